This design comes from an exercise in tuning for a short achievable clock period and few clock cycles on the open sky130 flow, not from production work. At most, simulation tests tie the RTL to the original design; equivalence was not proved. Runs are listed by start time; runs that overlapped did not see each other's results, and the first one shown may already differ from the original design. Not every run is shown, and edits may drop behaviour that the tests do not exercise. Function not checked in run 2: the RTL went through the layout flow alone.

--- design/flow/run.sh ---
#!/bin/bash
# synth_recipe.tcl (not shown) runs the flow's synth.tcl, then flattens the netlist and writes it again
# the make line also repeats each setting of config.mk as NAME=value (left out here)
make -C /OpenROAD-flow-scripts/flow DESIGN_CONFIG=/design/flow/config.mk WORK_HOME=/design/flow/orfs CLKGATE_MAP_FILE= SYNTH_SCRIPT=/design/flow/synth_recipe.tcl finish
--- design/flow/config.mk ---
export PLATFORM = sky130hd
export DESIGN_NAME = as2650
export DESIGN_NICKNAME = as2650
export VERILOG_FILES = /design/flow/design.v
export SDC_FILE = /design/flow/constraint.sdc
export NUM_CORES = 4
export LEC_CHECK = 0
export CAP_MARGIN = 20
export CORE_MARGIN = 2
export CORE_UTILIZATION = 40
export SLEW_MARGIN = 20
--- design/flow/constraint.sdc ---
create_clock -name core_clock -period 8.0 [get_ports {clk}]
set_input_delay 1.6000 -clock core_clock [delete_from_list [all_inputs] [get_ports {clk}]]
set_output_delay 1.6000 -clock core_clock [all_outputs]
set_load 0.01 [all_outputs]
--- design/flow/design.v ---
`default_nettype none
module as2650(
	input reset,
	output [12:0] adr,
	input [7:0] dbus_in,
	output [7:0] dbus_out,
	output oeb,
	output rw,
	output opreq,
	output wrp,
	output m_io,
	output d_c,
	input sense,
	output flag,
	input clk
);
	reg [7:0] r0;
	reg [7:0] r123[2:0];
	reg [7:0] r123_2[2:0];
	reg [14:0] pc;
	reg [7:0] psu;
	reg [7:0] psl;
	reg [7:0] ins_reg;
	reg [14:0] stack[7:0];
	reg [7:0] cycle;
	reg halted;
	reg [7:0] holding_reg;
	reg [7:0] addr_buff;
	reg [1:0] idx_ctrl;
	assign flag = psu[6];
	reg r_opreq;
	assign opreq = r_opreq;
	reg r_rw;
	assign rw = r_rw;
	reg [12:0] r_addr;
	assign adr = r_addr;
	reg r_m_io;
	assign m_io = r_m_io;
	reg r_d_c;
	assign d_c = r_d_c;
	reg r_wrp;
	assign wrp = r_wrp;
	reg [7:0] b_buf;
	assign oeb = r_rw ? 0 : 1;
	assign dbus_out = b_buf;
	wire [7:0] instr_reg = ins_reg[1:0] == 0 ? r0 : (psl[4] ? r123_2[ins_reg[1:0] - 1] : r123[ins_reg[1:0] - 1]);
	wire [7:0] instr_reg_p1 = instr_reg + 1;
	wire [7:0] instr_reg_m1 = instr_reg - 1;
	wire [14:0] branch_addr = pc + (dbus_in[6:0] >= 64 ? -(64 - (dbus_in[6:0] - 64)) : dbus_in[6:0]);
	wire carry = psl[0];
	wire overflow = psl[2];
	wire [7:0] rrr = psl[3] ? {carry, instr_reg[7:1]} : {instr_reg[0], instr_reg[7:1]};
	wire [7:0] rrl = psl[3] ? {instr_reg[6:0], carry} : {instr_reg[6:0], instr_reg[7]};
	wire [7:0] input1 = ins_reg[3:2] == 0 ? holding_reg : instr_reg;
	wire [7:0] input2 = ins_reg[3:2] == 0 ? instr_reg : holding_reg;
	wire [7:0] alu_next = alu_step(input1, input2);
	wire [16:0] mul_res = r0 * (psl[4] ? r123_2[0] : r123[0]);
	always @(posedge clk) begin
		if(reset) begin
			pc <= 0;
			r0 <= 0;
			r123[0] <= 0;
			r123[1] <= 0;
			r123[2] <= 0;
			r123_2[0] <= 0;
			r123_2[1] <= 0;
			r123_2[2] <= 0;
			psu <= 0;
			psl <= 0;
			cycle <= 0;
			r_opreq <= 0;
			r_rw <= 0;
			r_addr <= 0;
			r_m_io <= 1;
			r_d_c <= 0;
			r_wrp <= 0;
			halted <= 0;
			idx_ctrl <= 0;
			b_buf <= 0;
		end else if(!halted) begin
			psu[7] <= sense;
			cycle <= cycle + 1;
			if(cycle == 0) begin  
				idx_ctrl <= 0;
				r_m_io <= 1;
				r_opreq <= 1;
				r_rw <= 0;
				r_addr <= pc[12:0];
				pc <= pc + 1;
			end else if(cycle == 1) begin  
				ins_reg <= dbus_in;
				r_opreq <= 0;
			end else begin
				if(ins_reg[4]) begin
					if(ins_reg[3]) begin
						if(ins_reg == 'h9B || ins_reg == 'hBB) begin
							if(cycle == 2) begin  
								pc <= pc + 1;
								r_addr <= pc[12:0];
								r_opreq <= 1;
								r_rw <= 0;
							end else if(cycle == 3) begin  
								if(dbus_in[7]) begin  
									r_addr <= branch_addr[12:0];
									r_opreq <= 1;
									r_rw <= 0;
									cycle <= 8;
									ins_reg <= ins_reg == 'h9B ? 'h1B : 'h3B;
								end else begin  
									pc <= {1'b0, 1'b0, branch_addr[12:0]};
									r_opreq <= 0;
									cycle <= 0;
								end
							end
						end else if(ins_reg == 'h9F || ins_reg == 'hBF) begin
							if(cycle == 2) begin
								pc <= pc + 1;
								r_addr <= pc;
								r_opreq <= 1;
								r_rw <= 0;
							end else if(cycle == 3) begin
								addr_buff <= dbus_in;
								pc <= pc + 1;
								r_addr <= pc;
							end else if(cycle == 4) begin
								if(ins_reg == 'hBF) begin
									stack[psu[2:0]] <= pc;
									psu[2:0] <= psu[2:0] + 1;
								end
								if(addr_buff[7]) begin  
									r_addr <= {addr_buff[4:0], dbus_in};
								end else begin  
									r_opreq <= 0;
									pc <= {addr_buff[4:0], dbus_in} + (psl[4] ? r123_2[2] : r123[2]);
									cycle <= 0;
								end
							end else if(cycle == 5) begin
								addr_buff <= dbus_in;
								r_addr <= r_addr + 1;
							end else if(cycle == 6) begin
								pc <= {addr_buff[6:0], dbus_in};
								r_opreq <= 0;
								cycle <= 0;
							end
						end else begin
							if(cycle == 2) begin
								if(ins_reg[7:4] == 'h5 || ins_reg[7:4] == 'h7 || ins_reg[7:4] == 'hD || ins_reg[7:4] == 'hF) begin
									write_reg(ins_reg[7:4] == 'hD ? instr_reg_p1 : (ins_reg[7:4] == 'hF ? instr_reg_m1 : instr_reg), ins_reg[1:0]);
									if((ins_reg[7:4] == 'hD ? instr_reg_p1 : (ins_reg[7:4] == 'hF ? instr_reg_m1 : instr_reg)) == 0) begin  
										pc <= pc + (ins_reg[2] ? 2 : 1);
										cycle <= 0;
									end else begin
										pc <= pc + 1;
										r_addr <= pc;
										r_opreq <= 1;
										r_rw <= 0;
									end
								end else begin
									if(
										((ins_reg[7:4] == 'h1 || ins_reg[7:4] == 'h3)
										&&
										(ins_reg[1:0] != 'b11 && ins_reg[1:0] != psl[7:6]))
										||
										((ins_reg[7:4] == 'h9 || ins_reg[7:4] == 'hB)
										&&
										(ins_reg[1:0] == psl[7:6]))
										) begin  
										pc <= pc + (ins_reg[2] ? 2 : 1);
										cycle <= 0;
									end else begin
										pc <= pc + 1;
										r_addr <= pc;
										r_opreq <= 1;
										r_rw <= 0;
									end
								end
							end else if(cycle == 3) begin
								if(!ins_reg[2]) begin  
									if(dbus_in[7]) begin  
										r_addr <= branch_addr[12:0];
										cycle <= 8;
									end else begin  
										push_stack();
										pc <= branch_addr[12:0];
										r_opreq <= 0;
										cycle <= 0;
									end
								end else begin  
									addr_buff <= dbus_in;
									pc <= pc + 1;
									r_addr <= pc;
								end
							end else if(cycle == 4) begin  
								if(addr_buff[7]) begin  
									r_addr <= {addr_buff[4:0], dbus_in};
									cycle <= 8;
								end else begin  
									push_stack();
									pc <= {addr_buff[6:0], dbus_in};
									r_opreq <= 0;
									cycle <= 0;
								end
							end else if(cycle == 8) begin  
								addr_buff <= dbus_in;
								r_addr <= r_addr + 1;
							end else if(cycle == 9) begin  
								push_stack();
								pc <= {dbus_in[4:0], addr_buff};
								r_opreq <= 0;
								cycle <= 0;
							end
						end
					end else begin
						if((ins_reg[7:4] == 'h1 || ins_reg[7:4] == 'h3) && ins_reg[2]) begin
							if(cycle == 2) begin
								if(ins_reg[1:0] == 'b11 || ins_reg[1:0] == psl[7:6]) begin  
									pc <= stack[psu[2:0] - 3'd1];
									psu[2:0] <= psu[2:0] - 1;
									if(ins_reg[7:4] == 'h3) begin  
										psu[5] <= 0;
									end
									cycle <= 0;
								end else begin  
									cycle <= 0;
								end
							end
						end else if((ins_reg[7:4] == 'h3 || ins_reg[7:4] == 'h7) && !ins_reg[2]) begin
							if(cycle == 2) begin
								r_opreq <= 1;
								r_rw <= 0;
								r_m_io <= 0;
								r_d_c <= ins_reg[7:4] == 'h7 ? 1 : 0;
							end else if(cycle == 3) begin
								set_cc_for(dbus_in);
								write_reg(dbus_in, ins_reg[1:0]);
								r_opreq <= 0;
								r_m_io <= 1;
								cycle <= 0;
							end
						end else if((ins_reg[7:4] == 'hB || ins_reg[7:4] == 'hF) && !ins_reg[2]) begin
							if(cycle == 2) begin
								r_opreq <= 1;
								r_rw <= 1;
								b_buf <= instr_reg;
								r_m_io <= 0;
								r_d_c <= ins_reg[7:4] == 'hF ? 1 : 0;
							end else if(cycle == 3) begin
								r_wrp <= 1;
							end else if(cycle == 4) begin
								r_wrp <= 0;
								r_opreq <= 0;
								r_rw <= 0;
								r_m_io <= 1;
								cycle <= 0;
							end
						end else if(ins_reg[7:4] == 'h5 && !ins_reg[2]) begin
							if(cycle == 2) begin
								if(psl[3]) begin
									psl[0] <= instr_reg[0];
									psl[5] <= instr_reg[6];
								end
								set_cc_for(rrr);
								write_reg(rrr, ins_reg[1:0]);
								cycle <= 0;
							end
						end else if(ins_reg[7:4] == 'hD && !ins_reg[2]) begin
							if(cycle == 2) begin
								if(psl[3]) begin
									psl[0] <= instr_reg[7];
									psl[5] <= instr_reg[4];
								end
								set_cc_for(rrl);
								write_reg(rrl, ins_reg[1:0]);
								cycle <= 0;
							end
						end else if(ins_reg[7:4] >= 'h94 && ins_reg[7:4] <= 'h97) begin  
							if(cycle == 2) begin
								write_reg(instr_reg + (psl[0] ? 0 : 'hA0) + (psl[5] ? 0 : 'h0A), ins_reg[1:0]);
								cycle <= 0;
							end
						end else begin
							if(cycle == 2) begin
								if(ins_reg == 'h90) begin  
									if(psl[4]) begin
										r123_2[1] <= mul_res[7:0];
										r123_2[2] <= mul_res[15:8];
									end else begin
										r123[1] <= mul_res[7:0];
										r123[2] <= mul_res[15:8];
									end
									cycle <= 0;
								end else if(ins_reg == 'h91) begin  
									if(psl[4]) begin
										r0 <= r123_2[0];
										r123_2[0] <= r0;
									end else begin
										r0 <= r123[0];
										r123[0] <= r0;
									end
									cycle <= 0;
								end else if(ins_reg == 'h10) begin  
									r0 <= stack[psu[2:0] - 3'd1][7:0];
									if(psl[4]) begin
										r123_2[0] <= stack[psu[2:0] - 3'd1][14:8];
									end else begin
										r123[0] <= stack[psu[2:0] - 3'd1][14:8];
									end
									psu[2:0] <= psu[2:0] - 1;
									cycle <= 0;
								end else if(ins_reg == 'h11) begin  
									stack[psu[2:0] - 3'd1][7:0] <= r0;
									if(psl[4]) begin
										stack[psu[2:0]][14:8] <= r123_2[0];
									end else begin
										stack[psu[2:0]][14:8] <= r123[0];
									end
									psu[2:0] <= psu[2:0] + 1;
									cycle <= 0;
								end else if(ins_reg == 'h12) begin
									r0 <= psu;
									set_cc_for(r0);
									cycle <= 0;
								end else if(ins_reg == 'h13) begin
									r0 <= psl;
									set_cc_for(r0);
									cycle <= 0;
								end else if(ins_reg == 'h92) begin
									psu <= r0;
								end else if(ins_reg == 'h93) begin
									psl <= r0;
								end else begin
									r_rw <= 0;
									r_opreq <= 1;
									pc <= pc + 1;
									r_addr <= pc;
								end
							end else if(cycle == 3) begin
								if(ins_reg == 'h74) begin
									psu <= psu & ~dbus_in;
								end else if(ins_reg == 'h75) begin
									psl <= psl & ~dbus_in;
								end else if(ins_reg == 'h76) begin
									psu <= psu | dbus_in;
								end else if(ins_reg == 'h77) begin
									psl <= psl | dbus_in;
								end else if(ins_reg == 'hB4 || ins_reg == 'hB6) begin
									psl[7:6] <= (psu & dbus_in) == dbus_in ? 0 : 2;
								end else if(ins_reg == 'hB5 || ins_reg == 'hB7) begin
									psl[7:6] <= (psl & dbus_in) == dbus_in ? 0 : 2;
								end else if(ins_reg >= 'hF4 && ins_reg <= 'hF7) begin  
									psl[7:6] <= (instr_reg & dbus_in) == dbus_in ? 0 : 2;
								end
								r_opreq <= 0;
								cycle <= 0;
							end
						end
					end
				end else begin
					if(cycle == 2) begin
						if(ins_reg == 'h40) begin  
							halted <= 1;
							cycle <= 0;
						end else if(ins_reg == 'hC0) begin  
							cycle <= 0;
						end else begin
							if(ins_reg[3:2] == 0) begin  
								if(ins_reg[7:4] == 0) begin  
									r0 <= instr_reg;
									set_cc_for(instr_reg);
									cycle <= 0;
								end else if(ins_reg[7:4] == 'hC && ins_reg[3:2] == 0) begin  
									write_reg(r0, ins_reg[1:0]);
									set_cc_for(r0);
									cycle <= 0;
								end else begin  
									holding_reg <= r0;
									cycle <= 4;
								end
							end else begin
								r_opreq <= 1;
								r_rw <= 0;
								r_addr <= pc[12:0];
								pc <= pc + 1;
								if(ins_reg[3:2] == 1) begin
									cycle <= 3;
								end else if(ins_reg[3:2] == 2) begin
									cycle <= 'b10_000000;
								end else if(ins_reg[3:2] == 3) begin
									cycle <= 'b11_000000;
								end
							end
						end
					end else if(cycle == 3) begin
						r_opreq <= 0;
						holding_reg <= dbus_in;
					end else if(cycle == 4) begin
						if(ins_reg[7:5] == 7) begin
							if(psl[1]) begin
								psl[7:6] <= input1 > input2 ? 'b01 : (input1 < input2 ? 'b10 : 'b00);
							end else begin
								psl[7:6] <= input1[7] == input2[7] ? (input1 > input2 ? 'b01 : (input1 < input2 ? 'b10 : 'b00)) : (input1[7] ? 'b10 : 'b01);
							end
						end else begin
							set_cc_for(alu_next);
							write_reg(alu_next, idx_ctrl != 0 || ins_reg[3:2] == 0 ? 0 : ins_reg[1:0]);
							if(ins_reg[7:5] == 4 || ins_reg[7:5] == 5) begin
								psl[5] <= alu_next[4];
								psl[2] <= input1[7] == input2[7] && alu_next[7] != input1[7];
								psl[0] <= alu_next < input1;
							end
						end
						r_opreq <= 0;
						cycle <= 0;
					end
					else if(cycle == 8) begin
						if(ins_reg >= 'hC4 && ins_reg <= 'hC7) begin
							cycle <= 0;
						end else begin
							r_wrp <= 1;
						end
					end else if(cycle == 9) begin
						r_rw <= 0;
						r_wrp <= 0;
						r_opreq <= 0;
						cycle <= 0;
					end
					else if(cycle == 'b10_000000) begin
						cycle <= dbus_in[7] ? 'b01_000000 : (ins_reg[7:5] == 6 ? 8 : 3);  
						r_addr <= pc[12:0] + 1 + (dbus_in[6:0] >= 64 ? -(64 - (dbus_in[6:0] - 64)) : dbus_in[6:0]);  
						if(!dbus_in[7]) begin
							setup_read();
						end
					end
					else if(cycle == 'b11_000000) begin
						addr_buff <= dbus_in;  
						r_addr <= r_addr + 1;  
						pc <= pc + 1;
					end else if(cycle == 'b11_000001) begin
						cycle <= addr_buff[7] ? 'b01_000000 : (ins_reg[7:5] == 6 ? 8 : 3);  
						idx_ctrl <= addr_buff[6:5];
						if(!addr_buff[7]) begin
							if(addr_buff[6:5] == 0) begin
								r_addr <= {addr_buff[4:0], dbus_in};
							end else begin
								r_addr <= {addr_buff[4:0], dbus_in} + (addr_buff[6:5] == 1 ? instr_reg_p1 : (addr_buff[6:5] == 2 ? instr_reg_m1 : instr_reg));
								write_reg(addr_buff[6:5] == 1 ? instr_reg_p1 : (addr_buff[6:5] == 2 ? instr_reg_m1 : instr_reg), ins_reg[1:0]);
							end
							setup_read();
						end else begin
							r_addr <= {addr_buff[4:0], dbus_in};
						end
					end
					else if(cycle == 'b01_000000) begin
						addr_buff <= dbus_in;  
						r_addr <= r_addr + 1;  
					end else if(cycle == 'b01_000001) begin
						if(idx_ctrl == 0) begin
							r_addr <= {addr_buff[4:0], dbus_in};
						end else begin
							r_addr <= {addr_buff[4:0], dbus_in} + (idx_ctrl[1:0] == 1 ? instr_reg_p1 : (idx_ctrl[1:0] == 2 ? instr_reg_m1 : instr_reg));
							write_reg(idx_ctrl[1:0] == 1 ? instr_reg_p1 : (idx_ctrl[1:0] == 2 ? instr_reg_m1 : instr_reg), ins_reg[1:0]);
						end
						cycle <= ins_reg[7:5] == 6 ? 8 : 3;  
						setup_read();
					end
				end
			end
		end
	end
	task write_reg(input [7:0] data, input [1:0] r_addr);
		begin
			if(r_addr == 0) begin
				r0 <= data;
			end else begin
				if(psl[4]) begin
					r123_2[r_addr - 1] <= data;
				end else begin
					r123[r_addr - 1] <= data;
				end
			end
		end
	endtask
	task push_stack();
		begin
			if(ins_reg[7:4] == 'h3 || ins_reg[7:4] == 'h7 || ins_reg[7:4] == 'hB) begin
				stack[psu[2:0]] <= pc;
				psu[2:0] <= psu[2:0] + 1;
			end
		end
	endtask
	task set_cc_for(input [7:0] val);
		begin
			psl[7:6] <= val > 127 ? 'b10 : (val != 0 ? 'b01 : 'b00);
		end
	endtask
	task setup_read();
		begin
			if(ins_reg[7:4] == 'hC) begin
				r_rw <= 1;
				b_buf <= addr_buff[6:5] != 0 ? r0 : instr_reg;  
				cycle <= 8;
			end
		end
	endtask
	function [7:0] alu_step(input [7:0] input1, input [7:0] input2);
		begin
			if(ins_reg[7:5] == 1) begin
				alu_step = input1 ^ input2;
			end else if(ins_reg[7:5] == 2) begin
				alu_step = input1 & input2;
			end else if(ins_reg[7:5] == 3) begin
				alu_step = input1 | input2;
			end else if(ins_reg[7:5] == 4) begin
				alu_step = input1 + input2 + (psl[3] && psl[0]);
			end else if(ins_reg[7:5] == 5) begin
				alu_step = input1 + ~input2 + (!psl[3] || psl[0]);
			end else begin
				alu_step = input2;
			end
		end
	endfunction
endmodule
==> results of run 1 <==
-- layout make-up --
type | instances | area, µm²
clock inverters | 21 | 296.5
clock buffers | 49 | 1012
repair buffers | 190 | 1516
multi-input cells | 2835 | 19560
flip-flops and latches | 284 | 7769
well taps | 950 | 1189
inverters | 179 | 671.9
fillers | 7211 | 39720
-- cells in the final DEF, fill, tap and decap left out, types with 54 or more instances in the layout --
cell type,count
mux2i_1,96
edfxtp_1,208
a21oi_1,267
nor2_1,336
ha_1,120
buf_4,151
nand2_1,389
o22ai_1,83
nand3_1,95
o211ai_1,54
inv_1,171
mux2_2,79
o21ai_0,225
nor3_1,71
a211oi_1,61
dfxtp_1,75
xnor2_1,88
-- critical path: cells and delay by family (launching register included) --
family	cells	cell delay [ps]
xor gates and xnor gates	1	410
adders and majority gates	3	1690
AOI/OAI and AO/OA	8	2100
and+or+nand+nor	4	810
buffers and inverters	7	1340
muxes	1	100
DFF	1	450
-- logic make-up (layout without fill, tap and decap cells) --
| family | after synthesis | in the layout | share of synthesized area |
|---|---|---|---|
| simple gates | 1178 | 1178 | 0.1879 |
| compound gates | 1154 | 1154 | 0.2676 |
| buf+inv | 490 | 439 | 0.06423 |
| flops | 284 | 284 | 0.2674 |
| mux | 213 | 213 | 0.09275 |
| fa+ha+maj | 165 | 165 | 0.08236 |
| xor+xnor | 125 | 125 | 0.03769 |
-- cell usage after synthesis (all sizes together), types with 16 or more instances --
cell | n | area share
dfxtp | 76 | 0.052
mux2 | 79 | 0.031
o211ai | 54 | 0.014
o21ai | 233 | 0.040
mux2i | 97 | 0.033
xnor2 | 88 | 0.027
and3 | 27 | 0.0058
nand2b | 17 | 0.0037
xor2 | 37 | 0.011
nand2 | 390 | 0.050
nor3 | 78 | 0.014
a311oi | 20 | 0.0060
ha | 120 | 0.052
a31oi | 39 | 0.0084
a22oi | 30 | 0.0078
and2 | 50 | 0.011
a221o | 17 | 0.0059
fa | 44 | 0.030
nor4 | 43 | 0.0098
buf | 42 | 0.0062
nor2b | 24 | 0.0052
o31ai | 20 | 0.0052
a21oi | 269 | 0.047
o221ai | 44 | 0.013
a21o | 38 | 0.0098
edfxtp | 208 | 0.22
nor2 | 337 | 0.044
mux4 | 37 | 0.029
a22o | 16 | 0.0048
inv | 173 | 0.022
nand3 | 95 | 0.016
o22ai | 83 | 0.018
or3 | 19 | 0.0041
o21bai | 23 | 0.0059
a211oi | 61 | 0.016
nand4 | 32 | 0.0069
a221oi | 45 | 0.015
or4 | 16 | 0.0043
clkbuf | 269 | 0.035
-- final timing paths --
check | from | end | slack (ps) | depth (start not counted)
worst max-delay path | ins_reg[1] | r_addr[8] | 930 | 24
worst min-delay path | b_buf[6] | b_buf[6] | 490 | 2
worst max register to register | ins_reg[1] | r_addr[8] | 930 | 24
worst min register to register | b_buf[6] | b_buf[6] | 490 | 2
-- stage by stage --
step	utilization	area, µm²	hold slack (ps)	worst slack, ps	cells
after CTS	0.4456	31960	496.5	1189	4506
final	0.4463	32010	494.0	932.3	4508
after floorplan	-	29050	460.1	1741	3609
after detailed placement	0.4274	30660	482.8	950.8	4436
after global placement	0.4274	30660	478.4	917.9	4436
after global routing	0.4463	32010	529.6	712.0	4508
-- per-layer routing --
layer / track usage / share of wire / vias to the layer above
met2: 0.5471 / 0.40 / 2564
met5: 0 / 0 / -
met4: 0.2259 / 0.073 / 0
met1: 0.4988 / 0.38 / 15146
met3: 0.1297 / 0.15 / 624
li1: - / - / 13358
==> results by group, run 1 <==
Clock network
  • H-tree Lvls: 2
  • CTS Buf Count: 38
  • CTS tree: yes
  • Clock sink count: 284
  • Root Buffer: clkbuf_16
  • Clk Latency, worst-skew pair: 600 ps
  • Post-CTS Setup Bufs: 0
  • Post-CTS sizing: 0
  • Clock tree buffer depth: 3
  • # hold bufs at CTS: 0
  • Reg clk slew, reported paths: 60 ps

Setup path
  • Slowest-stage cell, CP: ha_1
  • WP data arrival: 7520 ps
  • Critical Path Start Type: flip-flop
  • Req. time, crit path: 8450 ps
  • Crit-path most repeated cell: inv_1
  • Crit path largest cell delay: 850 ps
  • Critical path class: reg -> reg
  • Crit-path max FO: 19
  • Worst setup EP type: flip-flop
  • Crit-path cells: inv_1 > ha_1 > buf_4 > mux2i_1 > o22ai_1 > nor3_2 > buf_4 > inv_1 > buf_4 > ha_1 > o311ai_2 > nor3_1 > a22oi_1 > xnor2_1 > inv_1 > ha_1 > inv_1 > o21bai_1 > a21oi_1 > nor2_1 > o221ai_1 > nand3_1 > a222oi_1 > a211oi_1

STA
  • Max_slew headroom: 0.1880
  • Count of final hold-check violations: 0
  • Unrepaired setup endpoints after global routing: false
  • Worst-Margin Slew: 1205 ps
  • Final period utilization: 0.8835
  • Setup TNS: 0 ps
  • Final setup viols: 0
  • Clock skew: 31.05 ps
  • Tmin final: 7068 ps
  • Max Clk Rate: 0.1415 GHz
  • Pins Over Slew Limit: 0

Drt
  • Vias per cell: 7.030
  • Antenna-violating nets left: 0
  • First-pass iteration count of the detailed router: 8
  • Post-Route WL: 146800 µm
  • Initial DRC count: 5593
  • Drt drc: 0
  • DR WL/cell: 32.57 µm
  • Total number of vias: 31692

Logic synthesis
  • Synth Flop Type: edfxtp_1
  • Post-synth EDFFs: 208
  • Register area share after synthesis: 0.2674
  • Fraction of registers with async set/reset: 0
  • Cell Area, Synth: 29050 µm²
  • Yosys reg bits: 284
  • Avg Synthesized Cell Area: 8.048 µm²
  • Post-synthesis cell type count: 100
  • Synthesis Warnings: 1
  • Synthesized instance count: 3609

GRT
  • GRT Total Usage: 0.3828
  • First-pass GRT wire length: 210300 µm
  • Initial antenna violation count: 3
  • Grt ovf: 0
  • Largest net degree at the start of global routing: 63
  • Vias in the first global route: 29141

Floorplan
  • Row count: 98
  • Core area: 71730 µm²
  • Die Footprint: 74790 µm²
  • Num ports: 39
  • Die width: 273.5 µm
  • Die Height: 273.5 µm
  • Initial Util: 0.4049

Placement
  • DP HPWL: 106600 µm
  • Placer Congestion: 1.077
  • Port buffer count: 38

Finish
  • Synthesis-to-finish area growth: 10.21%
  • Nets: 3703
  • Antenna cells: 0
  • Max reg flops: 120
  • Layout cells sized above 1: 0.1074

Job
  • Max_cap viols: 0

Run status
  • Status: complete, no violations

Hold path
  • Hold Crit Class: reg -> reg
Testbench counts, summed over its fixed seeds: cycles 45,937.
Power of run 1 is not shown: the default activity estimate is doubtful for this run.
==> run 2: changes to the inputs <==
==> design/flow/design.v (replaced) <==
`default_nettype none
module as2650(
	input reset,
	output [12:0] adr,
	input [7:0] dbus_in,
	output [7:0] dbus_out,
	output oeb,
	output rw,
	output opreq,
	output wrp,
	output m_io,
	output d_c,
	input sense,
	output flag,
	input clk
);
	localparam F     = 0;   
	localparam OP1   = 1;   
	localparam REL1  = 2;   
	localparam ABSH  = 3;   
	localparam ABSL  = 4;   
	localparam INDH  = 5;   
	localparam INDL  = 6;   
	localparam DATA  = 7;   
	localparam WR    = 8;   
	localparam IOR   = 9;   
	localparam IOW   = 10;  
	localparam IOWL  = 11;  
	localparam MUL   = 12;  
	localparam RETL  = 13;  
	localparam BRT   = 14;  
	localparam BRL   = 15;  
	localparam BR2   = 16;  
	localparam BIND1 = 17;  
	localparam BIND2 = 18;  
	localparam BX1   = 19;  
	localparam BX2   = 20;  
	localparam BXI1  = 21;  
	localparam BXI2  = 22;  
	localparam HALT  = 23;
	localparam NPH   = 24;
	localparam EX_NONE = 3'd0;
	localparam EX_ALU  = 3'd1;  
	localparam EX_ROT  = 3'd2;
	localparam EX_MISC = 3'd3;  
	localparam EX_MUL  = 3'd4;
	reg [7:0] r0;
	reg [7:0] r1, r2, r3;
	reg [7:0] s1, s2, s3;
	reg [14:0] pc;
	reg [6:0] psu;
	reg psu7;
	reg [7:0] psl;
	reg [14:0] stack[7:0];
	reg [7:0] addr_buff;
	reg [1:0] idx_ctrl;
	reg [NPH-1:0] ph;
	reg [2:0] ex;
	reg [7:0] ir;
	reg [11:0] mp_lo;
	reg [11:0] mp_hi;
	reg [12:0] r_addr;
	reg r_opreq, r_rw, r_oeb, r_m_io, r_d_c, r_wrp;
	reg [7:0] b_buf;
	assign adr = r_addr;
	assign opreq = r_opreq;
	assign rw = r_rw;
	assign oeb = r_oeb;
	assign m_io = r_m_io;
	assign d_c = r_d_c;
	assign wrp = r_wrp;
	assign flag = psu[6];
	assign dbus_out = b_buf;
	wire [7:0] d = dbus_in;
	wire [7:0] psu_full = {psu7, psu};
	function [7:0] regsel(input [1:0] n);
		regsel = n == 0 ? r0 : (n == 1 ? r1 : (n == 2 ? r2 : r3));
	endfunction
	function [1:0] cc_for(input [7:0] v);
		cc_for = v[7] ? 2'b10 : (v != 0 ? 2'b01 : 2'b00);
	endfunction
	task write_reg(input [1:0] n, input [7:0] v);
		begin
			case(n)
				2'd0: r0 <= v;
				2'd1: r1 <= v;
				2'd2: r2 <= v;
				2'd3: r3 <= v;
			endcase
		end
	endtask
	wire [7:0] rn = regsel(ir[1:0]);
	wire [7:0] rn_p1 = rn + 8'd1;
	wire [7:0] rn_m1 = rn - 8'd1;
	wire [2:0] sp = psu[2:0];
	wire [2:0] sp_m1 = sp - 3'd1;
	wire [14:0] stk_top = stack[sp_m1];
	wire [14:0] pc_p1 = pc + 15'd1;
	wire [14:0] pc_p2 = pc + 15'd2;
	wire [14:0] pc_p3 = pc + 15'd3;
	function reg_nz(input [3:0] h, input [7:0] v);
		reg_nz = h == 4'hD ? (v != 8'hFF) : (h == 4'hF ? (v != 8'h01) : (v != 8'h00));
	endfunction
	function is_regbr(input [3:0] h);
		is_regbr = h == 4'h5 || h == 4'h7 || h == 4'hD || h == 4'hF;
	endfunction
	function cc_taken(input [3:0] h, input [1:0] c);
		cc_taken = (h == 4'h1 || h == 4'h3) ? (c == 2'b11 || c == psl[7:6]) : (c != psl[7:6]);
	endfunction
	function is_call(input [3:0] h);
		is_call = h == 4'h3 || h == 4'h7 || h == 4'hB;
	endfunction
	wire [3:0] hi = ir[7:4];
	wire br_taken = is_regbr(hi) ? reg_nz(hi, rn) : cc_taken(hi, ir[1:0]);
	wire ret_taken = ir[1:0] == 2'b11 || ir[1:0] == psl[7:6];
	wire [3:0] dhi = d[7:4];
	wire [7:0] rd = regsel(d[1:0]);
	wire [3:0] nz_any = {r3 != 8'h00, r2 != 8'h00, r1 != 8'h00, r0 != 8'h00};
	wire [3:0] nz_inc = {r3 != 8'hFF, r2 != 8'hFF, r1 != 8'hFF, r0 != 8'hFF};
	wire [3:0] nz_dec = {r3 != 8'h01, r2 != 8'h01, r1 != 8'h01, r0 != 8'h01};
	wire d_reg_nz = dhi == 4'hD ? nz_inc[d[1:0]] : (dhi == 4'hF ? nz_dec[d[1:0]] : nz_any[d[1:0]]);
	wire d_taken = is_regbr(dhi) ? d_reg_nz : cc_taken(dhi, d[1:0]);
	wire d_ret_taken = d[1:0] == 2'b11 || d[1:0] == psl[7:6];
	wire [7:0] rd_p1 = rd + 8'd1;
	wire [7:0] rd_m1 = rd - 8'd1;
	wire d_branch = d[4] && d[3];
	wire d_zbr = d == 8'h9B || d == 8'hBB;
	wire d_bxa = d == 8'h9F || d == 8'hBF;
	wire d_uncond = (dhi == 4'h1 || dhi == 4'h3) && d[1:0] == 2'b11;
	wire d_ret = d[4] && !d[3] && (dhi == 4'h1 || dhi == 4'h3) && d[2];
	wire d_red = d[4] && !d[3] && (dhi == 4'h3 || dhi == 4'h7) && !d[2];
	wire d_wrt = d[4] && !d[3] && (dhi == 4'hB || dhi == 4'hF) && !d[2];
	wire d_rot = d[4] && !d[3] && (dhi == 4'h5 || dhi == 4'hD) && !d[2];
	wire d_misc1 = d == 8'h10 || d == 8'h11 || d == 8'h12 || d == 8'h13 ||
		d == 8'h91 || d == 8'h92 || d == 8'h93;
	wire d_mul = d == 8'h90;
	wire e_pend = ex != EX_NONE;
	wire br_defer = !d_uncond && e_pend;
	wire ret_defer = ex == EX_MISC || (d[1:0] != 2'b11 && e_pend);
	function [12:0] rel_add(input [12:0] base, input [6:0] dd);
		reg [7:0] lo;
		reg [5:0] up;
		begin
			lo = {1'b0, base[6:0]} + {1'b0, dd};
			case({dd[6], lo[7]})
				2'b01: up = base[12:7] + 6'd1;
				2'b10: up = base[12:7] - 6'd1;
				default: up = base[12:7];
			endcase
			rel_add = {up, lo[6:0]};
		end
	endfunction
	wire [12:0] br_target = rel_add(pc_p1[12:0], d[6:0]);
	wire [12:0] rel_data = rel_add(pc_p2[12:0], d[6:0]);
	wire [12:0] abs_base = {addr_buff[4:0], d};
	function [7:0] idx_val(input [1:0] c);
		idx_val = c == 1 ? rn_p1 : (c == 2 ? rn_m1 : rn);
	endfunction
	wire [1:0] ind_idx = ir[3:2] == 2'b11 ? idx_ctrl : 2'b00;
	reg [7:0] idxv;
	wire [4:0] ab_p1 = addr_buff[4:0] + 5'd1;
	wire [8:0] idx_lo = {1'b0, d} + {1'b0, idxv};
	wire [12:0] idx_addr = {idx_lo[8] ? ab_p1 : addr_buff[4:0], idx_lo[7:0]};
	wire [12:0] abs_addr = addr_buff[6:5] != 0 ? idx_addr : abs_base;
	wire [12:0] ind_addr = ind_idx != 0 ? idx_addr : abs_base;
	wire [8:0] bxa_lo = {1'b0, d} + {1'b0, r3};
	wire [6:0] ab7_p1 = {2'b00, addr_buff[4:0]} + 7'd1;
	wire [14:0] bxa_target = {bxa_lo[8] ? ab7_p1 : {2'b00, addr_buff[4:0]}, bxa_lo[7:0]};
	wire is_store = ir[7:5] == 3'd6;
	wire [7:0] st_data = addr_buff[6:5] != 0 ? r0 : rn;
	wire push_early = is_call(hi) && ir != 8'hBB;
	wire [2:0] aop = ir[7:5];
	wire cin_add = psl[3] && psl[0];
	wire cin_sub = !psl[3] || psl[0];
	wire [8:0] a_add9 = {1'b0, rn} + {1'b0, d} + {8'd0, cin_add};
	wire [8:0] a_sub9 = {1'b0, rn} + {1'b0, ~d} + {8'd0, cin_sub};
	wire [7:0] a_add = a_add9[7:0];
	wire [7:0] a_sub = a_sub9[7:0];
	wire a_c = aop == 3'd4 ? (a_add9[8] && !(d == 8'hFF && cin_add)) : (a_sub9[8] && !(d == 8'h00 && cin_sub));
	reg [7:0] a_res;
	always @(*) begin
		case(aop)
			3'd1: a_res = rn ^ d;
			3'd2: a_res = rn & d;
			3'd3: a_res = rn | d;
			3'd4: a_res = a_add;
			3'd5: a_res = a_sub;
			default: a_res = d;
		endcase
	end
	wire [1:0] a_cmp = (psl[1] || rn[7] == d[7]) ?
		(rn > d ? 2'b01 : (rn < d ? 2'b10 : 2'b00)) : (rn[7] ? 2'b10 : 2'b01);
	wire [1:0] a_dest = (ir[3:2] == 2'b11 && idx_ctrl != 0) ? 2'd0 : ir[1:0];
	wire [8:0] z_add9 = {1'b0, r0} + {1'b0, rn} + {8'd0, cin_add};
	wire [8:0] z_sub9 = {1'b0, r0} + {1'b0, ~rn} + {8'd0, cin_sub};
	wire [7:0] z_add = z_add9[7:0];
	wire [7:0] z_sub = z_sub9[7:0];
	wire z_c = aop == 3'd4 ? (z_add9[8] && !(rn == 8'hFF && cin_add)) : (z_sub9[8] && !(rn == 8'h00 && cin_sub));
	reg [7:0] z_res;
	always @(*) begin
		case(aop)
			3'd1: z_res = r0 ^ rn;
			3'd2: z_res = r0 & rn;
			3'd3: z_res = r0 | rn;
			3'd4: z_res = z_add;
			3'd5: z_res = z_sub;
			default: z_res = rn;
		endcase
	end
	wire [1:0] z_cmp = (psl[1] || r0[7] == rn[7]) ?
		(r0 > rn ? 2'b01 : (r0 < rn ? 2'b10 : 2'b00)) : (r0[7] ? 2'b10 : 2'b01);
	wire [15:0] mul_res = {4'd0, mp_lo} + {mp_hi, 4'd0};
	wire [7:0] rrr = psl[3] ? {psl[0], rn[7:1]} : {rn[0], rn[7:1]};
	wire [7:0] rrl = psl[3] ? {rn[6:0], psl[0]} : {rn[6:0], rn[7]};
	task write_psl(input [7:0] v);
		begin
			psl <= v;
			if(v[4] != psl[4]) begin
				r1 <= s1; r2 <= s2; r3 <= s3;
				s1 <= r1; s2 <= r2; s3 <= r3;
			end
		end
	endtask
	task goto_f(input [14:0] a);
		begin
			pc <= a;
			r_addr <= a[12:0];
			ph <= 1 << F;
		end
	endtask
	task start_write(input [7:0] v);
		begin
			ph <= 1 << WR;
			r_rw <= 1;
			r_oeb <= 0;
			r_wrp <= 1;
			b_buf <= v;
		end
	endtask
	always @(posedge clk) begin
		if(reset) begin
			pc <= 0;
			r0 <= 0;
			r1 <= 0; r2 <= 0; r3 <= 0;
			s1 <= 0; s2 <= 0; s3 <= 0;
			psu <= 0;
			psu7 <= 0;
			psl <= 0;
			ph <= 1 << F;
			ex <= EX_NONE;
			r_addr <= 0;
			r_opreq <= 1;
			r_rw <= 0;
			r_oeb <= 1;
			r_m_io <= 1;
			r_d_c <= 0;
			r_wrp <= 0;
			b_buf <= 0;
			idx_ctrl <= 0;
		end else if(!ph[HALT]) begin
			psu7 <= sense;
			if(ph[F]) begin
				case(ex)
					EX_ALU: begin
						if(aop == 3'd7) begin
							psl[7:6] <= z_cmp;
						end else if(aop == 3'd6) begin  
							write_reg(ir[1:0], r0);
							psl[7:6] <= cc_for(r0);
						end else begin
							psl[7:6] <= cc_for(z_res);
							r0 <= z_res;
							if(aop == 3'd4 || aop == 3'd5) begin
								psl[5] <= z_res[4];
								psl[2] <= r0[7] == rn[7] && z_res[7] != r0[7];
								psl[0] <= z_c;
							end
						end
					end
					EX_ROT: begin
						if(!ir[7]) begin
							if(psl[3]) begin
								psl[0] <= rn[0];
								psl[5] <= rn[6];
							end
							psl[7:6] <= cc_for(rrr);
							write_reg(ir[1:0], rrr);
						end else begin
							if(psl[3]) begin
								psl[0] <= rn[7];
								psl[5] <= rn[4];
							end
							psl[7:6] <= cc_for(rrl);
							write_reg(ir[1:0], rrl);
						end
					end
					EX_MISC: begin
						if(ir == 8'h91) begin
							r0 <= r1;
							write_reg(2'd1, r0);
						end else if(ir == 8'h10) begin
							r0 <= stk_top[7:0];
							write_reg(2'd1, {1'b0, stk_top[14:8]});
							psu[2:0] <= sp_m1;
						end else if(ir == 8'h11) begin
							stack[sp_m1][7:0] <= r0;
							stack[sp][14:8] <= r1[6:0];
							psu[2:0] <= sp + 3'd1;
						end else if(ir == 8'h12) begin
							r0 <= psu_full;
							psl[7:6] <= cc_for(r0);
						end else if(ir == 8'h13) begin
							r0 <= psl;
							psl[7:6] <= cc_for(r0);
						end else if(ir == 8'h92) begin
							psu <= r0[6:0];
						end else begin  
							write_psl(r0);
						end
					end
					EX_MUL: begin
						write_reg(2'd2, mul_res[7:0]);
						write_reg(2'd3, mul_res[15:8]);
					end
					default: ;
				endcase
				ir <= d;
				ex <= EX_NONE;
				pc <= pc_p1;
				r_addr <= pc_p1[12:0];
				ph <= 1 << F;
				if(d == 8'h40) begin  
					ph <= 1 << HALT;
					r_opreq <= 0;
				end else if(d[4] == 0) begin
					if(d[3:2] == 2'b00) begin
						ex <= d == 8'hC0 ? EX_NONE : EX_ALU;
					end else if(d[3:2] == 2'b01) begin
						ph <= 1 << OP1;
					end else if(d[3:2] == 2'b10) begin
						ph <= 1 << REL1;
					end else begin
						ph <= 1 << ABSH;
					end
				end else if(d_branch) begin
					if(d_zbr) begin
						ph <= 1 << BRT;
					end else if(d_bxa) begin
						ph <= 1 << BX1;
					end else if(br_defer) begin
						ph <= 1 << BRL;
					end else begin
						if(dhi == 4'hD) write_reg(d[1:0], rd_p1);
						if(dhi == 4'hF) write_reg(d[1:0], rd_m1);
						if(d_taken) begin
							ph <= 1 << BRT;
						end else begin
							pc <= d[2] ? pc_p3 : pc_p2;
							r_addr <= d[2] ? pc_p3[12:0] : pc_p2[12:0];
						end
					end
				end else if(d_ret) begin
					if(ret_defer) begin
						ph <= 1 << RETL;
						r_opreq <= 0;
					end else if(d_ret_taken) begin
						pc <= stk_top;
						r_addr <= stk_top[12:0];
						psu[2:0] <= sp_m1;
						if(dhi == 4'h3) psu[5] <= 0;
					end
				end else if(d_red) begin
					ph <= 1 << IOR;
					r_m_io <= 0;
					r_d_c <= d[6];
				end else if(d_wrt) begin
					r_d_c <= d[6];
					if(e_pend) begin
						ph <= 1 << IOWL;
						r_opreq <= 0;
					end else begin
						ph <= 1 << IOW;
						r_m_io <= 0;
						r_rw <= 1;
						r_oeb <= 0;
						r_wrp <= 1;
						b_buf <= rd;
					end
				end else if(d_rot) begin
					ex <= EX_ROT;
				end else if(d_misc1) begin
					ex <= EX_MISC;
				end else if(d_mul) begin
					ph <= 1 << MUL;
					r_opreq <= 0;
				end else begin  
					ph <= 1 << OP1;
				end
			end
			if(ph[OP1]) begin
				goto_f(pc_p1);
				if(!ir[4]) begin  
					if(aop == 3'd7) begin
						psl[7:6] <= a_cmp;
					end else begin
						psl[7:6] <= cc_for(a_res);
						write_reg(ir[1:0], a_res);
						if(aop == 3'd4 || aop == 3'd5) begin
							psl[5] <= a_res[4];
							psl[2] <= rn[7] == d[7] && a_res[7] != rn[7];
							psl[0] <= a_c;
						end
					end
				end else begin
					case(ir)
						8'h74: psu <= psu & ~d[6:0];
						8'h75: write_psl(psl & ~d);
						8'h76: psu <= psu | d[6:0];
						8'h77: write_psl(psl | d);
						8'hB4, 8'hB6: psl[7:6] <= (psu_full & d) == d ? 2'b00 : 2'b10;
						8'hB5, 8'hB7: psl[7:6] <= (psl & d) == d ? 2'b00 : 2'b10;
						8'hF4, 8'hF5, 8'hF6, 8'hF7: psl[7:6] <= (rn & d) == d ? 2'b00 : 2'b10;
						default: ;
					endcase
				end
			end
			if(ph[DATA]) begin
				goto_f(pc);
				if(aop == 3'd7) begin
					psl[7:6] <= a_cmp;
				end else begin
					psl[7:6] <= cc_for(a_res);
					write_reg(a_dest, a_res);
					if(aop == 3'd4 || aop == 3'd5) begin
						psl[5] <= a_res[4];
						psl[2] <= rn[7] == d[7] && a_res[7] != rn[7];
						psl[0] <= a_c;
					end
				end
			end
			if(ph[IOR]) begin
				goto_f(pc);
				r_m_io <= 1;
				write_reg(ir[1:0], d);
				psl[7:6] <= cc_for(d);
			end
			if(ph[REL1]) begin
				pc <= pc_p1;
				r_addr <= rel_data;
				if(d[7]) begin
					ph <= 1 << INDH;
				end else if(is_store) begin
					start_write(st_data);
				end else begin
					ph <= 1 << DATA;
				end
			end
			if(ph[ABSH]) begin
				addr_buff <= d;
				idxv <= idx_val(d[6:5]);
				pc <= pc_p1;
				r_addr <= pc_p1[12:0];
				ph <= 1 << ABSL;
			end
			if(ph[ABSL]) begin
				pc <= pc_p1;
				idx_ctrl <= addr_buff[6:5];
				if(addr_buff[7]) begin
					r_addr <= abs_base;
					ph <= 1 << INDH;
				end else begin
					r_addr <= abs_addr;
					if(addr_buff[6:5] != 0) write_reg(ir[1:0], idxv);
					if(is_store) start_write(st_data);
					else ph <= 1 << DATA;
				end
			end
			if(ph[INDH]) begin
				addr_buff <= d;
				r_addr <= r_addr + 13'd1;
				ph <= 1 << INDL;
			end
			if(ph[INDL]) begin
				r_addr <= ind_addr;
				if(ind_idx != 0) write_reg(ir[1:0], idxv);
				if(is_store) start_write(st_data);
				else ph <= 1 << DATA;
			end
			if(ph[WR] || ph[IOW]) begin
				goto_f(pc);
				r_rw <= 0;
				r_oeb <= 1;
				r_wrp <= 0;
				r_m_io <= 1;
			end
			if(ph[IOWL]) begin
				ph <= 1 << IOW;
				r_opreq <= 1;
				r_m_io <= 0;
				r_rw <= 1;
				r_oeb <= 0;
				r_wrp <= 1;
				b_buf <= rn;
			end
			if(ph[MUL]) begin
				mp_lo <= r0 * r1[3:0];
				mp_hi <= r0 * r1[7:4];
				ex <= EX_MUL;
				goto_f(pc);
				r_opreq <= 1;
			end
			if(ph[RETL]) begin
				r_opreq <= 1;
				if(ret_taken) begin
					goto_f(stk_top);
					psu[2:0] <= sp_m1;
					if(hi == 4'h3) psu[5] <= 0;
				end else begin
					goto_f(pc);
				end
			end
			if(ph[BRL]) begin
				if(hi == 4'hD) write_reg(ir[1:0], rn_p1);
				if(hi == 4'hF) write_reg(ir[1:0], rn_m1);
				if(!br_taken) goto_f(ir[2] ? pc_p2 : pc_p1);
			end
			if(ph[BRT] || (ph[BRL] && br_taken)) begin
				if(!ir[2]) begin
					pc <= pc_p1;
					if(push_early) begin
						stack[sp] <= pc_p1;
						psu[2:0] <= sp + 3'd1;
					end
					if(d[7]) begin
						r_addr <= br_target;
						ph <= 1 << BIND1;
					end else begin
						goto_f({2'b00, br_target});
					end
				end else begin
					addr_buff <= d;
					pc <= pc_p1;
					r_addr <= pc_p1[12:0];
					ph <= 1 << BR2;
				end
			end
			if(ph[BR2]) begin
				if(is_call(hi)) begin
					stack[sp] <= pc_p1;
					psu[2:0] <= sp + 3'd1;
				end
				if(addr_buff[7]) begin
					pc <= pc_p1;
					r_addr <= abs_base;
					ph <= 1 << BIND1;
				end else begin
					pc <= {addr_buff[6:0], d};
					r_addr <= abs_base;
					ph <= 1 << F;
				end
			end
			if(ph[BIND1]) begin
				addr_buff <= d;
				r_addr <= r_addr + 13'd1;
				ph <= 1 << BIND2;
			end
			if(ph[BIND2]) begin
				if(ir == 8'hBB) begin
					stack[sp] <= pc;
					psu[2:0] <= sp + 3'd1;
				end
				goto_f({2'b00, d[4:0], addr_buff});
			end
			if(ph[BX1]) begin
				addr_buff <= d;
				pc <= pc_p1;
				r_addr <= pc_p1[12:0];
				ph <= 1 << BX2;
			end
			if(ph[BX2]) begin
				if(ir[5]) begin  
					stack[sp] <= pc_p1;
					psu[2:0] <= sp + 3'd1;
				end
				if(addr_buff[7]) begin
					pc <= pc_p1;
					r_addr <= abs_base;
					ph <= 1 << BXI1;
				end else begin
					goto_f(bxa_target);
				end
			end
			if(ph[BXI1]) begin
				addr_buff <= d;
				r_addr <= r_addr + 13'd1;
				ph <= 1 << BXI2;
			end
			if(ph[BXI2]) begin
				pc <= {addr_buff[6:0], d};
				r_addr <= abs_base;
				ph <= 1 << F;
			end
		end
	end
endmodule
--- a/design/flow/config.mk
+++ b/design/flow/config.mk
@@ -7,2 +7,3 @@
 export LEC_CHECK = 0
+export ABC_CLOCK_PERIOD_IN_PS = 3000
 export CAP_MARGIN = 20
@@ -10,2 +11,3 @@
 export CORE_UTILIZATION = 40
+export SETUP_SLACK_MARGIN = 4.5
 export SLEW_MARGIN = 20
==> results by group, run 2 <==
Run status
  • Status: complete, no violations

STA
  • Unrepaired setup endpoints after global routing: true
  • Count of final hold-check violations: 0
  • Clock skew: 37.55 ps
  • Tmin final: 4483 ps
  • Max_slew headroom: 0.1341
  • Max Clk Rate: 0.2231 GHz
  • Worst-Margin Slew: 1290 ps
  • Final setup viols: 0
  • Setup TNS: 0 ps
  • Final period utilization: 0.5603
  • Pins Over Slew Limit: 0

Hold path
  • Hold Crit Class: reg -> reg
  • Hold Path Depth: 1
  • Hold_sp: r_rw

Floorplan
  • Die width: 300.2 µm
  • Die Footprint: 90130 µm²
  • Num ports: 39
  • Die Height: 300.2 µm
  • Row count: 108
  • Initial Util: 0.4039
  • Core area: 86890 µm²

Drt
  • Initial DRC count: 8439
  • Vias per cell: 7.395
  • Total number of vias: 45543
  • DR WL/cell: 37.35 µm
  • Drt drc: 0
  • Antenna-violating nets left: 0
  • First-pass iteration count of the detailed router: 14
  • Post-Route WL: 230100 µm

Placement
  • Placer Congestion: 1.084
  • DP HPWL: 150800 µm
  • Port buffer count: 38

GRT
  • Largest net degree at the start of global routing: 56
  • First-pass GRT wire length: 315400 µm
  • Grt ovf: 0
  • GRT Total Usage: 0.4858
  • Vias in the first global route: 41512
  • Initial antenna violation count: 16

Clock network
  • Clock tree buffer depth: 3
  • Clock sink count: 311
  • H-tree Lvls: 2
  • CTS Buf Count: 41
  • CTS tree: yes
  • Clk Latency, worst-skew pair: 660 ps
  • Reg clk slew, reported paths: 70 ps
  • Root Buffer: clkbuf_16
  • # hold bufs at CTS: 0

Logic synthesis
  • Yosys top cell by area: edfxtp_1
  • Fraction of registers with async set/reset: 0
  • Synthesis Warnings: 1
  • Top post-synthesis cells by area: edfxtp_1, dfxtp_1, nand2_1
  • Post-synth EDFFs: 168
  • Avg Synthesized Cell Area: 7.426 µm²
  • Post-synthesis cell type count: 103
  • Cell Area, Synth: 35100 µm²
  • Leading cell types by count after synthesis: nand2_1, a21oi_1, nor2_1
  • Synth Flop Type: edfxtp_1
  • Share of the synthesized area in the top cell type: 0.1437
  • Register area share after synthesis: 0.2253
  • Yosys reg bits: 311
  • Synthesized instance count: 4726
  • Most frequent cell after synthesis: nand2_1

Setup path
  • Worst Path Buf+Inv: 3
  • CP Depth: 18
  • Crit-path max FO: 20
  • R2r startpoint: pc[3]
  • Cell family with most CP delay: compound AO/OA/AOI/OAI gates
  • Crit-path cells: buf_4 > and3_4 > xnor2_4 > inv_2 > ha_1 > a21oi_2 > o21bai_1 > a21oi_1 > ha_2 > buf_12 > ha_4 > a21o_1 > a31oi_2 > xnor2_2 > nand2_1 > a32o_1 > or4_4 > o211a_1
  • CP endpoint: r_addr[12]
  • R2R depth: 18
  • Req. time, crit path: 8550 ps
  • RR Endpoint: r_addr[12]
  • Critical path class: reg -> reg
  • Critical Path Start Type: flip-flop
  • Slowest-stage cell, CP: or4_4
  • Crit path largest cell delay: 420 ps
  • WP data arrival: 5040 ps
  • Flop2flop setup slack: 3520 ps
  • Worst setup EP type: flip-flop
  • Crit path from: pc[3]

Finish
  • Max reg flops: 120
  • Layout cells sized above 1: 0.2912
  • Nets: 5164
  • Most frequent cells in the layout: nand2_1, nor2_1, buf_4
  • Commonest non-fill, non-tap cell in the layout: nand2_1
  • Synthesis-to-finish area growth: 35.65%

Job
  • Max_cap viols: 0
==> run 2: cell count changes after synthesis, moves of 59 or more <==
cell / before / now
a21oi_1: 267 / 449
dfxtp_1: 76 / 143
mux2_2: 79 / 20
nand2_1: 390 / 601
nor2_1: 337 / 441
o21ai_0: 225 / 391
==> run 2: layout make-up <==
class | count | area, µm²
Tap cell | 1155 | 1445
Timing Repair Buffer | 602 | 6437
Clock buffer | 50 | 1091
Fill cell | 8024 | 39280
Sequential cell | 311 | 7971
Clock inverter | 25 | 375.4
Inverter | 155 | 679.4
Antenna cell | 15 | 37.54
Multi-Input combinational cell | 3846 | 29570
==> run 2: metal layers <==
layer  vias to the layer above  wire (µm)  GRT usage
met4                        24      18700     0.2915
met2                      4367      85430     0.6388
met3                      1220      40840     0.2447
li1                      18178          -          -
met5                         -        321    0.02011
met1                     21754      84770     0.6245
==> run 2: timing repair <==
action                     CTS  global route
gates resized for setup    699           368
buffers inserted           267            89
pin swaps                  225           231
setup endpoints to repair  377           365
cloned                      27             3
==> run 2: how the worst min path moves through the flow <==
stage	to	slack [ps]
final	r_rw	470
after detailed placement	r_wrp	460
after CTS	r_rw	480
after global placement	r_rw	450
after floorplan	s3[1]	450
after global routing	r_rw	500
==> run 2: logic make-up (layout without fill, tap and decap cells) <==
group | Yosys count | in the layout | share of synthesized area
other | 0 | 15 | 0
AO/OA/AOI/OAI | 1696 | 1696 | 0.3152
multiplexers | 163 | 163 | 0.06396
XOR/XNOR | 192 | 192 | 0.04834
AND/OR/NAND/NOR | 1593 | 1599 | 0.2051
buffers and inverters | 575 | 832 | 0.06389
flip-flops | 311 | 311 | 0.2253
adder cells (fa/ha/maj) | 196 | 196 | 0.07822
==> run 2: metrics by stage <==
stage | hold slack [ps] | std cells | area, µm² | utilization | setup slack [ps]
after floorplan | 445.7 | 4726 | 36610 | - | 3334
after global placement | 451.0 | 5683 | 37670 | 0.4336 | 2075
after detailed placement | 460.0 | 5683 | 37680 | 0.4336 | 2042
after CTS | 478.5 | 6052 | 45080 | 0.5188 | 3528
after global routing | 497.5 | 6145 | 47570 | 0.5475 | 3394
final | 473.3 | 6159 | 47610 | 0.5479 | 3517
Power of run 2 is not shown: the default activity estimate is doubtful for this run.
==> run 3: changes to the inputs <==
--- a/design/flow/design.v
+++ b/design/flow/design.v
@@ -16,27 +16,26 @@
 );
-	localparam F     = 0;   
-	localparam OP1   = 1;   
-	localparam REL1  = 2;   
-	localparam ABSH  = 3;   
-	localparam ABSL  = 4;   
-	localparam INDH  = 5;   
-	localparam INDL  = 6;   
-	localparam DATA  = 7;   
-	localparam WR    = 8;   
-	localparam IOR   = 9;   
-	localparam IOW   = 10;  
-	localparam IOWL  = 11;  
-	localparam MUL   = 12;  
-	localparam RETL  = 13;  
-	localparam BRT   = 14;  
-	localparam BRL   = 15;  
-	localparam BR2   = 16;  
-	localparam BIND1 = 17;  
-	localparam BIND2 = 18;  
-	localparam BX1   = 19;  
-	localparam BX2   = 20;  
-	localparam BXI1  = 21;  
-	localparam BXI2  = 22;  
-	localparam HALT  = 23;
-	localparam NPH   = 24;
+	localparam F     = 5'd0;   
+	localparam OP1   = 5'd1;   
+	localparam REL1  = 5'd2;   
+	localparam ABSH  = 5'd3;   
+	localparam ABSL  = 5'd4;   
+	localparam INDH  = 5'd5;   
+	localparam INDL  = 5'd6;   
+	localparam DATA  = 5'd7;   
+	localparam WR    = 5'd8;   
+	localparam IOR   = 5'd9;   
+	localparam IOW   = 5'd10;  
+	localparam IOWL  = 5'd11;  
+	localparam MUL   = 5'd12;  
+	localparam RETL  = 5'd13;  
+	localparam BRT   = 5'd14;  
+	localparam BRL   = 5'd15;  
+	localparam BR2   = 5'd16;  
+	localparam BIND1 = 5'd17;  
+	localparam BIND2 = 5'd18;  
+	localparam BX1   = 5'd19;  
+	localparam BX2   = 5'd20;  
+	localparam BXI1  = 5'd21;  
+	localparam BXI2  = 5'd22;  
+	localparam HALT  = 5'd23;
 	localparam EX_NONE = 3'd0;
@@ -56,3 +55,3 @@
 	reg [1:0] idx_ctrl;
-	reg [NPH-1:0] ph;
+	reg [4:0] ph;
 	reg [2:0] ex;
@@ -91,5 +90,68 @@
 	endtask
-	wire [7:0] rn = regsel(ir[1:0]);
-	wire [7:0] rn_p1 = rn + 8'd1;
-	wire [7:0] rn_m1 = rn - 8'd1;
+	function [8:0] add8(input [7:0] a, input [7:0] b, input cin);
+		reg [7:0] p, g, gg, pp, gn, pn;
+		reg [8:0] c;
+		integer i, l;
+		begin
+			p = a ^ b;
+			g = a & b;
+			gg = g;
+			pp = p;
+			for(l = 0; l < 3; l = l + 1) begin
+				gn = gg;
+				pn = pp;
+				for(i = 0; i < 8; i = i + 1) begin
+					if(i >= (1 << l)) begin
+						gn[i] = gg[i] | (pp[i] & gg[i - (1 << l)]);
+						pn[i] = pp[i] & pp[i - (1 << l)];
+					end
+				end
+				gg = gn;
+				pp = pn;
+			end
+			c[0] = cin;
+			for(i = 0; i < 8; i = i + 1) c[i + 1] = gg[i] | (pp[i] & cin);
+			add8 = {c[8], p ^ c[7:0]};
+		end
+	endfunction
+	function [14:0] inc15(input [14:0] a);
+		reg [14:0] c;
+		integer i;
+		begin
+			for(i = 0; i < 15; i = i + 1) c[i] = &(a | ~((15'd1 << i) - 15'd1));
+			inc15 = a ^ c;
+		end
+	endfunction
+	function [14:0] dec15(input [14:0] a);
+		reg [14:0] c;
+		integer i;
+		begin
+			for(i = 0; i < 15; i = i + 1) c[i] = ~|(a & ((15'd1 << i) - 15'd1));
+			dec15 = a ^ c;
+		end
+	endfunction
+	reg [3:0] irs;
+	wire [7:0] rn = ({8{irs[0]}} & r0) | ({8{irs[1]}} & r1) | ({8{irs[2]}} & r2) | ({8{irs[3]}} & r3);
+	wire [14:0] r0_p1w = inc15({7'd0, r0});
+	wire [14:0] r1_p1w = inc15({7'd0, r1});
+	wire [14:0] r2_p1w = inc15({7'd0, r2});
+	wire [14:0] r3_p1w = inc15({7'd0, r3});
+	wire [14:0] r0_m1w = dec15({7'd0, r0});
+	wire [14:0] r1_m1w = dec15({7'd0, r1});
+	wire [14:0] r2_m1w = dec15({7'd0, r2});
+	wire [14:0] r3_m1w = dec15({7'd0, r3});
+	task step_reg(input [1:0] n, input up);
+		begin
+			case(n)
+				2'd0: r0 <= up ? r0_p1w[7:0] : r0_m1w[7:0];
+				2'd1: r1 <= up ? r1_p1w[7:0] : r1_m1w[7:0];
+				2'd2: r2 <= up ? r2_p1w[7:0] : r2_m1w[7:0];
+				2'd3: r3 <= up ? r3_p1w[7:0] : r3_m1w[7:0];
+			endcase
+		end
+	endtask
+	wire [14:0] rn_p1_w = inc15({7'd0, rn});
+	wire [14:0] rn_m1_w = dec15({7'd0, rn});
+	wire [7:0] rn_p1 = rn_p1_w[7:0];
+	wire [7:0] rn_m1 = rn_m1_w[7:0];
 	wire [2:0] sp = psu[2:0];
@@ -97,5 +159,7 @@
 	wire [14:0] stk_top = stack[sp_m1];
-	wire [14:0] pc_p1 = pc + 15'd1;
-	wire [14:0] pc_p2 = pc + 15'd2;
-	wire [14:0] pc_p3 = pc + 15'd3;
+	wire [14:0] pc_p1 = inc15(pc);
+	wire [14:0] pc_h1 = inc15({1'b0, pc[14:1]});
+	wire [14:0] pc_p2 = {pc_h1[13:0], pc[0]};
+	wire [14:0] pc_h3 = inc15({1'b0, pc_p1[14:1]});
+	wire [14:0] pc_p3 = {pc_h3[13:0], pc_p1[0]};
 	function reg_nz(input [3:0] h, input [7:0] v);
@@ -113,6 +177,2 @@
 	wire [3:0] hi = ir[7:4];
-	wire br_taken = is_regbr(hi) ? reg_nz(hi, rn) : cc_taken(hi, ir[1:0]);
-	wire ret_taken = ir[1:0] == 2'b11 || ir[1:0] == psl[7:6];
-	wire [3:0] dhi = d[7:4];
-	wire [7:0] rd = regsel(d[1:0]);
 	wire [3:0] nz_any = {r3 != 8'h00, r2 != 8'h00, r1 != 8'h00, r0 != 8'h00};
@@ -120,2 +180,7 @@
 	wire [3:0] nz_dec = {r3 != 8'h01, r2 != 8'h01, r1 != 8'h01, r0 != 8'h01};
+	wire ir_reg_nz = hi == 4'hD ? nz_inc[ir[1:0]] : (hi == 4'hF ? nz_dec[ir[1:0]] : nz_any[ir[1:0]]);
+	wire br_taken = is_regbr(hi) ? ir_reg_nz : cc_taken(hi, ir[1:0]);
+	wire ret_taken = ir[1:0] == 2'b11 || ir[1:0] == psl[7:6];
+	wire [3:0] dhi = d[7:4];
+	wire [7:0] rd = regsel(d[1:0]);
 	wire d_reg_nz = dhi == 4'hD ? nz_inc[d[1:0]] : (dhi == 4'hF ? nz_dec[d[1:0]] : nz_any[d[1:0]]);
@@ -123,4 +188,2 @@
 	wire d_ret_taken = d[1:0] == 2'b11 || d[1:0] == psl[7:6];
-	wire [7:0] rd_p1 = rd + 8'd1;
-	wire [7:0] rd_m1 = rd - 8'd1;
 	wire d_branch = d[4] && d[3];
@@ -140,9 +203,12 @@
 	function [12:0] rel_add(input [12:0] base, input [6:0] dd);
-		reg [7:0] lo;
+		reg [8:0] lo;
+		reg [14:0] upi, upd;
 		reg [5:0] up;
 		begin
-			lo = {1'b0, base[6:0]} + {1'b0, dd};
+			lo = add8({1'b0, base[6:0]}, {1'b0, dd}, 1'b0);
+			upi = inc15({9'd0, base[12:7]});
+			upd = dec15({9'd0, base[12:7]});
 			case({dd[6], lo[7]})
-				2'b01: up = base[12:7] + 6'd1;
-				2'b10: up = base[12:7] - 6'd1;
+				2'b01: up = upi[5:0];
+				2'b10: up = upd[5:0];
 				default: up = base[12:7];
@@ -155,2 +221,4 @@
 	wire [12:0] abs_base = {addr_buff[4:0], d};
+	wire [14:0] r_addr_p1_w = inc15({2'b00, r_addr});
+	wire [12:0] r_addr_p1 = r_addr_p1_w[12:0];
 	function [7:0] idx_val(input [1:0] c);
@@ -160,4 +228,5 @@
 	reg [7:0] idxv;
-	wire [4:0] ab_p1 = addr_buff[4:0] + 5'd1;
-	wire [8:0] idx_lo = {1'b0, d} + {1'b0, idxv};
+	wire [14:0] ab_p1_w = inc15({10'd0, addr_buff[4:0]});
+	wire [4:0] ab_p1 = ab_p1_w[4:0];
+	wire [8:0] idx_lo = add8(d, idxv, 1'b0);
 	wire [12:0] idx_addr = {idx_lo[8] ? ab_p1 : addr_buff[4:0], idx_lo[7:0]};
@@ -165,4 +234,4 @@
 	wire [12:0] ind_addr = ind_idx != 0 ? idx_addr : abs_base;
-	wire [8:0] bxa_lo = {1'b0, d} + {1'b0, r3};
-	wire [6:0] ab7_p1 = {2'b00, addr_buff[4:0]} + 7'd1;
+	wire [8:0] bxa_lo = add8(d, r3, 1'b0);
+	wire [6:0] ab7_p1 = ab_p1_w[6:0];
 	wire [14:0] bxa_target = {bxa_lo[8] ? ab7_p1 : {2'b00, addr_buff[4:0]}, bxa_lo[7:0]};
@@ -174,4 +243,5 @@
 	wire cin_sub = !psl[3] || psl[0];
-	wire [8:0] a_add9 = {1'b0, rn} + {1'b0, d} + {8'd0, cin_add};
-	wire [8:0] a_sub9 = {1'b0, rn} + {1'b0, ~d} + {8'd0, cin_sub};
+	wire [8:0] a_add9 = add8(rn, d, cin_add);
+	wire [8:0] a_sub9 = add8(rn, ~d, cin_sub);
+	wire [8:0] a_cmp9 = add8(rn, ~d, 1'b1);
 	wire [7:0] a_add = a_add9[7:0];
@@ -191,6 +261,7 @@
 	wire [1:0] a_cmp = (psl[1] || rn[7] == d[7]) ?
-		(rn > d ? 2'b01 : (rn < d ? 2'b10 : 2'b00)) : (rn[7] ? 2'b10 : 2'b01);
+		(!a_cmp9[8] ? 2'b10 : (rn != d ? 2'b01 : 2'b00)) : (rn[7] ? 2'b10 : 2'b01);
 	wire [1:0] a_dest = (ir[3:2] == 2'b11 && idx_ctrl != 0) ? 2'd0 : ir[1:0];
-	wire [8:0] z_add9 = {1'b0, r0} + {1'b0, rn} + {8'd0, cin_add};
-	wire [8:0] z_sub9 = {1'b0, r0} + {1'b0, ~rn} + {8'd0, cin_sub};
+	wire [8:0] z_add9 = add8(r0, rn, cin_add);
+	wire [8:0] z_sub9 = add8(r0, ~rn, cin_sub);
+	wire [8:0] z_cmp9 = add8(r0, ~rn, 1'b1);
 	wire [7:0] z_add = z_add9[7:0];
@@ -210,4 +281,6 @@
 	wire [1:0] z_cmp = (psl[1] || r0[7] == rn[7]) ?
-		(r0 > rn ? 2'b01 : (r0 < rn ? 2'b10 : 2'b00)) : (r0[7] ? 2'b10 : 2'b01);
-	wire [15:0] mul_res = {4'd0, mp_lo} + {mp_hi, 4'd0};
+		(!z_cmp9[8] ? 2'b10 : (r0 != rn ? 2'b01 : 2'b00)) : (r0[7] ? 2'b10 : 2'b01);
+	wire [8:0] mul_mid = add8(mp_lo[11:4], mp_hi[7:0], 1'b0);
+	wire [14:0] mul_top1 = inc15({11'd0, mp_hi[11:8]});
+	wire [15:0] mul_res = {mul_mid[8] ? mul_top1[3:0] : mp_hi[11:8], mul_mid[7:0], mp_lo[3:0]};
 	wire [7:0] rrr = psl[3] ? {psl[0], rn[7:1]} : {rn[0], rn[7:1]};
@@ -227,3 +300,3 @@
 			r_addr <= a[12:0];
-			ph <= 1 << F;
+			ph <= F;
 		end
@@ -232,3 +305,3 @@
 		begin
-			ph <= 1 << WR;
+			ph <= WR;
 			r_rw <= 1;
@@ -239,2 +312,24 @@
 	endtask
+	task branch_taken;
+		begin
+			if(!ir[2]) begin
+				pc <= pc_p1;
+				if(push_early) begin
+					stack[sp] <= pc_p1;
+					psu[2:0] <= sp + 3'd1;
+				end
+				if(d[7]) begin
+					r_addr <= br_target;
+					ph <= BIND1;
+				end else begin
+					goto_f({2'b00, br_target});
+				end
+			end else begin
+				addr_buff <= d;
+				pc <= pc_p1;
+				r_addr <= pc_p1[12:0];
+				ph <= BR2;
+			end
+		end
+	endtask
 	always @(posedge clk) begin
@@ -248,3 +343,3 @@
 			psl <= 0;
-			ph <= 1 << F;
+			ph <= F;
 			ex <= EX_NONE;
@@ -259,5 +354,6 @@
 			idx_ctrl <= 0;
-		end else if(!ph[HALT]) begin
+		end else if(ph != HALT) begin
 			psu7 <= sense;
-			if(ph[F]) begin
+			case(ph)
+			F: begin
 				case(ex)
@@ -327,2 +423,3 @@
 				ir <= d;
+				irs <= 4'b0001 << d[1:0];
 				ex <= EX_NONE;
@@ -330,5 +427,5 @@
 				r_addr <= pc_p1[12:0];
-				ph <= 1 << F;
+				ph <= F;
 				if(d == 8'h40) begin  
-					ph <= 1 << HALT;
+					ph <= HALT;
 					r_opreq <= 0;
@@ -338,7 +435,7 @@
 					end else if(d[3:2] == 2'b01) begin
-						ph <= 1 << OP1;
+						ph <= OP1;
 					end else if(d[3:2] == 2'b10) begin
-						ph <= 1 << REL1;
+						ph <= REL1;
 					end else begin
-						ph <= 1 << ABSH;
+						ph <= ABSH;
 					end
@@ -346,12 +443,11 @@
 					if(d_zbr) begin
-						ph <= 1 << BRT;
+						ph <= BRT;
 					end else if(d_bxa) begin
-						ph <= 1 << BX1;
+						ph <= BX1;
 					end else if(br_defer) begin
-						ph <= 1 << BRL;
+						ph <= BRL;
 					end else begin
-						if(dhi == 4'hD) write_reg(d[1:0], rd_p1);
-						if(dhi == 4'hF) write_reg(d[1:0], rd_m1);
+						if(dhi == 4'hD || dhi == 4'hF) step_reg(d[1:0], !d[5]);
 						if(d_taken) begin
-							ph <= 1 << BRT;
+							ph <= BRT;
 						end else begin
@@ -363,3 +459,3 @@
 					if(ret_defer) begin
-						ph <= 1 << RETL;
+						ph <= RETL;
 						r_opreq <= 0;
@@ -372,3 +468,3 @@
 				end else if(d_red) begin
-					ph <= 1 << IOR;
+					ph <= IOR;
 					r_m_io <= 0;
@@ -378,6 +474,6 @@
 					if(e_pend) begin
-						ph <= 1 << IOWL;
+						ph <= IOWL;
 						r_opreq <= 0;
 					end else begin
-						ph <= 1 << IOW;
+						ph <= IOW;
 						r_m_io <= 0;
@@ -393,9 +489,9 @@
 				end else if(d_mul) begin
-					ph <= 1 << MUL;
+					ph <= MUL;
 					r_opreq <= 0;
 				end else begin  
-					ph <= 1 << OP1;
+					ph <= OP1;
 				end
 			end
-			if(ph[OP1]) begin
+			OP1: begin
 				goto_f(pc_p1);
@@ -426,3 +522,3 @@
 			end
-			if(ph[DATA]) begin
+			DATA: begin
 				goto_f(pc);
@@ -440,3 +536,3 @@
 			end
-			if(ph[IOR]) begin
+			IOR: begin
 				goto_f(pc);
@@ -446,3 +542,3 @@
 			end
-			if(ph[REL1]) begin
+			REL1: begin
 				pc <= pc_p1;
@@ -450,3 +546,3 @@
 				if(d[7]) begin
-					ph <= 1 << INDH;
+					ph <= INDH;
 				end else if(is_store) begin
@@ -454,6 +550,6 @@
 				end else begin
-					ph <= 1 << DATA;
+					ph <= DATA;
 				end
 			end
-			if(ph[ABSH]) begin
+			ABSH: begin
 				addr_buff <= d;
@@ -462,5 +558,5 @@
 				r_addr <= pc_p1[12:0];
-				ph <= 1 << ABSL;
+				ph <= ABSL;
 			end
-			if(ph[ABSL]) begin
+			ABSL: begin
 				pc <= pc_p1;
@@ -469,3 +565,3 @@
 					r_addr <= abs_base;
-					ph <= 1 << INDH;
+					ph <= INDH;
 				end else begin
@@ -474,11 +570,11 @@
 					if(is_store) start_write(st_data);
-					else ph <= 1 << DATA;
+					else ph <= DATA;
 				end
 			end
-			if(ph[INDH]) begin
+			INDH: begin
 				addr_buff <= d;
-				r_addr <= r_addr + 13'd1;
-				ph <= 1 << INDL;
+				r_addr <= r_addr_p1;
+				ph <= INDL;
 			end
-			if(ph[INDL]) begin
+			INDL: begin
 				r_addr <= ind_addr;
@@ -486,5 +582,5 @@
 				if(is_store) start_write(st_data);
-				else ph <= 1 << DATA;
+				else ph <= DATA;
 			end
-			if(ph[WR] || ph[IOW]) begin
+			WR, IOW: begin
 				goto_f(pc);
@@ -495,4 +591,4 @@
 			end
-			if(ph[IOWL]) begin
-				ph <= 1 << IOW;
+			IOWL: begin
+				ph <= IOW;
 				r_opreq <= 1;
@@ -504,3 +600,3 @@
 			end
-			if(ph[MUL]) begin
+			MUL: begin
 				mp_lo <= r0 * r1[3:0];
@@ -511,3 +607,3 @@
 			end
-			if(ph[RETL]) begin
+			RETL: begin
 				r_opreq <= 1;
@@ -521,28 +617,11 @@
 			end
-			if(ph[BRL]) begin
-				if(hi == 4'hD) write_reg(ir[1:0], rn_p1);
-				if(hi == 4'hF) write_reg(ir[1:0], rn_m1);
+			BRL: begin
+				if(hi == 4'hD || hi == 4'hF) step_reg(ir[1:0], !ir[5]);
 				if(!br_taken) goto_f(ir[2] ? pc_p2 : pc_p1);
+				else branch_taken;
 			end
-			if(ph[BRT] || (ph[BRL] && br_taken)) begin
-				if(!ir[2]) begin
-					pc <= pc_p1;
-					if(push_early) begin
-						stack[sp] <= pc_p1;
-						psu[2:0] <= sp + 3'd1;
-					end
-					if(d[7]) begin
-						r_addr <= br_target;
-						ph <= 1 << BIND1;
-					end else begin
-						goto_f({2'b00, br_target});
-					end
-				end else begin
-					addr_buff <= d;
-					pc <= pc_p1;
-					r_addr <= pc_p1[12:0];
-					ph <= 1 << BR2;
-				end
+			BRT: begin
+				branch_taken;
 			end
-			if(ph[BR2]) begin
+			BR2: begin
 				if(is_call(hi)) begin
@@ -554,3 +633,3 @@
 					r_addr <= abs_base;
-					ph <= 1 << BIND1;
+					ph <= BIND1;
 				end else begin
@@ -558,11 +637,11 @@
 					r_addr <= abs_base;
-					ph <= 1 << F;
+					ph <= F;
 				end
 			end
-			if(ph[BIND1]) begin
+			BIND1: begin
 				addr_buff <= d;
-				r_addr <= r_addr + 13'd1;
-				ph <= 1 << BIND2;
+				r_addr <= r_addr_p1;
+				ph <= BIND2;
 			end
-			if(ph[BIND2]) begin
+			BIND2: begin
 				if(ir == 8'hBB) begin
@@ -573,3 +652,3 @@
 			end
-			if(ph[BX1]) begin
+			BX1: begin
 				addr_buff <= d;
@@ -577,5 +656,5 @@
 				r_addr <= pc_p1[12:0];
-				ph <= 1 << BX2;
+				ph <= BX2;
 			end
-			if(ph[BX2]) begin
+			BX2: begin
 				if(ir[5]) begin  
@@ -587,3 +666,3 @@
 					r_addr <= abs_base;
-					ph <= 1 << BXI1;
+					ph <= BXI1;
 				end else begin
@@ -592,12 +671,14 @@
 			end
-			if(ph[BXI1]) begin
+			BXI1: begin
 				addr_buff <= d;
-				r_addr <= r_addr + 13'd1;
-				ph <= 1 << BXI2;
+				r_addr <= r_addr_p1;
+				ph <= BXI2;
 			end
-			if(ph[BXI2]) begin
+			BXI2: begin
 				pc <= {addr_buff[6:0], d};
 				r_addr <= abs_base;
-				ph <= 1 << F;
+				ph <= F;
 			end
+			default: ;
+			endcase
 		end
==> results by group, run 3 <==
STA
  • Final period utilization: 0.5316
  • Count of final hold-check violations: 0
  • Clock skew: 29.05 ps
  • Final setup viols: 0
  • Setup TNS: 0 ps
  • Worst-Margin Slew: 1352 ps
  • Unrepaired setup endpoints after global routing: true
  • Max Clk Rate: 0.2351 GHz
  • Tmin final: 4253 ps
  • Pins Over Slew Limit: 0
  • Max_slew headroom: 0.09203

Logic synthesis
  • Avg Synthesized Cell Area: 8.154 µm²
  • Fraction of registers with async set/reset: 0
  • Post-synth EDFFs: 172
  • Register area share after synthesis: 0.2475
  • Share of the synthesized area in the top cell type: 0.1671
  • Most frequent cell after synthesis: nor2_1
  • Post-synthesis cell type count: 118
  • Leading cell types by count after synthesis: nor2_1, a21oi_1, nand2_1
  • Cell Area, Synth: 30900 µm²
  • Synthesis Warnings: 1
  • Yosys top cell by area: edfxtp_1
  • Top post-synthesis cells by area: edfxtp_1, dfxtp_1, ha_1
  • Yosys reg bits: 296
  • Synth Flop Type: edfxtp_1
  • Synthesized instance count: 3790

Drt
  • First-pass iteration count of the detailed router: 10
  • Initial DRC count: 7037
  • Post-Route WL: 170400 µm
  • Drt drc: 0
  • Vias per cell: 7.246
  • Total number of vias: 37112
  • DR WL/cell: 33.28 µm
  • Antenna-violating nets left: 0

Placement
  • DP HPWL: 108400 µm
  • Placer Congestion: 1.039
  • Port buffer count: 38

Setup path
  • Req. time, crit path: 8450 ps
  • Crit-path max FO: 16
  • Critical path class: reg -> reg
  • Worst setup EP type: flip-flop
  • WP data arrival: 4710 ps
  • Critical Path Start Type: flip-flop

Clock network
  • # hold bufs at CTS: 0
  • Clk Latency, worst-skew pair: 600 ps
  • Root Buffer: clkbuf_16
  • H-tree Lvls: 2
  • Clock sink count: 296
  • Clock tree buffer depth: 3
  • CTS tree: yes
  • CTS Buf Count: 40
  • Reg clk slew, reported paths: 60 ps

Floorplan
  • Die width: 282.0 µm
  • Die Footprint: 79500 µm²
  • Row count: 101
  • Num ports: 39
  • Initial Util: 0.4055
  • Core area: 76200 µm²
  • Die Height: 282.0 µm

GRT
  • Initial antenna violation count: 7
  • Largest net degree at the start of global routing: 50
  • GRT Total Usage: 0.4052
  • Vias in the first global route: 33120
  • First-pass GRT wire length: 236100 µm
  • Grt ovf: 0

Run status
  • Status: complete, no violations

Hold path
  • Hold Crit Class: reg -> reg

Finish
  • Nets: 4290
  • Max reg flops: 120
  • Synthesis-to-finish area growth: 36.18%
  • Filler cell count: 6754
  • Commonest non-fill, non-tap cell in the layout: buf_4
  • Layout cells sized above 1: 0.3028
  • Most frequent cells in the layout: buf_4, nor2_1, nand2_1

Job
  • Max_cap viols: 0
==> run 3: cell count changes after synthesis, moves of 29 or more <==
cell / previous run / this run
nand2_1: 601 / 310
o21ai_0: 391 / 216
a21oi_1: 449 / 314
clkbuf_1: 308 / 205
nor2_1: 441 / 366
nor3_1: 127 / 69
a2bb2oi_1: 6 / 62
ha_1: 157 / 191
mux2i_1: 96 / 126
buf_1: 65 / 36
==> run 3: final timing paths <==
kind / start / slack (ps) / depth (start not counted) / endpoint
hold reg to reg: idx_ctrl[0] / 460 / 2 / idx_ctrl[0]
setup / recovery: ex[0] / 3750 / 9 / r_addr[12]
setup reg to reg: ex[0] / 3750 / 9 / r_addr[12]
hold / removal: idx_ctrl[0] / 460 / 2 / idx_ctrl[0]
==> run 3: worst max-delay path, cell delays in order (launching register included) <==
cell,delay [ps]
dfxtp_1,560
nor3_1,1180
a31oi_2,270
nor2_2,520
inv_1,190
nor4_1,470
nor4_2,130
a311o_1,410
or2_1,240
nor4bb_1,140
==> run 3: cell type report <==
cell class	instances	area, µm²	area share
multi-input cells	3041	25190	0.5987
flip-flops and latches	296	7716	0.1834
diodes	7	17.52	0.0004162
inverters	136	669.4	0.01591
clock inverters	24	245.2	0.005827
repair buffers	540	5871	0.1395
well taps	1030	1289	0.03062
clock buffers	48	1082	0.02572
==> run 3: timing repair <==
item,CTS,global route
endpoints found under the hold margin,0,0
setup buffers,225,143
pin swaps,147,206
resized for setup,505,369
setup endpoints to repair,370,332
cloned,15,3
==> run 3: stage by stage <==
stage	util	worst slack [ps]	hold WS [ps]	area (µm²)	instances
floorplan	-	3617	436.1	31730	3790
global placement	0.4286	2572	442.9	32660	4657
detailed placement	0.4287	2437	451.1	32670	4657
CTS	0.5089	4016	459.8	38780	4969
global route	0.5521	3792	472.7	42070	5117
finish	0.5523	3747	459.2	42080	5122
==> run 3: metal layers <==
layer	track usage	part of all wire	wire (µm)	vias to the layer above
met5	0.01343	0.0011	185	-
met4	0.2608	0.090	15320	10
met2	0.5608	0.39	66280	3511
met3	0.1731	0.16	27890	1094
li1	-	-	-	15020
met1	0.5102	0.36	60770	17477
==> run 3: cells by family (layout without fill, tap and decap cells) <==
family | Yosys count | count (layout) | share of synthesized area
buffers and inverters | 455 | 748 | 0.05956
and+or+nand+nor | 1162 | 1162 | 0.1806
adders and majority gates | 224 | 224 | 0.09871
muxes | 174 | 174 | 0.07215
xor gates and xnor gates | 158 | 158 | 0.04527
other | 0 | 7 | 0
DFF | 296 | 296 | 0.2475
AOI/OAI and AO/OA | 1321 | 1323 | 0.2962
Testbench counts for the RTL of run 3, summed over its fixed seeds: cycles 21,264.
Power of run 3 is not shown: the default activity estimate is doubtful for this run.
==> run 4: changes to the inputs <==
--- a/design/flow/design.v
+++ b/design/flow/design.v
@@ -45,2 +45,3 @@
 	localparam EX_MUL  = 3'd4;
+	localparam EX_HALU = 3'd5;  
 	reg [7:0] r0;
@@ -56,4 +57,8 @@
 	reg [4:0] ph;
+	reg [23:0] pho;  
 	reg [2:0] ex;
 	reg [7:0] ir;
+	reg [7:0] holding;
+	reg push_pend;        
+	reg [14:0] ret_r;
 	reg [11:0] mp_lo;
@@ -201,21 +206,7 @@
 	wire br_defer = !d_uncond && e_pend;
-	wire ret_defer = ex == EX_MISC || (d[1:0] != 2'b11 && e_pend);
-	function [12:0] rel_add(input [12:0] base, input [6:0] dd);
-		reg [8:0] lo;
-		reg [14:0] upi, upd;
-		reg [5:0] up;
-		begin
-			lo = add8({1'b0, base[6:0]}, {1'b0, dd}, 1'b0);
-			upi = inc15({9'd0, base[12:7]});
-			upd = dec15({9'd0, base[12:7]});
-			case({dd[6], lo[7]})
-				2'b01: up = upi[5:0];
-				2'b10: up = upd[5:0];
-				default: up = base[12:7];
-			endcase
-			rel_add = {up, lo[6:0]};
-		end
-	endfunction
-	wire [12:0] br_target = rel_add(pc_p1[12:0], d[6:0]);
-	wire [12:0] rel_data = rel_add(pc_p2[12:0], d[6:0]);
+	wire ret_defer = ex == EX_MISC || push_pend || (d[1:0] != 2'b11 && e_pend);
+	reg [6:0] ob_lo;
+	reg [5:0] ob_hi, ob_hi_p1, ob_hi_m1;
+	wire [14:0] ob_hi_p1_w = inc15({9'd0, pc_p2[12:7]});
+	wire [14:0] ob_hi_m1_w = dec15({9'd0, pc_p2[12:7]});
 	wire [12:0] abs_base = {addr_buff[4:0], d};
@@ -228,11 +219,6 @@
 	reg [7:0] idxv;
-	wire [14:0] ab_p1_w = inc15({10'd0, addr_buff[4:0]});
-	wire [4:0] ab_p1 = ab_p1_w[4:0];
-	wire [8:0] idx_lo = add8(d, idxv, 1'b0);
-	wire [12:0] idx_addr = {idx_lo[8] ? ab_p1 : addr_buff[4:0], idx_lo[7:0]};
-	wire [12:0] abs_addr = addr_buff[6:5] != 0 ? idx_addr : abs_base;
-	wire [12:0] ind_addr = ind_idx != 0 ? idx_addr : abs_base;
-	wire [8:0] bxa_lo = add8(d, r3, 1'b0);
-	wire [6:0] ab7_p1 = ab_p1_w[6:0];
-	wire [14:0] bxa_target = {bxa_lo[8] ? ab7_p1 : {2'b00, addr_buff[4:0]}, bxa_lo[7:0]};
+	reg [6:0] ab_p1_r;
+	wire [14:0] d_p1_w = inc15({10'd0, d[4:0]});
+	wire [4:0] ab_p1 = ab_p1_r[4:0];
+	wire [6:0] ab7_p1 = ab_p1_r;
 	wire is_store = ir[7:5] == 3'd6;
@@ -243,8 +229,3 @@
 	wire cin_sub = !psl[3] || psl[0];
-	wire [8:0] a_add9 = add8(rn, d, cin_add);
-	wire [8:0] a_sub9 = add8(rn, ~d, cin_sub);
-	wire [8:0] a_cmp9 = add8(rn, ~d, 1'b1);
-	wire [7:0] a_add = a_add9[7:0];
-	wire [7:0] a_sub = a_sub9[7:0];
-	wire a_c = aop == 3'd4 ? (a_add9[8] && !(d == 8'hFF && cin_add)) : (a_sub9[8] && !(d == 8'h00 && cin_sub));
+	wire a_arith = aop == 3'd4 || aop == 3'd5 || aop == 3'd7;
 	reg [7:0] a_res;
@@ -255,4 +236,2 @@
 			3'd3: a_res = rn | d;
-			3'd4: a_res = a_add;
-			3'd5: a_res = a_sub;
 			default: a_res = d;
@@ -260,20 +239,31 @@
 	end
-	wire [1:0] a_cmp = (psl[1] || rn[7] == d[7]) ?
-		(!a_cmp9[8] ? 2'b10 : (rn != d ? 2'b01 : 2'b00)) : (rn[7] ? 2'b10 : 2'b01);
+	function sum_zero(input [7:0] a, input [7:0] b, input ci);
+		sum_zero = &((a ^ b) ~^ {a[6:0] | b[6:0], ci});
+	endfunction
+	wire is_add = aop == 3'd4;
+	wire alu_ci = is_add ? cin_add : (aop == 3'd5 ? cin_sub : 1'b1);
+	wire [7:0] h_b = is_add ? holding : ~holding;
+	wire [8:0] h9;
+	as2650_add8 u_h9(.a(rn), .b(h_b), .ci(alu_ci), .s(h9));
+	wire [7:0] h_res = h9[7:0];
+	wire h_zero = sum_zero(rn, h_b, alu_ci);
+	wire [1:0] h_cc = {h9[7], !h9[7] && !h_zero};
+	wire h_c = h9[8] && !(h_b == 8'hFF && alu_ci);
+	wire [1:0] h_cmp = (psl[1] || rn[7] == holding[7]) ?
+		(!h9[8] ? 2'b10 : (h_zero ? 2'b00 : 2'b01)) : (rn[7] ? 2'b10 : 2'b01);
 	wire [1:0] a_dest = (ir[3:2] == 2'b11 && idx_ctrl != 0) ? 2'd0 : ir[1:0];
-	wire [8:0] z_add9 = add8(r0, rn, cin_add);
-	wire [8:0] z_sub9 = add8(r0, ~rn, cin_sub);
-	wire [8:0] z_cmp9 = add8(r0, ~rn, 1'b1);
-	wire [7:0] z_add = z_add9[7:0];
-	wire [7:0] z_sub = z_sub9[7:0];
-	wire z_c = aop == 3'd4 ? (z_add9[8] && !(rn == 8'hFF && cin_add)) : (z_sub9[8] && !(rn == 8'h00 && cin_sub));
-	reg [7:0] z_res;
+	wire z_arith = aop == 3'd4 || aop == 3'd5 || aop == 3'd7;
+	wire [7:0] z_b = is_add ? rn : ~rn;
+	wire [8:0] z9;
+	as2650_add8 u_z9(.a(r0), .b(z_b), .ci(alu_ci), .s(z9));
+	wire z_zero = sum_zero(r0, z_b, alu_ci);
+	wire [1:0] z_cc = {z9[7], !z9[7] && !z_zero};
+	wire z_c = z9[8] && !(z_b == 8'hFF && alu_ci);
+	reg [7:0] z_logic;
 	always @(*) begin
 		case(aop)
-			3'd1: z_res = r0 ^ rn;
-			3'd2: z_res = r0 & rn;
-			3'd3: z_res = r0 | rn;
-			3'd4: z_res = z_add;
-			3'd5: z_res = z_sub;
-			default: z_res = rn;
+			3'd1: z_logic = r0 ^ rn;
+			3'd2: z_logic = r0 & rn;
+			3'd3: z_logic = r0 | rn;
+			default: z_logic = rn;
 		endcase
@@ -281,4 +271,5 @@
 	wire [1:0] z_cmp = (psl[1] || r0[7] == rn[7]) ?
-		(!z_cmp9[8] ? 2'b10 : (r0 != rn ? 2'b01 : 2'b00)) : (r0[7] ? 2'b10 : 2'b01);
-	wire [8:0] mul_mid = add8(mp_lo[11:4], mp_hi[7:0], 1'b0);
+		(!z9[8] ? 2'b10 : (z_zero ? 2'b00 : 2'b01)) : (r0[7] ? 2'b10 : 2'b01);
+	wire [8:0] mul_mid;
+	as2650_add8 u_mul_mid(.a(mp_lo[11:4]), .b(mp_hi[7:0]), .ci(1'b0), .s(mul_mid));
 	wire [14:0] mul_top1 = inc15({11'd0, mp_hi[11:8]});
@@ -296,7 +287,6 @@
 	endtask
-	task goto_f(input [14:0] a);
+	task go(input [4:0] p);
 		begin
-			pc <= a;
-			r_addr <= a[12:0];
-			ph <= F;
+			ph <= p;
+			pho <= 24'd1 << p;
 		end
@@ -305,3 +295,3 @@
 		begin
-			ph <= WR;
+			go(WR);
 			r_rw <= 1;
@@ -312,2 +302,67 @@
 	endtask
+	wire rel_mode = pho[REL1] || pho[BRT] || pho[BRL];
+	wire x_idx = pho[ABSL] ? (!addr_buff[7] && addr_buff[6:5] != 0) : (pho[INDL] && ind_idx != 0);
+	wire [7:0] x_lo = x_idx ? idxv : ((pho[BX2] && !addr_buff[7]) ? r3 : (rel_mode ? {1'b0, ob_lo} : 8'd0));
+	wire [7:0] d_lo = rel_mode ? {1'b0, d[6:0]} : d;
+	wire [8:0] sum_lo;
+	as2650_add8 u_sum_lo(.a(x_lo), .b(d_lo), .ci(pho[REL1]), .s(sum_lo));
+	wire [5:0] up_c0 = d[6] ? ob_hi_m1 : ob_hi;
+	wire [5:0] up_c1 = d[6] ? ob_hi : ob_hi_p1;
+	wire [12:0] rel_addr = {sum_lo[7] ? up_c1 : up_c0, sum_lo[6:0]};
+	wire [14:0] abs_sum = {sum_lo[8] ? ab_p1_r : {2'b00, addr_buff[4:0]}, sum_lo[7:0]};
+	wire [14:0] cat_pc = {addr_buff[6:0], d};
+	wire [12:0] sum_addr = rel_mode ? rel_addr : abs_sum[12:0];
+	wire brt_now = pho[BRT] || (pho[BRL] && br_taken);
+	wire sel_sum = pho[REL1] || pho[ABSL] || pho[INDL] || pho[BR2] || pho[BX2] || pho[BXI2] || (brt_now && !ir[2]);
+	wire f_skip = d_branch && !d_zbr && !d_bxa && !br_defer && !d_taken;
+	wire f_ret = d_ret && !ret_defer && d_ret_taken;
+	wire [14:0] f_pc = f_ret ? stk_top : (f_skip ? (d[2] ? pc_p3 : pc_p2) : pc_p1);
+	reg [14:0] pc_nx;
+	reg [12:0] r_addr_early;
+	always @(*) begin
+		pc_nx = pc;
+		r_addr_early = r_addr;
+		case(ph)
+			F: begin
+				pc_nx = f_pc;
+			end
+			OP1, ABSH, BX1, REL1, ABSL: begin
+				pc_nx = pc_p1;
+				r_addr_early = pc_p1[12:0];
+			end
+			DATA, IOR, WR, IOW, MUL: begin
+				r_addr_early = pc[12:0];
+			end
+			INDH, BIND1, BXI1: begin
+				r_addr_early = r_addr_p1;
+			end
+			RETL: begin
+				pc_nx = ret_taken ? stk_top : pc;
+				r_addr_early = ret_taken ? stk_top[12:0] : pc[12:0];
+			end
+			BRL, BRT: begin
+				if(pho[BRL] && !br_taken) begin
+					pc_nx = ir[2] ? pc_p2 : pc_p1;
+					r_addr_early = ir[2] ? pc_p2[12:0] : pc_p1[12:0];
+				end else begin
+					pc_nx = (ir[2] || d[7]) ? pc_p1 : {2'b00, rel_addr};
+					r_addr_early = pc_p1[12:0];
+				end
+			end
+			BR2: begin
+				pc_nx = addr_buff[7] ? pc_p1 : cat_pc;
+			end
+			BIND2: begin
+				pc_nx = {2'b00, d[4:0], addr_buff};
+			end
+			BX2: begin
+				pc_nx = addr_buff[7] ? pc_p1 : abs_sum;
+			end
+			BXI2: begin
+				pc_nx = cat_pc;
+			end
+			default: ;
+		endcase
+	end
+	wire [12:0] r_addr_nx = sel_sum ? sum_addr : (pho[BIND2] ? {d[4:0], addr_buff} : (pho[F] ? f_pc[12:0] : r_addr_early));
 	task branch_taken;
@@ -315,12 +370,10 @@
 			if(!ir[2]) begin
-				pc <= pc_p1;
 				if(push_early) begin
-					stack[sp] <= pc_p1;
-					psu[2:0] <= sp + 3'd1;
+					push_pend <= 1;
+					ret_r <= pc_p1;
 				end
 				if(d[7]) begin
-					r_addr <= br_target;
-					ph <= BIND1;
+					go(BIND1);
 				end else begin
-					goto_f({2'b00, br_target});
+					go(F);
 				end
@@ -328,5 +381,4 @@
 				addr_buff <= d;
-				pc <= pc_p1;
-				r_addr <= pc_p1[12:0];
-				ph <= BR2;
+				ab_p1_r <= d_p1_w[6:0];
+				go(BR2);
 			end
@@ -343,3 +395,4 @@
 			psl <= 0;
-			ph <= F;
+			go(F);
+			push_pend <= 0;
 			ex <= EX_NONE;
@@ -356,2 +409,9 @@
 			psu7 <= sense;
+			pc <= pc_nx;
+			r_addr <= r_addr_nx;
+			push_pend <= 0;
+			if(push_pend) begin
+				stack[sp] <= ret_r;
+				psu[2:0] <= sp + 3'd1;
+			end
 			case(ph)
@@ -360,15 +420,8 @@
 					EX_ALU: begin
-						if(aop == 3'd7) begin
-							psl[7:6] <= z_cmp;
-						end else if(aop == 3'd6) begin  
+						if(aop == 3'd6) begin  
 							write_reg(ir[1:0], r0);
 							psl[7:6] <= cc_for(r0);
-						end else begin
-							psl[7:6] <= cc_for(z_res);
-							r0 <= z_res;
-							if(aop == 3'd4 || aop == 3'd5) begin
-								psl[5] <= z_res[4];
-								psl[2] <= r0[7] == rn[7] && z_res[7] != r0[7];
-								psl[0] <= z_c;
-							end
+						end else if(!z_arith) begin
+							psl[7:6] <= cc_for(z_logic);
+							r0 <= z_logic;
 						end
@@ -424,8 +477,10 @@
 				irs <= 4'b0001 << d[1:0];
+				ob_lo <= pc_p2[6:0];
+				ob_hi <= pc_p2[12:7];
+				ob_hi_p1 <= ob_hi_p1_w[5:0];
+				ob_hi_m1 <= ob_hi_m1_w[5:0];
 				ex <= EX_NONE;
-				pc <= pc_p1;
-				r_addr <= pc_p1[12:0];
-				ph <= F;
+				go(F);
 				if(d == 8'h40) begin  
-					ph <= HALT;
+					go(HALT);
 					r_opreq <= 0;
@@ -435,7 +490,7 @@
 					end else if(d[3:2] == 2'b01) begin
-						ph <= OP1;
+						go(OP1);
 					end else if(d[3:2] == 2'b10) begin
-						ph <= REL1;
+						go(REL1);
 					end else begin
-						ph <= ABSH;
+						go(ABSH);
 					end
@@ -443,7 +498,7 @@
 					if(d_zbr) begin
-						ph <= BRT;
+						go(BRT);
 					end else if(d_bxa) begin
-						ph <= BX1;
+						go(BX1);
 					end else if(br_defer) begin
-						ph <= BRL;
+						go(BRL);
 					end else begin
@@ -451,6 +506,4 @@
 						if(d_taken) begin
-							ph <= BRT;
+							go(BRT);
 						end else begin
-							pc <= d[2] ? pc_p3 : pc_p2;
-							r_addr <= d[2] ? pc_p3[12:0] : pc_p2[12:0];
 						end
@@ -459,7 +512,5 @@
 					if(ret_defer) begin
-						ph <= RETL;
+						go(RETL);
 						r_opreq <= 0;
 					end else if(d_ret_taken) begin
-						pc <= stk_top;
-						r_addr <= stk_top[12:0];
 						psu[2:0] <= sp_m1;
@@ -468,3 +519,3 @@
 				end else if(d_red) begin
-					ph <= IOR;
+					go(IOR);
 					r_m_io <= 0;
@@ -474,6 +525,6 @@
 					if(e_pend) begin
-						ph <= IOWL;
+						go(IOWL);
 						r_opreq <= 0;
 					end else begin
-						ph <= IOW;
+						go(IOW);
 						r_m_io <= 0;
@@ -489,6 +540,6 @@
 				end else if(d_mul) begin
-					ph <= MUL;
+					go(MUL);
 					r_opreq <= 0;
 				end else begin  
-					ph <= OP1;
+					go(OP1);
 				end
@@ -496,6 +547,7 @@
 			OP1: begin
-				goto_f(pc_p1);
+				go(F);
 				if(!ir[4]) begin  
-					if(aop == 3'd7) begin
-						psl[7:6] <= a_cmp;
+					if(a_arith) begin
+						holding <= d;
+						ex <= EX_HALU;
 					end else begin
@@ -503,7 +555,2 @@
 						write_reg(ir[1:0], a_res);
-						if(aop == 3'd4 || aop == 3'd5) begin
-							psl[5] <= a_res[4];
-							psl[2] <= rn[7] == d[7] && a_res[7] != rn[7];
-							psl[0] <= a_c;
-						end
 					end
@@ -523,5 +570,6 @@
 			DATA: begin
-				goto_f(pc);
-				if(aop == 3'd7) begin
-					psl[7:6] <= a_cmp;
+				go(F);
+				if(a_arith) begin
+					holding <= d;
+					ex <= EX_HALU;
 				end else begin
@@ -529,7 +577,2 @@
 					write_reg(a_dest, a_res);
-					if(aop == 3'd4 || aop == 3'd5) begin
-						psl[5] <= a_res[4];
-						psl[2] <= rn[7] == d[7] && a_res[7] != rn[7];
-						psl[0] <= a_c;
-					end
 				end
@@ -537,3 +580,3 @@
 			IOR: begin
-				goto_f(pc);
+				go(F);
 				r_m_io <= 1;
@@ -543,6 +586,4 @@
 			REL1: begin
-				pc <= pc_p1;
-				r_addr <= rel_data;
 				if(d[7]) begin
-					ph <= INDH;
+					go(INDH);
 				end else if(is_store) begin
@@ -550,3 +591,3 @@
 				end else begin
-					ph <= DATA;
+					go(DATA);
 				end
@@ -555,18 +596,14 @@
 				addr_buff <= d;
+				ab_p1_r <= d_p1_w[6:0];
 				idxv <= idx_val(d[6:5]);
-				pc <= pc_p1;
-				r_addr <= pc_p1[12:0];
-				ph <= ABSL;
+				go(ABSL);
 			end
 			ABSL: begin
-				pc <= pc_p1;
 				idx_ctrl <= addr_buff[6:5];
 				if(addr_buff[7]) begin
-					r_addr <= abs_base;
-					ph <= INDH;
+					go(INDH);
 				end else begin
-					r_addr <= abs_addr;
 					if(addr_buff[6:5] != 0) write_reg(ir[1:0], idxv);
 					if(is_store) start_write(st_data);
-					else ph <= DATA;
+					else go(DATA);
 				end
@@ -575,13 +612,12 @@
 				addr_buff <= d;
-				r_addr <= r_addr_p1;
-				ph <= INDL;
+				ab_p1_r <= d_p1_w[6:0];
+				go(INDL);
 			end
 			INDL: begin
-				r_addr <= ind_addr;
 				if(ind_idx != 0) write_reg(ir[1:0], idxv);
 				if(is_store) start_write(st_data);
-				else ph <= DATA;
+				else go(DATA);
 			end
 			WR, IOW: begin
-				goto_f(pc);
+				go(F);
 				r_rw <= 0;
@@ -592,3 +628,3 @@
 			IOWL: begin
-				ph <= IOW;
+				go(IOW);
 				r_opreq <= 1;
@@ -604,3 +640,3 @@
 				ex <= EX_MUL;
-				goto_f(pc);
+				go(F);
 				r_opreq <= 1;
@@ -610,3 +646,3 @@
 				if(ret_taken) begin
-					goto_f(stk_top);
+					go(F);
 					psu[2:0] <= sp_m1;
@@ -614,3 +650,3 @@
 				end else begin
-					goto_f(pc);
+					go(F);
 				end
@@ -619,3 +655,3 @@
 				if(hi == 4'hD || hi == 4'hF) step_reg(ir[1:0], !ir[5]);
-				if(!br_taken) goto_f(ir[2] ? pc_p2 : pc_p1);
+				if(!br_taken) go(F);
 				else branch_taken;
@@ -631,9 +667,5 @@
 				if(addr_buff[7]) begin
-					pc <= pc_p1;
-					r_addr <= abs_base;
-					ph <= BIND1;
-				end else begin
-					pc <= {addr_buff[6:0], d};
-					r_addr <= abs_base;
-					ph <= F;
+					go(BIND1);
+				end else begin
+					go(F);
 				end
@@ -642,4 +674,4 @@
 				addr_buff <= d;
-				r_addr <= r_addr_p1;
-				ph <= BIND2;
+				ab_p1_r <= d_p1_w[6:0];
+				go(BIND2);
 			end
@@ -650,3 +682,3 @@
 				end
-				goto_f({2'b00, d[4:0], addr_buff});
+				go(F);
 			end
@@ -654,5 +686,4 @@
 				addr_buff <= d;
-				pc <= pc_p1;
-				r_addr <= pc_p1[12:0];
-				ph <= BX2;
+				ab_p1_r <= d_p1_w[6:0];
+				go(BX2);
 			end
@@ -664,7 +695,5 @@
 				if(addr_buff[7]) begin
-					pc <= pc_p1;
-					r_addr <= abs_base;
-					ph <= BXI1;
+					go(BXI1);
 				end else begin
-					goto_f(bxa_target);
+					go(F);
 				end
@@ -673,9 +702,7 @@
 				addr_buff <= d;
-				r_addr <= r_addr_p1;
-				ph <= BXI2;
+				ab_p1_r <= d_p1_w[6:0];
+				go(BXI2);
 			end
 			BXI2: begin
-				pc <= {addr_buff[6:0], d};
-				r_addr <= abs_base;
-				ph <= F;
+				go(F);
 			end
@@ -683,2 +710,24 @@
 			endcase
+			if(pho[F] && ex == EX_ALU && z_arith) begin
+				if(aop == 3'd7) begin
+					psl[7:6] <= z_cmp;
+				end else begin
+					psl[7:6] <= z_cc;
+					r0 <= z9[7:0];
+					psl[5] <= z9[4];
+					psl[2] <= r0[7] == rn[7] && z9[7] != r0[7];
+					psl[0] <= z_c;
+				end
+			end
+			if(pho[F] && ex == EX_HALU) begin
+				if(aop == 3'd7) begin
+					psl[7:6] <= h_cmp;
+				end else begin
+					psl[7:6] <= h_cc;
+					write_reg(a_dest, h_res);
+					psl[5] <= h_res[4];
+					psl[2] <= rn[7] == holding[7] && h_res[7] != rn[7];
+					psl[0] <= h_c;
+				end
+			end
 		end
@@ -686 +735,35 @@
 endmodule
+module as2650_add8(
+	input [7:0] a,
+	input [7:0] b,
+	input ci,
+	output [8:0] s
+);
+	function [8:0] add8(input [7:0] a, input [7:0] b, input cin);
+		reg [7:0] p, g, gg, pp, gn, pn;
+		reg [8:0] c;
+		integer i, l;
+		begin
+			p = a ^ b;
+			g = a & b;
+			gg = g;
+			pp = p;
+			for(l = 0; l < 3; l = l + 1) begin
+				gn = gg;
+				pn = pp;
+				for(i = 0; i < 8; i = i + 1) begin
+					if(i >= (1 << l)) begin
+						gn[i] = gg[i] | (pp[i] & gg[i - (1 << l)]);
+						pn[i] = pp[i] & pp[i - (1 << l)];
+					end
+				end
+				gg = gn;
+				pp = pn;
+			end
+			c[0] = cin;
+			for(i = 0; i < 8; i = i + 1) c[i + 1] = gg[i] | (pp[i] & cin);
+			add8 = {c[8], p ^ c[7:0]};
+		end
+	endfunction
+	assign s = add8(a, b, ci);
+endmodule
--- a/design/flow/config.mk
+++ b/design/flow/config.mk
@@ -13 +13,2 @@
 export SLEW_MARGIN = 20
+export SYNTH_HIERARCHICAL = 1
==> results by group, run 4 <==
Logic synthesis
  • Cell Area, Synth: 33150 µm²
  • Top post-synthesis cells by area: edfxtp_1, dfxtp_1, ha_1
  • Post-Synth Simple-Gate Area: 0.2002
  • Synthesis Warnings: 8
  • Post-Synth Adder-Cell Area: 0.07580
  • Synth Flop Type: edfxtp_1
  • Leading cell types by count after synthesis: nand2_1, nor2_1, a21oi_1
  • Post-synthesis cell type count: 101
  • Compound-Gate Fraction of Synth Area: 0.2686
  • Share of the synthesized area in the top cell type: 0.2047
  • Fraction of registers with async set/reset: 0
  • Most frequent cell after synthesis: nand2_1
  • Post-synthesis xor/xnor area fraction: 0.03884
  • Main combinational cell family by area after synthesis: compound AO/OA/AOI/OAI gates
  • Multiplexer share of the synthesized area: 0.07123
  • Synthesized instance count: 4164
  • Post-synth EDFFs: 226
  • Yosys reg bits: 361
  • Avg Synthesized Cell Area: 7.960 µm²
  • Yosys top cell by area: edfxtp_1
  • Register area share after synthesis: 0.2863

Setup path
  • RR Endpoint: pc[3]
  • Crit-path max FO: 3
  • Critical Path Start Type: flip-flop
  • Flop2flop setup slack: 4000 ps
  • Req. time, crit path: 8530 ps
  • Critical path class: reg -> reg
  • R2R depth: 16
  • Worst setup EP type: flip-flop
  • Crit path from: addr_buff[7]
  • WP data arrival: 4530 ps
  • R2r startpoint: addr_buff[7]

STA
  • Worst-Margin Slew: 1199 ps
  • Tmin final: 4000 ps
  • Setup TNS: 0 ps
  • Final period utilization: 0.5000
  • Unrepaired setup endpoints after global routing: true
  • Max_slew headroom: 0.1964
  • Clock skew: 28.95 ps
  • Count of final hold-check violations: 0
  • Pins Over Slew Limit: 0
  • Max Clk Rate: 0.2500 GHz
  • Final setup viols: 0

Drt
  • Post-Route WL: 191300 µm
  • Initial DRC count: 7126
  • DR WL/cell: 34.86 µm
  • Vias per cell: 7.170
  • Met1 WL: 69470 µm
  • Antenna-violating nets left: 0
  • Drt drc: 0
  • Total number of vias: 39342
  • First-pass iteration count of the detailed router: 13
  • Top Metal Used: met5
  • Wire length on met2: 73380 µm
  • Metal3 WL: 30730 µm

Floorplan
  • Num ports: 39
  • Core area: 82110 µm²
  • Row count: 105
  • Die Height: 291.9 µm
  • Die width: 291.9 µm
  • Initial Util: 0.4037
  • Die Footprint: 85190 µm²

Clock network
  • CTS tree: yes
  • CTS Buf Count: 48
  • Clock tree buffer depth: 3
  • # hold bufs at CTS: 0
  • Clock sink count: 361
  • Reg clk slew, reported paths: 60 ps
  • Clk Latency, worst-skew pair: 660 ps
  • H-tree Lvls: 2
  • Root Buffer: clkbuf_16

GRT
  • Grt ovf: 0
  • GRT Total Usage: 0.4293
  • Initial antenna violation count: 12
  • Largest net degree at the start of global routing: 58
  • Vias in the first global route: 35952
  • First-pass GRT wire length: 266200 µm

Hold path
  • Hold_sp: r_oeb
  • Hold Path Depth: 2
  • Hold Crit Class: reg -> reg
  • Worst Hold Path EP: r_oeb

Placement
  • DP HPWL: 129600 µm
  • Placer Congestion: 1.098
  • Port buffer count: 38

Finish
  • Synthesis-to-finish area growth: 28.68%
  • Commonest non-fill, non-tap cell in the layout: nand2_1
  • Max reg flops: 120
  • Nets: 4565
  • Most frequent cells in the layout: nand2_1, nor2_1, buf_4
  • Layout cells sized above 1: 0.2488

Run status
  • Status: complete, no violations

Job
  • Max_cap viols: 0
==> run 4: cell types whose count changed after synthesis, moves of 26 or more <==
cell,delta
nand2_1,+155
ha_1,-35
o21ai_0,+91
buf_2,-49
edfxtp_1,+54
a2bb2oi_1,-60
clkbuf_1,+86
nor2_1,+26
mux2_2,+33
a21oi_1,+26
nor3_1,+53
==> run 4: worst max-delay path, cell delays in order (launching register included) <==
cell      delay (ps)
edfxtp_1         440
buf_4            160
o21bai_4         190
mux2i_4          210
buf_6            130
nand2_2           60
o21ai_4           90
ha_4             230
a21oi_4          140
and2b_2          250
o21ai_2          190
a21oi_4          120
a222oi_1         880
o221ai_1         270
nor2_1           190
o31ai_2          100
a32o_1           250
==> run 4: repair_timing <==
item                                    CTS  global route
pin swaps                               108           158
cloned                                   11             2
endpoints found under the setup margin  407           318
gates resized for setup                 404           307
setup buffers                           182           112
==> run 4: worst max path at each step <==
stage | endpoint
floorplan | r_addr[7]
global placement | r_addr[0]
detailed placement | r_addr[0]
CTS | r_addr[7]
global route | pc[3]
finish | pc[3]
==> run 4: metrics by stage <==
stage | worst slack, ps | instance area, µm² | utilization | cells | hold slack (ps)
floorplan | 4036 | 33790 | - | 4165 | 430.8
global placement | 2364 | 35200 | 0.4287 | 5082 | 433.6
detailed placement | 2292 | 35220 | 0.4289 | 5082 | 434.7
CTS | 4123 | 40350 | 0.4915 | 5360 | 447.3
global route | 3901 | 42630 | 0.5192 | 5479 | 470.5
finish | 4000 | 42650 | 0.5195 | 5487 | 445.2
==> run 4: logic make-up after synthesis <==
family | count (synthesis)
simple gates | 1427
flops | 361
buf+inv | 511
xor+xnor | 147
mux | 193
other cells | 1
compound gates | 1340
fa+ha+maj | 184
==> run 4: per-layer routing <==
layer / up-vias / track usage
met3: 1023 / 0.1863
met2: 3515 / 0.5747
met1: 18773 / 0.5450
met5: - / 0
li1: 16017 / -
met4: 14 / 0.3078
==> run 4: final cells by class <==
type / instances / area (µm²)
multi-input cells: 3296 / 24370
repair buffers: 502 / 4935
flip-flops and latches: 361 / 9553
clock inverters: 26 / 441.7
inverters: 161 / 728.2
clock buffers: 59 / 1252
well taps: 1070 / 1339
fillers: 7580 / 39460
diodes: 12 / 30.03
==> run 4: modules after synthesis, one instance, submodules excluded <==
module	flip-flops and latches	area, µm²	copies in the design	cells
as2650	361	31930	1	4020
as2650_add8	0	305.3	4	36
Testbench counts for the RTL of run 4, summed over its fixed seeds: cycles 21,343.
Power of run 4 is not shown: the default activity estimate is doubtful for this run.
==> run 5: changes to the inputs <==
--- a/design/flow/design.v
+++ b/design/flow/design.v
@@ -191,3 +191,6 @@
 	wire d_reg_nz = dhi == 4'hD ? nz_inc[d[1:0]] : (dhi == 4'hF ? nz_dec[d[1:0]] : nz_any[d[1:0]]);
-	wire d_taken = is_regbr(dhi) ? d_reg_nz : cc_taken(dhi, d[1:0]);
+	wire [3:0] cc_eq = {psl[7:6] == 2'd3, psl[7:6] == 2'd2, psl[7:6] == 2'd1, psl[7:6] == 2'd0};
+	wire [3:0] cc_t = cc_eq | 4'b1000;
+	wire d_taken = d[6] ? (d[7] ? (d[5] ? nz_dec[d[1:0]] : nz_inc[d[1:0]]) : nz_any[d[1:0]]) :
+		(d[7] ? !cc_eq[d[1:0]] : cc_t[d[1:0]]);
 	wire d_ret_taken = d[1:0] == 2'b11 || d[1:0] == psl[7:6];
@@ -303,4 +306,4 @@
 	wire rel_mode = pho[REL1] || pho[BRT] || pho[BRL];
-	wire x_idx = pho[ABSL] ? (!addr_buff[7] && addr_buff[6:5] != 0) : (pho[INDL] && ind_idx != 0);
-	wire [7:0] x_lo = x_idx ? idxv : ((pho[BX2] && !addr_buff[7]) ? r3 : (rel_mode ? {1'b0, ob_lo} : 8'd0));
+	reg [7:0] xlo_r;
+	wire [7:0] x_lo = xlo_r;
 	wire [7:0] d_lo = rel_mode ? {1'b0, d[6:0]} : d;
@@ -409,2 +412,3 @@
 			psu7 <= sense;
+			xlo_r <= 8'd0;
 			pc <= pc_nx;
@@ -478,2 +482,3 @@
 				ob_lo <= pc_p2[6:0];
+				xlo_r <= {1'b0, pc_p2[6:0]};
 				ob_hi <= pc_p2[12:7];
@@ -595,2 +600,3 @@
 			ABSH: begin
+				xlo_r <= (d[7] || d[6:5] == 2'b00) ? 8'd0 : idx_val(d[6:5]);
 				addr_buff <= d;
@@ -611,2 +617,3 @@
 			INDH: begin
+				xlo_r <= ind_idx != 0 ? idxv : 8'd0;
 				addr_buff <= d;
@@ -685,2 +692,3 @@
 			BX1: begin
+				xlo_r <= d[7] ? 8'd0 : r3;
 				addr_buff <= d;
==> results by group, run 5 <==
Floorplan
  • Die width: 291.4 µm
  • Initial Util: 0.4030
  • Core area: 81980 µm²
  • Die Footprint: 84910 µm²
  • Num ports: 39
  • Die Height: 291.4 µm
  • Row count: 105

GRT
  • Initial antenna violation count: 14
  • GRT Total Usage: 0.4334
  • Largest net degree at the start of global routing: 56
  • First-pass GRT wire length: 266600 µm
  • Vias in the first global route: 35271
  • Grt ovf: 0

STA
  • Final setup viols: 0
  • Unrepaired setup endpoints after global routing: true
  • Final period utilization: 0.4610
  • Tmin final: 3688 ps
  • Max Clk Rate: 0.2711 GHz
  • Max_slew headroom: 0.2362
  • Clock skew: 29.40 ps
  • Setup TNS: 0 ps
  • Pins Over Slew Limit: 0
  • Worst-Margin Slew: 1141 ps
  • Count of final hold-check violations: 0

Placement
  • DP HPWL: 127900 µm
  • Placer Congestion: 1.079
  • DP Area: 35530 µm²
  • Port buffer count: 38

Setup path
  • Critical path class: in -> reg
  • Critical Path Start Type: input pin
  • WP data arrival: 4200 ps
  • Worst setup EP type: flip-flop
  • Crit-path max FO: 7
  • Req. time, crit path: 8520 ps

Clock network
  • CTS tree: yes
  • Reg clk slew, reported paths: 60 ps
  • Clock sink count: 362
  • Root Buffer: clkbuf_16
  • CTS Buf Count: 49
  • Clock tree buffer depth: 3
  • H-tree Lvls: 2
  • Clk Latency, worst-skew pair: 650 ps
  • # hold bufs at CTS: 0

Logic synthesis
  • Post-synthesis cell type count: 102
  • Leading cell types by count after synthesis: nand2_1, nor2_1, o21ai_0
  • Most frequent cell after synthesis: nand2_1
  • Top post-synthesis cells by area: edfxtp_1, dfxtp_1, ha_1
  • Fraction of registers with async set/reset: 0
  • Yosys reg bits: 362
  • Share of the synthesized area in the top cell type: 0.2063
  • Post-synth EDFFs: 227
  • Register area share after synthesis: 0.2881
  • Avg Synthesized Cell Area: 8.098 µm²
  • Cell Area, Synth: 33040 µm²
  • Yosys top cell by area: edfxtp_1
  • Synthesis Warnings: 8
  • Synthesized instance count: 4080
  • Synth Flop Type: edfxtp_1

Job
  • Max_cap viols: 0

Finish
  • Synthesis-to-finish area growth: 29.40%
  • Filler cell count: 7679
  • Most frequent cells in the layout: nand2_1, nor2_1, buf_4
  • Commonest non-fill, non-tap cell in the layout: nand2_1
  • Nets: 4475
  • Sequential cell area: 9594 µm²
  • Final Util: 0.5215
  • Max reg flops: 120
  • Layout cells sized above 1: 0.2464
  • Finished Cell Area: 42750 µm²
  • Area occupied by multi-input gates: 24490 µm²

Drt
  • Drt drc: 0
  • Initial DRC count: 6701
  • Vias per cell: 7.205
  • DR WL/cell: 35.97 µm
  • Post-Route WL: 193300 µm
  • First-pass iteration count of the detailed router: 10
  • Antenna-violating nets left: 0
  • Total number of vias: 38705

Hold path
  • Hold Crit Class: reg -> reg

Run status
  • Status: complete, no violations
run 5: cell types whose count changed after synthesis, moves of 14 or more:
cell / delta
o21ai_0: +15
a22oi_1: +16
a2111oi_0: -14
ha_1: +26
a211oi_1: +22
buf_2: +26
o211ai_1: +22
mux2_2: -30
nand2_1: -29
nor3_1: -33
clkbuf_1: -35
a21oi_1: -39
run 5: per-module statistics from Yosys, one instance, submodules excluded:
module       flops+latches  cell area (µm²)  cells inside
as2650                 362            31820          3936
as2650_add8              0            305.3            36
run 5: cell type report:
type	instances	area share
inverters	153	0.01610
diodes	8	0.0004682
clock inverters	25	0.006585
well taps	1070	0.03131
clock buffers	66	0.03231
flip-flops and latches	362	0.2244
multi-input cells	3227	0.5728
repair buffers	461	0.1160
run 5: logic make-up after synthesis:
logic type,Yosys count,share of synthesized area
AO/OA/AOI/OAI,1347,0.2740
AND/OR/NAND/NOR,1341,0.1891
buffers and inverters,494,0.05817
flip-flops,362,0.2881
adder cells (fa/ha/maj),210,0.08589
multiplexers,175,0.06487
XOR/XNOR,150,0.03976
other,1,0.0001135
run 5: final timing paths:
| path | from | end | slack, ps | depth (start not counted) |
|---|---|---|---|---|
| min | pho[4] | pho[4] | 460 | 2 |
| max reg2reg | r3[4] | r0[4] | 4330 | 13 |
| min reg2reg | pho[4] | pho[4] | 460 | 2 |
| max | dbus_in[0] | r_addr[1] | 4310 | 15 |
run 5: critical path, cell delays in order:
cell,delay [ps]
buf_12,120
buf_12,120
buf_12,130
ha_4,190
and3_4,190
a21o_1,190
a21oi_4,220
nor2b_4,270
buf_6,120
a21o_4,180
buf_4,140
mux2i_1,170
mux2i_1,130
a221oi_1,310
a21oi_1,120
run 5: timing repair:
action,in CTS,in global routing
buffers inserted,128,117
resized for setup,346,274
setup endpoints to repair,400,263
pin swaps,70,136
gates cloned,12,6
run 5: through the flow:
step	setup slack, ps	hold WS, ps	instances
after global placement	2267	442.3	5010
after floorplan	4089	431.9	4081
after global routing	4206	478.4	5364
after detailed placement	2204	450.0	5010
after CTS	4322	456.8	5241
final	4312	457.6	5372
run 5: routing by layer:
layer / share of wire / GRT usage
met1: 0.35 / 0.5403
met2: 0.40 / 0.6093
met3: 0.15 / 0.1565
met4: 0.10 / 0.3264
met5: 0.00030 / 0
Testbench counts for the RTL of run 5, summed over its fixed seeds: cycles 21,343.
Power of run 5 is not shown: the default activity estimate is doubtful for this run.
==> run 6: changes to the inputs <==
--- a/design/flow/design.v
+++ b/design/flow/design.v
@@ -40,2 +40,3 @@
 	localparam HALT  = 5'd23;
+	localparam MUL2  = 5'd24;  
 	localparam EX_NONE = 3'd0;
@@ -57,3 +58,3 @@
 	reg [4:0] ph;
-	reg [23:0] pho;  
+	reg [24:0] pho;  
 	reg [2:0] ex;
@@ -63,2 +64,3 @@
 	reg [14:0] ret_r;
+	reg [9:0] pp0, pp1, pp2, pp3;
 	reg [11:0] mp_lo;
@@ -293,3 +295,3 @@
 			ph <= p;
-			pho <= 24'd1 << p;
+			pho <= 25'd1 << p;
 		end
@@ -318,20 +320,23 @@
 	wire brt_now = pho[BRT] || (pho[BRL] && br_taken);
-	wire sel_sum = pho[REL1] || pho[ABSL] || pho[INDL] || pho[BR2] || pho[BX2] || pho[BXI2] || (brt_now && !ir[2]);
+	wire sel_sum = pho[REL1] || pho[ABSL] || pho[INDL] || pho[BX2] || pho[BXI2] || (brt_now && !ir[2]);
 	wire f_skip = d_branch && !d_zbr && !d_bxa && !br_defer && !d_taken;
 	wire f_ret = d_ret && !ret_defer && d_ret_taken;
-	wire [14:0] f_pc = f_ret ? stk_top : (f_skip ? (d[2] ? pc_p3 : pc_p2) : pc_p1);
-	reg [14:0] pc_nx;
+	wire [14:0] f_pc = ({15{f_ret}} & stk_top) | ({15{f_skip && d[2]}} & pc_p3) |
+		({15{f_skip && !d[2]}} & pc_p2) | ({15{!f_ret && !f_skip}} & pc_p1);
+	reg [7:0] hi_tmp;
+	wire sel_pc_sum = (brt_now && !ir[2] && !d[7]) || (pho[BX2] && !addr_buff[7]);
+	wire [14:0] pc_sum = rel_mode ? {2'b00, rel_addr} : abs_sum;
+	wire sel_pc_cat = (pho[BR2] && !hi_tmp[7]) || pho[BXI2];
+	wire [14:0] pc_cat = pho[BR2] ? {hi_tmp[6:0], d} : {addr_buff[6:0], d};
+	reg [14:0] pc_early;
 	reg [12:0] r_addr_early;
 	always @(*) begin
-		pc_nx = pc;
+		pc_early = pc;
 		r_addr_early = r_addr;
 		case(ph)
-			F: begin
-				pc_nx = f_pc;
-			end
 			OP1, ABSH, BX1, REL1, ABSL: begin
-				pc_nx = pc_p1;
+				pc_early = pc_p1;
 				r_addr_early = pc_p1[12:0];
 			end
-			DATA, IOR, WR, IOW, MUL: begin
+			DATA, IOR, WR, IOW, MUL, MUL2: begin
 				r_addr_early = pc[12:0];
@@ -342,3 +347,3 @@
 			RETL: begin
-				pc_nx = ret_taken ? stk_top : pc;
+				pc_early = ret_taken ? stk_top : pc;
 				r_addr_early = ret_taken ? stk_top[12:0] : pc[12:0];
@@ -347,6 +352,6 @@
 				if(pho[BRL] && !br_taken) begin
-					pc_nx = ir[2] ? pc_p2 : pc_p1;
+					pc_early = ir[2] ? pc_p2 : pc_p1;
 					r_addr_early = ir[2] ? pc_p2[12:0] : pc_p1[12:0];
 				end else begin
-					pc_nx = (ir[2] || d[7]) ? pc_p1 : {2'b00, rel_addr};
+					pc_early = pc_p1;
 					r_addr_early = pc_p1[12:0];
@@ -354,13 +359,4 @@
 			end
-			BR2: begin
-				pc_nx = addr_buff[7] ? pc_p1 : cat_pc;
-			end
-			BIND2: begin
-				pc_nx = {2'b00, d[4:0], addr_buff};
-			end
-			BX2: begin
-				pc_nx = addr_buff[7] ? pc_p1 : abs_sum;
-			end
-			BXI2: begin
-				pc_nx = cat_pc;
+			BR2, BX2: begin
+				pc_early = pc_p1;
 			end
@@ -369,3 +365,31 @@
 	end
-	wire [12:0] r_addr_nx = sel_sum ? sum_addr : (pho[BIND2] ? {d[4:0], addr_buff} : (pho[F] ? f_pc[12:0] : r_addr_early));
+	wire pc_sel_rest = !(pho[F] || sel_pc_sum || sel_pc_cat || pho[BIND2]);
+	wire [14:0] pc_nx = ({15{pho[F]}} & f_pc) | ({15{sel_pc_sum}} & pc_sum) | ({15{sel_pc_cat}} & pc_cat) |
+		({15{pho[BIND2]}} & {2'b00, d[4:0], addr_buff}) | ({15{pc_sel_rest}} & pc_early);
+	wire ra_sel_rest = !(pho[F] || sel_sum || pho[BIND2] || pho[BR2]);
+	wire [12:0] r_addr_nx = ({13{pho[F]}} & f_pc[12:0]) | ({13{sel_sum}} & sum_addr) |
+		({13{pho[BIND2]}} & {d[4:0], addr_buff}) | ({13{pho[BR2]}} & {hi_tmp[4:0], d}) |
+		({13{ra_sel_rest}} & r_addr_early);
+	wire e_zalu = pho[F] && ex == EX_ALU;
+	wire e_halu = pho[F] && ex == EX_HALU;
+	wire cc_r0 = (e_zalu && aop == 3'd6) || (pho[F] && ex == EX_MISC && (ir == 8'h12 || ir == 8'h13));
+	wire cc_zl = e_zalu && !z_arith && aop != 3'd6;
+	wire cc_zc = e_zalu && aop == 3'd7;
+	wire cc_za = e_zalu && z_arith && aop != 3'd7;
+	wire cc_rot = pho[F] && ex == EX_ROT;
+	wire cc_hc = e_halu && aop == 3'd7;
+	wire cc_ha = e_halu && aop != 3'd7;
+	wire cc_al = ((pho[OP1] && !ir[4]) || pho[DATA]) && !a_arith;
+	wire cc_tu = pho[OP1] && (ir == 8'hB4 || ir == 8'hB6);
+	wire cc_tl = pho[OP1] && (ir == 8'hB5 || ir == 8'hB7);
+	wire cc_tm = pho[OP1] && ir[7:2] == 6'b111101;
+	wire cc_io = pho[IOR];
+	wire cc_we = cc_r0 || cc_zl || cc_zc || cc_za || cc_rot || cc_hc || cc_ha || cc_al || cc_tu || cc_tl || cc_tm || cc_io;
+	wire [1:0] cc_nx = ({2{cc_r0}} & cc_for(r0)) | ({2{cc_zl}} & cc_for(z_logic)) | ({2{cc_zc}} & z_cmp) |
+		({2{cc_za}} & z_cc) | ({2{cc_rot}} & cc_for(ir[7] ? rrl : rrr)) | ({2{cc_hc}} & h_cmp) |
+		({2{cc_ha}} & h_cc) | ({2{cc_al}} & cc_for(a_res)) |
+		({2{cc_tu}} & ((psu_full & d) == d ? 2'b00 : 2'b10)) |
+		({2{cc_tl}} & ((psl & d) == d ? 2'b00 : 2'b10)) |
+		({2{cc_tm}} & ((rn & d) == d ? 2'b00 : 2'b10)) |
+		({2{cc_io}} & cc_for(d));
 	task branch_taken;
@@ -383,4 +407,2 @@
 			end else begin
-				addr_buff <= d;
-				ab_p1_r <= d_p1_w[6:0];
 				go(BR2);
@@ -413,2 +435,3 @@
 			xlo_r <= 8'd0;
+			hi_tmp <= d;
 			pc <= pc_nx;
@@ -416,6 +439,3 @@
 			push_pend <= 0;
-			if(push_pend) begin
-				stack[sp] <= ret_r;
-				psu[2:0] <= sp + 3'd1;
-			end
+			if(push_pend) psu[2:0] <= sp + 3'd1;
 			case(ph)
@@ -426,5 +446,5 @@
 							write_reg(ir[1:0], r0);
-							psl[7:6] <= cc_for(r0);
+							;  
 						end else if(!z_arith) begin
-							psl[7:6] <= cc_for(z_logic);
+							;  
 							r0 <= z_logic;
@@ -438,3 +458,3 @@
 							end
-							psl[7:6] <= cc_for(rrr);
+							;  
 							write_reg(ir[1:0], rrr);
@@ -445,3 +465,3 @@
 							end
-							psl[7:6] <= cc_for(rrl);
+							;  
 							write_reg(ir[1:0], rrl);
@@ -458,4 +478,2 @@
 						end else if(ir == 8'h11) begin
-							stack[sp_m1][7:0] <= r0;
-							stack[sp][14:8] <= r1[6:0];
 							psu[2:0] <= sp + 3'd1;
@@ -463,6 +481,6 @@
 							r0 <= psu_full;
-							psl[7:6] <= cc_for(r0);
+							;  
 						end else if(ir == 8'h13) begin
 							r0 <= psl;
-							psl[7:6] <= cc_for(r0);
+							;  
 						end else if(ir == 8'h92) begin
@@ -558,3 +576,3 @@
 					end else begin
-						psl[7:6] <= cc_for(a_res);
+						;  
 						write_reg(ir[1:0], a_res);
@@ -567,5 +585,5 @@
 						8'h77: write_psl(psl | d);
-						8'hB4, 8'hB6: psl[7:6] <= (psu_full & d) == d ? 2'b00 : 2'b10;
-						8'hB5, 8'hB7: psl[7:6] <= (psl & d) == d ? 2'b00 : 2'b10;
-						8'hF4, 8'hF5, 8'hF6, 8'hF7: psl[7:6] <= (rn & d) == d ? 2'b00 : 2'b10;
+						8'hB4, 8'hB6: ;  
+						8'hB5, 8'hB7: ;  
+						8'hF4, 8'hF5, 8'hF6, 8'hF7: ;  
 						default: ;
@@ -580,3 +598,3 @@
 				end else begin
-					psl[7:6] <= cc_for(a_res);
+					;  
 					write_reg(a_dest, a_res);
@@ -588,3 +606,3 @@
 				write_reg(ir[1:0], d);
-				psl[7:6] <= cc_for(d);
+				;  
 			end
@@ -644,4 +662,11 @@
 			MUL: begin
-				mp_lo <= r0 * r1[3:0];
-				mp_hi <= r0 * r1[7:4];
+				pp0 <= r0 * r1[1:0];
+				pp1 <= r0 * r1[3:2];
+				pp2 <= r0 * r1[5:4];
+				pp3 <= r0 * r1[7:6];
+				go(MUL2);
+			end
+			MUL2: begin
+				mp_lo <= {2'b00, pp0} + {pp1, 2'b00};
+				mp_hi <= {2'b00, pp2} + {pp3, 2'b00};
 				ex <= EX_MUL;
@@ -669,7 +694,8 @@
 			BR2: begin
+				addr_buff <= hi_tmp;
 				if(is_call(hi)) begin
-					stack[sp] <= pc_p1;
-					psu[2:0] <= sp + 3'd1;
+					push_pend <= 1;
+					ret_r <= pc_p1;
 				end
-				if(addr_buff[7]) begin
+				if(hi_tmp[7]) begin
 					go(BIND1);
@@ -686,4 +712,4 @@
 				if(ir == 8'hBB) begin
-					stack[sp] <= pc;
-					psu[2:0] <= sp + 3'd1;
+					push_pend <= 1;
+					ret_r <= pc;
 				end
@@ -699,4 +725,4 @@
 				if(ir[5]) begin  
-					stack[sp] <= pc_p1;
-					psu[2:0] <= sp + 3'd1;
+					push_pend <= 1;
+					ret_r <= pc_p1;
 				end
@@ -718,7 +744,8 @@
 			endcase
+			if(cc_we) psl[7:6] <= cc_nx;
 			if(pho[F] && ex == EX_ALU && z_arith) begin
 				if(aop == 3'd7) begin
-					psl[7:6] <= z_cmp;
+					;  
 				end else begin
-					psl[7:6] <= z_cc;
+					;  
 					r0 <= z9[7:0];
@@ -731,5 +758,5 @@
 				if(aop == 3'd7) begin
-					psl[7:6] <= h_cmp;
+					;  
 				end else begin
-					psl[7:6] <= h_cc;
+					;  
 					write_reg(a_dest, h_res);
@@ -741,2 +768,10 @@
 		end
+	end
+	wire e_push = pho[F] && ex == EX_MISC && ir == 8'h11;
+	always @(posedge clk) begin
+		if(push_pend) stack[sp] <= ret_r;
+		if(e_push) begin
+			stack[sp_m1][7:0] <= r0;
+			stack[sp][14:8] <= r1[6:0];
+		end
 	end
==> results by group, run 6 <==
Setup path
  • Crit path largest cell delay: 400 ps
  • Slowest-stage cell, CP: a221o_1
  • Critical Path Start Type: input pin
  • Cell family with most CP delay: compound AO/OA/AOI/OAI gates
  • Worst Path Buf+Inv: 4
  • Req. time, crit path: 8500 ps
  • WP data arrival: 4150 ps
  • Crit-path cells: buf_12 > buf_12 > ha_4 > and3_4 > a221o_1 > xor2_2 > buf_4 > buf_6 > mux2i_1 > nand2_1 > a21oi_1 > a21oi_1 > a22oi_1 > a311oi_1
  • Worst setup EP type: flip-flop
  • Crit-path max FO: 6
  • Critical path class: in -> reg

STA
  • Tmin final: 3644 ps
  • Pins Over Slew Limit: 0
  • Worst-Margin Slew: 1309 ps
  • Max Clk Rate: 0.2744 GHz
  • Unrepaired setup endpoints after global routing: true
  • Max_slew headroom: 0.1179
  • Final setup viols: 0
  • Count of final hold-check violations: 0
  • Clock skew: 48.94 ps
  • Final period utilization: 0.4555
  • Post-route setup slack: 4356 ps
  • Setup TNS: 0 ps

Logic synthesis
  • Top post-synthesis cells by area: edfxtp_1, dfxtp_1, ha_1
  • Share of the synthesized area in the top cell type: 0.2359
  • Synthesized instance count: 4167
  • Synth Flop Type: edfxtp_1
  • Register area share after synthesis: 0.3151
  • Yosys reg bits: 412
  • Avg Synthesized Cell Area: 8.370 µm²
  • Post-synthesis cell type count: 122
  • Synthesis Warnings: 8
  • Leading cell types by count after synthesis: nand2_1, nor2_1, o21ai_0
  • Cell Area, Synth: 34880 µm²
  • Yosys top cell by area: edfxtp_1
  • Fraction of registers with async set/reset: 0
  • Most frequent cell after synthesis: nand2_1
  • Post-synth EDFFs: 274

Clock network
  • # hold bufs at CTS: 0
  • CTS Buf Count: 53
  • H-tree Lvls: 2
  • Clock tree buffer depth: 3
  • CTS tree: yes
  • Reg clk slew, reported paths: 60 ps
  • Clock sink count: 412
  • Clk Latency, worst-skew pair: 660 ps
  • Root Buffer: clkbuf_16

Drt
  • Vias per cell: 6.847
  • Total number of vias: 37400
  • Initial DRC count: 6226
  • Drt drc: 0
  • First-pass iteration count of the detailed router: 12
  • Post-Route WL: 178400 µm
  • Antenna-violating nets left: 0
  • DR WL/cell: 32.66 µm

Finish
  • Filler cell count: 8261
  • Synthesis-to-finish area growth: 20.48%
  • Commonest non-fill, non-tap cell in the layout: nand2_1
  • Max reg flops: 120
  • Nets: 4472
  • Layout cells sized above 1: 0.1966
  • Most frequent cells in the layout: nand2_1, nor2_1, o21ai_0
  • Layout Cells excl Fill: 5462

Floorplan
  • Initial Util: 0.4027
  • Die width: 299.3 µm
  • Num ports: 39
  • Die Height: 299.3 µm
  • Die Footprint: 89580 µm²
  • Core area: 86620 µm²
  • Row count: 108

GRT
  • Largest net degree at the start of global routing: 49
  • Grt met1 use: 0.5047
  • Vias in the first global route: 33834
  • Initial antenna violation count: 12
  • Grt ovf: 0
  • First-pass GRT wire length: 249200 µm
  • Met2 GRT Util: 0.5343
  • GRT Total Usage: 0.3815
  • Met3 Use GR: 0.1396
  • Gr busiest metal: met2

Placement
  • Placer Congestion: 1.052
  • Placed cells: 5185
  • DP HPWL: 122500 µm
  • Port buffer count: 38
  • Dpl ws: 2802 ps

Run status
  • Status: complete, no violations

Job
  • Max_cap viols: 0

Hold path
  • Hold Crit Class: reg -> reg
[run 6: cell count changes after synthesis, sizes merged, moves of 22 or more]
cell    previous run  this run
o21ai            330       392
a21oi            306       259
edfxtp           227       274
clkbuf           257       223
nor2             390       422
buf               84       113
and3              54        28
o211ai            76        51
nand3            114        92
[run 6: timing repair]
item                       4_1_cts  5_1_grt
gates cloned                     5        2
gates resized for setup        263      183
buffers inserted                85       80
pin swaps                       57       74
setup endpoints to repair      276      182
[run 6: cell type report]
cell class / count / area, µm² / area share
clock buffer: 60 / 1363 / 0.03243
timing repair buffer: 369 / 3356 / 0.07986
multi-input combinational: 3265 / 23830 / 0.5670
antenna: 4 / 10.01 / 0.0002382
sequential: 412 / 11010 / 0.2621
inverter: 157 / 666.9 / 0.01587
tap: 1155 / 1445 / 0.03439
clock inverter: 40 / 339.1 / 0.008069
[run 6: logic make-up (layout without fill, tap and decap cells)]
kind of cell | after synthesis | after routing | synth area share
and+or+nand+nor | 1340 | 1341 | 0.1790
AOI/OAI and AO/OA | 1326 | 1326 | 0.2542
buffers and inverters | 493 | 626 | 0.05754
DFF | 412 | 412 | 0.3151
muxes | 215 | 215 | 0.07368
adders and majority gates | 203 | 203 | 0.07497
xor gates and xnor gates | 177 | 178 | 0.04545
other | 1 | 6 | 0.0001075
[run 6: final timing paths]
check,start,endpoint,slack (ps),cells after the start
max,dbus_in[4],r_addr[12],4360,14
min,pp2[0],mp_hi[0],420,0
min reg2reg,pp2[0],mp_hi[0],420,0
max reg2reg,ir[3],r0[2],4370,9
[run 6: stage by stage]
step | hold slack [ps] | util | area [µm²]
CTS | 417.5 | 0.4667 | 40430
global route | 432.3 | 0.4850 | 42010
global placement | 401.0 | 0.4241 | 36740
finish | 416.8 | 0.4851 | 42020
detailed placement | 405.6 | 0.4243 | 36750
floorplan | 400.3 | - | 35220
[run 6: modules after synthesis, one instance, submodules excluded]
module	flip-flops and latches	cells inside	times used	area, µm²
as2650	412	4023	1	33660
as2650_add8	0	36	4	305.3
[run 6: metal layers]
layer / wire (µm) / vias to the layer above
li1: - / 15709
met1: 68140 / 17935
met2: 71040 / 3029
met3: 25970 / 717
met4: 13170 / 10
met5: 61 / -
Testbench counts for the RTL of run 6, summed over its fixed seeds: cycles 21,388.
Power of run 6 is not shown: the default activity estimate is doubtful for this run.
==> run 7: changes to the inputs <==
--- a/design/flow/design.v
+++ b/design/flow/design.v
@@ -249,11 +249,11 @@
 	wire alu_ci = is_add ? cin_add : (aop == 3'd5 ? cin_sub : 1'b1);
-	wire [7:0] h_b = is_add ? holding : ~holding;
+	reg [7:0] ea, hb;
 	wire [8:0] h9;
-	as2650_add8 u_h9(.a(rn), .b(h_b), .ci(alu_ci), .s(h9));
+	as2650_add8 u_h9(.a(ea), .b(hb), .ci(alu_ci), .s(h9));
 	wire [7:0] h_res = h9[7:0];
-	wire h_zero = sum_zero(rn, h_b, alu_ci);
+	wire h_zero = sum_zero(ea, hb, alu_ci);
 	wire [1:0] h_cc = {h9[7], !h9[7] && !h_zero};
-	wire h_c = h9[8] && !(h_b == 8'hFF && alu_ci);
-	wire [1:0] h_cmp = (psl[1] || rn[7] == holding[7]) ?
-		(!h9[8] ? 2'b10 : (h_zero ? 2'b00 : 2'b01)) : (rn[7] ? 2'b10 : 2'b01);
+	wire h_c = h9[8] && !(hb == 8'hFF && alu_ci);
+	wire [1:0] h_cmp = (psl[1] || ea[7] == holding[7]) ?
+		(!h9[8] ? 2'b10 : (h_zero ? 2'b00 : 2'b01)) : (ea[7] ? 2'b10 : 2'b01);
 	wire [1:0] a_dest = (ir[3:2] == 2'b11 && idx_ctrl != 0) ? 2'd0 : ir[1:0];
@@ -574,2 +574,4 @@
 						holding <= d;
+						ea <= rn;
+						hb <= is_add ? d : ~d;
 						ex <= EX_HALU;
@@ -596,2 +598,4 @@
 					holding <= d;
+						ea <= rn;
+						hb <= is_add ? d : ~d;
 					ex <= EX_HALU;
@@ -763,3 +767,3 @@
 					psl[5] <= h_res[4];
-					psl[2] <= rn[7] == holding[7] && h_res[7] != rn[7];
+					psl[2] <= ea[7] == holding[7] && h_res[7] != ea[7];
 					psl[0] <= h_c;
==> results by group, run 7 <==
Drt
  • DR WL/cell: 33.52 µm
  • First-pass iteration count of the detailed router: 13
  • Post-Route WL: 183400 µm
  • Drt drc: 0
  • Total number of vias: 38499
  • Antenna-violating nets left: 0
  • Vias per cell: 7.034
  • Initial DRC count: 6566

Finish
  • Most frequent cells in the layout: nand2_1, nor2_1, o21ai_0
  • Layout cells sized above 1: 0.2058
  • Commonest non-fill, non-tap cell in the layout: nand2_1
  • Synthesis-to-finish area growth: 23.17%
  • Max reg flops: 120
  • Nets: 4480

Logic synthesis
  • Cell Area, Synth: 34880 µm²
  • Synthesized instance count: 4153
  • Synth Flop Type: edfxtp_1
  • Leading cell types by count after synthesis: nand2_1, nor2_1, o21ai_0
  • Synthesis Warnings: 8
  • Avg Synthesized Cell Area: 8.399 µm²
  • Yosys top cell by area: edfxtp_1
  • Post-synthesis cell type count: 94
  • Top post-synthesis cells by area: edfxtp_1, dfxtp_1, ha_1
  • Share of the synthesized area in the top cell type: 0.2436
  • Most frequent cell after synthesis: nand2_1
  • Post-synth EDFFs: 283
  • Fraction of registers with async set/reset: 0
  • Register area share after synthesis: 0.3228
  • Yosys reg bits: 421

Hold path
  • Hold Crit Class: reg -> reg

Setup path
  • Crit-path cells: buf_12 > buf_4 > nand2b_1 > nand2_4 > o21ai_0 > a31oi_2 > o21ai_0 > o21ai_0 > nand2_1 > a31oi_1 > o31ai_1
  • Crit path largest cell delay: 610 ps
  • Crit path from: ir[5]
  • Flop2flop setup slack: 4280 ps
  • Critical Path Start Type: flip-flop
  • Slowest-stage cell, CP: a31oi_2
  • Req. time, crit path: 8510 ps
  • Crit-path most repeated cell: o21ai_0
  • Critical path class: reg -> reg
  • RR Endpoint: r0[5]
  • CP endpoint: r0[5]
  • R2r startpoint: ir[5]
  • WP data arrival: 4230 ps
  • Worst setup EP type: flip-flop
  • Crit-path max FO: 14
  • R2R depth: 11

STA
  • Max_slew headroom: 0.1221
  • Final period utilization: 0.4645
  • Count of final hold-check violations: 0
  • Setup TNS: 0 ps
  • Clock skew: 46.79 ps
  • Final setup viols: 0
  • Unrepaired setup endpoints after global routing: true
  • Tmin final: 3716 ps
  • Max Clk Rate: 0.2691 GHz
  • Worst-Margin Slew: 1308 ps
  • Pins Over Slew Limit: 0

Job
  • Max_cap viols: 0

Floorplan
  • Num ports: 39
  • Die Height: 299.3 µm
  • Row count: 108
  • Die Footprint: 89580 µm²
  • Core area: 86620 µm²
  • Initial Util: 0.4027
  • Die width: 299.3 µm

GRT
  • Gr busiest metal: met2
  • Grt ovf: 0
  • Vias in the first global route: 34650
  • First-pass GRT wire length: 255300 µm
  • Largest net degree at the start of global routing: 60
  • Met2 GRT Util: 0.5245
  • Grt met1 use: 0.5194
  • GRT Total Usage: 0.3909
  • Met3 Use GR: 0.1656
  • Initial antenna violation count: 11

Clock network
  • CTS Buf Count: 51
  • # hold bufs at CTS: 0
  • H-tree Lvls: 2
  • Reg clk slew, reported paths: 60 ps
  • Clk Latency, worst-skew pair: 680 ps
  • Root Buffer: clkbuf_16
  • CTS tree: yes
  • Clock tree buffer depth: 3
  • Clock sink count: 421

Placement
  • DP HPWL: 122900 µm
  • Placer Congestion: 1.084
  • Port buffer count: 38

Run status
  • Status: complete, no violations
==> run 7: cell types whose count changed after synthesis, moves of 19 or more <==
cell and delta:
clkbuf_1 +65, nand2_1 -54, buf_2 -35, o21ai_1 -29
a21oi_1 +27, a311oi_1 +21, o21ai_0 -20, nor2_1 -19
==> run 7: logic make-up (layout without fill, tap and decap cells) <==
| family | after synthesis | in the layout | synth area share |
|---|---|---|---|
| compound gates | 1335 | 1335 | 0.2562 |
| xor+xnor | 184 | 184 | 0.04620 |
| fa+ha+maj | 204 | 204 | 0.07526 |
| buf+inv | 519 | 674 | 0.05718 |
| flops | 421 | 421 | 0.3228 |
| mux | 214 | 214 | 0.07379 |
| other cells | 1 | 11 | 0.0001075 |
| simple gates | 1275 | 1275 | 0.1685 |
==> run 7: how the worst min path moves through the flow <==
stage          slack (ps)  depth (start not counted)        to    from
6_report              400                          0  mp_hi[0]  pp2[0]
5_1_grt               420                          0  mp_hi[0]  pp2[0]
4_1_cts               410                          0  mp_hi[0]  pp2[0]
3_5_place_dp          410                          0  mp_hi[0]  pp2[0]
3_3_place_gp          400                          0  mp_hi[0]  pp2[0]
2_1_floorplan         400                          0  mp_hi[0]  pp2[0]
==> run 7: Yosys stat by module (local to each module, per instance) <==
| module | copies in the design | flops+latches |
|---|---|---|
| as2650 | 1 | 421 |
| as2650_add8 | 4 | 0 |
==> run 7: layer usage <==
metal  vias up  share of wire
li1      15821              -
met1     18481           0.38
met2      3320           0.38
met3       869           0.16
met4         8          0.077
met5         -        0.00026
==> run 7: per-stage QoR <==
| step | instances | hold WS [ps] | utilization | cell area (µm²) | setup slack [ps] |
|---|---|---|---|---|---|
| 2_1_floorplan | 4154 | 400.3 | - | 35300 | 3880 |
| 3_3_place_gp | 5151 | 401.4 | 0.4246 | 36780 | 2437 |
| 3_5_place_dp | 5153 | 409.0 | 0.4250 | 36810 | 2372 |
| 4_1_cts | 5366 | 411.9 | 0.4758 | 41210 | 4371 |
| 5_1_grt | 5465 | 420.2 | 0.4957 | 42940 | 4208 |
| 6_report | 5473 | 396.6 | 0.4960 | 42960 | 4284 |
==> run 7: layout make-up <==
class / count / area (µm²)
fillers: 8152 / 43660
multi-input cells: 3214 / 23510
flip-flops and latches: 421 / 11330
repair buffers: 413 / 4185
clock buffers: 72 / 1446
well taps: 1155 / 1445
inverters: 165 / 737.0
clock inverters: 24 / 285.3
diodes: 9 / 22.52
==> run 7: worst max-delay path, delay by kind of cell (launching register included) <==
kind | cells | cell delay, ps
and+or+nand+nor | 3 | 770
AOI/OAI and AO/OA | 6 | 1960
DFF | 1 | 450
buffers and inverters | 2 | 350
==> run 7: timing repair <==
item / 4_1_cts / 5_1_grt
resized for setup: 312 / 196
pin swaps: 64 / 77
endpoints found under the setup margin: 328 / 229
buffers inserted: 105 / 93
gates cloned: 12 / 5
Testbench counts for the RTL of run 7, summed over its fixed seeds: cycles 21,388.
Power of run 7 is not shown: the default activity estimate is doubtful for this run.
==> run 8: changes to the inputs <==
--- a/design/flow/design.v
+++ b/design/flow/design.v
@@ -60,2 +60,4 @@
 	reg [2:0] ex;
+	reg [5:0] exo;           
+	reg op_add, op_sub, op_str, op_cmp;  
 	reg [7:0] ir;
@@ -209,5 +211,5 @@
 	wire d_mul = d == 8'h90;
-	wire e_pend = ex != EX_NONE;
+	wire e_pend = !exo[EX_NONE];
 	wire br_defer = !d_uncond && e_pend;
-	wire ret_defer = ex == EX_MISC || push_pend || (d[1:0] != 2'b11 && e_pend);
+	wire ret_defer = exo[EX_MISC] || push_pend || (d[1:0] != 2'b11 && e_pend);
 	reg [6:0] ob_lo;
@@ -234,3 +236,3 @@
 	wire cin_sub = !psl[3] || psl[0];
-	wire a_arith = aop == 3'd4 || aop == 3'd5 || aop == 3'd7;
+	wire a_arith = op_add || op_sub || op_cmp;
 	reg [7:0] a_res;
@@ -247,4 +249,4 @@
 	endfunction
-	wire is_add = aop == 3'd4;
-	wire alu_ci = is_add ? cin_add : (aop == 3'd5 ? cin_sub : 1'b1);
+	wire is_add = op_add;
+	wire alu_ci = is_add ? cin_add : (op_sub ? cin_sub : 1'b1);
 	reg [7:0] ea, hb;
@@ -259,3 +261,3 @@
 	wire [1:0] a_dest = (ir[3:2] == 2'b11 && idx_ctrl != 0) ? 2'd0 : ir[1:0];
-	wire z_arith = aop == 3'd4 || aop == 3'd5 || aop == 3'd7;
+	wire z_arith = op_add || op_sub || op_cmp;
 	wire [7:0] z_b = is_add ? rn : ~rn;
@@ -292,2 +294,8 @@
 	endtask
+	task set_ex(input [2:0] k);
+		begin
+			ex <= k;
+			exo <= 6'd1 << k;
+		end
+	endtask
 	task go(input [4:0] p);
@@ -372,11 +380,11 @@
 		({13{ra_sel_rest}} & r_addr_early);
-	wire e_zalu = pho[F] && ex == EX_ALU;
-	wire e_halu = pho[F] && ex == EX_HALU;
-	wire cc_r0 = (e_zalu && aop == 3'd6) || (pho[F] && ex == EX_MISC && (ir == 8'h12 || ir == 8'h13));
-	wire cc_zl = e_zalu && !z_arith && aop != 3'd6;
-	wire cc_zc = e_zalu && aop == 3'd7;
-	wire cc_za = e_zalu && z_arith && aop != 3'd7;
-	wire cc_rot = pho[F] && ex == EX_ROT;
-	wire cc_hc = e_halu && aop == 3'd7;
-	wire cc_ha = e_halu && aop != 3'd7;
+	wire e_zalu = pho[F] && exo[EX_ALU];
+	wire e_halu = pho[F] && exo[EX_HALU];
+	wire cc_r0 = (e_zalu && op_str) || (pho[F] && exo[EX_MISC] && (ir == 8'h12 || ir == 8'h13));
+	wire cc_zl = e_zalu && !z_arith && !op_str;
+	wire cc_zc = e_zalu && op_cmp;
+	wire cc_za = e_zalu && z_arith && !op_cmp;
+	wire cc_rot = pho[F] && exo[EX_ROT];
+	wire cc_hc = e_halu && op_cmp;
+	wire cc_ha = e_halu && !op_cmp;
 	wire cc_al = ((pho[OP1] && !ir[4]) || pho[DATA]) && !a_arith;
@@ -422,3 +430,3 @@
 			push_pend <= 0;
-			ex <= EX_NONE;
+			set_ex(EX_NONE);
 			r_addr <= 0;
@@ -444,3 +452,3 @@
 					EX_ALU: begin
-						if(aop == 3'd6) begin  
+						if(op_str) begin  
 							write_reg(ir[1:0], r0);
@@ -498,2 +506,6 @@
 				ir <= d;
+				op_add <= d[7:5] == 3'd4;
+				op_sub <= d[7:5] == 3'd5;
+				op_str <= d[7:5] == 3'd6;
+				op_cmp <= d[7:5] == 3'd7;
 				irs <= 4'b0001 << d[1:0];
@@ -504,3 +516,3 @@
 				ob_hi_m1 <= ob_hi_m1_w[5:0];
-				ex <= EX_NONE;
+				set_ex(EX_NONE);
 				go(F);
@@ -511,3 +523,3 @@
 					if(d[3:2] == 2'b00) begin
-						ex <= d == 8'hC0 ? EX_NONE : EX_ALU;
+						set_ex(d == 8'hC0 ? EX_NONE : EX_ALU);
 					end else if(d[3:2] == 2'b01) begin
@@ -559,5 +571,5 @@
 				end else if(d_rot) begin
-					ex <= EX_ROT;
+					set_ex(EX_ROT);
 				end else if(d_misc1) begin
-					ex <= EX_MISC;
+					set_ex(EX_MISC);
 				end else if(d_mul) begin
@@ -576,3 +588,3 @@
 						hb <= is_add ? d : ~d;
-						ex <= EX_HALU;
+						set_ex(EX_HALU);
 					end else begin
@@ -600,3 +612,3 @@
 						hb <= is_add ? d : ~d;
-					ex <= EX_HALU;
+					set_ex(EX_HALU);
 				end else begin
@@ -675,3 +687,3 @@
 				mp_hi <= {2'b00, pp2} + {pp3, 2'b00};
-				ex <= EX_MUL;
+				set_ex(EX_MUL);
 				go(F);
@@ -749,4 +761,4 @@
 			if(cc_we) psl[7:6] <= cc_nx;
-			if(pho[F] && ex == EX_ALU && z_arith) begin
-				if(aop == 3'd7) begin
+			if(pho[F] && exo[EX_ALU] && z_arith) begin
+				if(op_cmp) begin
 					;  
@@ -760,4 +772,4 @@
 			end
-			if(pho[F] && ex == EX_HALU) begin
-				if(aop == 3'd7) begin
+			if(pho[F] && exo[EX_HALU]) begin
+				if(op_cmp) begin
 					;  
@@ -773,3 +785,3 @@
 	end
-	wire e_push = pho[F] && ex == EX_MISC && ir == 8'h11;
+	wire e_push = pho[F] && exo[EX_MISC] && ir == 8'h11;
 	always @(posedge clk) begin
==> results by group, run 8 <==
Run status
  • Status: complete, no violations

Finish
  • Synthesis-to-finish area growth: 20.01%
  • Nets: 4553
  • Most frequent cells in the layout: nand2_1, nor2_1, a21oi_1
  • Layout cells sized above 1: 0.1967
  • Commonest non-fill, non-tap cell in the layout: nand2_1
  • Max reg flops: 120
  • Layout Cells excl Fill: 5548
  • Filler cell count: 8352

Setup path
  • WP data arrival: 4570 ps
  • Crit-path max FO: 5
  • Req. time, crit path: 8520 ps
  • Critical path class: reg -> reg
  • Critical Path Start Type: flip-flop
  • Worst setup EP type: flip-flop
  • R2R depth: 15
  • R2r startpoint: irs[2]
  • Flop2flop setup slack: 3940 ps

Hold path
  • Worst Hold Path EP: mp_lo[0]
  • Hold_sp: pp0[0]
  • Hold Crit Class: reg -> reg
  • Hold Path Depth: 0

Logic synthesis
  • Top post-synthesis cells by area: edfxtp_1, dfxtp_1, ha_1
  • Yosys top cell by area: edfxtp_1
  • Avg Synthesized Cell Area: 8.354 µm²
  • Yosys reg bits: 430
  • Synth Flop Type: edfxtp_1
  • Fraction of registers with async set/reset: 0
  • Synthesized instance count: 4280
  • Synthesis Warnings: 8
  • Cell Area, Synth: 35750 µm²
  • Leading cell types by count after synthesis: nand2_1, nor2_1, a21oi_1
  • Post-synth EDFFs: 287
  • Post-synthesis cell type count: 111
  • Register area share after synthesis: 0.3211
  • Share of the synthesized area in the top cell type: 0.2410
  • Most frequent cell after synthesis: nand2_1

Floorplan
  • Die Footprint: 91790 µm²
  • Die width: 303.0 µm
  • Core area: 88510 µm²
  • Die Height: 303.0 µm
  • Num ports: 39
  • Initial Util: 0.4039
  • Row count: 109

Drt
  • Total number of vias: 38489
  • Vias per cell: 6.937
  • Drt drc: 0
  • First-pass iteration count of the detailed router: 11
  • Initial DRC count: 7207
  • Post-Route WL: 184000 µm
  • Antenna-violating nets left: 0
  • DR WL/cell: 33.17 µm

Clock network
  • Clk Latency, worst-skew pair: 660 ps
  • H-tree Lvls: 2
  • # hold bufs at CTS: 0
  • CTS Buf Count: 51
  • Reg clk slew, reported paths: 70 ps
  • CTS tree: yes
  • Root Buffer: clkbuf_16
  • Clock sink count: 430
  • Clock tree buffer depth: 3

STA
  • Max_slew headroom: 0.1325
  • Setup TNS: 0 ps
  • Final setup viols: 0
  • Final period utilization: 0.5071
  • Worst Hold Slack: 425.9 ps
  • Pins Over Slew Limit: 0
  • Count of final hold-check violations: 0
  • Post-route setup slack: 3944 ps
  • Tmin final: 4056 ps
  • Clock skew: 38.15 ps
  • Unrepaired setup endpoints after global routing: true
  • Worst-Margin Slew: 1301 ps
  • Max Clk Rate: 0.2465 GHz

Job
  • Max_cap viols: 0

GRT
  • Largest net degree at the start of global routing: 56
  • First-pass GRT wire length: 258900 µm
  • Vias in the first global route: 34881
  • Grt ovf: 0
  • Initial antenna violation count: 12
  • GRT Total Usage: 0.3902

Placement
  • Port buffer count: 38
  • Placed cells: 5301
  • Placer Congestion: 1.108
  • Dpl ws: 2401 ps
  • DP HPWL: 126100 µm
==> run 8: cell types whose count changed after synthesis, moves of 16 or more <==
cell / before / now
a21oi_1: 278 / 330
buf_1: 41 / 22
mux2_2: 45 / 63
mux2i_1: 139 / 105
nand2_1: 399 / 465
nor2_1: 398 / 423
nor3_1: 87 / 71
o21ai_0: 338 / 316
==> run 8: kinds of logic after synthesis <==
kind of cell / synth area share
buffers and inverters: 0.05624
AND/OR/NAND/NOR: 0.1770
multiplexers: 0.06877
XOR/XNOR: 0.04598
other: 0.0001049
AO/OA/AOI/OAI: 0.2566
flip-flops: 0.3211
adder cells (fa/ha/maj): 0.07419
==> run 8: worst max-delay path by stage <==
stage / start / slack (ps) / to
2_1_floorplan: dbus_in[0] / 4110 / r_addr[11]
3_3_place_gp: dbus_in[1] / 2430 / r3[1]
3_5_place_dp: dbus_in[1] / 2400 / pc[11]
4_1_cts: irs[2] / 4210 / flip-flop
5_1_grt: irs[2] / 3920 / flip-flop
6_report: irs[2] / 3940 / flip-flop
==> run 8: critical path, stage by stage, from the launching register on <==
cell	delay, ps
edfxtp_1	540
a22o_1	320
a221o_1	330
buf_12	160
xnor2_4	180
ha_4	250
nand2_1	150
o2111ai_4	140
a221o_2	530
xor2_4	230
a21oi_2	160
o2111ai_2	190
nor3_2	340
a31oi_1	130
a21oi_1	150
a211oi_1	80
==> run 8: layer usage <==
layer | GRT usage | up-vias | wire length [µm] | part of all wire
met2 | 0.5441 | 3242 | 72560 | 0.39
met3 | 0.1549 | 919 | 27880 | 0.15
met1 | 0.5064 | 18258 | 68390 | 0.37
li1 | - | 16054 | - | -
met5 | 0 | - | 108 | 0.00059
met4 | 0.2295 | 16 | 15070 | 0.082
==> run 8: cell type report <==
type	instances	area [µm²]	area share
well taps	1165	1458	0.03397
inverters	165	721.9	0.01683
diodes	5	12.51	0.0002916
repair buffers	352	3416	0.07961
multi-input cells	3336	24080	0.5613
clock inverters	34	389.1	0.009069
clock buffers	61	1314	0.03062
flip-flops and latches	430	11510	0.2683
==> run 8: stage by stage <==
step	cell area, µm²	utilization
floorplan	36310	-
global placement	37840	0.4275
detailed placement	37850	0.4276
CTS	41630	0.4703
global route	42890	0.4846
finish	42910	0.4848
==> run 8: what timing repair did <==
item                                    CTS  global route
gates cloned                              4             1
endpoints found under the setup margin  383           190
gates resized for setup                 282           182
setup buffers                            96            46
hold endpoints to repair                  0             0
pin swaps                                86            83
==> run 8: Yosys stat by module, one instance, submodules excluded <==
module       area, µm²  cells
as2650           34530   4136
as2650_add8      305.3     36
Testbench counts for the RTL of run 8, summed over its fixed seeds: cycles 21,388.
Power of run 8 is not shown: the default activity estimate is doubtful for this run.
==> run 9: changes to the inputs <==
==> design/flow/design.v: back to that of run 6 <==
--- a/design/flow/config.mk
+++ b/design/flow/config.mk
@@ -11,3 +11,3 @@
 export CORE_UTILIZATION = 40
-export SETUP_SLACK_MARGIN = 4.5
+export SETUP_SLACK_MARGIN = 5
 export SLEW_MARGIN = 20
==> results by group, run 9 <==
Run status
  • Status: complete, no violations

Setup path
  • Worst setup EP type: flip-flop
  • Critical path class: reg -> reg
  • Critical Path Start Type: flip-flop
  • R2R depth: 15
  • Req. time, crit path: 8520 ps
  • WP data arrival: 4170 ps
  • Crit-path max FO: 14

Placement
  • DP HPWL: 118700 µm
  • Placer Congestion: 1.087
  • Dpl ws: 2899 ps
  • Port buffer count: 38

Clock network
  • H-tree Lvls: 2
  • Reg clk slew, reported paths: 70 ps
  • CTS tree: yes
  • Clock sink count: 412
  • Root Buffer: clkbuf_16
  • Clock tree buffer depth: 3
  • Clk Latency, worst-skew pair: 670 ps
  • CTS Buf Count: 51
  • # hold bufs at CTS: 0

STA
  • Worst-Margin Slew: 1280 ps
  • Setup TNS: 0 ps
  • Clock skew: 66.83 ps
  • Pins Over Slew Limit: 0
  • Unrepaired setup endpoints after global routing: true
  • Tmin final: 3653 ps
  • Post-route setup slack: 4347 ps
  • Count of final hold-check violations: 0
  • Final setup viols: 0
  • Final period utilization: 0.4566
  • Max_slew headroom: 0.1433
  • Max Clk Rate: 0.2738 GHz

Logic synthesis
  • Synthesized instance count: 4167
  • Yosys reg bits: 412
  • Cell Area, Synth: 34880 µm²
  • Post-synthesis cell type count: 122
  • Yosys top cell by area: edfxtp_1
  • Share of the synthesized area in the top cell type: 0.2359
  • Post-synth EDFFs: 274
  • Fraction of registers with async set/reset: 0
  • Most frequent cell after synthesis: nand2_1
  • Top post-synthesis cells by area: edfxtp_1, dfxtp_1, ha_1
  • Synthesis Warnings: 8
  • Avg Synthesized Cell Area: 8.370 µm²
  • Register area share after synthesis: 0.3151
  • Synth Flop Type: edfxtp_1
  • Leading cell types by count after synthesis: nand2_1, nor2_1, o21ai_0

Floorplan
  • Row count: 108
  • Core area: 86620 µm²
  • Die Footprint: 89580 µm²
  • Die Height: 299.3 µm
  • Num ports: 39
  • Initial Util: 0.4027
  • Die width: 299.3 µm

Drt
  • Wire length on met2: 72720 µm
  • Initial DRC count: 7916
  • DR WL/cell: 33.98 µm
  • Top Metal Used: met5
  • Post-Route WL: 194000 µm
  • Met1 WL: 68890 µm
  • Total number of vias: 40592
  • Vias per cell: 7.110
  • Antenna-violating nets left: 0
  • Metal3 WL: 34560 µm
  • First-pass iteration count of the detailed router: 15
  • Drt drc: 0

Finish
  • Nets: 4715
  • Max reg flops: 120
  • Most frequent cells in the layout: nor2_1, nand2_1, buf_4
  • Filler cell count: 7393
  • Synthesis-to-finish area growth: 38.30%
  • Commonest non-fill, non-tap cell in the layout: nor2_1
  • Layout cells sized above 1: 0.3257

GRT
  • Largest net degree at the start of global routing: 52
  • First-pass GRT wire length: 264800 µm
  • Vias in the first global route: 36776
  • Grt ovf: 0
  • GRT Total Usage: 0.4052
  • Initial antenna violation count: 14

Hold path
  • Hold Crit Class: reg -> reg
  • Hold Path Depth: 0

Job
  • Max_cap viols: 0
-- run 9: cell count changes after synthesis, moves of 23 or more --
cell	previous run	this run
clkbuf_1	284	223
o21ai_0	316	358
o21ai_1	10	33
mux2i_1	105	151
a21oi_1	330	251
mux2_2	63	34
-- run 9: what timing repair did --
item	in CTS	in global routing
gates cloned	29	8
setup endpoints to repair	475	332
buffers inserted	286	117
pin swaps	227	210
resized for setup	734	498
-- run 9: worst max-delay path, stage by stage, from the launching register on --
cell	delay (ps)
edfxtp_1	540
buf_6	190
a22oi_1	210
nand2_1	100
buf_4	250
xnor2_2	250
ha_1	300
and3_1	160
a221o_1	420
a21o_1	270
o21ai_2	110
nor2_1	60
o21ai_1	180
o41ai_2	140
nor4_2	260
o31ai_1	80
-- run 9: worst paths after layout --
check | from | endpoint | slack (ps)
setup / recovery | irs[0] | flip-flop | 4350
hold reg to reg | pp0[1] | mp_lo[1] | 410
hold / removal | pp0[1] | mp_lo[1] | 410
setup reg to reg | irs[0] | flip-flop | 4350
-- run 9: through the flow --
stage          utilization  area, µm²  hold WS [ps]  cells
3_5_place_dp        0.4284      37110         405.4   5162
5_1_grt             0.5567      48220         416.9   5700
3_3_place_gp        0.4284      37110         402.8   5162
2_1_floorplan            -      36080         400.3   4168
6_report            0.5569      48240         413.3   5709
4_1_cts             0.5209      45120         411.8   5573
-- run 9: cell families after synthesis --
kind of cell    synth area share
simple gates              0.1790
xor+xnor                 0.04545
fa+ha+maj                0.07497
compound gates            0.2542
mux                      0.07368
other cells            0.0001075
flops                     0.3151
buf+inv                  0.05754
-- run 9: cell type report --
| cell class | instances | area [µm²] | area share |
|---|---|---|---|
| timing repair buffer | 601 | 6571 | 0.1362 |
| clock inverter | 24 | 391.6 | 0.008118 |
| timing repair inverter | 1 | 8.758 | 0.0001816 |
| multi-input combinational | 3277 | 26500 | 0.5494 |
| inverter | 157 | 763.2 | 0.01582 |
| clock buffer | 72 | 1478 | 0.03063 |
| sequential | 412 | 11050 | 0.2291 |
| tap | 1155 | 1445 | 0.02996 |
| antenna | 10 | 25.02 | 0.0005187 |
-- run 9: modules after synthesis, one instance, submodules excluded --
module	cell area, µm²	flops+latches	cells inside
as2650	33660	412	4023
as2650_add8	305.3	0	36
-- run 9: per-layer routing --
layer,track usage,vias up
li1,-,16291
met1,0.5017,19188
met2,0.5427,3849
met3,0.2168,1234
met4,0.2544,30
met5,0.01958,-
Testbench counts for the RTL of run 9, summed over its fixed seeds: cycles 21,388.
Power of run 9 is not shown: the default activity estimate is doubtful for this run.

==> static timing again, ports no longer ideal <==
How much do the figures lean on ideal ports? The routed layouts below were timed once more, with nothing changed but the port constraints. Step 1, drivers: a clkbuf_16 drives clk and a buf_2 each remaining input, both assumed. Step 2 also shifts input and output timing later by t, the mid clock arrival at the registers, as if the neighbouring blocks saw the same clock. Three values: ideal, step 1, step 2; two values: the first two.
run | t, ns | setup WS [ns] | hold WS [ns] | clock arrival spread, ns
run 1 | 0.651 | 0.932 / 0.932 / 0.683 | 0.494 / 0.494 / 0.494 | 0.031 / 0.031
run 2 | 0.724 | 3.517 / 3.509 / 2.785 | 0.473 / 0.473 / 0.473 | 0.038 / 0.038
run 3 | 0.659 | 3.747 / 3.747 / 3.096 | 0.459 / 0.459 / 0.459 | 0.029 / 0.029
run 4 | 0.713 | 4.000 / 4.000 / 3.370 | 0.445 / 0.445 / 0.445 | 0.029 / 0.030
run 5 | 0.702 | 4.312 / 4.282 / 3.579 | 0.458 / 0.458 / 0.458 | 0.030 / 0.029
run 6 | 0.709 | 4.356 / 4.366 / 3.670 | 0.417 / 0.417 / 0.417 | 0.052 / 0.052
run 7 | 0.728 | 4.284 / 4.284 / 3.600 | 0.397 / 0.397 / 0.397 | 0.047 / 0.047
run 8 | 0.712 | 3.944 / 3.943 / 3.503 | 0.426 / 0.426 / 0.426 | 0.039 / 0.038
run 9 | 0.713 | 4.347 / 4.347 / 3.686 | 0.413 / 0.413 / 0.413 | 0.067 / 0.067
After both steps every run listed still meets setup and hold. For run 5, which loses most, drivers alone change the setup slack by -0.030 ns; drivers and shift together by -0.733 ns.
